Context: an optimization exercise on an open-source flow, tuned for small area. The choices shown serve that exercise and are no tape-out recipe. In this exercise RTL edits were held to simulation tests only and were not proved equivalent to the original. The runs stand in the order in which they began. Some may have run side by side, so a run need not build on the results above it, and the first need not be the original design. Some runs may be left out. An edit can pass the tests and still lose a function that they never use. Power is estimated from default activity; no workload was simulated.

[flow/design.v]
`timescale 1ns / 1ps
module gemm(A,B,C,D,Cout,clk);
    input [31:0] A;
    input [31:0] B;
    input [31:0] C;
    input [31:0] D;  
    output [31:0] Cout;
    localparam integer alpha = 2;
    localparam integer beta = 1;
    input clk;
    reg [31:0] Cout;
    reg [7:0] A1 [0:1][0:1];
    reg [7:0] B1 [0:1][0:1];
    reg [7:0] C1 [0:1][0:1];
    reg [7:0] D1 [0:1][0:1];
    reg [7:0] Cout1 [0:1][0:1]; 
    integer i,j,k;
    integer m,n,o;
    always@ (posedge clk)
    begin
        {A1[0][0],A1[0][1],A1[1][0],A1[1][1]} = A;
        {B1[0][0],B1[0][1],B1[1][0],B1[1][1]} = B;
        {C1[0][0],C1[0][1],C1[1][0],C1[1][1]} = C;
        {D1[0][0],D1[0][1],D1[1][0],D1[1][1]} = D;
        i = 0;
        j = 0;
        k = 0;
        {Cout1[0][0],Cout1[0][1],Cout1[1][0],Cout1[1][1]} = 32'd0;  
        for(i=0;i < 2;i=i+1)
               for(j=0;j < 2;j=j+1)
                       for(k=0;k < 2;k=k+1)
                           Cout1[i][j] = Cout1[i][j] + ((A1[i][k] * B1[k][j] * alpha)+ (C1[i][k] * D1[k][j] * beta));      
        Cout = {Cout1[0][0],Cout1[0][1],Cout1[1][0],Cout1[1][1]};            
    end 
endmodule
[flow/run.sh]
#!/bin/bash
# synth_recipe.tcl (not shown) runs the flow's synth.tcl, then flattens the netlist and writes it again
# the make line also repeats each setting of config.mk as NAME=value (left out here)
make -C /OpenROAD-flow-scripts/flow DESIGN_CONFIG=/design/flow/config.mk WORK_HOME=/design/flow/orfs CLKGATE_MAP_FILE= SYNTH_SCRIPT=/design/flow/synth_recipe.tcl finish
[flow/config.mk]
export PLATFORM = sky130hd
export DESIGN_NAME = gemm
export DESIGN_NICKNAME = gemm
export VERILOG_FILES = /design/flow/design.v
export SDC_FILE = /design/flow/constraint.sdc
export NUM_CORES = 4
export LEC_CHECK = 0
export CAP_MARGIN = 20
export CORE_MARGIN = 2
export CORE_UTILIZATION = 40
export SLEW_MARGIN = 20
[flow/constraint.sdc]
create_clock -name core_clock -period 10.0 [get_ports {clk}]
set_input_delay 2.0000 -clock core_clock [delete_from_list [all_inputs] [get_ports {clk}]]
set_output_delay 2.0000 -clock core_clock [all_outputs]
set_load 0.01 [all_outputs]
==> impl_results.md, run 1 <==
- Detail Route Antenna Nets: 0
- Hold Startpoint: C[24]
- CTS tree: yes
- GP Congestion: between 0.8 and 0.9
- DR WL/cell: ~20 um
- Library cells used by synthesis: 21
- Avg Cell Area, Syn: 9.234 sq um
- Max_cap viols: 0
- Die area: 38020 sq um
- Post-place setup slack: ~0.44 ns
- Vias per std cell: 4.930
- Synthesized instance count: 1580
- Fin worst setup slack: 0.8104 ns
- CTS hold repair buffers: 0
- Slew Viols, Final: 0
- Num rows: 69
- IO Port Bufs: 152
- Clock Pin Slew Worst Setup and Hold Paths: around 0.090 ns
- Worst hold path class: in2reg
- Syn nets: 2177
- Layout cell share with drive strength beyond 1: under 10%
- NumNets Final: 2305
- Yosys warning count: 6
- Setup CP Type: in2reg
- Hold EP: Cout[16]$_DFF_P_
- Fmax: 108.8 MHz
- Post-CTS Setup Bufs: 0
- Sequential fraction of the synthesis area: ~4.4%
- DRC viols: 0
- CTS root buf: clkbuf_16
- RSZ-0062 raised after global routing: false
- Max FFs per register: 32
- Die Width: 195.0 um
- HPWL Detailed: roughly 36 mm
- Yosys reg bits: 32
- Initial Utilization: between 40% and 50%
- PD cells: 298.1 nW/um^2
- Least-Margin Pin Slew: 0.8134 ns
- IO Count: 161
- Final period util: 91.90%
- Fin cells: 2170
- Area growth from synthesis to layout: 14.98%
- Pin count of the biggest net entering global routing: 17
- Worst Path Max Fanout: 10
- GRT Resource Usage Total: 23.33%
- Post-Route WL: roughly 43 mm
- Status: finished clean
- CP Launch Type: input pin
- Vias in the first global route: 11400
- Final hold slack: roughly 2.7 ns
- Final hold violation count: 0
- Worst slew margin: around 46%
- Total CTS buffers: 5
- Fillers: 3509
- Vias: roughly 11000
- Worst Path Required: about 10 ns
- H-tree depth: 2
- P_leak: about 0.0081 uW
- First-pass GRT wire length: approximately 67 mm
- Core region area: 35740 sq um
- Die height: 195.0 um
- Setup_tns: 0 ns
- Max Buffers Root-to-Sink: 2
- Clock Sinks: 32
- Initial antenna violation count: 2
- Pre-antenna DRT Iters: 5
- Crit. End Element: register
- Congestion Overflow GR: 0
- Dpl cells: approximately 2200
- Syn Std Cell Area: approximately 15000 sq um
- Worst VDD drop: roughly 0.21 mV
- Fin crit period: just over 9 ns
- # setup viols final: 0
- Initial DRC Count: 598
- # resized after CTS: 0
- Worst EP arrival: 9.39 ns
- Hold Crit Depth: 4
## kinds of logic after synthesis
| group | after synthesis | share of synthesized area [%] |
|---|---|---|
| adders and majority gates | 468 | 51.45 |
| xor gates and xnor gates | 248 | 16.12 |
| DFF | 32 | 4.391 |
| AOI/OAI and AO/OA | 52 | 2.195 |
| buffers and inverters | 260 | 6.869 |
| and+or+nand+nor | 520 | 18.97 |
## routing by layer
layer,wire (um),GRT usage [%]
met1,21070,35.02
met4,782,4.919
met2,17740,34.99
met5,0,0
met3,2995,4.059
## report_power, final
part	total (uW)	switching, uW	internal (uW)
sequential	266	15.8	250
combinational	4550	2130	2410
clock	188	82.9	105
## how the worst max path moves through the flow
stage | startpoint | to | slack, ns | depth (start not counted)
floorplan | B[17] | Cout[23]$_DFF_P_ | 1.59 | 24
global placement | B[3] | Cout[23]$_DFF_P_ | 0.44 | 23
detailed placement | B[3] | Cout[23]$_DFF_P_ | 0.44 | 23
CTS | B[3] | Cout[23]$_DFF_P_ | 0.78 | 23
global route | B[2] | Cout[23]$_DFF_P_ | 0.49 | 23
finish | B[2] | Cout[23]$_DFF_P_ | 0.81 | 23
## Yosys cell counts, drive strengths merged
master	n	area, sq um
xor2	56	490.5
and2	321	2013
ha	248	3103
a21oi	28	140.1
dfxtp	32	640.6
nand2	191	724.4
a21o	20	150.1
xnor2	180	1592
o21bai	4	30.03
clkbuf	43	162.7
nor2	8	30.03
inv	209	784.5
xnor3	12	270.3
buf	8	55.05
fa	220	4404
## worst max-delay path, cell delays in order
cell,delay [ns]
clkdlybuf4s50_1,0.76
nand2_1,0.15
fa_1,0.53
inv_1,0.04
ha_1,0.26
inv_1,0.05
fa_1,0.51
fa_1,0.55
inv_1,0.04
ha_1,0.31
xor2_1,0.18
fa_1,0.48
inv_1,0.05
fa_1,0.47
fa_1,0.53
inv_1,0.05
fa_1,0.47
fa_1,0.54
inv_1,0.04
ha_1,0.34
a21oi_1,0.34
xnor3_1,0.49
xnor3_1,0.20
## area by class of cell
class | count | area [sq um] | area share, %
Timing Repair Buffer | 172 | 1672 | 9.964
Multi-Input combinational cell | 1288 | 12950 | 77.18
Inverter | 209 | 784.5 | 4.676
Tap cell | 461 | 576.8 | 3.438
Sequential cell | 32 | 640.6 | 3.819
Clock buffer | 7 | 152.6 | 0.9099
Antenna cell | 1 | 2.502 | 0.01492
## metrics by stage
stage          util [%]  cell area [sq um]  total power (uW)
2_1_floorplan         -              14590              3746
3_3_place_gp      46.50              16620              4768
3_5_place_dp      46.50              16620              4836
4_1_cts           46.93              16770              5060
5_1_grt           46.93              16770              5580
6_report          46.94              16780              5000
## cells in the final DEF, fill, tap and decap left out
cell type        netlist  layout
a21o_1                20      20
a21oi_1               28      28
and2_1               317     317
and2_2                 4       4
buf_4                  1      20
clkbuf_16              0       5
clkbuf_8               0       2
clkdlybuf4s50_1        0     152
dfxtp_1               32      32
diode_2                0       1
fa_1                 220     220
ha_1                 248     248
inv_1                209     209
nand2_1              188     188
nand2_2                3       3
nor2_1                 8       8
o21bai_1               4       4
xnor2_1              178     178
xnor2_2                2       2
xnor3_1               12      12
xor2_1                56      56
==> inputs of run 2 (changes only) <==
==> flow/design.v (replaced) <==
module gemm(A, B, C, D, Cout, clk);
    input [31:0] A;
    input [31:0] B;
    input [31:0] C;
    input [31:0] D;
    input clk;
    output reg [31:0] Cout;
    wire s1, s2;
    gemm_ha g2 (A[25], A[24], s1, s2);
    wire s3, s4;
    gemm_fa g4 (A[26], A[25], s2, s3, s4);
    wire s5, s6;
    gemm_fa g6 (A[27], A[26], s4, s5, s6);
    wire s7, s8;
    gemm_fa g8 (A[28], A[27], s6, s7, s8);
    wire s9, s10;
    gemm_fa g10 (A[29], A[28], s8, s9, s10);
    wire x11;
    gemm_x2 g11 (A[30], A[29], x11);
    wire x12;
    gemm_x2 g12 (x11, s10, x12);
    wire q13;
    gemm_nd g13 (B[24], B[25], q13);
    wire q14;
    gemm_and2 g14 (B[24], q13, q14);
    wire q15;
    gemm_and2 g15 (B[25], q13, q15);
    wire v16;
    gemm_inv g16 (q13, v16);
    wire p17;
    gemm_nd g17 (A[24], B[24], p17);
    wire p18;
    gemm_aoi g18 (q14, A[25], q15, A[24], v16, s1, p18);
    wire p19;
    gemm_aoi g19 (q14, A[26], q15, A[25], v16, s3, p19);
    wire p20;
    gemm_aoi g20 (q14, A[27], q15, A[26], v16, s5, p20);
    wire p21;
    gemm_aoi g21 (q14, A[28], q15, A[27], v16, s7, p21);
    wire p22;
    gemm_aoi g22 (q14, A[29], q15, A[28], v16, s9, p22);
    wire p23;
    gemm_aoi g23 (q14, A[30], q15, A[29], v16, x12, p23);
    wire q24;
    gemm_nd g24 (B[26], B[27], q24);
    wire q25;
    gemm_and2 g25 (B[26], q24, q25);
    wire q26;
    gemm_and2 g26 (B[27], q24, q26);
    wire v27;
    gemm_inv g27 (q24, v27);
    wire p28;
    gemm_nd g28 (A[24], B[26], p28);
    wire p29;
    gemm_aoi g29 (q25, A[25], q26, A[24], v27, s1, p29);
    wire p30;
    gemm_aoi g30 (q25, A[26], q26, A[25], v27, s3, p30);
    wire p31;
    gemm_aoi g31 (q25, A[27], q26, A[26], v27, s5, p31);
    wire p32;
    gemm_aoi g32 (q25, A[28], q26, A[27], v27, s7, p32);
    wire q33;
    gemm_nd g33 (B[28], B[29], q33);
    wire q34;
    gemm_and2 g34 (B[28], q33, q34);
    wire q35;
    gemm_and2 g35 (B[29], q33, q35);
    wire v36;
    gemm_inv g36 (q33, v36);
    wire p37;
    gemm_nd g37 (A[24], B[28], p37);
    wire p38;
    gemm_aoi g38 (q34, A[25], q35, A[24], v36, s1, p38);
    wire p39;
    gemm_aoi g39 (q34, A[26], q35, A[25], v36, s3, p39);
    wire p40;
    gemm_nd g40 (A[24], B[30], p40);
    wire s41, s42;
    gemm_ha g42 (C[25], C[24], s41, s42);
    wire s43, s44;
    gemm_fa g44 (C[26], C[25], s42, s43, s44);
    wire s45, s46;
    gemm_fa g46 (C[27], C[26], s44, s45, s46);
    wire s47, s48;
    gemm_fa g48 (C[28], C[27], s46, s47, s48);
    wire s49, s50;
    gemm_fa g50 (C[29], C[28], s48, s49, s50);
    wire s51, s52;
    gemm_fa g52 (C[30], C[29], s50, s51, s52);
    wire x53;
    gemm_x2 g53 (C[31], C[30], x53);
    wire x54;
    gemm_x2 g54 (x53, s52, x54);
    wire q55;
    gemm_nd g55 (D[24], D[25], q55);
    wire q56;
    gemm_and2 g56 (D[24], q55, q56);
    wire q57;
    gemm_and2 g57 (D[25], q55, q57);
    wire v58;
    gemm_inv g58 (q55, v58);
    wire p59;
    gemm_nd g59 (C[24], D[24], p59);
    wire p60;
    gemm_aoi g60 (q56, C[25], q57, C[24], v58, s41, p60);
    wire p61;
    gemm_aoi g61 (q56, C[26], q57, C[25], v58, s43, p61);
    wire p62;
    gemm_aoi g62 (q56, C[27], q57, C[26], v58, s45, p62);
    wire p63;
    gemm_aoi g63 (q56, C[28], q57, C[27], v58, s47, p63);
    wire p64;
    gemm_aoi g64 (q56, C[29], q57, C[28], v58, s49, p64);
    wire p65;
    gemm_aoi g65 (q56, C[30], q57, C[29], v58, s51, p65);
    wire p66;
    gemm_aoi g66 (q56, C[31], q57, C[30], v58, x54, p66);
    wire q67;
    gemm_nd g67 (D[26], D[27], q67);
    wire q68;
    gemm_and2 g68 (D[26], q67, q68);
    wire q69;
    gemm_and2 g69 (D[27], q67, q69);
    wire v70;
    gemm_inv g70 (q67, v70);
    wire p71;
    gemm_nd g71 (C[24], D[26], p71);
    wire p72;
    gemm_aoi g72 (q68, C[25], q69, C[24], v70, s41, p72);
    wire p73;
    gemm_aoi g73 (q68, C[26], q69, C[25], v70, s43, p73);
    wire p74;
    gemm_aoi g74 (q68, C[27], q69, C[26], v70, s45, p74);
    wire p75;
    gemm_aoi g75 (q68, C[28], q69, C[27], v70, s47, p75);
    wire p76;
    gemm_aoi g76 (q68, C[29], q69, C[28], v70, s49, p76);
    wire q77;
    gemm_nd g77 (D[28], D[29], q77);
    wire q78;
    gemm_and2 g78 (D[28], q77, q78);
    wire q79;
    gemm_and2 g79 (D[29], q77, q79);
    wire v80;
    gemm_inv g80 (q77, v80);
    wire p81;
    gemm_nd g81 (C[24], D[28], p81);
    wire p82;
    gemm_aoi g82 (q78, C[25], q79, C[24], v80, s41, p82);
    wire p83;
    gemm_aoi g83 (q78, C[26], q79, C[25], v80, s43, p83);
    wire p84;
    gemm_aoi g84 (q78, C[27], q79, C[26], v80, s45, p84);
    wire q85;
    gemm_nd g85 (D[30], D[31], q85);
    wire q86;
    gemm_and2 g86 (D[30], q85, q86);
    wire q87;
    gemm_and2 g87 (D[31], q85, q87);
    wire v88;
    gemm_inv g88 (q85, v88);
    wire p89;
    gemm_nd g89 (C[24], D[30], p89);
    wire p90;
    gemm_aoi g90 (q86, C[25], q87, C[24], v88, s41, p90);
    wire s91, s92;
    gemm_ha g92 (A[17], A[16], s91, s92);
    wire s93, s94;
    gemm_fa g94 (A[18], A[17], s92, s93, s94);
    wire s95, s96;
    gemm_fa g96 (A[19], A[18], s94, s95, s96);
    wire s97, s98;
    gemm_fa g98 (A[20], A[19], s96, s97, s98);
    wire s99, s100;
    gemm_fa g100 (A[21], A[20], s98, s99, s100);
    wire x101;
    gemm_x2 g101 (A[22], A[21], x101);
    wire x102;
    gemm_x2 g102 (x101, s100, x102);
    wire q103;
    gemm_nd g103 (B[8], B[9], q103);
    wire q104;
    gemm_and2 g104 (B[8], q103, q104);
    wire q105;
    gemm_and2 g105 (B[9], q103, q105);
    wire v106;
    gemm_inv g106 (q103, v106);
    wire p107;
    gemm_nd g107 (A[16], B[8], p107);
    wire p108;
    gemm_aoi g108 (q104, A[17], q105, A[16], v106, s91, p108);
    wire p109;
    gemm_aoi g109 (q104, A[18], q105, A[17], v106, s93, p109);
    wire p110;
    gemm_aoi g110 (q104, A[19], q105, A[18], v106, s95, p110);
    wire p111;
    gemm_aoi g111 (q104, A[20], q105, A[19], v106, s97, p111);
    wire p112;
    gemm_aoi g112 (q104, A[21], q105, A[20], v106, s99, p112);
    wire p113;
    gemm_aoi g113 (q104, A[22], q105, A[21], v106, x102, p113);
    wire q114;
    gemm_nd g114 (B[10], B[11], q114);
    wire q115;
    gemm_and2 g115 (B[10], q114, q115);
    wire q116;
    gemm_and2 g116 (B[11], q114, q116);
    wire v117;
    gemm_inv g117 (q114, v117);
    wire p118;
    gemm_nd g118 (A[16], B[10], p118);
    wire p119;
    gemm_aoi g119 (q115, A[17], q116, A[16], v117, s91, p119);
    wire p120;
    gemm_aoi g120 (q115, A[18], q116, A[17], v117, s93, p120);
    wire p121;
    gemm_aoi g121 (q115, A[19], q116, A[18], v117, s95, p121);
    wire p122;
    gemm_aoi g122 (q115, A[20], q116, A[19], v117, s97, p122);
    wire q123;
    gemm_nd g123 (B[12], B[13], q123);
    wire q124;
    gemm_and2 g124 (B[12], q123, q124);
    wire q125;
    gemm_and2 g125 (B[13], q123, q125);
    wire v126;
    gemm_inv g126 (q123, v126);
    wire p127;
    gemm_nd g127 (A[16], B[12], p127);
    wire p128;
    gemm_aoi g128 (q124, A[17], q125, A[16], v126, s91, p128);
    wire p129;
    gemm_aoi g129 (q124, A[18], q125, A[17], v126, s93, p129);
    wire p130;
    gemm_nd g130 (A[16], B[14], p130);
    wire s131, s132;
    gemm_ha g132 (C[17], C[16], s131, s132);
    wire s133, s134;
    gemm_fa g134 (C[18], C[17], s132, s133, s134);
    wire s135, s136;
    gemm_fa g136 (C[19], C[18], s134, s135, s136);
    wire s137, s138;
    gemm_fa g138 (C[20], C[19], s136, s137, s138);
    wire s139, s140;
    gemm_fa g140 (C[21], C[20], s138, s139, s140);
    wire s141, s142;
    gemm_fa g142 (C[22], C[21], s140, s141, s142);
    wire x143;
    gemm_x2 g143 (C[23], C[22], x143);
    wire x144;
    gemm_x2 g144 (x143, s142, x144);
    wire q145;
    gemm_nd g145 (D[8], D[9], q145);
    wire q146;
    gemm_and2 g146 (D[8], q145, q146);
    wire q147;
    gemm_and2 g147 (D[9], q145, q147);
    wire v148;
    gemm_inv g148 (q145, v148);
    wire p149;
    gemm_nd g149 (C[16], D[8], p149);
    wire p150;
    gemm_aoi g150 (q146, C[17], q147, C[16], v148, s131, p150);
    wire p151;
    gemm_aoi g151 (q146, C[18], q147, C[17], v148, s133, p151);
    wire p152;
    gemm_aoi g152 (q146, C[19], q147, C[18], v148, s135, p152);
    wire p153;
    gemm_aoi g153 (q146, C[20], q147, C[19], v148, s137, p153);
    wire p154;
    gemm_aoi g154 (q146, C[21], q147, C[20], v148, s139, p154);
    wire p155;
    gemm_aoi g155 (q146, C[22], q147, C[21], v148, s141, p155);
    wire p156;
    gemm_aoi g156 (q146, C[23], q147, C[22], v148, x144, p156);
    wire q157;
    gemm_nd g157 (D[10], D[11], q157);
    wire q158;
    gemm_and2 g158 (D[10], q157, q158);
    wire q159;
    gemm_and2 g159 (D[11], q157, q159);
    wire v160;
    gemm_inv g160 (q157, v160);
    wire p161;
    gemm_nd g161 (C[16], D[10], p161);
    wire p162;
    gemm_aoi g162 (q158, C[17], q159, C[16], v160, s131, p162);
    wire p163;
    gemm_aoi g163 (q158, C[18], q159, C[17], v160, s133, p163);
    wire p164;
    gemm_aoi g164 (q158, C[19], q159, C[18], v160, s135, p164);
    wire p165;
    gemm_aoi g165 (q158, C[20], q159, C[19], v160, s137, p165);
    wire p166;
    gemm_aoi g166 (q158, C[21], q159, C[20], v160, s139, p166);
    wire q167;
    gemm_nd g167 (D[12], D[13], q167);
    wire q168;
    gemm_and2 g168 (D[12], q167, q168);
    wire q169;
    gemm_and2 g169 (D[13], q167, q169);
    wire v170;
    gemm_inv g170 (q167, v170);
    wire p171;
    gemm_nd g171 (C[16], D[12], p171);
    wire p172;
    gemm_aoi g172 (q168, C[17], q169, C[16], v170, s131, p172);
    wire p173;
    gemm_aoi g173 (q168, C[18], q169, C[17], v170, s133, p173);
    wire p174;
    gemm_aoi g174 (q168, C[19], q169, C[18], v170, s135, p174);
    wire q175;
    gemm_nd g175 (D[14], D[15], q175);
    wire q176;
    gemm_and2 g176 (D[14], q175, q176);
    wire q177;
    gemm_and2 g177 (D[15], q175, q177);
    wire v178;
    gemm_inv g178 (q175, v178);
    wire p179;
    gemm_nd g179 (C[16], D[14], p179);
    wire p180;
    gemm_aoi g180 (q176, C[17], q177, C[16], v178, s131, p180);
    wire x181;
    gemm_xn2 g181 (p59, p149, x181);
    wire o182;
    gemm_or2 g182 (p59, p149, o182);
    wire s183, s184;
    gemm_fa g184 (p17, p107, o182, s183, s184);
    wire s185, s186;
    gemm_fa g186 (p60, p150, s183, s185, s186);
    wire s187, s188;
    gemm_fa g188 (p71, p161, p18, s187, s188);
    wire s189, s190;
    gemm_fa g190 (p108, s184, p61, s189, s190);
    wire s191, s192;
    gemm_fa g192 (p151, s187, s186, s191, s192);
    wire x193;
    gemm_xn2 g193 (s189, s191, x193);
    wire o194;
    gemm_or2 g194 (s189, s191, o194);
    wire s195, s196;
    gemm_fa g196 (p28, p118, p72, s195, s196);
    wire s197, s198;
    gemm_fa g198 (p162, p19, p109, s197, s198);
    wire s199, s200;
    gemm_fa g200 (s188, s195, s190, s199, s200);
    wire s201, s202;
    gemm_fa g202 (p62, p152, s197, s201, s202);
    wire s203, s204;
    gemm_fa g204 (s192, o194, s199, s203, s204);
    wire x205;
    gemm_xn2 g205 (s201, s203, x205);
    wire o206;
    gemm_or2 g206 (s201, s203, o206);
    wire s207, s208;
    gemm_fa g208 (p81, p171, p29, s207, s208);
    wire s209, s210;
    gemm_fa g210 (p119, p73, p163, s209, s210);
    wire s211, s212;
    gemm_fa g212 (s196, s207, s198, s211, s212);
    wire s213, s214;
    gemm_fa g214 (p20, p110, s209, s213, s214);
    wire s215, s216;
    gemm_fa g216 (p63, p153, s200, s215, s216);
    wire s217, s218;
    gemm_fa g218 (s202, s211, s213, s217, s218);
    wire s219, s220;
    gemm_fa g220 (s204, s215, s217, s219, s220);
    wire x221;
    gemm_xn2 g221 (o206, s219, x221);
    wire o222;
    gemm_or2 g222 (o206, s219, o222);
    wire s223, s224;
    gemm_fa g224 (p37, p127, p82, s223, s224);
    wire s225, s226;
    gemm_fa g226 (p172, p30, p120, s225, s226);
    wire s227, s228;
    gemm_fa g228 (s208, s223, s210, s227, s228);
    wire s229, s230;
    gemm_fa g230 (p74, p164, s225, s229, s230);
    wire s231, s232;
    gemm_fa g232 (p21, p111, s212, s231, s232);
    wire s233, s234;
    gemm_fa g234 (s214, s227, s229, s233, s234);
    wire s235, s236;
    gemm_fa g236 (s216, p64, p154, s235, s236);
    wire s237, s238;
    gemm_fa g238 (s231, s218, s233, s237, s238);
    wire s239, s240;
    gemm_fa g240 (s235, s220, s237, s239, s240);
    wire x241;
    gemm_xn2 g241 (o222, s239, x241);
    wire o242;
    gemm_or2 g242 (o222, s239, o242);
    wire s243, s244;
    gemm_fa g244 (p89, p179, p38, s243, s244);
    wire s245, s246;
    gemm_fa g246 (p128, p83, p173, s245, s246);
    wire s247, s248;
    gemm_fa g248 (s224, s243, s226, s247, s248);
    wire s249, s250;
    gemm_fa g250 (p31, p121, s245, s249, s250);
    wire s251, s252;
    gemm_fa g252 (p75, p165, s228, s251, s252);
    wire s253, s254;
    gemm_fa g254 (s230, s247, s249, s253, s254);
    wire s255, s256;
    gemm_fa g256 (s232, p22, p112, s255, s256);
    wire s257, s258;
    gemm_fa g258 (s251, s234, s253, s257, s258);
    wire s259, s260;
    gemm_fa g260 (p65, p155, s236, s259, s260);
    wire s261, s262;
    gemm_fa g262 (s255, s238, s257, s261, s262);
    wire s263, s264;
    gemm_fa g264 (s259, s240, s261, s263, s264);
    wire x265;
    gemm_xn2 g265 (o242, s263, x265);
    wire o266;
    gemm_or2 g266 (o242, s263, o266);
    wire x267;
    gemm_x2 g267 (p40, p130, x267);
    wire x268;
    gemm_x2 g268 (x267, p90, x268);
    wire x269;
    gemm_x2 g269 (p180, x268, x269);
    wire x270;
    gemm_x2 g270 (p39, p129, x270);
    wire x271;
    gemm_x2 g271 (s244, x269, x271);
    wire x272;
    gemm_x2 g272 (x270, x271, x272);
    wire x273;
    gemm_x2 g273 (s246, p84, x273);
    wire x274;
    gemm_x2 g274 (p174, x272, x274);
    wire x275;
    gemm_x2 g275 (x273, x274, x275);
    wire x276;
    gemm_x2 g276 (p32, p122, x276);
    wire x277;
    gemm_x2 g277 (s248, s250, x277);
    wire x278;
    gemm_x2 g278 (x275, x276, x278);
    wire x279;
    gemm_x2 g279 (x277, s252, x279);
    wire x280;
    gemm_x2 g280 (p76, p166, x280);
    wire x281;
    gemm_x2 g281 (x278, s254, x281);
    wire x282;
    gemm_x2 g282 (p23, p113, x282);
    wire x283;
    gemm_x2 g283 (x279, x280, x283);
    wire x284;
    gemm_x2 g284 (x281, x282, x284);
    wire x285;
    gemm_x2 g285 (s256, x283, x285);
    wire x286;
    gemm_x2 g286 (s258, p66, x286);
    wire x287;
    gemm_x2 g287 (p156, x284, x287);
    wire x288;
    gemm_x2 g288 (x285, x286, x288);
    wire x289;
    gemm_x2 g289 (s260, x287, x289);
    wire x290;
    gemm_x2 g290 (s262, x288, x290);
    wire x291;
    gemm_x2 g291 (x289, x290, x291);
    wire x292;
    gemm_x2 g292 (s264, x291, x292);
    wire x293;
    gemm_x2 g293 (x292, o266, x293);
    wire v294;
    gemm_inv g294 (x181, v294);
    wire v295;
    gemm_inv g295 (s185, v295);
    wire v296;
    gemm_inv g296 (x193, v296);
    wire v297;
    gemm_inv g297 (x205, v297);
    wire v298;
    gemm_inv g298 (x221, v298);
    wire v299;
    gemm_inv g299 (x241, v299);
    wire v300;
    gemm_inv g300 (x265, v300);
    wire q301;
    gemm_nd g301 (B[16], B[17], q301);
    wire q302;
    gemm_and2 g302 (B[16], q301, q302);
    wire q303;
    gemm_and2 g303 (B[17], q301, q303);
    wire v304;
    gemm_inv g304 (q301, v304);
    wire p305;
    gemm_nd g305 (A[24], B[16], p305);
    wire p306;
    gemm_aoi g306 (q302, A[25], q303, A[24], v304, s1, p306);
    wire p307;
    gemm_aoi g307 (q302, A[26], q303, A[25], v304, s3, p307);
    wire p308;
    gemm_aoi g308 (q302, A[27], q303, A[26], v304, s5, p308);
    wire p309;
    gemm_aoi g309 (q302, A[28], q303, A[27], v304, s7, p309);
    wire p310;
    gemm_aoi g310 (q302, A[29], q303, A[28], v304, s9, p310);
    wire p311;
    gemm_aoi g311 (q302, A[30], q303, A[29], v304, x12, p311);
    wire q312;
    gemm_nd g312 (B[18], B[19], q312);
    wire q313;
    gemm_and2 g313 (B[18], q312, q313);
    wire q314;
    gemm_and2 g314 (B[19], q312, q314);
    wire v315;
    gemm_inv g315 (q312, v315);
    wire p316;
    gemm_nd g316 (A[24], B[18], p316);
    wire p317;
    gemm_aoi g317 (q313, A[25], q314, A[24], v315, s1, p317);
    wire p318;
    gemm_aoi g318 (q313, A[26], q314, A[25], v315, s3, p318);
    wire p319;
    gemm_aoi g319 (q313, A[27], q314, A[26], v315, s5, p319);
    wire p320;
    gemm_aoi g320 (q313, A[28], q314, A[27], v315, s7, p320);
    wire q321;
    gemm_nd g321 (B[20], B[21], q321);
    wire q322;
    gemm_and2 g322 (B[20], q321, q322);
    wire q323;
    gemm_and2 g323 (B[21], q321, q323);
    wire v324;
    gemm_inv g324 (q321, v324);
    wire p325;
    gemm_nd g325 (A[24], B[20], p325);
    wire p326;
    gemm_aoi g326 (q322, A[25], q323, A[24], v324, s1, p326);
    wire p327;
    gemm_aoi g327 (q322, A[26], q323, A[25], v324, s3, p327);
    wire p328;
    gemm_nd g328 (A[24], B[22], p328);
    wire q329;
    gemm_nd g329 (D[16], D[17], q329);
    wire q330;
    gemm_and2 g330 (D[16], q329, q330);
    wire q331;
    gemm_and2 g331 (D[17], q329, q331);
    wire v332;
    gemm_inv g332 (q329, v332);
    wire p333;
    gemm_nd g333 (C[24], D[16], p333);
    wire p334;
    gemm_aoi g334 (q330, C[25], q331, C[24], v332, s41, p334);
    wire p335;
    gemm_aoi g335 (q330, C[26], q331, C[25], v332, s43, p335);
    wire p336;
    gemm_aoi g336 (q330, C[27], q331, C[26], v332, s45, p336);
    wire p337;
    gemm_aoi g337 (q330, C[28], q331, C[27], v332, s47, p337);
    wire p338;
    gemm_aoi g338 (q330, C[29], q331, C[28], v332, s49, p338);
    wire p339;
    gemm_aoi g339 (q330, C[30], q331, C[29], v332, s51, p339);
    wire p340;
    gemm_aoi g340 (q330, C[31], q331, C[30], v332, x54, p340);
    wire q341;
    gemm_nd g341 (D[18], D[19], q341);
    wire q342;
    gemm_and2 g342 (D[18], q341, q342);
    wire q343;
    gemm_and2 g343 (D[19], q341, q343);
    wire v344;
    gemm_inv g344 (q341, v344);
    wire p345;
    gemm_nd g345 (C[24], D[18], p345);
    wire p346;
    gemm_aoi g346 (q342, C[25], q343, C[24], v344, s41, p346);
    wire p347;
    gemm_aoi g347 (q342, C[26], q343, C[25], v344, s43, p347);
    wire p348;
    gemm_aoi g348 (q342, C[27], q343, C[26], v344, s45, p348);
    wire p349;
    gemm_aoi g349 (q342, C[28], q343, C[27], v344, s47, p349);
    wire p350;
    gemm_aoi g350 (q342, C[29], q343, C[28], v344, s49, p350);
    wire q351;
    gemm_nd g351 (D[20], D[21], q351);
    wire q352;
    gemm_and2 g352 (D[20], q351, q352);
    wire q353;
    gemm_and2 g353 (D[21], q351, q353);
    wire v354;
    gemm_inv g354 (q351, v354);
    wire p355;
    gemm_nd g355 (C[24], D[20], p355);
    wire p356;
    gemm_aoi g356 (q352, C[25], q353, C[24], v354, s41, p356);
    wire p357;
    gemm_aoi g357 (q352, C[26], q353, C[25], v354, s43, p357);
    wire p358;
    gemm_aoi g358 (q352, C[27], q353, C[26], v354, s45, p358);
    wire q359;
    gemm_nd g359 (D[22], D[23], q359);
    wire q360;
    gemm_and2 g360 (D[22], q359, q360);
    wire q361;
    gemm_and2 g361 (D[23], q359, q361);
    wire v362;
    gemm_inv g362 (q359, v362);
    wire p363;
    gemm_nd g363 (C[24], D[22], p363);
    wire p364;
    gemm_aoi g364 (q360, C[25], q361, C[24], v362, s41, p364);
    wire q365;
    gemm_nd g365 (B[0], B[1], q365);
    wire q366;
    gemm_and2 g366 (B[0], q365, q366);
    wire q367;
    gemm_and2 g367 (B[1], q365, q367);
    wire v368;
    gemm_inv g368 (q365, v368);
    wire p369;
    gemm_nd g369 (A[16], B[0], p369);
    wire p370;
    gemm_aoi g370 (q366, A[17], q367, A[16], v368, s91, p370);
    wire p371;
    gemm_aoi g371 (q366, A[18], q367, A[17], v368, s93, p371);
    wire p372;
    gemm_aoi g372 (q366, A[19], q367, A[18], v368, s95, p372);
    wire p373;
    gemm_aoi g373 (q366, A[20], q367, A[19], v368, s97, p373);
    wire p374;
    gemm_aoi g374 (q366, A[21], q367, A[20], v368, s99, p374);
    wire p375;
    gemm_aoi g375 (q366, A[22], q367, A[21], v368, x102, p375);
    wire q376;
    gemm_nd g376 (B[2], B[3], q376);
    wire q377;
    gemm_and2 g377 (B[2], q376, q377);
    wire q378;
    gemm_and2 g378 (B[3], q376, q378);
    wire v379;
    gemm_inv g379 (q376, v379);
    wire p380;
    gemm_nd g380 (A[16], B[2], p380);
    wire p381;
    gemm_aoi g381 (q377, A[17], q378, A[16], v379, s91, p381);
    wire p382;
    gemm_aoi g382 (q377, A[18], q378, A[17], v379, s93, p382);
    wire p383;
    gemm_aoi g383 (q377, A[19], q378, A[18], v379, s95, p383);
    wire p384;
    gemm_aoi g384 (q377, A[20], q378, A[19], v379, s97, p384);
    wire q385;
    gemm_nd g385 (B[4], B[5], q385);
    wire q386;
    gemm_and2 g386 (B[4], q385, q386);
    wire q387;
    gemm_and2 g387 (B[5], q385, q387);
    wire v388;
    gemm_inv g388 (q385, v388);
    wire p389;
    gemm_nd g389 (A[16], B[4], p389);
    wire p390;
    gemm_aoi g390 (q386, A[17], q387, A[16], v388, s91, p390);
    wire p391;
    gemm_aoi g391 (q386, A[18], q387, A[17], v388, s93, p391);
    wire p392;
    gemm_nd g392 (A[16], B[6], p392);
    wire q393;
    gemm_nd g393 (D[0], D[1], q393);
    wire q394;
    gemm_and2 g394 (D[0], q393, q394);
    wire q395;
    gemm_and2 g395 (D[1], q393, q395);
    wire v396;
    gemm_inv g396 (q393, v396);
    wire p397;
    gemm_nd g397 (C[16], D[0], p397);
    wire p398;
    gemm_aoi g398 (q394, C[17], q395, C[16], v396, s131, p398);
    wire p399;
    gemm_aoi g399 (q394, C[18], q395, C[17], v396, s133, p399);
    wire p400;
    gemm_aoi g400 (q394, C[19], q395, C[18], v396, s135, p400);
    wire p401;
    gemm_aoi g401 (q394, C[20], q395, C[19], v396, s137, p401);
    wire p402;
    gemm_aoi g402 (q394, C[21], q395, C[20], v396, s139, p402);
    wire p403;
    gemm_aoi g403 (q394, C[22], q395, C[21], v396, s141, p403);
    wire p404;
    gemm_aoi g404 (q394, C[23], q395, C[22], v396, x144, p404);
    wire q405;
    gemm_nd g405 (D[2], D[3], q405);
    wire q406;
    gemm_and2 g406 (D[2], q405, q406);
    wire q407;
    gemm_and2 g407 (D[3], q405, q407);
    wire v408;
    gemm_inv g408 (q405, v408);
    wire p409;
    gemm_nd g409 (C[16], D[2], p409);
    wire p410;
    gemm_aoi g410 (q406, C[17], q407, C[16], v408, s131, p410);
    wire p411;
    gemm_aoi g411 (q406, C[18], q407, C[17], v408, s133, p411);
    wire p412;
    gemm_aoi g412 (q406, C[19], q407, C[18], v408, s135, p412);
    wire p413;
    gemm_aoi g413 (q406, C[20], q407, C[19], v408, s137, p413);
    wire p414;
    gemm_aoi g414 (q406, C[21], q407, C[20], v408, s139, p414);
    wire q415;
    gemm_nd g415 (D[4], D[5], q415);
    wire q416;
    gemm_and2 g416 (D[4], q415, q416);
    wire q417;
    gemm_and2 g417 (D[5], q415, q417);
    wire v418;
    gemm_inv g418 (q415, v418);
    wire p419;
    gemm_nd g419 (C[16], D[4], p419);
    wire p420;
    gemm_aoi g420 (q416, C[17], q417, C[16], v418, s131, p420);
    wire p421;
    gemm_aoi g421 (q416, C[18], q417, C[17], v418, s133, p421);
    wire p422;
    gemm_aoi g422 (q416, C[19], q417, C[18], v418, s135, p422);
    wire q423;
    gemm_nd g423 (D[6], D[7], q423);
    wire q424;
    gemm_and2 g424 (D[6], q423, q424);
    wire q425;
    gemm_and2 g425 (D[7], q423, q425);
    wire v426;
    gemm_inv g426 (q423, v426);
    wire p427;
    gemm_nd g427 (C[16], D[6], p427);
    wire p428;
    gemm_aoi g428 (q424, C[17], q425, C[16], v426, s131, p428);
    wire x429;
    gemm_xn2 g429 (p333, p397, x429);
    wire o430;
    gemm_or2 g430 (p333, p397, o430);
    wire s431, s432;
    gemm_fa g432 (p305, p369, o430, s431, s432);
    wire s433, s434;
    gemm_fa g434 (p334, p398, s431, s433, s434);
    wire s435, s436;
    gemm_fa g436 (p345, p409, p306, s435, s436);
    wire s437, s438;
    gemm_fa g438 (p370, s432, p335, s437, s438);
    wire s439, s440;
    gemm_fa g440 (p399, s435, s434, s439, s440);
    wire x441;
    gemm_xn2 g441 (s437, s439, x441);
    wire o442;
    gemm_or2 g442 (s437, s439, o442);
    wire s443, s444;
    gemm_fa g444 (p316, p380, p346, s443, s444);
    wire s445, s446;
    gemm_fa g446 (p410, p307, p371, s445, s446);
    wire s447, s448;
    gemm_fa g448 (s436, s443, s438, s447, s448);
    wire s449, s450;
    gemm_fa g450 (p336, p400, s445, s449, s450);
    wire s451, s452;
    gemm_fa g452 (s440, o442, s447, s451, s452);
    wire x453;
    gemm_xn2 g453 (s449, s451, x453);
    wire o454;
    gemm_or2 g454 (s449, s451, o454);
    wire s455, s456;
    gemm_fa g456 (p355, p419, p317, s455, s456);
    wire s457, s458;
    gemm_fa g458 (p381, p347, p411, s457, s458);
    wire s459, s460;
    gemm_fa g460 (s444, s455, s446, s459, s460);
    wire s461, s462;
    gemm_fa g462 (p308, p372, s457, s461, s462);
    wire s463, s464;
    gemm_fa g464 (p337, p401, s448, s463, s464);
    wire s465, s466;
    gemm_fa g466 (s450, s459, s461, s465, s466);
    wire s467, s468;
    gemm_fa g468 (s452, s463, s465, s467, s468);
    wire x469;
    gemm_xn2 g469 (o454, s467, x469);
    wire o470;
    gemm_or2 g470 (o454, s467, o470);
    wire s471, s472;
    gemm_fa g472 (p325, p389, p356, s471, s472);
    wire s473, s474;
    gemm_fa g474 (p420, p318, p382, s473, s474);
    wire s475, s476;
    gemm_fa g476 (s456, s471, s458, s475, s476);
    wire s477, s478;
    gemm_fa g478 (p348, p412, s473, s477, s478);
    wire s479, s480;
    gemm_fa g480 (p309, p373, s460, s479, s480);
    wire s481, s482;
    gemm_fa g482 (s462, s475, s477, s481, s482);
    wire s483, s484;
    gemm_fa g484 (s464, p338, p402, s483, s484);
    wire s485, s486;
    gemm_fa g486 (s479, s466, s481, s485, s486);
    wire s487, s488;
    gemm_fa g488 (s483, s468, s485, s487, s488);
    wire x489;
    gemm_xn2 g489 (o470, s487, x489);
    wire o490;
    gemm_or2 g490 (o470, s487, o490);
    wire s491, s492;
    gemm_fa g492 (p363, p427, p326, s491, s492);
    wire s493, s494;
    gemm_fa g494 (p390, p357, p421, s493, s494);
    wire s495, s496;
    gemm_fa g496 (s472, s491, s474, s495, s496);
    wire s497, s498;
    gemm_fa g498 (p319, p383, s493, s497, s498);
    wire s499, s500;
    gemm_fa g500 (p349, p413, s476, s499, s500);
    wire s501, s502;
    gemm_fa g502 (s478, s495, s497, s501, s502);
    wire s503, s504;
    gemm_fa g504 (s480, p310, p374, s503, s504);
    wire s505, s506;
    gemm_fa g506 (s499, s482, s501, s505, s506);
    wire s507, s508;
    gemm_fa g508 (p339, p403, s484, s507, s508);
    wire s509, s510;
    gemm_fa g510 (s503, s486, s505, s509, s510);
    wire s511, s512;
    gemm_fa g512 (s507, s488, s509, s511, s512);
    wire x513;
    gemm_xn2 g513 (o490, s511, x513);
    wire o514;
    gemm_or2 g514 (o490, s511, o514);
    wire x515;
    gemm_x2 g515 (p328, p392, x515);
    wire x516;
    gemm_x2 g516 (x515, p364, x516);
    wire x517;
    gemm_x2 g517 (p428, x516, x517);
    wire x518;
    gemm_x2 g518 (p327, p391, x518);
    wire x519;
    gemm_x2 g519 (s492, x517, x519);
    wire x520;
    gemm_x2 g520 (x518, x519, x520);
    wire x521;
    gemm_x2 g521 (s494, p358, x521);
    wire x522;
    gemm_x2 g522 (p422, x520, x522);
    wire x523;
    gemm_x2 g523 (x521, x522, x523);
    wire x524;
    gemm_x2 g524 (p320, p384, x524);
    wire x525;
    gemm_x2 g525 (s496, s498, x525);
    wire x526;
    gemm_x2 g526 (x523, x524, x526);
    wire x527;
    gemm_x2 g527 (x525, s500, x527);
    wire x528;
    gemm_x2 g528 (p350, p414, x528);
    wire x529;
    gemm_x2 g529 (x526, s502, x529);
    wire x530;
    gemm_x2 g530 (p311, p375, x530);
    wire x531;
    gemm_x2 g531 (x527, x528, x531);
    wire x532;
    gemm_x2 g532 (x529, x530, x532);
    wire x533;
    gemm_x2 g533 (s504, x531, x533);
    wire x534;
    gemm_x2 g534 (s506, p340, x534);
    wire x535;
    gemm_x2 g535 (p404, x532, x535);
    wire x536;
    gemm_x2 g536 (x533, x534, x536);
    wire x537;
    gemm_x2 g537 (s508, x535, x537);
    wire x538;
    gemm_x2 g538 (s510, x536, x538);
    wire x539;
    gemm_x2 g539 (x537, x538, x539);
    wire x540;
    gemm_x2 g540 (s512, x539, x540);
    wire x541;
    gemm_x2 g541 (x540, o514, x541);
    wire v542;
    gemm_inv g542 (x429, v542);
    wire v543;
    gemm_inv g543 (s433, v543);
    wire v544;
    gemm_inv g544 (x441, v544);
    wire v545;
    gemm_inv g545 (x453, v545);
    wire v546;
    gemm_inv g546 (x469, v546);
    wire v547;
    gemm_inv g547 (x489, v547);
    wire v548;
    gemm_inv g548 (x513, v548);
    wire s549, s550;
    gemm_ha g550 (A[9], A[8], s549, s550);
    wire s551, s552;
    gemm_fa g552 (A[10], A[9], s550, s551, s552);
    wire s553, s554;
    gemm_fa g554 (A[11], A[10], s552, s553, s554);
    wire s555, s556;
    gemm_fa g556 (A[12], A[11], s554, s555, s556);
    wire s557, s558;
    gemm_fa g558 (A[13], A[12], s556, s557, s558);
    wire x559;
    gemm_x2 g559 (A[14], A[13], x559);
    wire x560;
    gemm_x2 g560 (x559, s558, x560);
    wire p561;
    gemm_nd g561 (A[8], B[24], p561);
    wire p562;
    gemm_aoi g562 (q14, A[9], q15, A[8], v16, s549, p562);
    wire p563;
    gemm_aoi g563 (q14, A[10], q15, A[9], v16, s551, p563);
    wire p564;
    gemm_aoi g564 (q14, A[11], q15, A[10], v16, s553, p564);
    wire p565;
    gemm_aoi g565 (q14, A[12], q15, A[11], v16, s555, p565);
    wire p566;
    gemm_aoi g566 (q14, A[13], q15, A[12], v16, s557, p566);
    wire p567;
    gemm_aoi g567 (q14, A[14], q15, A[13], v16, x560, p567);
    wire p568;
    gemm_nd g568 (A[8], B[26], p568);
    wire p569;
    gemm_aoi g569 (q25, A[9], q26, A[8], v27, s549, p569);
    wire p570;
    gemm_aoi g570 (q25, A[10], q26, A[9], v27, s551, p570);
    wire p571;
    gemm_aoi g571 (q25, A[11], q26, A[10], v27, s553, p571);
    wire p572;
    gemm_aoi g572 (q25, A[12], q26, A[11], v27, s555, p572);
    wire p573;
    gemm_nd g573 (A[8], B[28], p573);
    wire p574;
    gemm_aoi g574 (q34, A[9], q35, A[8], v36, s549, p574);
    wire p575;
    gemm_aoi g575 (q34, A[10], q35, A[9], v36, s551, p575);
    wire p576;
    gemm_nd g576 (A[8], B[30], p576);
    wire s577, s578;
    gemm_ha g578 (C[9], C[8], s577, s578);
    wire s579, s580;
    gemm_fa g580 (C[10], C[9], s578, s579, s580);
    wire s581, s582;
    gemm_fa g582 (C[11], C[10], s580, s581, s582);
    wire s583, s584;
    gemm_fa g584 (C[12], C[11], s582, s583, s584);
    wire s585, s586;
    gemm_fa g586 (C[13], C[12], s584, s585, s586);
    wire s587, s588;
    gemm_fa g588 (C[14], C[13], s586, s587, s588);
    wire x589;
    gemm_x2 g589 (C[15], C[14], x589);
    wire x590;
    gemm_x2 g590 (x589, s588, x590);
    wire p591;
    gemm_nd g591 (C[8], D[24], p591);
    wire p592;
    gemm_aoi g592 (q56, C[9], q57, C[8], v58, s577, p592);
    wire p593;
    gemm_aoi g593 (q56, C[10], q57, C[9], v58, s579, p593);
    wire p594;
    gemm_aoi g594 (q56, C[11], q57, C[10], v58, s581, p594);
    wire p595;
    gemm_aoi g595 (q56, C[12], q57, C[11], v58, s583, p595);
    wire p596;
    gemm_aoi g596 (q56, C[13], q57, C[12], v58, s585, p596);
    wire p597;
    gemm_aoi g597 (q56, C[14], q57, C[13], v58, s587, p597);
    wire p598;
    gemm_aoi g598 (q56, C[15], q57, C[14], v58, x590, p598);
    wire p599;
    gemm_nd g599 (C[8], D[26], p599);
    wire p600;
    gemm_aoi g600 (q68, C[9], q69, C[8], v70, s577, p600);
    wire p601;
    gemm_aoi g601 (q68, C[10], q69, C[9], v70, s579, p601);
    wire p602;
    gemm_aoi g602 (q68, C[11], q69, C[10], v70, s581, p602);
    wire p603;
    gemm_aoi g603 (q68, C[12], q69, C[11], v70, s583, p603);
    wire p604;
    gemm_aoi g604 (q68, C[13], q69, C[12], v70, s585, p604);
    wire p605;
    gemm_nd g605 (C[8], D[28], p605);
    wire p606;
    gemm_aoi g606 (q78, C[9], q79, C[8], v80, s577, p606);
    wire p607;
    gemm_aoi g607 (q78, C[10], q79, C[9], v80, s579, p607);
    wire p608;
    gemm_aoi g608 (q78, C[11], q79, C[10], v80, s581, p608);
    wire p609;
    gemm_nd g609 (C[8], D[30], p609);
    wire p610;
    gemm_aoi g610 (q86, C[9], q87, C[8], v88, s577, p610);
    wire s611, s612;
    gemm_ha g612 (A[1], A[0], s611, s612);
    wire s613, s614;
    gemm_fa g614 (A[2], A[1], s612, s613, s614);
    wire s615, s616;
    gemm_fa g616 (A[3], A[2], s614, s615, s616);
    wire s617, s618;
    gemm_fa g618 (A[4], A[3], s616, s617, s618);
    wire s619, s620;
    gemm_fa g620 (A[5], A[4], s618, s619, s620);
    wire x621;
    gemm_x2 g621 (A[6], A[5], x621);
    wire x622;
    gemm_x2 g622 (x621, s620, x622);
    wire p623;
    gemm_nd g623 (A[0], B[8], p623);
    wire p624;
    gemm_aoi g624 (q104, A[1], q105, A[0], v106, s611, p624);
    wire p625;
    gemm_aoi g625 (q104, A[2], q105, A[1], v106, s613, p625);
    wire p626;
    gemm_aoi g626 (q104, A[3], q105, A[2], v106, s615, p626);
    wire p627;
    gemm_aoi g627 (q104, A[4], q105, A[3], v106, s617, p627);
    wire p628;
    gemm_aoi g628 (q104, A[5], q105, A[4], v106, s619, p628);
    wire p629;
    gemm_aoi g629 (q104, A[6], q105, A[5], v106, x622, p629);
    wire p630;
    gemm_nd g630 (A[0], B[10], p630);
    wire p631;
    gemm_aoi g631 (q115, A[1], q116, A[0], v117, s611, p631);
    wire p632;
    gemm_aoi g632 (q115, A[2], q116, A[1], v117, s613, p632);
    wire p633;
    gemm_aoi g633 (q115, A[3], q116, A[2], v117, s615, p633);
    wire p634;
    gemm_aoi g634 (q115, A[4], q116, A[3], v117, s617, p634);
    wire p635;
    gemm_nd g635 (A[0], B[12], p635);
    wire p636;
    gemm_aoi g636 (q124, A[1], q125, A[0], v126, s611, p636);
    wire p637;
    gemm_aoi g637 (q124, A[2], q125, A[1], v126, s613, p637);
    wire p638;
    gemm_nd g638 (A[0], B[14], p638);
    wire s639, s640;
    gemm_ha g640 (C[1], C[0], s639, s640);
    wire s641, s642;
    gemm_fa g642 (C[2], C[1], s640, s641, s642);
    wire s643, s644;
    gemm_fa g644 (C[3], C[2], s642, s643, s644);
    wire s645, s646;
    gemm_fa g646 (C[4], C[3], s644, s645, s646);
    wire s647, s648;
    gemm_fa g648 (C[5], C[4], s646, s647, s648);
    wire s649, s650;
    gemm_fa g650 (C[6], C[5], s648, s649, s650);
    wire x651;
    gemm_x2 g651 (C[7], C[6], x651);
    wire x652;
    gemm_x2 g652 (x651, s650, x652);
    wire p653;
    gemm_nd g653 (C[0], D[8], p653);
    wire p654;
    gemm_aoi g654 (q146, C[1], q147, C[0], v148, s639, p654);
    wire p655;
    gemm_aoi g655 (q146, C[2], q147, C[1], v148, s641, p655);
    wire p656;
    gemm_aoi g656 (q146, C[3], q147, C[2], v148, s643, p656);
    wire p657;
    gemm_aoi g657 (q146, C[4], q147, C[3], v148, s645, p657);
    wire p658;
    gemm_aoi g658 (q146, C[5], q147, C[4], v148, s647, p658);
    wire p659;
    gemm_aoi g659 (q146, C[6], q147, C[5], v148, s649, p659);
    wire p660;
    gemm_aoi g660 (q146, C[7], q147, C[6], v148, x652, p660);
    wire p661;
    gemm_nd g661 (C[0], D[10], p661);
    wire p662;
    gemm_aoi g662 (q158, C[1], q159, C[0], v160, s639, p662);
    wire p663;
    gemm_aoi g663 (q158, C[2], q159, C[1], v160, s641, p663);
    wire p664;
    gemm_aoi g664 (q158, C[3], q159, C[2], v160, s643, p664);
    wire p665;
    gemm_aoi g665 (q158, C[4], q159, C[3], v160, s645, p665);
    wire p666;
    gemm_aoi g666 (q158, C[5], q159, C[4], v160, s647, p666);
    wire p667;
    gemm_nd g667 (C[0], D[12], p667);
    wire p668;
    gemm_aoi g668 (q168, C[1], q169, C[0], v170, s639, p668);
    wire p669;
    gemm_aoi g669 (q168, C[2], q169, C[1], v170, s641, p669);
    wire p670;
    gemm_aoi g670 (q168, C[3], q169, C[2], v170, s643, p670);
    wire p671;
    gemm_nd g671 (C[0], D[14], p671);
    wire p672;
    gemm_aoi g672 (q176, C[1], q177, C[0], v178, s639, p672);
    wire x673;
    gemm_xn2 g673 (p591, p653, x673);
    wire o674;
    gemm_or2 g674 (p591, p653, o674);
    wire s675, s676;
    gemm_fa g676 (p561, p623, o674, s675, s676);
    wire s677, s678;
    gemm_fa g678 (p592, p654, s675, s677, s678);
    wire s679, s680;
    gemm_fa g680 (p599, p661, p562, s679, s680);
    wire s681, s682;
    gemm_fa g682 (p624, s676, p593, s681, s682);
    wire s683, s684;
    gemm_fa g684 (p655, s679, s678, s683, s684);
    wire x685;
    gemm_xn2 g685 (s681, s683, x685);
    wire o686;
    gemm_or2 g686 (s681, s683, o686);
    wire s687, s688;
    gemm_fa g688 (p568, p630, p600, s687, s688);
    wire s689, s690;
    gemm_fa g690 (p662, p563, p625, s689, s690);
    wire s691, s692;
    gemm_fa g692 (s680, s687, s682, s691, s692);
    wire s693, s694;
    gemm_fa g694 (p594, p656, s689, s693, s694);
    wire s695, s696;
    gemm_fa g696 (s684, o686, s691, s695, s696);
    wire x697;
    gemm_xn2 g697 (s693, s695, x697);
    wire o698;
    gemm_or2 g698 (s693, s695, o698);
    wire s699, s700;
    gemm_fa g700 (p605, p667, p569, s699, s700);
    wire s701, s702;
    gemm_fa g702 (p631, p601, p663, s701, s702);
    wire s703, s704;
    gemm_fa g704 (s688, s699, s690, s703, s704);
    wire s705, s706;
    gemm_fa g706 (p564, p626, s701, s705, s706);
    wire s707, s708;
    gemm_fa g708 (p595, p657, s692, s707, s708);
    wire s709, s710;
    gemm_fa g710 (s694, s703, s705, s709, s710);
    wire s711, s712;
    gemm_fa g712 (s696, s707, s709, s711, s712);
    wire x713;
    gemm_xn2 g713 (o698, s711, x713);
    wire o714;
    gemm_or2 g714 (o698, s711, o714);
    wire s715, s716;
    gemm_fa g716 (p573, p635, p606, s715, s716);
    wire s717, s718;
    gemm_fa g718 (p668, p570, p632, s717, s718);
    wire s719, s720;
    gemm_fa g720 (s700, s715, s702, s719, s720);
    wire s721, s722;
    gemm_fa g722 (p602, p664, s717, s721, s722);
    wire s723, s724;
    gemm_fa g724 (p565, p627, s704, s723, s724);
    wire s725, s726;
    gemm_fa g726 (s706, s719, s721, s725, s726);
    wire s727, s728;
    gemm_fa g728 (s708, p596, p658, s727, s728);
    wire s729, s730;
    gemm_fa g730 (s723, s710, s725, s729, s730);
    wire s731, s732;
    gemm_fa g732 (s727, s712, s729, s731, s732);
    wire x733;
    gemm_xn2 g733 (o714, s731, x733);
    wire o734;
    gemm_or2 g734 (o714, s731, o734);
    wire s735, s736;
    gemm_fa g736 (p609, p671, p574, s735, s736);
    wire s737, s738;
    gemm_fa g738 (p636, p607, p669, s737, s738);
    wire s739, s740;
    gemm_fa g740 (s716, s735, s718, s739, s740);
    wire s741, s742;
    gemm_fa g742 (p571, p633, s737, s741, s742);
    wire s743, s744;
    gemm_fa g744 (p603, p665, s720, s743, s744);
    wire s745, s746;
    gemm_fa g746 (s722, s739, s741, s745, s746);
    wire s747, s748;
    gemm_fa g748 (s724, p566, p628, s747, s748);
    wire s749, s750;
    gemm_fa g750 (s743, s726, s745, s749, s750);
    wire s751, s752;
    gemm_fa g752 (p597, p659, s728, s751, s752);
    wire s753, s754;
    gemm_fa g754 (s747, s730, s749, s753, s754);
    wire s755, s756;
    gemm_fa g756 (s751, s732, s753, s755, s756);
    wire x757;
    gemm_xn2 g757 (o734, s755, x757);
    wire o758;
    gemm_or2 g758 (o734, s755, o758);
    wire x759;
    gemm_x2 g759 (p576, p638, x759);
    wire x760;
    gemm_x2 g760 (x759, p610, x760);
    wire x761;
    gemm_x2 g761 (p672, x760, x761);
    wire x762;
    gemm_x2 g762 (p575, p637, x762);
    wire x763;
    gemm_x2 g763 (s736, x761, x763);
    wire x764;
    gemm_x2 g764 (x762, x763, x764);
    wire x765;
    gemm_x2 g765 (s738, p608, x765);
    wire x766;
    gemm_x2 g766 (p670, x764, x766);
    wire x767;
    gemm_x2 g767 (x765, x766, x767);
    wire x768;
    gemm_x2 g768 (p572, p634, x768);
    wire x769;
    gemm_x2 g769 (s740, s742, x769);
    wire x770;
    gemm_x2 g770 (x767, x768, x770);
    wire x771;
    gemm_x2 g771 (x769, s744, x771);
    wire x772;
    gemm_x2 g772 (p604, p666, x772);
    wire x773;
    gemm_x2 g773 (x770, s746, x773);
    wire x774;
    gemm_x2 g774 (p567, p629, x774);
    wire x775;
    gemm_x2 g775 (x771, x772, x775);
    wire x776;
    gemm_x2 g776 (x773, x774, x776);
    wire x777;
    gemm_x2 g777 (s748, x775, x777);
    wire x778;
    gemm_x2 g778 (s750, p598, x778);
    wire x779;
    gemm_x2 g779 (p660, x776, x779);
    wire x780;
    gemm_x2 g780 (x777, x778, x780);
    wire x781;
    gemm_x2 g781 (s752, x779, x781);
    wire x782;
    gemm_x2 g782 (s754, x780, x782);
    wire x783;
    gemm_x2 g783 (x781, x782, x783);
    wire x784;
    gemm_x2 g784 (s756, x783, x784);
    wire x785;
    gemm_x2 g785 (x784, o758, x785);
    wire v786;
    gemm_inv g786 (x673, v786);
    wire v787;
    gemm_inv g787 (s677, v787);
    wire v788;
    gemm_inv g788 (x685, v788);
    wire v789;
    gemm_inv g789 (x697, v789);
    wire v790;
    gemm_inv g790 (x713, v790);
    wire v791;
    gemm_inv g791 (x733, v791);
    wire v792;
    gemm_inv g792 (x757, v792);
    wire p793;
    gemm_nd g793 (A[8], B[16], p793);
    wire p794;
    gemm_aoi g794 (q302, A[9], q303, A[8], v304, s549, p794);
    wire p795;
    gemm_aoi g795 (q302, A[10], q303, A[9], v304, s551, p795);
    wire p796;
    gemm_aoi g796 (q302, A[11], q303, A[10], v304, s553, p796);
    wire p797;
    gemm_aoi g797 (q302, A[12], q303, A[11], v304, s555, p797);
    wire p798;
    gemm_aoi g798 (q302, A[13], q303, A[12], v304, s557, p798);
    wire p799;
    gemm_aoi g799 (q302, A[14], q303, A[13], v304, x560, p799);
    wire p800;
    gemm_nd g800 (A[8], B[18], p800);
    wire p801;
    gemm_aoi g801 (q313, A[9], q314, A[8], v315, s549, p801);
    wire p802;
    gemm_aoi g802 (q313, A[10], q314, A[9], v315, s551, p802);
    wire p803;
    gemm_aoi g803 (q313, A[11], q314, A[10], v315, s553, p803);
    wire p804;
    gemm_aoi g804 (q313, A[12], q314, A[11], v315, s555, p804);
    wire p805;
    gemm_nd g805 (A[8], B[20], p805);
    wire p806;
    gemm_aoi g806 (q322, A[9], q323, A[8], v324, s549, p806);
    wire p807;
    gemm_aoi g807 (q322, A[10], q323, A[9], v324, s551, p807);
    wire p808;
    gemm_nd g808 (A[8], B[22], p808);
    wire p809;
    gemm_nd g809 (C[8], D[16], p809);
    wire p810;
    gemm_aoi g810 (q330, C[9], q331, C[8], v332, s577, p810);
    wire p811;
    gemm_aoi g811 (q330, C[10], q331, C[9], v332, s579, p811);
    wire p812;
    gemm_aoi g812 (q330, C[11], q331, C[10], v332, s581, p812);
    wire p813;
    gemm_aoi g813 (q330, C[12], q331, C[11], v332, s583, p813);
    wire p814;
    gemm_aoi g814 (q330, C[13], q331, C[12], v332, s585, p814);
    wire p815;
    gemm_aoi g815 (q330, C[14], q331, C[13], v332, s587, p815);
    wire p816;
    gemm_aoi g816 (q330, C[15], q331, C[14], v332, x590, p816);
    wire p817;
    gemm_nd g817 (C[8], D[18], p817);
    wire p818;
    gemm_aoi g818 (q342, C[9], q343, C[8], v344, s577, p818);
    wire p819;
    gemm_aoi g819 (q342, C[10], q343, C[9], v344, s579, p819);
    wire p820;
    gemm_aoi g820 (q342, C[11], q343, C[10], v344, s581, p820);
    wire p821;
    gemm_aoi g821 (q342, C[12], q343, C[11], v344, s583, p821);
    wire p822;
    gemm_aoi g822 (q342, C[13], q343, C[12], v344, s585, p822);
    wire p823;
    gemm_nd g823 (C[8], D[20], p823);
    wire p824;
    gemm_aoi g824 (q352, C[9], q353, C[8], v354, s577, p824);
    wire p825;
    gemm_aoi g825 (q352, C[10], q353, C[9], v354, s579, p825);
    wire p826;
    gemm_aoi g826 (q352, C[11], q353, C[10], v354, s581, p826);
    wire p827;
    gemm_nd g827 (C[8], D[22], p827);
    wire p828;
    gemm_aoi g828 (q360, C[9], q361, C[8], v362, s577, p828);
    wire p829;
    gemm_nd g829 (A[0], B[0], p829);
    wire p830;
    gemm_aoi g830 (q366, A[1], q367, A[0], v368, s611, p830);
    wire p831;
    gemm_aoi g831 (q366, A[2], q367, A[1], v368, s613, p831);
    wire p832;
    gemm_aoi g832 (q366, A[3], q367, A[2], v368, s615, p832);
    wire p833;
    gemm_aoi g833 (q366, A[4], q367, A[3], v368, s617, p833);
    wire p834;
    gemm_aoi g834 (q366, A[5], q367, A[4], v368, s619, p834);
    wire p835;
    gemm_aoi g835 (q366, A[6], q367, A[5], v368, x622, p835);
    wire p836;
    gemm_nd g836 (A[0], B[2], p836);
    wire p837;
    gemm_aoi g837 (q377, A[1], q378, A[0], v379, s611, p837);
    wire p838;
    gemm_aoi g838 (q377, A[2], q378, A[1], v379, s613, p838);
    wire p839;
    gemm_aoi g839 (q377, A[3], q378, A[2], v379, s615, p839);
    wire p840;
    gemm_aoi g840 (q377, A[4], q378, A[3], v379, s617, p840);
    wire p841;
    gemm_nd g841 (A[0], B[4], p841);
    wire p842;
    gemm_aoi g842 (q386, A[1], q387, A[0], v388, s611, p842);
    wire p843;
    gemm_aoi g843 (q386, A[2], q387, A[1], v388, s613, p843);
    wire p844;
    gemm_nd g844 (A[0], B[6], p844);
    wire p845;
    gemm_nd g845 (C[0], D[0], p845);
    wire p846;
    gemm_aoi g846 (q394, C[1], q395, C[0], v396, s639, p846);
    wire p847;
    gemm_aoi g847 (q394, C[2], q395, C[1], v396, s641, p847);
    wire p848;
    gemm_aoi g848 (q394, C[3], q395, C[2], v396, s643, p848);
    wire p849;
    gemm_aoi g849 (q394, C[4], q395, C[3], v396, s645, p849);
    wire p850;
    gemm_aoi g850 (q394, C[5], q395, C[4], v396, s647, p850);
    wire p851;
    gemm_aoi g851 (q394, C[6], q395, C[5], v396, s649, p851);
    wire p852;
    gemm_aoi g852 (q394, C[7], q395, C[6], v396, x652, p852);
    wire p853;
    gemm_nd g853 (C[0], D[2], p853);
    wire p854;
    gemm_aoi g854 (q406, C[1], q407, C[0], v408, s639, p854);
    wire p855;
    gemm_aoi g855 (q406, C[2], q407, C[1], v408, s641, p855);
    wire p856;
    gemm_aoi g856 (q406, C[3], q407, C[2], v408, s643, p856);
    wire p857;
    gemm_aoi g857 (q406, C[4], q407, C[3], v408, s645, p857);
    wire p858;
    gemm_aoi g858 (q406, C[5], q407, C[4], v408, s647, p858);
    wire p859;
    gemm_nd g859 (C[0], D[4], p859);
    wire p860;
    gemm_aoi g860 (q416, C[1], q417, C[0], v418, s639, p860);
    wire p861;
    gemm_aoi g861 (q416, C[2], q417, C[1], v418, s641, p861);
    wire p862;
    gemm_aoi g862 (q416, C[3], q417, C[2], v418, s643, p862);
    wire p863;
    gemm_nd g863 (C[0], D[6], p863);
    wire p864;
    gemm_aoi g864 (q424, C[1], q425, C[0], v426, s639, p864);
    wire x865;
    gemm_xn2 g865 (p809, p845, x865);
    wire o866;
    gemm_or2 g866 (p809, p845, o866);
    wire s867, s868;
    gemm_fa g868 (p793, p829, o866, s867, s868);
    wire s869, s870;
    gemm_fa g870 (p810, p846, s867, s869, s870);
    wire s871, s872;
    gemm_fa g872 (p817, p853, p794, s871, s872);
    wire s873, s874;
    gemm_fa g874 (p830, s868, p811, s873, s874);
    wire s875, s876;
    gemm_fa g876 (p847, s871, s870, s875, s876);
    wire x877;
    gemm_xn2 g877 (s873, s875, x877);
    wire o878;
    gemm_or2 g878 (s873, s875, o878);
    wire s879, s880;
    gemm_fa g880 (p800, p836, p818, s879, s880);
    wire s881, s882;
    gemm_fa g882 (p854, p795, p831, s881, s882);
    wire s883, s884;
    gemm_fa g884 (s872, s879, s874, s883, s884);
    wire s885, s886;
    gemm_fa g886 (p812, p848, s881, s885, s886);
    wire s887, s888;
    gemm_fa g888 (s876, o878, s883, s887, s888);
    wire x889;
    gemm_xn2 g889 (s885, s887, x889);
    wire o890;
    gemm_or2 g890 (s885, s887, o890);
    wire s891, s892;
    gemm_fa g892 (p823, p859, p801, s891, s892);
    wire s893, s894;
    gemm_fa g894 (p837, p819, p855, s893, s894);
    wire s895, s896;
    gemm_fa g896 (s880, s891, s882, s895, s896);
    wire s897, s898;
    gemm_fa g898 (p796, p832, s893, s897, s898);
    wire s899, s900;
    gemm_fa g900 (p813, p849, s884, s899, s900);
    wire s901, s902;
    gemm_fa g902 (s886, s895, s897, s901, s902);
    wire s903, s904;
    gemm_fa g904 (s888, s899, s901, s903, s904);
    wire x905;
    gemm_xn2 g905 (o890, s903, x905);
    wire o906;
    gemm_or2 g906 (o890, s903, o906);
    wire s907, s908;
    gemm_fa g908 (p805, p841, p824, s907, s908);
    wire s909, s910;
    gemm_fa g910 (p860, p802, p838, s909, s910);
    wire s911, s912;
    gemm_fa g912 (s892, s907, s894, s911, s912);
    wire s913, s914;
    gemm_fa g914 (p820, p856, s909, s913, s914);
    wire s915, s916;
    gemm_fa g916 (p797, p833, s896, s915, s916);
    wire s917, s918;
    gemm_fa g918 (s898, s911, s913, s917, s918);
    wire s919, s920;
    gemm_fa g920 (s900, p814, p850, s919, s920);
    wire s921, s922;
    gemm_fa g922 (s915, s902, s917, s921, s922);
    wire s923, s924;
    gemm_fa g924 (s919, s904, s921, s923, s924);
    wire x925;
    gemm_xn2 g925 (o906, s923, x925);
    wire o926;
    gemm_or2 g926 (o906, s923, o926);
    wire s927, s928;
    gemm_fa g928 (p827, p863, p806, s927, s928);
    wire s929, s930;
    gemm_fa g930 (p842, p825, p861, s929, s930);
    wire s931, s932;
    gemm_fa g932 (s908, s927, s910, s931, s932);
    wire s933, s934;
    gemm_fa g934 (p803, p839, s929, s933, s934);
    wire s935, s936;
    gemm_fa g936 (p821, p857, s912, s935, s936);
    wire s937, s938;
    gemm_fa g938 (s914, s931, s933, s937, s938);
    wire s939, s940;
    gemm_fa g940 (s916, p798, p834, s939, s940);
    wire s941, s942;
    gemm_fa g942 (s935, s918, s937, s941, s942);
    wire s943, s944;
    gemm_fa g944 (p815, p851, s920, s943, s944);
    wire s945, s946;
    gemm_fa g946 (s939, s922, s941, s945, s946);
    wire s947, s948;
    gemm_fa g948 (s943, s924, s945, s947, s948);
    wire x949;
    gemm_xn2 g949 (o926, s947, x949);
    wire o950;
    gemm_or2 g950 (o926, s947, o950);
    wire x951;
    gemm_x2 g951 (p808, p844, x951);
    wire x952;
    gemm_x2 g952 (x951, p828, x952);
    wire x953;
    gemm_x2 g953 (p864, x952, x953);
    wire x954;
    gemm_x2 g954 (p807, p843, x954);
    wire x955;
    gemm_x2 g955 (s928, x953, x955);
    wire x956;
    gemm_x2 g956 (x954, x955, x956);
    wire x957;
    gemm_x2 g957 (s930, p826, x957);
    wire x958;
    gemm_x2 g958 (p862, x956, x958);
    wire x959;
    gemm_x2 g959 (x957, x958, x959);
    wire x960;
    gemm_x2 g960 (p804, p840, x960);
    wire x961;
    gemm_x2 g961 (s932, s934, x961);
    wire x962;
    gemm_x2 g962 (x959, x960, x962);
    wire x963;
    gemm_x2 g963 (x961, s936, x963);
    wire x964;
    gemm_x2 g964 (p822, p858, x964);
    wire x965;
    gemm_x2 g965 (x962, s938, x965);
    wire x966;
    gemm_x2 g966 (p799, p835, x966);
    wire x967;
    gemm_x2 g967 (x963, x964, x967);
    wire x968;
    gemm_x2 g968 (x965, x966, x968);
    wire x969;
    gemm_x2 g969 (s940, x967, x969);
    wire x970;
    gemm_x2 g970 (s942, p816, x970);
    wire x971;
    gemm_x2 g971 (p852, x968, x971);
    wire x972;
    gemm_x2 g972 (x969, x970, x972);
    wire x973;
    gemm_x2 g973 (s944, x971, x973);
    wire x974;
    gemm_x2 g974 (s946, x972, x974);
    wire x975;
    gemm_x2 g975 (x973, x974, x975);
    wire x976;
    gemm_x2 g976 (s948, x975, x976);
    wire x977;
    gemm_x2 g977 (x976, o950, x977);
    wire v978;
    gemm_inv g978 (x865, v978);
    wire v979;
    gemm_inv g979 (s869, v979);
    wire v980;
    gemm_inv g980 (x877, v980);
    wire v981;
    gemm_inv g981 (x889, v981);
    wire v982;
    gemm_inv g982 (x905, v982);
    wire v983;
    gemm_inv g983 (x925, v983);
    wire v984;
    gemm_inv g984 (x949, v984);
    always @(posedge clk)
        Cout <= {x293, v300, v299, v298, v297, v296, v295, v294, x541, v548, v547, v546, v545, v544, v543, v542, x785, v792, v791, v790, v789, v788, v787, v786, x977, v984, v983, v982, v981, v980, v979, v978};
endmodule
module gemm_and2(a, b, y);
    input a, b;
    output y;
    assign y = a & b;
endmodule
module gemm_aoi(a1, a2, b1, b2, c1, c2, y);
    input a1, a2, b1, b2, c1, c2;
    output y;
    assign y = ~((a1 & a2) | (b1 & b2) | (c1 & c2));
endmodule
module gemm_fa(a, b, ci, s, co);
    input a, b, ci;
    output s, co;
    assign s = a ^ b ^ ci;
    assign co = (a & b) | (a & ci) | (b & ci);
endmodule
module gemm_ha(a, b, s, co);
    input a, b;
    output s, co;
    assign s = a ^ b;
    assign co = a & b;
endmodule
module gemm_inv(a, y);
    input a;
    output y;
    assign y = ~a;
endmodule
module gemm_nd(a, b, y);
    input a, b;
    output y;
    assign y = ~(a & b);
endmodule
module gemm_or2(a, b, y);
    input a, b;
    output y;
    assign y = a | b;
endmodule
module gemm_x2(a, b, y);
    input a, b;
    output y;
    assign y = a ^ b;
endmodule
module gemm_xn2(a, b, y);
    input a, b;
    output y;
    assign y = ~(a ^ b);
endmodule
--- a/flow/config.mk
+++ b/flow/config.mk
@@ -9,3 +9,4 @@
 export CORE_MARGIN = 2
 export CORE_UTILIZATION = 40
 export SLEW_MARGIN = 20
+export SYNTH_HIERARCHICAL = 1
==> impl_results.md, run 2 <==
- Die Width: 154.2 um (was 195.0 um)
- CTS tree: yes (unchanged)
- IO Port Bufs: 152 (unchanged)
- Crit-path leading delay family: adder cells (unchanged)
- Die area: 23760 sq um (was 38020 sq um)
- PD cells: 283.2 nW/um^2 (was 298.1 nW/um^2)
- Status: finished clean (unchanged)
- Area growth from synthesis to layout: 23.32% (was 14.98%)
- Worst Path Max Fanout: 16 (was 10)
- Worst hold path class: in2reg (unchanged)
- Syn nets: 1145 (was 2177)
- H-tree depth: 2 (unchanged)
- CP most frequent cell: fa_1 (unchanged)
- Worst slew margin: 47.57% (was 45.60%)
- Ys flop type: dfxtp_1 (unchanged)
- Post-place setup slack: 2.229 ns (was 0.4413 ns)
- Vias per std cell: 6.861 (was 4.930)
- Slowest cell on crit path: clkdlybuf4s50_1 (unchanged)
- WP buf/inv: 1 (was 7)
- Max FFs per register: 32 (unchanged)
- Initial DRC Count: 2434 (was 598)
- Worst Path Required: 10.16 ns (was 10.20 ns)
- CP Launch Type: input pin (unchanged)
- Max Buffers Root-to-Sink: 2 (unchanged)
- CTS root buf: clkbuf_16 (unchanged)
- Pre-antenna DRT Iters: 15 (was 5)
- Vias: 8734 (was 10700)
- Die height: 154.2 um (was 195.0 um)
- Setup_tns: 0 ns (unchanged)
- Initial antenna violation count: 0 (was 2)
- Syn Std Cell Area: 9019 sq um (was 14590 sq um)
- Synthesized instance count: 824 (was 1580)
- GP Congestion: 0.9615 (was 0.8681)
- Fillers: 2059 (was 3509)
- Max incr delay on CP: 0.82 ns (was 0.76 ns)
- Yosys reg bits: 32 (unchanged)
- Hold Startpoint: D[0] (was C[24])
- Post-synth top cells: a222oi_1 (224), fa_1 (184), xor2_1 (124), nand2_1 (92) (was and2_1 (317), ha_1 (248), fa_1 (220), inv_1 (209), nand2_1 (188))
- DRC viols: 0 (unchanged)
- Final period util: 75.55% (was 91.90%)
- Slew Viols, Final: 0 (unchanged)
- Post-CTS Setup Bufs: 0 (unchanged)
- Synth area leaders: fa_1 (41%), a222oi_1 (25%), xor2_1 (12%) (was fa_1 (30%), ha_1 (21%), and2_1 (14%))
- Library cells used by synthesis: 10 (was 21)
- Hold Crit Depth: 4 (unchanged)
- Post-Route WL: 35.08 mm (was 42.59 mm)
- Pin count of the biggest net entering global routing: 18 (was 17)
- Clock Pin Slew Worst Setup and Hold Paths: 0.05 ns (was 0.09 ns)
- Clock Sinks: 32 (unchanged)
- RSZ-0062 raised after global routing: false (unchanged)
- Worst-path cell chain: clkdlybuf4s50_1 > ha_1 > fa_1 > a222oi_1 > fa_1 > fa_1 > fa_1 > fa_1 > fa_1 > fa_1 > or2_1 > xor2_1 (was clkdlybuf4s50_1 > nand2_1 > fa_1 > inv_1 > ha_1 > inv_1 > fa_1 > fa_1 > inv_1 > ha_1 > xor2_1 > fa_1 > inv_1 > fa_1 > fa_1 > inv_1 > fa_1 > fa_1 > inv_1 > ha_1 > a21oi_1 > xnor3_1 > xnor3_1)
- CTS hold repair buffers: 0 (unchanged)
- Avg Cell Area, Syn: 10.94 sq um (was 9.234 sq um)
- Initial Utilization: 41.07% (was 40.82%)
- Yosys warning count: 7 (was 6)
- Worst EP arrival: 7.72 ns (was 9.39 ns)
- First-pass GRT wire length: 53.44 mm (was 67.14 mm)
- Least-Margin Pin Slew: 0.7840 ns (was 0.8134 ns)
- IO Count: 161 (unchanged)
- Largest area contributor in the netlist: fa_1 (unchanged)
- Most numerous cell in the Yosys netlist: a222oi_1 (was and2_1)
- Fin worst setup slack: 2.445 ns (was 0.8104 ns)
- Post-route cell area: 11120 sq um (was 16780 sq um)
- Crit. End Element: register (unchanged)
- Post-synth ARST share: 0% (unchanged)
- Fin crit period: 7.555 ns (was 9.190 ns)
- Num rows: 54 (was 69)
- Final hold slack: 2.438 ns (was 2.709 ns)
- HPWL Detailed: 28.35 mm (was 35.70 mm)
- Fmax: 132.4 MHz (was 108.8 MHz)
- Post-synth EDFFs: 0 (unchanged)
- Critical path depth: 12 (was 23)
- DP Area: 10960 sq um (was 16620 sq um)
- P_leak: 0.004088 uW (was 0.008134 uW)
- Sequential fraction of the synthesis area: 7.103% (was 4.391%)
- Worst VDD drop: 0.2189 mV (was 0.2099 mV)
- Critical path launch point: C[9] (was B[2])
- Most frequent cells in the layout: a222oi_1 (224), fa_1 (184), clkdlybuf4s50_1 (152) (was and2_1 (317), ha_1 (248), fa_1 (220))
- Core region area: 21960 sq um (was 35740 sq um)
- Vias in the first global route: 8725 (was 11400)
- GRT Resource Usage Total: 29.57% (was 23.33%)
- Commonest non-fill, non-tap cell in the layout: a222oi_1 (was and2_1)
- Max_cap viols: 0 (unchanged)
- # resized after CTS: 0 (unchanged)
- Post-synth top area share: 40.84% (was 30.19%)
- Congestion Overflow GR: 0 (unchanged)
- Detail Route Antenna Nets: 0 (unchanged)
- Setup CP Type: in2reg (unchanged)
- Total CTS buffers: 5 (unchanged)
- Layout cell share with drive strength beyond 1: 1.611% (was 2.108%)
- NumNets Final: 1313 (was 2305)
- ANT cells: 0 (was 1)
- DR WL/cell: 27.55 um (was 19.63 um)
- # setup viols final: 0 (unchanged)
- Final Power: 3150 uW (was 5000 uW)
- Final hold violation count: 0 (unchanged)
[run 2: cell count changes in the layout (fill, tap and decap cells not counted), moves of 20 or more]
| cell | delta |
|---|---|
| xnor2_1 | -154 |
| a222oi_1 | +224 |
| a21o_1 | -20 |
| fa_1 | -36 |
| a21oi_1 | -28 |
| or2_1 | +24 |
| ha_1 | -240 |
| and2_1 | -261 |
| inv_1 | -153 |
| xor2_1 | +68 |
| nand2_1 | -96 |
[run 2: final timing paths]
check | to | slack (ns)
max | Cout[7]$_DFF_P_ | 2.45
min | Cout[0]$_DFF_P_ | 2.44
[run 2: per-layer routing]
metal / part of all wire (%) / track usage (%) / vias to the layer above
met5: 0 / 0 / -
met4: 3.0 / 8.678 / 0
met3: 12 / 4.059 / 86
met2: 46 / 48.00 / 714
met1: 39 / 41.41 / 4262
li1: - / - / 3672
[run 2: worst min-delay path: stages]
cell and delay (ns):
clkdlybuf4s50_1 0.47, nand2_1 0.11, xnor2_1 0.07, inv_1 0.04
[run 2: power breakdown]
part           internal (uW)  switching (uW)
registers                236            12.4
logic                   1320            1410
clock network            117            53.5
[run 2: modules after synthesis, one instance, submodules excluded]
module     cells  area, sq um  times used
gemm_ha        1        12.51           8
gemm          32        640.6           1
gemm_or2       1        6.256          24
gemm_x2        1        8.758         124
gemm_inv       1        3.754          56
gemm_fa        1        20.02         184
gemm_xn2       1        8.758          24
gemm_and2      1        6.256          56
gemm_nd        1        3.754          92
gemm_aoi       1        10.01         224
[run 2: layout make-up]
cell class	instances	area, sq um	share of cell area (%)
Clock inverter	2	35.03	0.3150
Multi-Input combinational cell	736	8168	73.44
Tap cell	280	350.3	3.150
Timing Repair Buffer	161	1589	14.29
Inverter	56	210.2	1.890
Sequential cell	32	640.6	5.760
Clock buffer	6	128.9	1.159
[run 2: logic make-up (layout without fill, tap and decap cells)]
kind of cell    after synthesis  in the layout  share of synthesized area (%)
compound gates              224            224                          24.86
fa+ha+maj                   192            192                          41.95
simple gates                172            172                          9.378
xor+xnor                    148            148                          14.37
buf+inv                      56            225                          2.331
flops                        32             32                          7.103
[run 2: metrics by stage]
step | std cells | util (%)
after global placement | 1265 | 49.90
after global routing | 1273 | 50.65
after detailed placement | 1265 | 49.90
after CTS | 1273 | 50.65
after floorplan | 824 | -
final | 1273 | 50.65
==> inputs of run 3 (changes only) <==
==> flow/flow/run.sh (new file) <==
#!/bin/bash
# The standard layout, with the port buffers that global placement inserts made from the
# smallest buffer cell instead of the flow's default choice. Everything else is the standard flow's own flow.
set -euo pipefail
bash standard.sh "BUFFER_PORTS_ARGS=-buffer_cell sky130_fd_sc_hd__buf_1" finish > standard.log 2>&1
==> flow/standard.sh (new file) <==
#!/bin/bash
# synth_recipe.tcl (not shown) runs the flow's synth.tcl, then flattens the netlist and writes it again
# the make line also repeats each setting of config.mk as NAME=value (left out here)
make -C /OpenROAD-flow-scripts/flow DESIGN_CONFIG=/design/flow/config.mk WORK_HOME=/design/flow/orfs CLKGATE_MAP_FILE= SYNTH_SCRIPT=/design/flow/synth_recipe.tcl "${@:-finish}"
removed: flow/run.sh
==> impl_results.md, run 3 <==
- Crit. End Element: register (unchanged)
- Fillers: 2152 (was 2059)
- Critical path launch point: A[9] (was C[9])
- # resized after CTS: 0 (unchanged)
- Post-synth top area share: 40.84% (unchanged)
- First-pass GRT wire length: 51.35 mm (was 53.44 mm)
- Max Buffers Root-to-Sink: 2 (unchanged)
- Total CTS buffers: 5 (unchanged)
- PD cells: 296.5 nW/um^2 (was 283.2 nW/um^2)
- Flop pwr share: 8.2% (was 7.9%)
- Synth area leaders: fa_1 (41%), a222oi_1 (25%), xor2_1 (12%) (unchanged)
- Vias in the first global route: 8642 (was 8725)
- Switching Fraction: 48.72% (was 46.90%)
- CP most frequent cell: fa_1 (unchanged)
- Core region area: 21960 sq um (unchanged)
- Most frequent cells in the layout: a222oi_1 (224), fa_1 (184), buf_1 (152) (was a222oi_1 (224), fa_1 (184), clkdlybuf4s50_1 (152))
- Max incr delay on CP: 0.82 ns (about the same)
- Worst EP arrival: 7.34 ns (was 7.72 ns)
- Library cells used by synthesis: 10 (unchanged)
- Ys flop type: dfxtp_1 (unchanged)
- Worst Path Max Fanout: 14 (was 16)
- Post-synth top cells: a222oi_1 (224), fa_1 (184), xor2_1 (124), nand2_1 (92) (unchanged)
- Synthesized instance count: 824 (unchanged)
- Slowest cell on crit path: a222oi_1 (was clkdlybuf4s50_1)
- Final period util: 71.91% (was 75.55%)
- Worst Path Required: 10.15 ns (was 10.16 ns)
- Internal: 1548 uW (was 1672 uW)
- Max_cap viols: 0 (unchanged)
- Post-synth ARST share: 0% (unchanged)
- Sequential fraction of the synthesis area: 7.103% (unchanged)
- Synth Area in Compound Gates: 24.86% (unchanged)
- Largest area contributor in the netlist: fa_1 (unchanged)
- Num rows: 54 (unchanged)
- Least-Margin Pin Slew: 0.9285 ns (was 0.7840 ns)
- H-tree depth: 2 (unchanged)
- DR WL/cell: 26.13 um (was 27.55 um)
- HPWL Detailed: 27.33 mm (was 28.35 mm)
- Main combinational cell family by area after synthesis: adder cells (unchanged)
- Sw power: 1470 uW (was 1477 uW)
- Clock Sinks: 32 (unchanged)
- Pin count of the biggest net entering global routing: 18 (unchanged)
- Hold Startpoint: D[0] (unchanged)
- Initial antenna violation count: 0 (unchanged)
- Post-Synth Adder-Cell Area: 41.95% (unchanged)
- Area growth from synthesis to layout: 12.86% (was 23.32%)
- Worst slew margin: 38.10% (was 47.57%)
- Status: finished clean (unchanged)
- Detail Route Antenna Nets: 0 (unchanged)
- Congestion Overflow GR: 0 (unchanged)
- Die area: 23760 sq um (unchanged)
- ANT cells: 0 (unchanged)
- Slew Viols, Final: 0 (unchanged)
- GRT Resource Usage Total: 28.20% (was 29.57%)
- Yosys reg bits: 32 (unchanged)
- # setup viols final: 0 (unchanged)
- Initial DRC Count: 2521 (was 2434)
- Max FFs per register: 32 (unchanged)
- Vias per std cell: 6.779 (was 6.861)
- CTS hold repair buffers: 0 (unchanged)
- Die height: 154.2 um (unchanged)
- Fmax: 139.1 MHz (was 132.4 MHz)
- Fin crit period: 7.191 ns (was 7.555 ns)
- DRC viols: 0 (unchanged)
- Yosys warning count: 7 (unchanged)
- Worst-path cell chain: buf_1 > ha_1 > a222oi_1 > fa_1 > fa_1 > or2_1 > fa_1 > fa_1 > fa_1 > fa_1 > or2_1 > xor2_1 (was clkdlybuf4s50_1 > ha_1 > fa_1 > a222oi_1 > fa_1 > fa_1 > fa_1 > fa_1 > fa_1 > fa_1 > or2_1 > xor2_1)
- Setup CP Type: in2reg (unchanged)
- IO Count: 161 (unchanged)
- Post-CTS Setup Bufs: 0 (unchanged)
- Pre-antenna DRT Iters: 15 (unchanged)
- Multi-input gate area: 8168 sq um (unchanged)
- Syn nets: 1145 (unchanged)
- Clock Pin Slew Worst Setup and Hold Paths: 0.05 ns (about the same)
- Setup_tns: 0 ns (unchanged)
- CTS tree: yes (unchanged)
- Die Width: 154.2 um (unchanged)
- RSZ-0062 raised after global routing: false (unchanged)
- Most numerous cell in the Yosys netlist: a222oi_1 (unchanged)
- GP Congestion: 0.9467 (was 0.9615)
- Clock power frac: 4.6% (was 5.4%)
- Avg Cell Area, Syn: 10.94 sq um (unchanged)
- Post-synthesis xor/xnor area fraction: 14.37% (unchanged)
- Worst hold path class: in2reg (unchanged)
- Simple-gate share of the synthesized area: 9.378% (unchanged)
- Syn Std Cell Area: 9019 sq um (unchanged)
- Mux cell area share after synthesis: 0% (unchanged)
- Post-synth EDFFs: 0 (unchanged)
- CP Launch Type: input pin (unchanged)
- Final hold violation count: 0 (unchanged)
- Initial Utilization: 41.07% (unchanged)
- Core Util, Final: 46.35% (was 50.65%)
- NumNets Final: 1318 (was 1313)
- P_leak: 0.003684 uW (was 0.004088 uW)
- Logic pwr share: 87.2% (was 86.7%)
- Register area: 640.6 sq um (unchanged)
- Worst VDD drop: 0.1997 mV (was 0.2189 mV)
- CTS root buf: clkbuf_16 (unchanged)
- Vias: 8657 (was 8734)
- Layout cell share with drive strength beyond 1: 2.006% (was 1.611%)
- IO Port Bufs: 152 (unchanged)
- Final hold slack: 2.069 ns (was 2.438 ns)
- Commonest non-fill, non-tap cell in the layout: a222oi_1 (unchanged)
- Post-Route WL: 33.37 mm (was 35.08 mm)
## run 3: changes by cell type in the layout (fill, tap and decap cells not counted)
cell,before,now
buf_4,9,14
buf_1,0,152
clkdlybuf4s50_1,152,0
bufinv_16,1,0
## run 3: layout make-up
class | instances | share of cell area (%)
multi-input combinational | 736 | 80.25
sequential | 32 | 6.294
inverter | 56 | 2.065
timing repair buffer | 166 | 6.638
tap | 280 | 3.442
clock buffer | 6 | 1.266
clock inverter | 1 | 0.04917
## run 3: cells by family (layout without fill, tap and decap cells)
kind of cell | after synthesis | after routing
buf+inv | 56 | 229
compound gates | 224 | 224
fa+ha+maj | 192 | 192
simple gates | 172 | 172
xor+xnor | 148 | 148
flops | 32 | 32
## run 3: worst max-delay path, delay by kind of cell
family                     cells  cell delay [ns]
adders and majority gates      7             3.32
buffers and inverters          1             0.51
and+or+nand+nor                2             0.51
xor gates and xnor gates       1             0.16
AOI/OAI and AO/OA              1             0.82
## run 3: per-module statistics from Yosys (local to each module, per instance)
module	area [sq um]	times used	cells
gemm_fa	20.02	184	1
gemm_inv	3.754	56	1
gemm_x2	8.758	124	1
gemm_and2	6.256	56	1
gemm_or2	6.256	24	1
gemm_ha	12.51	8	1
gemm_aoi	10.01	224	1
gemm_nd	3.754	92	1
gemm	640.6	1	32
gemm_xn2	8.758	24	1
## run 3: power by group through the flow
stage | clock [uW] | combinational, uW | sequential, uW
6_report | 139 | 2630 | 247
5_1_grt | 150 | 2990 | 252
4_1_cts | 145 | 2640 | 248
3_5_place_dp | 0 | 2630 | 250
3_3_place_gp | 0 | 2590 | 250
2_1_floorplan | 0 | 1980 | 285
## run 3: worst paths after layout
| check | end | cells past startpoint |
|---|---|---|
| max | Cout[15]$_DFF_P_ | 12 |
| min | Cout[16]$_DFF_P_ | 4 |
## run 3: per-layer routing
metal / vias up / global-route usage [%] / wire [um] / part of all wire [%]
met4: 0 / 8.233 / 912 / 2.7
met1: 4205 / 37.85 / 12750 / 38
met3: 80 / 7.159 / 4622 / 14
met2: 692 / 45.21 / 15090 / 45
li1: 3680 / - / - / -
met5: - / 0 / 0 / 0
## run 3: metrics by stage
stage                     total power (uW)  setup slack [ns]  instances  cell area [sq um]
after floorplan                       2269             3.641        824               9019
after global placement                2836             2.751       1270              10040
after detailed placement              2884             2.681       1270              10040
after CTS                             3031             2.960       1277              10180
after global routing                  3387             2.649       1277              10180
final                                 3018             2.809       1277              10180
==> inputs of run 4 (changes only) <==
==> flow/flow/run.sh (replaced) <==
#!/bin/bash
# The standard layout (standard.sh) with two changes:
#  - the port buffers that global placement inserts use the smallest buffer cell;
#  - clock tree synthesis uses clkbuf_4 buffers and no dummy loads (32 flip-flops need no more).
# ORFS writes each step's full log under orfs/logs/; make's own output goes to standard.log.
set -euo pipefail
bash standard.sh \
  "BUFFER_PORTS_ARGS=-buffer_cell sky130_fd_sc_hd__buf_1" \
  "CTS_ARGS=-sink_clustering_enable -repair_clock_nets -dont_use_dummy_load -buf_list sky130_fd_sc_hd__clkbuf_4 -root_buf sky130_fd_sc_hd__clkbuf_4" \
  finish > standard.log 2>&1
==> impl_results.md, run 4 <==
- Status: finished clean (unchanged)
- Initial Utilization: 41.07% (unchanged)
- PD cells: 290.9 nW/um^2 (was 296.5 nW/um^2)
- Post-Synth Adder-Cell Area: 41.95% (unchanged)
- Post-synth top cells: a222oi_1 (224), fa_1 (184), xor2_1 (124), nand2_1 (92) (unchanged)
- Clock Pin Slew Worst Setup and Hold Paths: 0.09 ns (was 0.05 ns)
- Uppermost layer routed: met4 (unchanged)
- Slowest cell on crit path: fa_1 (was a222oi_1)
- Pre-antenna DRT Iters: 12 (was 15)
- Synth area leaders: fa_1 (41%), a222oi_1 (25%), xor2_1 (12%) (unchanged)
- Layout cell share with drive strength beyond 1: 1.910% (was 2.006%)
- Max Buffers Root-to-Sink: 2 (unchanged)
- DR WL/cell: 26.08 um (was 26.13 um)
- Max FFs per register: 32 (unchanged)
- Post-synthesis xor/xnor area fraction: 14.37% (unchanged)
- P_leak: 0.003640 uW (was 0.003684 uW)
- Met2 Wirelength: 15.17 mm (was 15.09 mm)
- Post-synth ARST share: 0% (unchanged)
- Die height: 154.2 um (unchanged)
- Worst EP arrival: 7.26 ns (was 7.34 ns)
- Synth Area in Compound Gates: 24.86% (unchanged)
- Worst VDD drop: 0.1995 mV (was 0.1997 mV)
- Initial antenna violation count: 1 (was 0)
- WP buf/inv: 1 (unchanged)
- WL met3: 4.837 mm (was 4.622 mm)
- Congestion Overflow GR: 0 (unchanged)
- Most frequent cells in the layout: a222oi_1 (224), fa_1 (184), buf_1 (152) (unchanged)
- Worst Path Max Fanout: 14 (unchanged)
- Core region area: 21960 sq um (unchanged)
- CP Launch Type: input pin (unchanged)
- Critical path launch point: A[9] (unchanged)
- Vias per std cell: 6.829 (was 6.779)
- Num rows: 54 (unchanged)
- Syn Std Cell Area: 9019 sq um (unchanged)
- Max_cap viols: 0 (unchanged)
- Detail Route Antenna Nets: 0 (unchanged)
- CP most frequent cell: fa_1 (unchanged)
- Slew Viols, Final: 0 (unchanged)
- Total CTS buffers: 5 (unchanged)
- CTS tree: yes (unchanged)
- Worst-path cell chain: buf_1 > ha_1 > fa_1 > a222oi_1 > fa_1 > fa_1 > fa_1 > fa_1 > fa_1 > fa_1 > or2_1 > xor2_1 (was buf_1 > ha_1 > a222oi_1 > fa_1 > fa_1 > or2_1 > fa_1 > fa_1 > fa_1 > fa_1 > or2_1 > xor2_1)
- Post-CTS Setup Bufs: 0 (unchanged)
- # setup viols final: 0 (unchanged)
- Yosys warning count: 7 (unchanged)
- Crit-path leading delay family: adder cells (unchanged)
- H-tree depth: 2 (unchanged)
- Simple-gate share of the synthesized area: 9.378% (unchanged)
- Post-synth EDFFs: 0 (unchanged)
- Mux cell area share after synthesis: 0% (unchanged)
- RSZ-0062 raised after global routing: false (unchanged)
- M1 WL: 12.51 mm (was 12.75 mm)
- Crit. End Element: register (unchanged)
- CTS hold repair buffers: 0 (unchanged)
- Post-synth top area share: 40.84% (unchanged)
- Area growth from synthesis to layout: 11.82% (was 12.86%)
- Final hold violation count: 0 (unchanged)
- Commonest non-fill, non-tap cell in the layout: a222oi_1 (unchanged)
- Worst Path Required: 10.22 ns (was 10.15 ns)
- Worst hold path class: in2reg (unchanged)
- Syn nets: 1145 (unchanged)
- Yosys reg bits: 32 (unchanged)
- Clock Sinks: 32 (unchanged)
- IO Port Bufs: 152 (unchanged)
- NumNets Final: 1318 (unchanged)
- Avg Cell Area, Syn: 10.94 sq um (unchanged)
- Sequential fraction of the synthesis area: 7.103% (unchanged)
- Worst slew margin: 43.52% (was 38.10%)
- Post-route cell area: 10080 sq um (was 10180 sq um)
- HPWL Detailed: 27.33 mm (unchanged)
- CTS root buf: clkbuf_4 (was clkbuf_16)
- Die Width: 154.2 um (unchanged)
- Die area: 23760 sq um (unchanged)
- Fillers: 2160 (was 2152)
- GRT Resource Usage Total: 28.22% (was 28.20%)
- Final period util: 70.44% (was 71.91%)
- Vias in the first global route: 8637 (was 8642)
- Most numerous cell in the Yosys netlist: a222oi_1 (unchanged)
- Hold Startpoint: D[0] (unchanged)
- # resized after CTS: 0 (unchanged)
- Largest area contributor in the netlist: fa_1 (unchanged)
- DRC viols: 0 (unchanged)
- Pin count of the biggest net entering global routing: 18 (unchanged)
- Fin crit period: 7.044 ns (was 7.191 ns)
- Main combinational cell family by area after synthesis: adder cells (unchanged)
- Initial DRC Count: 2525 (was 2521)
- GP Congestion: 0.9467 (unchanged)
- DP Area: 10040 sq um (unchanged)
- Ys flop type: dfxtp_1 (unchanged)
- Setup CP Type: in2reg (unchanged)
- Least-Margin Pin Slew: 0.8472 ns (was 0.9285 ns)
- First-pass GRT wire length: 51.43 mm (was 51.35 mm)
- Synthesized instance count: 824 (unchanged)
- Vias: 8714 (was 8657)
- Library cells used by synthesis: 10 (unchanged)
- Fmax: 142.0 MHz (was 139.1 MHz)
- IO Count: 161 (unchanged)
- Post-Route WL: 33.27 mm (was 33.37 mm)
- Max incr delay on CP: 0.59 ns (was 0.82 ns)
- Setup_tns: 0 ns (unchanged)
==> run 4: path summary, 6_finish.rpt <==
path	cells past startpoint	endpoint
setup / recovery	12	Cout[15]$_DFF_P_
hold / removal	4	Cout[16]$_DFF_P_
==> run 4: routing by layer <==
layer / up-vias / global-route usage [%]
met3: 72 / 6.144
met4: 0 / 7.566
met1: 4237 / 38.60
met2: 727 / 45.48
li1: 3678 / -
met5: - / 0
==> run 4: area by class of cell <==
type                            count  area, sq um  share of cell area [%]
Multi-Input combinational cell    736         8168                   80.99
Timing Repair Buffer              166        675.6                   6.700
Sequential cell                    32        640.6                   6.352
Tap cell                          280        350.3                   3.474
Inverter                           56        210.2                   2.084
Clock buffer                        5        37.54                  0.3722
Antenna cell                        1        2.502                 0.02481
==> run 4: cells by family after synthesis <==
group / count (synthesis)
buf+inv: 56
flops: 32
xor+xnor: 148
fa+ha+maj: 192
simple gates: 172
compound gates: 224
==> run 4: stage by stage <==
stage               cells  util, %  hold WS, ns  setup slack, ns  power [uW]
global route         1276    45.93        2.011            2.777        3307
floorplan             824        -        2.185            3.641        2269
detailed placement   1270    45.74        2.337            2.681        2884
CTS                  1275    45.91        1.991            3.040        2951
global placement     1270    45.74        2.341            2.751        2836
finish               1276    45.93        2.015            2.956        2934
==> run 4: Yosys stat by module (local to each module, per instance) <==
module | copies in the design | flops+latches | area [sq um] | cells
gemm | 1 | 32 | 640.6 | 32
gemm_fa | 184 | 0 | 20.02 | 1
gemm_ha | 8 | 0 | 12.51 | 1
gemm_aoi | 224 | 0 | 10.01 | 1
gemm_x2 | 124 | 0 | 8.758 | 1
gemm_xn2 | 24 | 0 | 8.758 | 1
gemm_and2 | 56 | 0 | 6.256 | 1
gemm_or2 | 24 | 0 | 6.256 | 1
gemm_inv | 56 | 0 | 3.754 | 1
gemm_nd | 92 | 0 | 3.754 | 1
==> run 4: report_power, final <==
part / switching (uW) / internal [uW] / leakage [uW] / total [uW]
registers: 11.4 / 235 / 0.000270 / 246
logic: 1400 / 1220 / 0.00335 / 2630
clock network: 38.8 / 23.4 / 0.0000230 / 62.2
total: 1450 / 1480 / 0.00364 / 2930
==> inputs of run 5 (changes only) <==
==> flow/design.v (replaced) <==
module gemm(A, B, C, D, Cout, clk);
    input [31:0] A;
    input [31:0] B;
    input [31:0] C;
    input [31:0] D;
    input clk;
    output reg [31:0] Cout;
    wire s1, s2;
    gemm_ha g2 (A[25], A[24], s1, s2);
    wire s3, s4;
    gemm_fa g4 (A[26], A[25], s2, s3, s4);
    wire s5, s6;
    gemm_fa g6 (A[27], A[26], s4, s5, s6);
    wire s7, s8;
    gemm_fa g8 (A[28], A[27], s6, s7, s8);
    wire s9, s10;
    gemm_fa g10 (A[29], A[28], s8, s9, s10);
    wire x11;
    gemm_x2 g11 (A[30], A[29], x11);
    wire x12;
    gemm_x2 g12 (x11, s10, x12);
    wire v13;
    gemm_inv g13 (B[24], v13);
    wire v14;
    gemm_inv g14 (B[25], v14);
    wire q15;
    gemm_nr g15 (v13, B[25], q15);
    wire q16;
    gemm_nr g16 (B[24], v14, q16);
    wire q17;
    gemm_nr g17 (v13, v14, q17);
    wire p18;
    gemm_nd g18 (A[24], B[24], p18);
    wire p19;
    gemm_aoi g19 (q15, A[25], q16, A[24], q17, s1, p19);
    wire p20;
    gemm_aoi g20 (q15, A[26], q16, A[25], q17, s3, p20);
    wire p21;
    gemm_aoi g21 (q15, A[27], q16, A[26], q17, s5, p21);
    wire p22;
    gemm_aoi g22 (q15, A[28], q16, A[27], q17, s7, p22);
    wire p23;
    gemm_aoi g23 (q15, A[29], q16, A[28], q17, s9, p23);
    wire p24;
    gemm_aoi g24 (q15, A[30], q16, A[29], q17, x12, p24);
    wire v25;
    gemm_inv g25 (B[26], v25);
    wire v26;
    gemm_inv g26 (B[27], v26);
    wire q27;
    gemm_nr g27 (v25, B[27], q27);
    wire q28;
    gemm_nr g28 (B[26], v26, q28);
    wire q29;
    gemm_nr g29 (v25, v26, q29);
    wire p30;
    gemm_nd g30 (A[24], B[26], p30);
    wire p31;
    gemm_aoi g31 (q27, A[25], q28, A[24], q29, s1, p31);
    wire p32;
    gemm_aoi g32 (q27, A[26], q28, A[25], q29, s3, p32);
    wire p33;
    gemm_aoi g33 (q27, A[27], q28, A[26], q29, s5, p33);
    wire p34;
    gemm_aoi g34 (q27, A[28], q28, A[27], q29, s7, p34);
    wire v35;
    gemm_inv g35 (B[28], v35);
    wire v36;
    gemm_inv g36 (B[29], v36);
    wire q37;
    gemm_nr g37 (v35, B[29], q37);
    wire q38;
    gemm_nr g38 (B[28], v36, q38);
    wire q39;
    gemm_nr g39 (v35, v36, q39);
    wire p40;
    gemm_nd g40 (A[24], B[28], p40);
    wire p41;
    gemm_aoi g41 (q37, A[25], q38, A[24], q39, s1, p41);
    wire p42;
    gemm_aoi g42 (q37, A[26], q38, A[25], q39, s3, p42);
    wire p43;
    gemm_nd g43 (A[24], B[30], p43);
    wire s44, s45;
    gemm_ha g45 (C[25], C[24], s44, s45);
    wire s46, s47;
    gemm_fa g47 (C[26], C[25], s45, s46, s47);
    wire s48, s49;
    gemm_fa g49 (C[27], C[26], s47, s48, s49);
    wire s50, s51;
    gemm_fa g51 (C[28], C[27], s49, s50, s51);
    wire s52, s53;
    gemm_fa g53 (C[29], C[28], s51, s52, s53);
    wire s54, s55;
    gemm_fa g55 (C[30], C[29], s53, s54, s55);
    wire x56;
    gemm_x2 g56 (C[31], C[30], x56);
    wire x57;
    gemm_x2 g57 (x56, s55, x57);
    wire v58;
    gemm_inv g58 (D[24], v58);
    wire v59;
    gemm_inv g59 (D[25], v59);
    wire q60;
    gemm_nr g60 (v58, D[25], q60);
    wire q61;
    gemm_nr g61 (D[24], v59, q61);
    wire q62;
    gemm_nr g62 (v58, v59, q62);
    wire p63;
    gemm_nd g63 (C[24], D[24], p63);
    wire p64;
    gemm_aoi g64 (q60, C[25], q61, C[24], q62, s44, p64);
    wire p65;
    gemm_aoi g65 (q60, C[26], q61, C[25], q62, s46, p65);
    wire p66;
    gemm_aoi g66 (q60, C[27], q61, C[26], q62, s48, p66);
    wire p67;
    gemm_aoi g67 (q60, C[28], q61, C[27], q62, s50, p67);
    wire p68;
    gemm_aoi g68 (q60, C[29], q61, C[28], q62, s52, p68);
    wire p69;
    gemm_aoi g69 (q60, C[30], q61, C[29], q62, s54, p69);
    wire p70;
    gemm_aoi g70 (q60, C[31], q61, C[30], q62, x57, p70);
    wire v71;
    gemm_inv g71 (D[26], v71);
    wire v72;
    gemm_inv g72 (D[27], v72);
    wire q73;
    gemm_nr g73 (v71, D[27], q73);
    wire q74;
    gemm_nr g74 (D[26], v72, q74);
    wire q75;
    gemm_nr g75 (v71, v72, q75);
    wire p76;
    gemm_nd g76 (C[24], D[26], p76);
    wire p77;
    gemm_aoi g77 (q73, C[25], q74, C[24], q75, s44, p77);
    wire p78;
    gemm_aoi g78 (q73, C[26], q74, C[25], q75, s46, p78);
    wire p79;
    gemm_aoi g79 (q73, C[27], q74, C[26], q75, s48, p79);
    wire p80;
    gemm_aoi g80 (q73, C[28], q74, C[27], q75, s50, p80);
    wire p81;
    gemm_aoi g81 (q73, C[29], q74, C[28], q75, s52, p81);
    wire v82;
    gemm_inv g82 (D[28], v82);
    wire v83;
    gemm_inv g83 (D[29], v83);
    wire q84;
    gemm_nr g84 (v82, D[29], q84);
    wire q85;
    gemm_nr g85 (D[28], v83, q85);
    wire q86;
    gemm_nr g86 (v82, v83, q86);
    wire p87;
    gemm_nd g87 (C[24], D[28], p87);
    wire p88;
    gemm_aoi g88 (q84, C[25], q85, C[24], q86, s44, p88);
    wire p89;
    gemm_aoi g89 (q84, C[26], q85, C[25], q86, s46, p89);
    wire p90;
    gemm_aoi g90 (q84, C[27], q85, C[26], q86, s48, p90);
    wire p91;
    gemm_nd g91 (C[24], D[30], p91);
    wire p92;
    gemm_nd g92 (C[25], D[30], p92);
    wire p93;
    gemm_nd g93 (C[24], D[31], p93);
    wire s94, s95;
    gemm_ha g95 (A[17], A[16], s94, s95);
    wire s96, s97;
    gemm_fa g97 (A[18], A[17], s95, s96, s97);
    wire s98, s99;
    gemm_fa g99 (A[19], A[18], s97, s98, s99);
    wire s100, s101;
    gemm_fa g101 (A[20], A[19], s99, s100, s101);
    wire s102, s103;
    gemm_fa g103 (A[21], A[20], s101, s102, s103);
    wire x104;
    gemm_x2 g104 (A[22], A[21], x104);
    wire x105;
    gemm_x2 g105 (x104, s103, x105);
    wire v106;
    gemm_inv g106 (B[8], v106);
    wire v107;
    gemm_inv g107 (B[9], v107);
    wire q108;
    gemm_nr g108 (v106, B[9], q108);
    wire q109;
    gemm_nr g109 (B[8], v107, q109);
    wire q110;
    gemm_nr g110 (v106, v107, q110);
    wire p111;
    gemm_nd g111 (A[16], B[8], p111);
    wire p112;
    gemm_aoi g112 (q108, A[17], q109, A[16], q110, s94, p112);
    wire p113;
    gemm_aoi g113 (q108, A[18], q109, A[17], q110, s96, p113);
    wire p114;
    gemm_aoi g114 (q108, A[19], q109, A[18], q110, s98, p114);
    wire p115;
    gemm_aoi g115 (q108, A[20], q109, A[19], q110, s100, p115);
    wire p116;
    gemm_aoi g116 (q108, A[21], q109, A[20], q110, s102, p116);
    wire p117;
    gemm_aoi g117 (q108, A[22], q109, A[21], q110, x105, p117);
    wire v118;
    gemm_inv g118 (B[10], v118);
    wire v119;
    gemm_inv g119 (B[11], v119);
    wire q120;
    gemm_nr g120 (v118, B[11], q120);
    wire q121;
    gemm_nr g121 (B[10], v119, q121);
    wire q122;
    gemm_nr g122 (v118, v119, q122);
    wire p123;
    gemm_nd g123 (A[16], B[10], p123);
    wire p124;
    gemm_aoi g124 (q120, A[17], q121, A[16], q122, s94, p124);
    wire p125;
    gemm_aoi g125 (q120, A[18], q121, A[17], q122, s96, p125);
    wire p126;
    gemm_aoi g126 (q120, A[19], q121, A[18], q122, s98, p126);
    wire p127;
    gemm_aoi g127 (q120, A[20], q121, A[19], q122, s100, p127);
    wire v128;
    gemm_inv g128 (B[12], v128);
    wire v129;
    gemm_inv g129 (B[13], v129);
    wire q130;
    gemm_nr g130 (v128, B[13], q130);
    wire q131;
    gemm_nr g131 (B[12], v129, q131);
    wire q132;
    gemm_nr g132 (v128, v129, q132);
    wire p133;
    gemm_nd g133 (A[16], B[12], p133);
    wire p134;
    gemm_aoi g134 (q130, A[17], q131, A[16], q132, s94, p134);
    wire p135;
    gemm_aoi g135 (q130, A[18], q131, A[17], q132, s96, p135);
    wire p136;
    gemm_nd g136 (A[16], B[14], p136);
    wire s137, s138;
    gemm_ha g138 (C[17], C[16], s137, s138);
    wire s139, s140;
    gemm_fa g140 (C[18], C[17], s138, s139, s140);
    wire s141, s142;
    gemm_fa g142 (C[19], C[18], s140, s141, s142);
    wire s143, s144;
    gemm_fa g144 (C[20], C[19], s142, s143, s144);
    wire s145, s146;
    gemm_fa g146 (C[21], C[20], s144, s145, s146);
    wire s147, s148;
    gemm_fa g148 (C[22], C[21], s146, s147, s148);
    wire x149;
    gemm_x2 g149 (C[23], C[22], x149);
    wire x150;
    gemm_x2 g150 (x149, s148, x150);
    wire v151;
    gemm_inv g151 (D[8], v151);
    wire v152;
    gemm_inv g152 (D[9], v152);
    wire q153;
    gemm_nr g153 (v151, D[9], q153);
    wire q154;
    gemm_nr g154 (D[8], v152, q154);
    wire q155;
    gemm_nr g155 (v151, v152, q155);
    wire p156;
    gemm_nd g156 (C[16], D[8], p156);
    wire p157;
    gemm_aoi g157 (q153, C[17], q154, C[16], q155, s137, p157);
    wire p158;
    gemm_aoi g158 (q153, C[18], q154, C[17], q155, s139, p158);
    wire p159;
    gemm_aoi g159 (q153, C[19], q154, C[18], q155, s141, p159);
    wire p160;
    gemm_aoi g160 (q153, C[20], q154, C[19], q155, s143, p160);
    wire p161;
    gemm_aoi g161 (q153, C[21], q154, C[20], q155, s145, p161);
    wire p162;
    gemm_aoi g162 (q153, C[22], q154, C[21], q155, s147, p162);
    wire p163;
    gemm_aoi g163 (q153, C[23], q154, C[22], q155, x150, p163);
    wire v164;
    gemm_inv g164 (D[10], v164);
    wire v165;
    gemm_inv g165 (D[11], v165);
    wire q166;
    gemm_nr g166 (v164, D[11], q166);
    wire q167;
    gemm_nr g167 (D[10], v165, q167);
    wire q168;
    gemm_nr g168 (v164, v165, q168);
    wire p169;
    gemm_nd g169 (C[16], D[10], p169);
    wire p170;
    gemm_aoi g170 (q166, C[17], q167, C[16], q168, s137, p170);
    wire p171;
    gemm_aoi g171 (q166, C[18], q167, C[17], q168, s139, p171);
    wire p172;
    gemm_aoi g172 (q166, C[19], q167, C[18], q168, s141, p172);
    wire p173;
    gemm_aoi g173 (q166, C[20], q167, C[19], q168, s143, p173);
    wire p174;
    gemm_aoi g174 (q166, C[21], q167, C[20], q168, s145, p174);
    wire v175;
    gemm_inv g175 (D[12], v175);
    wire v176;
    gemm_inv g176 (D[13], v176);
    wire q177;
    gemm_nr g177 (v175, D[13], q177);
    wire q178;
    gemm_nr g178 (D[12], v176, q178);
    wire q179;
    gemm_nr g179 (v175, v176, q179);
    wire p180;
    gemm_nd g180 (C[16], D[12], p180);
    wire p181;
    gemm_aoi g181 (q177, C[17], q178, C[16], q179, s137, p181);
    wire p182;
    gemm_aoi g182 (q177, C[18], q178, C[17], q179, s139, p182);
    wire p183;
    gemm_aoi g183 (q177, C[19], q178, C[18], q179, s141, p183);
    wire p184;
    gemm_nd g184 (C[16], D[14], p184);
    wire p185;
    gemm_nd g185 (C[17], D[14], p185);
    wire p186;
    gemm_nd g186 (C[16], D[15], p186);
    wire o187;
    gemm_or2 g187 (p63, p156, o187);
    wire x188;
    gemm_x2 g188 (p63, p156, x188);
    wire s189, s190;
    gemm_fa g190 (p18, p111, o187, s189, s190);
    wire s191, s192;
    gemm_fa g192 (p64, p157, s189, s191, s192);
    wire s193, s194;
    gemm_fa g194 (p76, p169, p19, s193, s194);
    wire s195, s196;
    gemm_fa g196 (p112, s190, p65, s195, s196);
    wire s197, s198;
    gemm_fa g198 (p158, s193, s192, s197, s198);
    wire o199;
    gemm_or2 g199 (s195, s197, o199);
    wire x200;
    gemm_x2 g200 (s195, s197, x200);
    wire s201, s202;
    gemm_fa g202 (p30, p123, p77, s201, s202);
    wire s203, s204;
    gemm_fa g204 (p170, p20, p113, s203, s204);
    wire s205, s206;
    gemm_fa g206 (s194, s201, s196, s205, s206);
    wire s207, s208;
    gemm_fa g208 (p66, p159, s203, s207, s208);
    wire s209, s210;
    gemm_fa g210 (s198, o199, s205, s209, s210);
    wire o211;
    gemm_or2 g211 (s207, s209, o211);
    wire x212;
    gemm_x2 g212 (s207, s209, x212);
    wire s213, s214;
    gemm_fa g214 (p87, p180, p31, s213, s214);
    wire s215, s216;
    gemm_fa g216 (p124, p78, p171, s215, s216);
    wire s217, s218;
    gemm_fa g218 (s202, s213, s204, s217, s218);
    wire s219, s220;
    gemm_fa g220 (p21, p114, s215, s219, s220);
    wire s221, s222;
    gemm_fa g222 (p67, p160, s206, s221, s222);
    wire s223, s224;
    gemm_fa g224 (s208, s217, s219, s223, s224);
    wire s225, s226;
    gemm_fa g226 (s210, s221, s223, s225, s226);
    wire o227;
    gemm_or2 g227 (o211, s225, o227);
    wire x228;
    gemm_x2 g228 (o211, s225, x228);
    wire s229, s230;
    gemm_fa g230 (p40, p133, p88, s229, s230);
    wire s231, s232;
    gemm_fa g232 (p181, p32, p125, s231, s232);
    wire s233, s234;
    gemm_fa g234 (s214, s229, s216, s233, s234);
    wire s235, s236;
    gemm_fa g236 (p79, p172, s231, s235, s236);
    wire s237, s238;
    gemm_fa g238 (p22, p115, s218, s237, s238);
    wire s239, s240;
    gemm_fa g240 (s220, s233, s235, s239, s240);
    wire s241, s242;
    gemm_fa g242 (s222, p68, p161, s241, s242);
    wire s243, s244;
    gemm_fa g244 (s237, s224, s239, s243, s244);
    wire s245, s246;
    gemm_fa g246 (s241, s226, s243, s245, s246);
    wire o247;
    gemm_or2 g247 (o227, s245, o247);
    wire x248;
    gemm_x2 g248 (o227, s245, x248);
    wire s249, s250;
    gemm_fa g250 (p91, p184, p41, s249, s250);
    wire s251, s252;
    gemm_fa g252 (p134, p89, p182, s251, s252);
    wire s253, s254;
    gemm_fa g254 (s230, s249, s232, s253, s254);
    wire s255, s256;
    gemm_fa g256 (p33, p126, s251, s255, s256);
    wire s257, s258;
    gemm_fa g258 (p80, p173, s234, s257, s258);
    wire s259, s260;
    gemm_fa g260 (s236, s253, s255, s259, s260);
    wire s261, s262;
    gemm_fa g262 (s238, p23, p116, s261, s262);
    wire s263, s264;
    gemm_fa g264 (s257, s240, s259, s263, s264);
    wire s265, s266;
    gemm_fa g266 (p69, p162, s242, s265, s266);
    wire s267, s268;
    gemm_fa g268 (s261, s244, s263, s267, s268);
    wire s269, s270;
    gemm_fa g270 (s265, s246, s267, s269, s270);
    wire o271;
    gemm_or2 g271 (o247, s269, o271);
    wire x272;
    gemm_x2 g272 (o247, s269, x272);
    wire x273;
    gemm_x2 g273 (p43, p92, x273);
    wire x274;
    gemm_x2 g274 (p93, p136, x274);
    wire x275;
    gemm_x2 g275 (p185, p186, x275);
    wire x276;
    gemm_x2 g276 (x273, x274, x276);
    wire x277;
    gemm_x2 g277 (x275, x276, x277);
    wire x278;
    gemm_x2 g278 (x277, p42, x278);
    wire x279;
    gemm_x2 g279 (p135, s250, x279);
    wire x280;
    gemm_x2 g280 (x278, x279, x280);
    wire x281;
    gemm_x2 g281 (s252, p90, x281);
    wire x282;
    gemm_x2 g282 (p183, x280, x282);
    wire x283;
    gemm_x2 g283 (x281, x282, x283);
    wire x284;
    gemm_x2 g284 (p34, p127, x284);
    wire x285;
    gemm_x2 g285 (s254, s256, x285);
    wire x286;
    gemm_x2 g286 (x283, x284, x286);
    wire x287;
    gemm_x2 g287 (x285, s258, x287);
    wire x288;
    gemm_x2 g288 (p81, p174, x288);
    wire x289;
    gemm_x2 g289 (x286, s260, x289);
    wire x290;
    gemm_x2 g290 (p24, p117, x290);
    wire x291;
    gemm_x2 g291 (x287, x288, x291);
    wire x292;
    gemm_x2 g292 (x289, x290, x292);
    wire x293;
    gemm_x2 g293 (s262, x291, x293);
    wire x294;
    gemm_x2 g294 (s264, p70, x294);
    wire x295;
    gemm_x2 g295 (p163, x292, x295);
    wire x296;
    gemm_x2 g296 (x293, x294, x296);
    wire x297;
    gemm_x2 g297 (s266, x295, x297);
    wire x298;
    gemm_x2 g298 (s268, x296, x298);
    wire x299;
    gemm_x2 g299 (x297, x298, x299);
    wire x300;
    gemm_x2 g300 (s270, x299, x300);
    wire x301;
    gemm_x2 g301 (x300, o271, x301);
    wire v302;
    gemm_inv g302 (s191, v302);
    wire v303;
    gemm_inv g303 (B[16], v303);
    wire v304;
    gemm_inv g304 (B[17], v304);
    wire q305;
    gemm_nr g305 (v303, B[17], q305);
    wire q306;
    gemm_nr g306 (B[16], v304, q306);
    wire q307;
    gemm_nr g307 (v303, v304, q307);
    wire p308;
    gemm_nd g308 (A[24], B[16], p308);
    wire p309;
    gemm_aoi g309 (q305, A[25], q306, A[24], q307, s1, p309);
    wire p310;
    gemm_aoi g310 (q305, A[26], q306, A[25], q307, s3, p310);
    wire p311;
    gemm_aoi g311 (q305, A[27], q306, A[26], q307, s5, p311);
    wire p312;
    gemm_aoi g312 (q305, A[28], q306, A[27], q307, s7, p312);
    wire p313;
    gemm_aoi g313 (q305, A[29], q306, A[28], q307, s9, p313);
    wire p314;
    gemm_aoi g314 (q305, A[30], q306, A[29], q307, x12, p314);
    wire v315;
    gemm_inv g315 (B[18], v315);
    wire v316;
    gemm_inv g316 (B[19], v316);
    wire q317;
    gemm_nr g317 (v315, B[19], q317);
    wire q318;
    gemm_nr g318 (B[18], v316, q318);
    wire q319;
    gemm_nr g319 (v315, v316, q319);
    wire p320;
    gemm_nd g320 (A[24], B[18], p320);
    wire p321;
    gemm_aoi g321 (q317, A[25], q318, A[24], q319, s1, p321);
    wire p322;
    gemm_aoi g322 (q317, A[26], q318, A[25], q319, s3, p322);
    wire p323;
    gemm_aoi g323 (q317, A[27], q318, A[26], q319, s5, p323);
    wire p324;
    gemm_aoi g324 (q317, A[28], q318, A[27], q319, s7, p324);
    wire v325;
    gemm_inv g325 (B[20], v325);
    wire v326;
    gemm_inv g326 (B[21], v326);
    wire q327;
    gemm_nr g327 (v325, B[21], q327);
    wire q328;
    gemm_nr g328 (B[20], v326, q328);
    wire q329;
    gemm_nr g329 (v325, v326, q329);
    wire p330;
    gemm_nd g330 (A[24], B[20], p330);
    wire p331;
    gemm_aoi g331 (q327, A[25], q328, A[24], q329, s1, p331);
    wire p332;
    gemm_aoi g332 (q327, A[26], q328, A[25], q329, s3, p332);
    wire p333;
    gemm_nd g333 (A[24], B[22], p333);
    wire v334;
    gemm_inv g334 (D[16], v334);
    wire v335;
    gemm_inv g335 (D[17], v335);
    wire q336;
    gemm_nr g336 (v334, D[17], q336);
    wire q337;
    gemm_nr g337 (D[16], v335, q337);
    wire q338;
    gemm_nr g338 (v334, v335, q338);
    wire p339;
    gemm_nd g339 (C[24], D[16], p339);
    wire p340;
    gemm_aoi g340 (q336, C[25], q337, C[24], q338, s44, p340);
    wire p341;
    gemm_aoi g341 (q336, C[26], q337, C[25], q338, s46, p341);
    wire p342;
    gemm_aoi g342 (q336, C[27], q337, C[26], q338, s48, p342);
    wire p343;
    gemm_aoi g343 (q336, C[28], q337, C[27], q338, s50, p343);
    wire p344;
    gemm_aoi g344 (q336, C[29], q337, C[28], q338, s52, p344);
    wire p345;
    gemm_aoi g345 (q336, C[30], q337, C[29], q338, s54, p345);
    wire p346;
    gemm_aoi g346 (q336, C[31], q337, C[30], q338, x57, p346);
    wire v347;
    gemm_inv g347 (D[18], v347);
    wire v348;
    gemm_inv g348 (D[19], v348);
    wire q349;
    gemm_nr g349 (v347, D[19], q349);
    wire q350;
    gemm_nr g350 (D[18], v348, q350);
    wire q351;
    gemm_nr g351 (v347, v348, q351);
    wire p352;
    gemm_nd g352 (C[24], D[18], p352);
    wire p353;
    gemm_aoi g353 (q349, C[25], q350, C[24], q351, s44, p353);
    wire p354;
    gemm_aoi g354 (q349, C[26], q350, C[25], q351, s46, p354);
    wire p355;
    gemm_aoi g355 (q349, C[27], q350, C[26], q351, s48, p355);
    wire p356;
    gemm_aoi g356 (q349, C[28], q350, C[27], q351, s50, p356);
    wire p357;
    gemm_aoi g357 (q349, C[29], q350, C[28], q351, s52, p357);
    wire v358;
    gemm_inv g358 (D[20], v358);
    wire v359;
    gemm_inv g359 (D[21], v359);
    wire q360;
    gemm_nr g360 (v358, D[21], q360);
    wire q361;
    gemm_nr g361 (D[20], v359, q361);
    wire q362;
    gemm_nr g362 (v358, v359, q362);
    wire p363;
    gemm_nd g363 (C[24], D[20], p363);
    wire p364;
    gemm_aoi g364 (q360, C[25], q361, C[24], q362, s44, p364);
    wire p365;
    gemm_aoi g365 (q360, C[26], q361, C[25], q362, s46, p365);
    wire p366;
    gemm_aoi g366 (q360, C[27], q361, C[26], q362, s48, p366);
    wire p367;
    gemm_nd g367 (C[24], D[22], p367);
    wire p368;
    gemm_nd g368 (C[25], D[22], p368);
    wire p369;
    gemm_nd g369 (C[24], D[23], p369);
    wire v370;
    gemm_inv g370 (B[0], v370);
    wire v371;
    gemm_inv g371 (B[1], v371);
    wire q372;
    gemm_nr g372 (v370, B[1], q372);
    wire q373;
    gemm_nr g373 (B[0], v371, q373);
    wire q374;
    gemm_nr g374 (v370, v371, q374);
    wire p375;
    gemm_nd g375 (A[16], B[0], p375);
    wire p376;
    gemm_aoi g376 (q372, A[17], q373, A[16], q374, s94, p376);
    wire p377;
    gemm_aoi g377 (q372, A[18], q373, A[17], q374, s96, p377);
    wire p378;
    gemm_aoi g378 (q372, A[19], q373, A[18], q374, s98, p378);
    wire p379;
    gemm_aoi g379 (q372, A[20], q373, A[19], q374, s100, p379);
    wire p380;
    gemm_aoi g380 (q372, A[21], q373, A[20], q374, s102, p380);
    wire p381;
    gemm_aoi g381 (q372, A[22], q373, A[21], q374, x105, p381);
    wire v382;
    gemm_inv g382 (B[2], v382);
    wire v383;
    gemm_inv g383 (B[3], v383);
    wire q384;
    gemm_nr g384 (v382, B[3], q384);
    wire q385;
    gemm_nr g385 (B[2], v383, q385);
    wire q386;
    gemm_nr g386 (v382, v383, q386);
    wire p387;
    gemm_nd g387 (A[16], B[2], p387);
    wire p388;
    gemm_aoi g388 (q384, A[17], q385, A[16], q386, s94, p388);
    wire p389;
    gemm_aoi g389 (q384, A[18], q385, A[17], q386, s96, p389);
    wire p390;
    gemm_aoi g390 (q384, A[19], q385, A[18], q386, s98, p390);
    wire p391;
    gemm_aoi g391 (q384, A[20], q385, A[19], q386, s100, p391);
    wire v392;
    gemm_inv g392 (B[4], v392);
    wire v393;
    gemm_inv g393 (B[5], v393);
    wire q394;
    gemm_nr g394 (v392, B[5], q394);
    wire q395;
    gemm_nr g395 (B[4], v393, q395);
    wire q396;
    gemm_nr g396 (v392, v393, q396);
    wire p397;
    gemm_nd g397 (A[16], B[4], p397);
    wire p398;
    gemm_aoi g398 (q394, A[17], q395, A[16], q396, s94, p398);
    wire p399;
    gemm_aoi g399 (q394, A[18], q395, A[17], q396, s96, p399);
    wire p400;
    gemm_nd g400 (A[16], B[6], p400);
    wire v401;
    gemm_inv g401 (D[0], v401);
    wire v402;
    gemm_inv g402 (D[1], v402);
    wire q403;
    gemm_nr g403 (v401, D[1], q403);
    wire q404;
    gemm_nr g404 (D[0], v402, q404);
    wire q405;
    gemm_nr g405 (v401, v402, q405);
    wire p406;
    gemm_nd g406 (C[16], D[0], p406);
    wire p407;
    gemm_aoi g407 (q403, C[17], q404, C[16], q405, s137, p407);
    wire p408;
    gemm_aoi g408 (q403, C[18], q404, C[17], q405, s139, p408);
    wire p409;
    gemm_aoi g409 (q403, C[19], q404, C[18], q405, s141, p409);
    wire p410;
    gemm_aoi g410 (q403, C[20], q404, C[19], q405, s143, p410);
    wire p411;
    gemm_aoi g411 (q403, C[21], q404, C[20], q405, s145, p411);
    wire p412;
    gemm_aoi g412 (q403, C[22], q404, C[21], q405, s147, p412);
    wire p413;
    gemm_aoi g413 (q403, C[23], q404, C[22], q405, x150, p413);
    wire v414;
    gemm_inv g414 (D[2], v414);
    wire v415;
    gemm_inv g415 (D[3], v415);
    wire q416;
    gemm_nr g416 (v414, D[3], q416);
    wire q417;
    gemm_nr g417 (D[2], v415, q417);
    wire q418;
    gemm_nr g418 (v414, v415, q418);
    wire p419;
    gemm_nd g419 (C[16], D[2], p419);
    wire p420;
    gemm_aoi g420 (q416, C[17], q417, C[16], q418, s137, p420);
    wire p421;
    gemm_aoi g421 (q416, C[18], q417, C[17], q418, s139, p421);
    wire p422;
    gemm_aoi g422 (q416, C[19], q417, C[18], q418, s141, p422);
    wire p423;
    gemm_aoi g423 (q416, C[20], q417, C[19], q418, s143, p423);
    wire p424;
    gemm_aoi g424 (q416, C[21], q417, C[20], q418, s145, p424);
    wire v425;
    gemm_inv g425 (D[4], v425);
    wire v426;
    gemm_inv g426 (D[5], v426);
    wire q427;
    gemm_nr g427 (v425, D[5], q427);
    wire q428;
    gemm_nr g428 (D[4], v426, q428);
    wire q429;
    gemm_nr g429 (v425, v426, q429);
    wire p430;
    gemm_nd g430 (C[16], D[4], p430);
    wire p431;
    gemm_aoi g431 (q427, C[17], q428, C[16], q429, s137, p431);
    wire p432;
    gemm_aoi g432 (q427, C[18], q428, C[17], q429, s139, p432);
    wire p433;
    gemm_aoi g433 (q427, C[19], q428, C[18], q429, s141, p433);
    wire p434;
    gemm_nd g434 (C[16], D[6], p434);
    wire p435;
    gemm_nd g435 (C[17], D[6], p435);
    wire p436;
    gemm_nd g436 (C[16], D[7], p436);
    wire o437;
    gemm_or2 g437 (p339, p406, o437);
    wire x438;
    gemm_x2 g438 (p339, p406, x438);
    wire s439, s440;
    gemm_fa g440 (p308, p375, o437, s439, s440);
    wire s441, s442;
    gemm_fa g442 (p340, p407, s439, s441, s442);
    wire s443, s444;
    gemm_fa g444 (p352, p419, p309, s443, s444);
    wire s445, s446;
    gemm_fa g446 (p376, s440, p341, s445, s446);
    wire s447, s448;
    gemm_fa g448 (p408, s443, s442, s447, s448);
    wire o449;
    gemm_or2 g449 (s445, s447, o449);
    wire x450;
    gemm_x2 g450 (s445, s447, x450);
    wire s451, s452;
    gemm_fa g452 (p320, p387, p353, s451, s452);
    wire s453, s454;
    gemm_fa g454 (p420, p310, p377, s453, s454);
    wire s455, s456;
    gemm_fa g456 (s444, s451, s446, s455, s456);
    wire s457, s458;
    gemm_fa g458 (p342, p409, s453, s457, s458);
    wire s459, s460;
    gemm_fa g460 (s448, o449, s455, s459, s460);
    wire o461;
    gemm_or2 g461 (s457, s459, o461);
    wire x462;
    gemm_x2 g462 (s457, s459, x462);
    wire s463, s464;
    gemm_fa g464 (p363, p430, p321, s463, s464);
    wire s465, s466;
    gemm_fa g466 (p388, p354, p421, s465, s466);
    wire s467, s468;
    gemm_fa g468 (s452, s463, s454, s467, s468);
    wire s469, s470;
    gemm_fa g470 (p311, p378, s465, s469, s470);
    wire s471, s472;
    gemm_fa g472 (p343, p410, s456, s471, s472);
    wire s473, s474;
    gemm_fa g474 (s458, s467, s469, s473, s474);
    wire s475, s476;
    gemm_fa g476 (s460, s471, s473, s475, s476);
    wire o477;
    gemm_or2 g477 (o461, s475, o477);
    wire x478;
    gemm_x2 g478 (o461, s475, x478);
    wire s479, s480;
    gemm_fa g480 (p330, p397, p364, s479, s480);
    wire s481, s482;
    gemm_fa g482 (p431, p322, p389, s481, s482);
    wire s483, s484;
    gemm_fa g484 (s464, s479, s466, s483, s484);
    wire s485, s486;
    gemm_fa g486 (p355, p422, s481, s485, s486);
    wire s487, s488;
    gemm_fa g488 (p312, p379, s468, s487, s488);
    wire s489, s490;
    gemm_fa g490 (s470, s483, s485, s489, s490);
    wire s491, s492;
    gemm_fa g492 (s472, p344, p411, s491, s492);
    wire s493, s494;
    gemm_fa g494 (s487, s474, s489, s493, s494);
    wire s495, s496;
    gemm_fa g496 (s491, s476, s493, s495, s496);
    wire o497;
    gemm_or2 g497 (o477, s495, o497);
    wire x498;
    gemm_x2 g498 (o477, s495, x498);
    wire s499, s500;
    gemm_fa g500 (p367, p434, p331, s499, s500);
    wire s501, s502;
    gemm_fa g502 (p398, p365, p432, s501, s502);
    wire s503, s504;
    gemm_fa g504 (s480, s499, s482, s503, s504);
    wire s505, s506;
    gemm_fa g506 (p323, p390, s501, s505, s506);
    wire s507, s508;
    gemm_fa g508 (p356, p423, s484, s507, s508);
    wire s509, s510;
    gemm_fa g510 (s486, s503, s505, s509, s510);
    wire s511, s512;
    gemm_fa g512 (s488, p313, p380, s511, s512);
    wire s513, s514;
    gemm_fa g514 (s507, s490, s509, s513, s514);
    wire s515, s516;
    gemm_fa g516 (p345, p412, s492, s515, s516);
    wire s517, s518;
    gemm_fa g518 (s511, s494, s513, s517, s518);
    wire s519, s520;
    gemm_fa g520 (s515, s496, s517, s519, s520);
    wire o521;
    gemm_or2 g521 (o497, s519, o521);
    wire x522;
    gemm_x2 g522 (o497, s519, x522);
    wire x523;
    gemm_x2 g523 (p333, p368, x523);
    wire x524;
    gemm_x2 g524 (p369, p400, x524);
    wire x525;
    gemm_x2 g525 (p435, p436, x525);
    wire x526;
    gemm_x2 g526 (x523, x524, x526);
    wire x527;
    gemm_x2 g527 (x525, x526, x527);
    wire x528;
    gemm_x2 g528 (x527, p332, x528);
    wire x529;
    gemm_x2 g529 (p399, s500, x529);
    wire x530;
    gemm_x2 g530 (x528, x529, x530);
    wire x531;
    gemm_x2 g531 (s502, p366, x531);
    wire x532;
    gemm_x2 g532 (p433, x530, x532);
    wire x533;
    gemm_x2 g533 (x531, x532, x533);
    wire x534;
    gemm_x2 g534 (p324, p391, x534);
    wire x535;
    gemm_x2 g535 (s504, s506, x535);
    wire x536;
    gemm_x2 g536 (x533, x534, x536);
    wire x537;
    gemm_x2 g537 (x535, s508, x537);
    wire x538;
    gemm_x2 g538 (p357, p424, x538);
    wire x539;
    gemm_x2 g539 (x536, s510, x539);
    wire x540;
    gemm_x2 g540 (p314, p381, x540);
    wire x541;
    gemm_x2 g541 (x537, x538, x541);
    wire x542;
    gemm_x2 g542 (x539, x540, x542);
    wire x543;
    gemm_x2 g543 (s512, x541, x543);
    wire x544;
    gemm_x2 g544 (s514, p346, x544);
    wire x545;
    gemm_x2 g545 (p413, x542, x545);
    wire x546;
    gemm_x2 g546 (x543, x544, x546);
    wire x547;
    gemm_x2 g547 (s516, x545, x547);
    wire x548;
    gemm_x2 g548 (s518, x546, x548);
    wire x549;
    gemm_x2 g549 (x547, x548, x549);
    wire x550;
    gemm_x2 g550 (s520, x549, x550);
    wire x551;
    gemm_x2 g551 (x550, o521, x551);
    wire v552;
    gemm_inv g552 (s441, v552);
    wire s553, s554;
    gemm_ha g554 (A[9], A[8], s553, s554);
    wire s555, s556;
    gemm_fa g556 (A[10], A[9], s554, s555, s556);
    wire s557, s558;
    gemm_fa g558 (A[11], A[10], s556, s557, s558);
    wire s559, s560;
    gemm_fa g560 (A[12], A[11], s558, s559, s560);
    wire s561, s562;
    gemm_fa g562 (A[13], A[12], s560, s561, s562);
    wire x563;
    gemm_x2 g563 (A[14], A[13], x563);
    wire x564;
    gemm_x2 g564 (x563, s562, x564);
    wire p565;
    gemm_nd g565 (A[8], B[24], p565);
    wire p566;
    gemm_aoi g566 (q15, A[9], q16, A[8], q17, s553, p566);
    wire p567;
    gemm_aoi g567 (q15, A[10], q16, A[9], q17, s555, p567);
    wire p568;
    gemm_aoi g568 (q15, A[11], q16, A[10], q17, s557, p568);
    wire p569;
    gemm_aoi g569 (q15, A[12], q16, A[11], q17, s559, p569);
    wire p570;
    gemm_aoi g570 (q15, A[13], q16, A[12], q17, s561, p570);
    wire p571;
    gemm_aoi g571 (q15, A[14], q16, A[13], q17, x564, p571);
    wire p572;
    gemm_nd g572 (A[8], B[26], p572);
    wire p573;
    gemm_aoi g573 (q27, A[9], q28, A[8], q29, s553, p573);
    wire p574;
    gemm_aoi g574 (q27, A[10], q28, A[9], q29, s555, p574);
    wire p575;
    gemm_aoi g575 (q27, A[11], q28, A[10], q29, s557, p575);
    wire p576;
    gemm_aoi g576 (q27, A[12], q28, A[11], q29, s559, p576);
    wire p577;
    gemm_nd g577 (A[8], B[28], p577);
    wire p578;
    gemm_aoi g578 (q37, A[9], q38, A[8], q39, s553, p578);
    wire p579;
    gemm_aoi g579 (q37, A[10], q38, A[9], q39, s555, p579);
    wire p580;
    gemm_nd g580 (A[8], B[30], p580);
    wire s581, s582;
    gemm_ha g582 (C[9], C[8], s581, s582);
    wire s583, s584;
    gemm_fa g584 (C[10], C[9], s582, s583, s584);
    wire s585, s586;
    gemm_fa g586 (C[11], C[10], s584, s585, s586);
    wire s587, s588;
    gemm_fa g588 (C[12], C[11], s586, s587, s588);
    wire s589, s590;
    gemm_fa g590 (C[13], C[12], s588, s589, s590);
    wire s591, s592;
    gemm_fa g592 (C[14], C[13], s590, s591, s592);
    wire x593;
    gemm_x2 g593 (C[15], C[14], x593);
    wire x594;
    gemm_x2 g594 (x593, s592, x594);
    wire p595;
    gemm_nd g595 (C[8], D[24], p595);
    wire p596;
    gemm_aoi g596 (q60, C[9], q61, C[8], q62, s581, p596);
    wire p597;
    gemm_aoi g597 (q60, C[10], q61, C[9], q62, s583, p597);
    wire p598;
    gemm_aoi g598 (q60, C[11], q61, C[10], q62, s585, p598);
    wire p599;
    gemm_aoi g599 (q60, C[12], q61, C[11], q62, s587, p599);
    wire p600;
    gemm_aoi g600 (q60, C[13], q61, C[12], q62, s589, p600);
    wire p601;
    gemm_aoi g601 (q60, C[14], q61, C[13], q62, s591, p601);
    wire p602;
    gemm_aoi g602 (q60, C[15], q61, C[14], q62, x594, p602);
    wire p603;
    gemm_nd g603 (C[8], D[26], p603);
    wire p604;
    gemm_aoi g604 (q73, C[9], q74, C[8], q75, s581, p604);
    wire p605;
    gemm_aoi g605 (q73, C[10], q74, C[9], q75, s583, p605);
    wire p606;
    gemm_aoi g606 (q73, C[11], q74, C[10], q75, s585, p606);
    wire p607;
    gemm_aoi g607 (q73, C[12], q74, C[11], q75, s587, p607);
    wire p608;
    gemm_aoi g608 (q73, C[13], q74, C[12], q75, s589, p608);
    wire p609;
    gemm_nd g609 (C[8], D[28], p609);
    wire p610;
    gemm_aoi g610 (q84, C[9], q85, C[8], q86, s581, p610);
    wire p611;
    gemm_aoi g611 (q84, C[10], q85, C[9], q86, s583, p611);
    wire p612;
    gemm_aoi g612 (q84, C[11], q85, C[10], q86, s585, p612);
    wire p613;
    gemm_nd g613 (C[8], D[30], p613);
    wire p614;
    gemm_nd g614 (C[9], D[30], p614);
    wire p615;
    gemm_nd g615 (C[8], D[31], p615);
    wire s616, s617;
    gemm_ha g617 (A[1], A[0], s616, s617);
    wire s618, s619;
    gemm_fa g619 (A[2], A[1], s617, s618, s619);
    wire s620, s621;
    gemm_fa g621 (A[3], A[2], s619, s620, s621);
    wire s622, s623;
    gemm_fa g623 (A[4], A[3], s621, s622, s623);
    wire s624, s625;
    gemm_fa g625 (A[5], A[4], s623, s624, s625);
    wire x626;
    gemm_x2 g626 (A[6], A[5], x626);
    wire x627;
    gemm_x2 g627 (x626, s625, x627);
    wire p628;
    gemm_nd g628 (A[0], B[8], p628);
    wire p629;
    gemm_aoi g629 (q108, A[1], q109, A[0], q110, s616, p629);
    wire p630;
    gemm_aoi g630 (q108, A[2], q109, A[1], q110, s618, p630);
    wire p631;
    gemm_aoi g631 (q108, A[3], q109, A[2], q110, s620, p631);
    wire p632;
    gemm_aoi g632 (q108, A[4], q109, A[3], q110, s622, p632);
    wire p633;
    gemm_aoi g633 (q108, A[5], q109, A[4], q110, s624, p633);
    wire p634;
    gemm_aoi g634 (q108, A[6], q109, A[5], q110, x627, p634);
    wire p635;
    gemm_nd g635 (A[0], B[10], p635);
    wire p636;
    gemm_aoi g636 (q120, A[1], q121, A[0], q122, s616, p636);
    wire p637;
    gemm_aoi g637 (q120, A[2], q121, A[1], q122, s618, p637);
    wire p638;
    gemm_aoi g638 (q120, A[3], q121, A[2], q122, s620, p638);
    wire p639;
    gemm_aoi g639 (q120, A[4], q121, A[3], q122, s622, p639);
    wire p640;
    gemm_nd g640 (A[0], B[12], p640);
    wire p641;
    gemm_aoi g641 (q130, A[1], q131, A[0], q132, s616, p641);
    wire p642;
    gemm_aoi g642 (q130, A[2], q131, A[1], q132, s618, p642);
    wire p643;
    gemm_nd g643 (A[0], B[14], p643);
    wire s644, s645;
    gemm_ha g645 (C[1], C[0], s644, s645);
    wire s646, s647;
    gemm_fa g647 (C[2], C[1], s645, s646, s647);
    wire s648, s649;
    gemm_fa g649 (C[3], C[2], s647, s648, s649);
    wire s650, s651;
    gemm_fa g651 (C[4], C[3], s649, s650, s651);
    wire s652, s653;
    gemm_fa g653 (C[5], C[4], s651, s652, s653);
    wire s654, s655;
    gemm_fa g655 (C[6], C[5], s653, s654, s655);
    wire x656;
    gemm_x2 g656 (C[7], C[6], x656);
    wire x657;
    gemm_x2 g657 (x656, s655, x657);
    wire p658;
    gemm_nd g658 (C[0], D[8], p658);
    wire p659;
    gemm_aoi g659 (q153, C[1], q154, C[0], q155, s644, p659);
    wire p660;
    gemm_aoi g660 (q153, C[2], q154, C[1], q155, s646, p660);
    wire p661;
    gemm_aoi g661 (q153, C[3], q154, C[2], q155, s648, p661);
    wire p662;
    gemm_aoi g662 (q153, C[4], q154, C[3], q155, s650, p662);
    wire p663;
    gemm_aoi g663 (q153, C[5], q154, C[4], q155, s652, p663);
    wire p664;
    gemm_aoi g664 (q153, C[6], q154, C[5], q155, s654, p664);
    wire p665;
    gemm_aoi g665 (q153, C[7], q154, C[6], q155, x657, p665);
    wire p666;
    gemm_nd g666 (C[0], D[10], p666);
    wire p667;
    gemm_aoi g667 (q166, C[1], q167, C[0], q168, s644, p667);
    wire p668;
    gemm_aoi g668 (q166, C[2], q167, C[1], q168, s646, p668);
    wire p669;
    gemm_aoi g669 (q166, C[3], q167, C[2], q168, s648, p669);
    wire p670;
    gemm_aoi g670 (q166, C[4], q167, C[3], q168, s650, p670);
    wire p671;
    gemm_aoi g671 (q166, C[5], q167, C[4], q168, s652, p671);
    wire p672;
    gemm_nd g672 (C[0], D[12], p672);
    wire p673;
    gemm_aoi g673 (q177, C[1], q178, C[0], q179, s644, p673);
    wire p674;
    gemm_aoi g674 (q177, C[2], q178, C[1], q179, s646, p674);
    wire p675;
    gemm_aoi g675 (q177, C[3], q178, C[2], q179, s648, p675);
    wire p676;
    gemm_nd g676 (C[0], D[14], p676);
    wire p677;
    gemm_nd g677 (C[1], D[14], p677);
    wire p678;
    gemm_nd g678 (C[0], D[15], p678);
    wire o679;
    gemm_or2 g679 (p595, p658, o679);
    wire x680;
    gemm_x2 g680 (p595, p658, x680);
    wire s681, s682;
    gemm_fa g682 (p565, p628, o679, s681, s682);
    wire s683, s684;
    gemm_fa g684 (p596, p659, s681, s683, s684);
    wire s685, s686;
    gemm_fa g686 (p603, p666, p566, s685, s686);
    wire s687, s688;
    gemm_fa g688 (p629, s682, p597, s687, s688);
    wire s689, s690;
    gemm_fa g690 (p660, s685, s684, s689, s690);
    wire o691;
    gemm_or2 g691 (s687, s689, o691);
    wire x692;
    gemm_x2 g692 (s687, s689, x692);
    wire s693, s694;
    gemm_fa g694 (p572, p635, p604, s693, s694);
    wire s695, s696;
    gemm_fa g696 (p667, p567, p630, s695, s696);
    wire s697, s698;
    gemm_fa g698 (s686, s693, s688, s697, s698);
    wire s699, s700;
    gemm_fa g700 (p598, p661, s695, s699, s700);
    wire s701, s702;
    gemm_fa g702 (s690, o691, s697, s701, s702);
    wire o703;
    gemm_or2 g703 (s699, s701, o703);
    wire x704;
    gemm_x2 g704 (s699, s701, x704);
    wire s705, s706;
    gemm_fa g706 (p609, p672, p573, s705, s706);
    wire s707, s708;
    gemm_fa g708 (p636, p605, p668, s707, s708);
    wire s709, s710;
    gemm_fa g710 (s694, s705, s696, s709, s710);
    wire s711, s712;
    gemm_fa g712 (p568, p631, s707, s711, s712);
    wire s713, s714;
    gemm_fa g714 (p599, p662, s698, s713, s714);
    wire s715, s716;
    gemm_fa g716 (s700, s709, s711, s715, s716);
    wire s717, s718;
    gemm_fa g718 (s702, s713, s715, s717, s718);
    wire o719;
    gemm_or2 g719 (o703, s717, o719);
    wire x720;
    gemm_x2 g720 (o703, s717, x720);
    wire s721, s722;
    gemm_fa g722 (p577, p640, p610, s721, s722);
    wire s723, s724;
    gemm_fa g724 (p673, p574, p637, s723, s724);
    wire s725, s726;
    gemm_fa g726 (s706, s721, s708, s725, s726);
    wire s727, s728;
    gemm_fa g728 (p606, p669, s723, s727, s728);
    wire s729, s730;
    gemm_fa g730 (p569, p632, s710, s729, s730);
    wire s731, s732;
    gemm_fa g732 (s712, s725, s727, s731, s732);
    wire s733, s734;
    gemm_fa g734 (s714, p600, p663, s733, s734);
    wire s735, s736;
    gemm_fa g736 (s729, s716, s731, s735, s736);
    wire s737, s738;
    gemm_fa g738 (s733, s718, s735, s737, s738);
    wire o739;
    gemm_or2 g739 (o719, s737, o739);
    wire x740;
    gemm_x2 g740 (o719, s737, x740);
    wire s741, s742;
    gemm_fa g742 (p613, p676, p578, s741, s742);
    wire s743, s744;
    gemm_fa g744 (p641, p611, p674, s743, s744);
    wire s745, s746;
    gemm_fa g746 (s722, s741, s724, s745, s746);
    wire s747, s748;
    gemm_fa g748 (p575, p638, s743, s747, s748);
    wire s749, s750;
    gemm_fa g750 (p607, p670, s726, s749, s750);
    wire s751, s752;
    gemm_fa g752 (s728, s745, s747, s751, s752);
    wire s753, s754;
    gemm_fa g754 (s730, p570, p633, s753, s754);
    wire s755, s756;
    gemm_fa g756 (s749, s732, s751, s755, s756);
    wire s757, s758;
    gemm_fa g758 (p601, p664, s734, s757, s758);
    wire s759, s760;
    gemm_fa g760 (s753, s736, s755, s759, s760);
    wire s761, s762;
    gemm_fa g762 (s757, s738, s759, s761, s762);
    wire o763;
    gemm_or2 g763 (o739, s761, o763);
    wire x764;
    gemm_x2 g764 (o739, s761, x764);
    wire x765;
    gemm_x2 g765 (p580, p614, x765);
    wire x766;
    gemm_x2 g766 (p615, p643, x766);
    wire x767;
    gemm_x2 g767 (p677, p678, x767);
    wire x768;
    gemm_x2 g768 (x765, x766, x768);
    wire x769;
    gemm_x2 g769 (x767, x768, x769);
    wire x770;
    gemm_x2 g770 (x769, p579, x770);
    wire x771;
    gemm_x2 g771 (p642, s742, x771);
    wire x772;
    gemm_x2 g772 (x770, x771, x772);
    wire x773;
    gemm_x2 g773 (s744, p612, x773);
    wire x774;
    gemm_x2 g774 (p675, x772, x774);
    wire x775;
    gemm_x2 g775 (x773, x774, x775);
    wire x776;
    gemm_x2 g776 (p576, p639, x776);
    wire x777;
    gemm_x2 g777 (s746, s748, x777);
    wire x778;
    gemm_x2 g778 (x775, x776, x778);
    wire x779;
    gemm_x2 g779 (x777, s750, x779);
    wire x780;
    gemm_x2 g780 (p608, p671, x780);
    wire x781;
    gemm_x2 g781 (x778, s752, x781);
    wire x782;
    gemm_x2 g782 (p571, p634, x782);
    wire x783;
    gemm_x2 g783 (x779, x780, x783);
    wire x784;
    gemm_x2 g784 (x781, x782, x784);
    wire x785;
    gemm_x2 g785 (s754, x783, x785);
    wire x786;
    gemm_x2 g786 (s756, p602, x786);
    wire x787;
    gemm_x2 g787 (p665, x784, x787);
    wire x788;
    gemm_x2 g788 (x785, x786, x788);
    wire x789;
    gemm_x2 g789 (s758, x787, x789);
    wire x790;
    gemm_x2 g790 (s760, x788, x790);
    wire x791;
    gemm_x2 g791 (x789, x790, x791);
    wire x792;
    gemm_x2 g792 (s762, x791, x792);
    wire x793;
    gemm_x2 g793 (x792, o763, x793);
    wire v794;
    gemm_inv g794 (s683, v794);
    wire p795;
    gemm_nd g795 (A[8], B[16], p795);
    wire p796;
    gemm_aoi g796 (q305, A[9], q306, A[8], q307, s553, p796);
    wire p797;
    gemm_aoi g797 (q305, A[10], q306, A[9], q307, s555, p797);
    wire p798;
    gemm_aoi g798 (q305, A[11], q306, A[10], q307, s557, p798);
    wire p799;
    gemm_aoi g799 (q305, A[12], q306, A[11], q307, s559, p799);
    wire p800;
    gemm_aoi g800 (q305, A[13], q306, A[12], q307, s561, p800);
    wire p801;
    gemm_aoi g801 (q305, A[14], q306, A[13], q307, x564, p801);
    wire p802;
    gemm_nd g802 (A[8], B[18], p802);
    wire p803;
    gemm_aoi g803 (q317, A[9], q318, A[8], q319, s553, p803);
    wire p804;
    gemm_aoi g804 (q317, A[10], q318, A[9], q319, s555, p804);
    wire p805;
    gemm_aoi g805 (q317, A[11], q318, A[10], q319, s557, p805);
    wire p806;
    gemm_aoi g806 (q317, A[12], q318, A[11], q319, s559, p806);
    wire p807;
    gemm_nd g807 (A[8], B[20], p807);
    wire p808;
    gemm_aoi g808 (q327, A[9], q328, A[8], q329, s553, p808);
    wire p809;
    gemm_aoi g809 (q327, A[10], q328, A[9], q329, s555, p809);
    wire p810;
    gemm_nd g810 (A[8], B[22], p810);
    wire p811;
    gemm_nd g811 (C[8], D[16], p811);
    wire p812;
    gemm_aoi g812 (q336, C[9], q337, C[8], q338, s581, p812);
    wire p813;
    gemm_aoi g813 (q336, C[10], q337, C[9], q338, s583, p813);
    wire p814;
    gemm_aoi g814 (q336, C[11], q337, C[10], q338, s585, p814);
    wire p815;
    gemm_aoi g815 (q336, C[12], q337, C[11], q338, s587, p815);
    wire p816;
    gemm_aoi g816 (q336, C[13], q337, C[12], q338, s589, p816);
    wire p817;
    gemm_aoi g817 (q336, C[14], q337, C[13], q338, s591, p817);
    wire p818;
    gemm_aoi g818 (q336, C[15], q337, C[14], q338, x594, p818);
    wire p819;
    gemm_nd g819 (C[8], D[18], p819);
    wire p820;
    gemm_aoi g820 (q349, C[9], q350, C[8], q351, s581, p820);
    wire p821;
    gemm_aoi g821 (q349, C[10], q350, C[9], q351, s583, p821);
    wire p822;
    gemm_aoi g822 (q349, C[11], q350, C[10], q351, s585, p822);
    wire p823;
    gemm_aoi g823 (q349, C[12], q350, C[11], q351, s587, p823);
    wire p824;
    gemm_aoi g824 (q349, C[13], q350, C[12], q351, s589, p824);
    wire p825;
    gemm_nd g825 (C[8], D[20], p825);
    wire p826;
    gemm_aoi g826 (q360, C[9], q361, C[8], q362, s581, p826);
    wire p827;
    gemm_aoi g827 (q360, C[10], q361, C[9], q362, s583, p827);
    wire p828;
    gemm_aoi g828 (q360, C[11], q361, C[10], q362, s585, p828);
    wire p829;
    gemm_nd g829 (C[8], D[22], p829);
    wire p830;
    gemm_nd g830 (C[9], D[22], p830);
    wire p831;
    gemm_nd g831 (C[8], D[23], p831);
    wire p832;
    gemm_nd g832 (A[0], B[0], p832);
    wire p833;
    gemm_aoi g833 (q372, A[1], q373, A[0], q374, s616, p833);
    wire p834;
    gemm_aoi g834 (q372, A[2], q373, A[1], q374, s618, p834);
    wire p835;
    gemm_aoi g835 (q372, A[3], q373, A[2], q374, s620, p835);
    wire p836;
    gemm_aoi g836 (q372, A[4], q373, A[3], q374, s622, p836);
    wire p837;
    gemm_aoi g837 (q372, A[5], q373, A[4], q374, s624, p837);
    wire p838;
    gemm_aoi g838 (q372, A[6], q373, A[5], q374, x627, p838);
    wire p839;
    gemm_nd g839 (A[0], B[2], p839);
    wire p840;
    gemm_aoi g840 (q384, A[1], q385, A[0], q386, s616, p840);
    wire p841;
    gemm_aoi g841 (q384, A[2], q385, A[1], q386, s618, p841);
    wire p842;
    gemm_aoi g842 (q384, A[3], q385, A[2], q386, s620, p842);
    wire p843;
    gemm_aoi g843 (q384, A[4], q385, A[3], q386, s622, p843);
    wire p844;
    gemm_nd g844 (A[0], B[4], p844);
    wire p845;
    gemm_aoi g845 (q394, A[1], q395, A[0], q396, s616, p845);
    wire p846;
    gemm_aoi g846 (q394, A[2], q395, A[1], q396, s618, p846);
    wire p847;
    gemm_nd g847 (A[0], B[6], p847);
    wire p848;
    gemm_nd g848 (C[0], D[0], p848);
    wire p849;
    gemm_aoi g849 (q403, C[1], q404, C[0], q405, s644, p849);
    wire p850;
    gemm_aoi g850 (q403, C[2], q404, C[1], q405, s646, p850);
    wire p851;
    gemm_aoi g851 (q403, C[3], q404, C[2], q405, s648, p851);
    wire p852;
    gemm_aoi g852 (q403, C[4], q404, C[3], q405, s650, p852);
    wire p853;
    gemm_aoi g853 (q403, C[5], q404, C[4], q405, s652, p853);
    wire p854;
    gemm_aoi g854 (q403, C[6], q404, C[5], q405, s654, p854);
    wire p855;
    gemm_aoi g855 (q403, C[7], q404, C[6], q405, x657, p855);
    wire p856;
    gemm_nd g856 (C[0], D[2], p856);
    wire p857;
    gemm_aoi g857 (q416, C[1], q417, C[0], q418, s644, p857);
    wire p858;
    gemm_aoi g858 (q416, C[2], q417, C[1], q418, s646, p858);
    wire p859;
    gemm_aoi g859 (q416, C[3], q417, C[2], q418, s648, p859);
    wire p860;
    gemm_aoi g860 (q416, C[4], q417, C[3], q418, s650, p860);
    wire p861;
    gemm_aoi g861 (q416, C[5], q417, C[4], q418, s652, p861);
    wire p862;
    gemm_nd g862 (C[0], D[4], p862);
    wire p863;
    gemm_aoi g863 (q427, C[1], q428, C[0], q429, s644, p863);
    wire p864;
    gemm_aoi g864 (q427, C[2], q428, C[1], q429, s646, p864);
    wire p865;
    gemm_aoi g865 (q427, C[3], q428, C[2], q429, s648, p865);
    wire p866;
    gemm_nd g866 (C[0], D[6], p866);
    wire p867;
    gemm_nd g867 (C[1], D[6], p867);
    wire p868;
    gemm_nd g868 (C[0], D[7], p868);
    wire o869;
    gemm_or2 g869 (p811, p848, o869);
    wire x870;
    gemm_x2 g870 (p811, p848, x870);
    wire s871, s872;
    gemm_fa g872 (p795, p832, o869, s871, s872);
    wire s873, s874;
    gemm_fa g874 (p812, p849, s871, s873, s874);
    wire s875, s876;
    gemm_fa g876 (p819, p856, p796, s875, s876);
    wire s877, s878;
    gemm_fa g878 (p833, s872, p813, s877, s878);
    wire s879, s880;
    gemm_fa g880 (p850, s875, s874, s879, s880);
    wire o881;
    gemm_or2 g881 (s877, s879, o881);
    wire x882;
    gemm_x2 g882 (s877, s879, x882);
    wire s883, s884;
    gemm_fa g884 (p802, p839, p820, s883, s884);
    wire s885, s886;
    gemm_fa g886 (p857, p797, p834, s885, s886);
    wire s887, s888;
    gemm_fa g888 (s876, s883, s878, s887, s888);
    wire s889, s890;
    gemm_fa g890 (p814, p851, s885, s889, s890);
    wire s891, s892;
    gemm_fa g892 (s880, o881, s887, s891, s892);
    wire o893;
    gemm_or2 g893 (s889, s891, o893);
    wire x894;
    gemm_x2 g894 (s889, s891, x894);
    wire s895, s896;
    gemm_fa g896 (p825, p862, p803, s895, s896);
    wire s897, s898;
    gemm_fa g898 (p840, p821, p858, s897, s898);
    wire s899, s900;
    gemm_fa g900 (s884, s895, s886, s899, s900);
    wire s901, s902;
    gemm_fa g902 (p798, p835, s897, s901, s902);
    wire s903, s904;
    gemm_fa g904 (p815, p852, s888, s903, s904);
    wire s905, s906;
    gemm_fa g906 (s890, s899, s901, s905, s906);
    wire s907, s908;
    gemm_fa g908 (s892, s903, s905, s907, s908);
    wire o909;
    gemm_or2 g909 (o893, s907, o909);
    wire x910;
    gemm_x2 g910 (o893, s907, x910);
    wire s911, s912;
    gemm_fa g912 (p807, p844, p826, s911, s912);
    wire s913, s914;
    gemm_fa g914 (p863, p804, p841, s913, s914);
    wire s915, s916;
    gemm_fa g916 (s896, s911, s898, s915, s916);
    wire s917, s918;
    gemm_fa g918 (p822, p859, s913, s917, s918);
    wire s919, s920;
    gemm_fa g920 (p799, p836, s900, s919, s920);
    wire s921, s922;
    gemm_fa g922 (s902, s915, s917, s921, s922);
    wire s923, s924;
    gemm_fa g924 (s904, p816, p853, s923, s924);
    wire s925, s926;
    gemm_fa g926 (s919, s906, s921, s925, s926);
    wire s927, s928;
    gemm_fa g928 (s923, s908, s925, s927, s928);
    wire o929;
    gemm_or2 g929 (o909, s927, o929);
    wire x930;
    gemm_x2 g930 (o909, s927, x930);
    wire s931, s932;
    gemm_fa g932 (p829, p866, p808, s931, s932);
    wire s933, s934;
    gemm_fa g934 (p845, p827, p864, s933, s934);
    wire s935, s936;
    gemm_fa g936 (s912, s931, s914, s935, s936);
    wire s937, s938;
    gemm_fa g938 (p805, p842, s933, s937, s938);
    wire s939, s940;
    gemm_fa g940 (p823, p860, s916, s939, s940);
    wire s941, s942;
    gemm_fa g942 (s918, s935, s937, s941, s942);
    wire s943, s944;
    gemm_fa g944 (s920, p800, p837, s943, s944);
    wire s945, s946;
    gemm_fa g946 (s939, s922, s941, s945, s946);
    wire s947, s948;
    gemm_fa g948 (p817, p854, s924, s947, s948);
    wire s949, s950;
    gemm_fa g950 (s943, s926, s945, s949, s950);
    wire s951, s952;
    gemm_fa g952 (s947, s928, s949, s951, s952);
    wire o953;
    gemm_or2 g953 (o929, s951, o953);
    wire x954;
    gemm_x2 g954 (o929, s951, x954);
    wire x955;
    gemm_x2 g955 (p810, p830, x955);
    wire x956;
    gemm_x2 g956 (p831, p847, x956);
    wire x957;
    gemm_x2 g957 (p867, p868, x957);
    wire x958;
    gemm_x2 g958 (x955, x956, x958);
    wire x959;
    gemm_x2 g959 (x957, x958, x959);
    wire x960;
    gemm_x2 g960 (x959, p809, x960);
    wire x961;
    gemm_x2 g961 (p846, s932, x961);
    wire x962;
    gemm_x2 g962 (x960, x961, x962);
    wire x963;
    gemm_x2 g963 (s934, p828, x963);
    wire x964;
    gemm_x2 g964 (p865, x962, x964);
    wire x965;
    gemm_x2 g965 (x963, x964, x965);
    wire x966;
    gemm_x2 g966 (p806, p843, x966);
    wire x967;
    gemm_x2 g967 (s936, s938, x967);
    wire x968;
    gemm_x2 g968 (x965, x966, x968);
    wire x969;
    gemm_x2 g969 (x967, s940, x969);
    wire x970;
    gemm_x2 g970 (p824, p861, x970);
    wire x971;
    gemm_x2 g971 (x968, s942, x971);
    wire x972;
    gemm_x2 g972 (p801, p838, x972);
    wire x973;
    gemm_x2 g973 (x969, x970, x973);
    wire x974;
    gemm_x2 g974 (x971, x972, x974);
    wire x975;
    gemm_x2 g975 (s944, x973, x975);
    wire x976;
    gemm_x2 g976 (s946, p818, x976);
    wire x977;
    gemm_x2 g977 (p855, x974, x977);
    wire x978;
    gemm_x2 g978 (x975, x976, x978);
    wire x979;
    gemm_x2 g979 (s948, x977, x979);
    wire x980;
    gemm_x2 g980 (s950, x978, x980);
    wire x981;
    gemm_x2 g981 (x979, x980, x981);
    wire x982;
    gemm_x2 g982 (s952, x981, x982);
    wire x983;
    gemm_x2 g983 (x982, o953, x983);
    wire v984;
    gemm_inv g984 (s873, v984);
    always @(posedge clk)
        Cout <= {x301, x272, x248, x228, x212, x200, v302, x188, x551, x522, x498, x478, x462, x450, v552, x438, x793, x764, x740, x720, x704, x692, v794, x680, x983, x954, x930, x910, x894, x882, v984, x870};
endmodule
module gemm_aoi(a1, a2, b1, b2, c1, c2, y);
    input a1, a2, b1, b2, c1, c2;
    output y;
    assign y = ~((a1 & a2) | (b1 & b2) | (c1 & c2));
endmodule
module gemm_fa(a, b, ci, s, co);
    input a, b, ci;
    output s, co;
    assign s = a ^ b ^ ci;
    assign co = (a & b) | (a & ci) | (b & ci);
endmodule
module gemm_ha(a, b, s, co);
    input a, b;
    output s, co;
    assign s = a ^ b;
    assign co = a & b;
endmodule
module gemm_inv(a, y);
    input a;
    output y;
    assign y = ~a;
endmodule
module gemm_nd(a, b, y);
    input a, b;
    output y;
    assign y = ~(a & b);
endmodule
module gemm_nr(a, b, y);
    input a, b;
    output y;
    assign y = ~(a | b);
endmodule
module gemm_or2(a, b, y);
    input a, b;
    output y;
    assign y = a | b;
endmodule
module gemm_x2(a, b, y);
    input a, b;
    output y;
    assign y = a ^ b;
endmodule
--- a/flow/config.mk
+++ b/flow/config.mk
@@ -8,5 +8,7 @@
 export CAP_MARGIN = 20
 export CORE_MARGIN = 2
 export CORE_UTILIZATION = 40
+export GPL_TIMING_DRIVEN = 0
+export PLACE_DENSITY = 0.5
 export SLEW_MARGIN = 20
 export SYNTH_HIERARCHICAL = 1
==> impl_results.md, run 5 <==
- Status: finished clean (unchanged)
- Clock Sinks: 32 (unchanged)
- CTS tree: yes (unchanged)
- Die area: 23380 sq um (was 23760 sq um)
- Initial antenna violation count: 2 (was 1)
- Worst-path cell chain: buf_1 > ha_1 > fa_1 > a222oi_1 > fa_1 > fa_1 > fa_1 > fa_1 > fa_1 > fa_1 > or2_1 > xor2_1 (unchanged)
- Pre-antenna DRT Iters: 12 (unchanged)
- # setup viols final: 0 (unchanged)
- Largest area contributor in the netlist: fa_1 (unchanged)
- Synth area leaders: fa_1 (42%), a222oi_1 (24%), xor2_1 (15%) (was fa_1 (41%), a222oi_1 (25%), xor2_1 (12%))
- Vias in the first global route: 8146 (was 8637)
- Detail Route Antenna Nets: 0 (unchanged)
- Fillers: 2178 (was 2160)
- Die Width: 152.9 um (was 154.2 um)
- Area growth from synthesis to layout: 10.92% (was 11.82%)
- Post-synthesis xor/xnor area fraction: 15.41% (was 14.37%)
- RSZ-0062 raised after global routing: false (unchanged)
- Worst hold path class: in2reg (unchanged)
- Max FFs per register: 32 (unchanged)
- Ys flop type: dfxtp_1 (unchanged)
- IO Count: 161 (unchanged)
- GRT Resource Usage Total: 28.57% (was 28.22%)
- Post-synth top area share: 41.53% (was 40.84%)
- Worst Path Required: 10.22 ns (about the same)
- IO Port Bufs: 152 (unchanged)
- Initial Utilization: 40.64% (was 41.07%)
- DP Area: 9789 sq um (was 10040 sq um)
- Worst Path Max Fanout: 17 (was 14)
- CP Launch Type: input pin (unchanged)
- Post-CTS Setup Bufs: 0 (unchanged)
- Yosys warning count: 7 (unchanged)
- Num rows: 54 (unchanged)
- Most numerous cell in the Yosys netlist: a222oi_1 (unchanged)
- Commonest non-fill, non-tap cell in the layout: a222oi_1 (unchanged)
- Yosys reg bits: 32 (unchanged)
- Die height: 152.9 um (was 154.2 um)
- Post-synth ARST share: 0% (unchanged)
- Max Buffers Root-to-Sink: 2 (unchanged)
- Max incr delay on CP: 0.70 ns (was 0.59 ns)
- Post-Synth Adder-Cell Area: 42.66% (was 41.95%)
- Least-Margin Pin Slew: 1.157 ns (was 0.8472 ns)
- P_leak: 0.003340 uW (was 0.003640 uW)
- Slowest cell on crit path: buf_1 (was fa_1)
- HPWL Detailed: 28.55 mm (was 27.33 mm)
- Crit. End Element: register (unchanged)
- Vias: 8426 (was 8714)
- Multi-input gate area: 8033 sq um (was 8168 sq um)
- Met2 Wirelength: 15.52 mm (was 15.17 mm)
- Total CTS buffers: 5 (unchanged)
- Post-synth top cells: a222oi_1 (216), fa_1 (184), xor2_1 (156), nand2_1 (80), nor2_1 (72) (was a222oi_1 (224), fa_1 (184), xor2_1 (124), nand2_1 (92))
- Post-synth EDFFs: 0 (unchanged)
- Setup CP Type: in2reg (unchanged)
- H-tree depth: 2 (unchanged)
- WL met3: 3.573 mm (was 4.837 mm)
- Worst slew margin: 22.57% (was 43.52%)
- Pin count of the biggest net entering global routing: 18 (unchanged)
- Mux cell area share after synthesis: 0% (unchanged)
- Post-Route WL: 34.07 mm (was 33.27 mm)
- Sequential fraction of the synthesis area: 7.223% (was 7.103%)
- Clock Pin Slew Worst Setup and Hold Paths: 0.10 ns (was 0.09 ns)
- Core Util, Final: 45.08% (was 45.93%)
- Uppermost layer routed: met5 (was met4)
- GP Congestion: 0.9299 (was 0.9467)
- Main combinational cell family by area after synthesis: adder cells (unchanged)
- CP most frequent cell: fa_1 (unchanged)
- CTS root buf: clkbuf_4 (unchanged)
- M1 WL: 14.36 mm (was 12.51 mm)
- Max_cap viols: 0 (unchanged)
- Congestion Overflow GR: 0 (unchanged)
- PD cells: 260.7 nW/um^2 (was 290.9 nW/um^2)
- Slew Viols, Final: 0 (unchanged)
- DRC viols: 0 (unchanged)
- First-pass GRT wire length: 50.87 mm (was 51.43 mm)
- Initial DRC Count: 1692 (was 2525)
- Vias per std cell: 6.671 (was 6.829)
- Avg Cell Area, Syn: 10.76 sq um (was 10.94 sq um)
- Worst EP arrival: 7.48 ns (was 7.26 ns)
- Fmax: 137.8 MHz (was 142.0 MHz)
- Most frequent cells in the layout: a222oi_1 (216), fa_1 (184), xor2_1 (156) (was a222oi_1 (224), fa_1 (184), buf_1 (152))
- Setup_tns: 0 ns (unchanged)
- Simple-gate share of the synthesized area: 8.126% (was 9.378%)
- NumNets Final: 1305 (was 1318)
- Final period util: 72.58% (was 70.44%)
- Register area: 640.6 sq um (unchanged)
- CTS hold repair buffers: 0 (unchanged)
- Library cells used by synthesis: 9 (was 10)
- Synthesized instance count: 824 (unchanged)
- Fin crit period: 7.258 ns (was 7.044 ns)
- Worst VDD drop: 0.1769 mV (was 0.1995 mV)
- Layout cell share with drive strength beyond 1: 0.6110% (was 1.910%)
- Core region area: 21820 sq um (was 21960 sq um)
- DR WL/cell: 26.98 um (was 26.08 um)
- Synth Area in Compound Gates: 24.38% (was 24.86%)
- Syn nets: 1145 (unchanged)
- Final hold violation count: 0 (unchanged)
- Syn Std Cell Area: 8869 sq um (was 9019 sq um)
- Post-route cell area: 9837 sq um (was 10080 sq um)
- # resized after CTS: 0 (unchanged)
-- run 5: cell types whose count changed after synthesis --
cell / change
a222oi_1: -8
xnor2_1: -24
and2_1: -56
xor2_1: +32
nor2_1: +72
inv_1: -4
nand2_1: -12
-- run 5: worst paths after layout --
path / slack (ns) / cells past startpoint / to / startpoint
worst max-delay path: 2.74 / 12 / Cout[23]$_DFF_P_ / C[24]
worst min-delay path: 2.00 / 3 / Cout[8]$_DFF_P_ / D[8]
-- run 5: report_power, final --
| group | switching [uW] | total (uW) | internal (uW) |
|---|---|---|---|
| Sequential | 12.1 | 240 | 228 |
| Clock | 38.6 | 62.0 | 23.4 |
| Combinational | 1260 | 2260 | 1000 |
-- run 5: worst max-delay path, delay by kind of cell --
family	cells	cell delay, ns
simple gates	1	0.25
fa+ha+maj	8	3.84
buf+inv	1	0.70
xor+xnor	1	0.16
compound gates	1	0.51
-- run 5: cell families after synthesis --
kind of cell	count (synthesis)
AO/OA/AOI/OAI	216
XOR/XNOR	156
adder cells (fa/ha/maj)	192
buffers and inverters	52
flip-flops	32
AND/OR/NAND/NOR	176
-- run 5: stage by stage --
step / cells / total power (uW) / setup WS (ns) / hold WS, ns
after detailed placement: 1256 / 2509 / 2.468 / 2.331
after global placement: 1256 / 2476 / 2.506 / 2.330
after global routing: 1263 / 2869 / 2.556 / 1.996
after CTS: 1261 / 2575 / 2.824 / 1.964
after floorplan: 824 / 1922 / 3.642 / 2.170
final: 1263 / 2565 / 2.742 / 1.998
-- run 5: routing by layer --
layer,up-vias,GRT usage (%)
li1,3626,-
met1,4200,40.67
met2,556,46.15
met3,42,5.047
met4,2,5.600
met5,-,0
-- run 5: per-module statistics from Yosys (local to each module, per instance) --
module | cells | flops+latches | cell area (sq um)
gemm_aoi | 1 | 0 | 10.01
gemm_nr | 1 | 0 | 3.754
gemm_nd | 1 | 0 | 3.754
gemm_or2 | 1 | 0 | 6.256
gemm | 32 | 32 | 640.6
gemm_x2 | 1 | 0 | 8.758
gemm_fa | 1 | 0 | 20.02
gemm_ha | 1 | 0 | 12.51
gemm_inv | 1 | 0 | 3.754
-- run 5: layout make-up --
type | instances | share of cell area, %
Tap cell | 280 | 3.561
Timing Repair Buffer | 153 | 5.876
Sequential cell | 32 | 6.512
Clock buffer | 5 | 0.3816
Multi-Input combinational cell | 740 | 81.66
Inverter | 52 | 1.984
Antenna cell | 1 | 0.02544
==> inputs of run 6 (changes only) <==
==> flow/design.v (replaced) <==
module gemm(A, B, C, D, Cout, clk);
    input [31:0] A;
    input [31:0] B;
    input [31:0] C;
    input [31:0] D;
    input clk;
    output reg [31:0] Cout;
    wire s1, s2;
    gemm_ha g2 (A[24], A[16], s1, s2);
    wire s3, s4;
    gemm_fa g4 (A[25], A[17], s2, s3, s4);
    wire s5, s6;
    gemm_fa g6 (A[26], A[18], s4, s5, s6);
    wire s7, s8;
    gemm_fa g8 (A[27], A[19], s6, s7, s8);
    wire s9, s10;
    gemm_fa g10 (A[28], A[20], s8, s9, s10);
    wire s11, s12;
    gemm_fa g12 (A[29], A[21], s10, s11, s12);
    wire x13;
    gemm_x2 g13 (A[30], A[22], x13);
    wire x14;
    gemm_x2 g14 (x13, s12, x14);
    wire v15;
    gemm_inv g15 (B[24], v15);
    wire v16;
    gemm_inv g16 (B[8], v16);
    wire q17;
    gemm_nr g17 (v15, B[8], q17);
    wire q18;
    gemm_nr g18 (B[24], v16, q18);
    wire q19;
    gemm_nr g19 (v15, v16, q19);
    wire p20;
    gemm_aoi g20 (q17, A[24], q18, A[16], q19, s1, p20);
    wire p21;
    gemm_aoi g21 (q17, A[25], q18, A[17], q19, s3, p21);
    wire p22;
    gemm_aoi g22 (q17, A[26], q18, A[18], q19, s5, p22);
    wire p23;
    gemm_aoi g23 (q17, A[27], q18, A[19], q19, s7, p23);
    wire p24;
    gemm_aoi g24 (q17, A[28], q18, A[20], q19, s9, p24);
    wire p25;
    gemm_aoi g25 (q17, A[29], q18, A[21], q19, s11, p25);
    wire p26;
    gemm_aoi g26 (q17, A[30], q18, A[22], q19, x14, p26);
    wire v27;
    gemm_inv g27 (B[25], v27);
    wire v28;
    gemm_inv g28 (B[9], v28);
    wire q29;
    gemm_nr g29 (v27, B[9], q29);
    wire q30;
    gemm_nr g30 (B[25], v28, q30);
    wire q31;
    gemm_nr g31 (v27, v28, q31);
    wire p32;
    gemm_aoi g32 (q29, A[24], q30, A[16], q31, s1, p32);
    wire p33;
    gemm_aoi g33 (q29, A[25], q30, A[17], q31, s3, p33);
    wire p34;
    gemm_aoi g34 (q29, A[26], q30, A[18], q31, s5, p34);
    wire p35;
    gemm_aoi g35 (q29, A[27], q30, A[19], q31, s7, p35);
    wire p36;
    gemm_aoi g36 (q29, A[28], q30, A[20], q31, s9, p36);
    wire p37;
    gemm_aoi g37 (q29, A[29], q30, A[21], q31, s11, p37);
    wire v38;
    gemm_inv g38 (B[26], v38);
    wire v39;
    gemm_inv g39 (B[10], v39);
    wire q40;
    gemm_nr g40 (v38, B[10], q40);
    wire q41;
    gemm_nr g41 (B[26], v39, q41);
    wire q42;
    gemm_nr g42 (v38, v39, q42);
    wire p43;
    gemm_aoi g43 (q40, A[24], q41, A[16], q42, s1, p43);
    wire p44;
    gemm_aoi g44 (q40, A[25], q41, A[17], q42, s3, p44);
    wire p45;
    gemm_aoi g45 (q40, A[26], q41, A[18], q42, s5, p45);
    wire p46;
    gemm_aoi g46 (q40, A[27], q41, A[19], q42, s7, p46);
    wire p47;
    gemm_aoi g47 (q40, A[28], q41, A[20], q42, s9, p47);
    wire v48;
    gemm_inv g48 (B[27], v48);
    wire v49;
    gemm_inv g49 (B[11], v49);
    wire q50;
    gemm_nr g50 (v48, B[11], q50);
    wire q51;
    gemm_nr g51 (B[27], v49, q51);
    wire q52;
    gemm_nr g52 (v48, v49, q52);
    wire p53;
    gemm_aoi g53 (q50, A[24], q51, A[16], q52, s1, p53);
    wire p54;
    gemm_aoi g54 (q50, A[25], q51, A[17], q52, s3, p54);
    wire p55;
    gemm_aoi g55 (q50, A[26], q51, A[18], q52, s5, p55);
    wire p56;
    gemm_aoi g56 (q50, A[27], q51, A[19], q52, s7, p56);
    wire v57;
    gemm_inv g57 (B[28], v57);
    wire v58;
    gemm_inv g58 (B[12], v58);
    wire q59;
    gemm_nr g59 (v57, B[12], q59);
    wire q60;
    gemm_nr g60 (B[28], v58, q60);
    wire q61;
    gemm_nr g61 (v57, v58, q61);
    wire p62;
    gemm_aoi g62 (q59, A[24], q60, A[16], q61, s1, p62);
    wire p63;
    gemm_aoi g63 (q59, A[25], q60, A[17], q61, s3, p63);
    wire p64;
    gemm_aoi g64 (q59, A[26], q60, A[18], q61, s5, p64);
    wire v65;
    gemm_inv g65 (B[29], v65);
    wire v66;
    gemm_inv g66 (B[13], v66);
    wire q67;
    gemm_nr g67 (v65, B[13], q67);
    wire q68;
    gemm_nr g68 (B[29], v66, q68);
    wire q69;
    gemm_nr g69 (v65, v66, q69);
    wire p70;
    gemm_aoi g70 (q67, A[24], q68, A[16], q69, s1, p70);
    wire p71;
    gemm_aoi g71 (q67, A[25], q68, A[17], q69, s3, p71);
    wire p72;
    gemm_nd g72 (A[24], B[30], p72);
    wire p73;
    gemm_nd g73 (A[16], B[14], p73);
    wire s74, s75;
    gemm_ha g75 (C[24], C[16], s74, s75);
    wire s76, s77;
    gemm_fa g77 (C[25], C[17], s75, s76, s77);
    wire s78, s79;
    gemm_fa g79 (C[26], C[18], s77, s78, s79);
    wire s80, s81;
    gemm_fa g81 (C[27], C[19], s79, s80, s81);
    wire s82, s83;
    gemm_fa g83 (C[28], C[20], s81, s82, s83);
    wire s84, s85;
    gemm_fa g85 (C[29], C[21], s83, s84, s85);
    wire s86, s87;
    gemm_fa g87 (C[30], C[22], s85, s86, s87);
    wire x88;
    gemm_x2 g88 (C[31], C[23], x88);
    wire x89;
    gemm_x2 g89 (x88, s87, x89);
    wire v90;
    gemm_inv g90 (D[24], v90);
    wire v91;
    gemm_inv g91 (D[8], v91);
    wire q92;
    gemm_nr g92 (v90, D[8], q92);
    wire q93;
    gemm_nr g93 (D[24], v91, q93);
    wire q94;
    gemm_nr g94 (v90, v91, q94);
    wire p95;
    gemm_aoi g95 (q92, C[24], q93, C[16], q94, s74, p95);
    wire p96;
    gemm_aoi g96 (q92, C[25], q93, C[17], q94, s76, p96);
    wire p97;
    gemm_aoi g97 (q92, C[26], q93, C[18], q94, s78, p97);
    wire p98;
    gemm_aoi g98 (q92, C[27], q93, C[19], q94, s80, p98);
    wire p99;
    gemm_aoi g99 (q92, C[28], q93, C[20], q94, s82, p99);
    wire p100;
    gemm_aoi g100 (q92, C[29], q93, C[21], q94, s84, p100);
    wire p101;
    gemm_aoi g101 (q92, C[30], q93, C[22], q94, s86, p101);
    wire p102;
    gemm_aoi g102 (q92, C[31], q93, C[23], q94, x89, p102);
    wire v103;
    gemm_inv g103 (D[25], v103);
    wire v104;
    gemm_inv g104 (D[9], v104);
    wire q105;
    gemm_nr g105 (v103, D[9], q105);
    wire q106;
    gemm_nr g106 (D[25], v104, q106);
    wire q107;
    gemm_nr g107 (v103, v104, q107);
    wire p108;
    gemm_aoi g108 (q105, C[24], q106, C[16], q107, s74, p108);
    wire p109;
    gemm_aoi g109 (q105, C[25], q106, C[17], q107, s76, p109);
    wire p110;
    gemm_aoi g110 (q105, C[26], q106, C[18], q107, s78, p110);
    wire p111;
    gemm_aoi g111 (q105, C[27], q106, C[19], q107, s80, p111);
    wire p112;
    gemm_aoi g112 (q105, C[28], q106, C[20], q107, s82, p112);
    wire p113;
    gemm_aoi g113 (q105, C[29], q106, C[21], q107, s84, p113);
    wire p114;
    gemm_aoi g114 (q105, C[30], q106, C[22], q107, s86, p114);
    wire v115;
    gemm_inv g115 (D[26], v115);
    wire v116;
    gemm_inv g116 (D[10], v116);
    wire q117;
    gemm_nr g117 (v115, D[10], q117);
    wire q118;
    gemm_nr g118 (D[26], v116, q118);
    wire q119;
    gemm_nr g119 (v115, v116, q119);
    wire p120;
    gemm_aoi g120 (q117, C[24], q118, C[16], q119, s74, p120);
    wire p121;
    gemm_aoi g121 (q117, C[25], q118, C[17], q119, s76, p121);
    wire p122;
    gemm_aoi g122 (q117, C[26], q118, C[18], q119, s78, p122);
    wire p123;
    gemm_aoi g123 (q117, C[27], q118, C[19], q119, s80, p123);
    wire p124;
    gemm_aoi g124 (q117, C[28], q118, C[20], q119, s82, p124);
    wire p125;
    gemm_aoi g125 (q117, C[29], q118, C[21], q119, s84, p125);
    wire v126;
    gemm_inv g126 (D[27], v126);
    wire v127;
    gemm_inv g127 (D[11], v127);
    wire q128;
    gemm_nr g128 (v126, D[11], q128);
    wire q129;
    gemm_nr g129 (D[27], v127, q129);
    wire q130;
    gemm_nr g130 (v126, v127, q130);
    wire p131;
    gemm_aoi g131 (q128, C[24], q129, C[16], q130, s74, p131);
    wire p132;
    gemm_aoi g132 (q128, C[25], q129, C[17], q130, s76, p132);
    wire p133;
    gemm_aoi g133 (q128, C[26], q129, C[18], q130, s78, p133);
    wire p134;
    gemm_aoi g134 (q128, C[27], q129, C[19], q130, s80, p134);
    wire p135;
    gemm_aoi g135 (q128, C[28], q129, C[20], q130, s82, p135);
    wire v136;
    gemm_inv g136 (D[28], v136);
    wire v137;
    gemm_inv g137 (D[12], v137);
    wire q138;
    gemm_nr g138 (v136, D[12], q138);
    wire q139;
    gemm_nr g139 (D[28], v137, q139);
    wire q140;
    gemm_nr g140 (v136, v137, q140);
    wire p141;
    gemm_aoi g141 (q138, C[24], q139, C[16], q140, s74, p141);
    wire p142;
    gemm_aoi g142 (q138, C[25], q139, C[17], q140, s76, p142);
    wire p143;
    gemm_aoi g143 (q138, C[26], q139, C[18], q140, s78, p143);
    wire p144;
    gemm_aoi g144 (q138, C[27], q139, C[19], q140, s80, p144);
    wire v145;
    gemm_inv g145 (D[29], v145);
    wire v146;
    gemm_inv g146 (D[13], v146);
    wire q147;
    gemm_nr g147 (v145, D[13], q147);
    wire q148;
    gemm_nr g148 (D[29], v146, q148);
    wire q149;
    gemm_nr g149 (v145, v146, q149);
    wire p150;
    gemm_aoi g150 (q147, C[24], q148, C[16], q149, s74, p150);
    wire p151;
    gemm_aoi g151 (q147, C[25], q148, C[17], q149, s76, p151);
    wire p152;
    gemm_aoi g152 (q147, C[26], q148, C[18], q149, s78, p152);
    wire v153;
    gemm_inv g153 (D[30], v153);
    wire v154;
    gemm_inv g154 (D[14], v154);
    wire q155;
    gemm_nr g155 (v153, D[14], q155);
    wire q156;
    gemm_nr g156 (D[30], v154, q156);
    wire q157;
    gemm_nr g157 (v153, v154, q157);
    wire p158;
    gemm_aoi g158 (q155, C[24], q156, C[16], q157, s74, p158);
    wire p159;
    gemm_aoi g159 (q155, C[25], q156, C[17], q157, s76, p159);
    wire p160;
    gemm_nd g160 (C[24], D[31], p160);
    wire p161;
    gemm_nd g161 (C[16], D[15], p161);
    wire s162, s163;
    gemm_fa g163 (p20, p108, p96, s162, s163);
    wire s164, s165;
    gemm_fa g165 (p32, p120, p21, s164, s165);
    wire s166, s167;
    gemm_fa g167 (p109, s163, p97, s166, s167);
    wire o168;
    gemm_or2 g168 (s164, s166, o168);
    wire x169;
    gemm_x2 g169 (s164, s166, x169);
    wire s170, s171;
    gemm_fa g171 (p43, p131, p33, s170, s171);
    wire s172, s173;
    gemm_fa g173 (p121, s165, p22, s172, s173);
    wire s174, s175;
    gemm_fa g175 (p110, s170, p98, s174, s175);
    wire s176, s177;
    gemm_fa g177 (s167, s172, o168, s176, s177);
    wire o178;
    gemm_or2 g178 (s174, s176, o178);
    wire x179;
    gemm_x2 g179 (s174, s176, x179);
    wire s180, s181;
    gemm_fa g181 (p53, p141, p44, s180, s181);
    wire s182, s183;
    gemm_fa g183 (p132, s171, p34, s182, s183);
    wire s184, s185;
    gemm_fa g185 (p122, s180, p23, s184, s185);
    wire s186, s187;
    gemm_fa g187 (p111, s173, s182, s186, s187);
    wire s188, s189;
    gemm_fa g189 (s175, p99, s184, s188, s189);
    wire s190, s191;
    gemm_fa g191 (s186, s177, s188, s190, s191);
    wire o192;
    gemm_or2 g192 (o178, s190, o192);
    wire x193;
    gemm_x2 g193 (o178, s190, x193);
    wire s194, s195;
    gemm_fa g195 (p62, p150, p54, s194, s195);
    wire s196, s197;
    gemm_fa g197 (p142, s181, p45, s196, s197);
    wire s198, s199;
    gemm_fa g199 (p133, s194, p35, s198, s199);
    wire s200, s201;
    gemm_fa g201 (p123, s183, s196, s200, s201);
    wire s202, s203;
    gemm_fa g203 (s185, p24, p112, s202, s203);
    wire s204, s205;
    gemm_fa g205 (s187, s198, s200, s204, s205);
    wire s206, s207;
    gemm_fa g207 (p100, s189, s202, s206, s207);
    wire s208, s209;
    gemm_fa g209 (s204, s191, s206, s208, s209);
    wire o210;
    gemm_or2 g210 (o192, s208, o210);
    wire x211;
    gemm_x2 g211 (o192, s208, x211);
    wire s212, s213;
    gemm_fa g213 (p70, p158, p63, s212, s213);
    wire s214, s215;
    gemm_fa g215 (p151, s195, p55, s214, s215);
    wire s216, s217;
    gemm_fa g217 (p143, s212, p46, s216, s217);
    wire s218, s219;
    gemm_fa g219 (p134, s197, s214, s218, s219);
    wire s220, s221;
    gemm_fa g221 (s199, p36, p124, s220, s221);
    wire s222, s223;
    gemm_fa g223 (s201, s216, s218, s222, s223);
    wire s224, s225;
    gemm_fa g225 (p25, p113, s203, s224, s225);
    wire s226, s227;
    gemm_fa g227 (s220, s205, s222, s226, s227);
    wire s228, s229;
    gemm_fa g229 (p101, s207, s224, s228, s229);
    wire s230, s231;
    gemm_fa g231 (s226, s209, s228, s230, s231);
    wire o232;
    gemm_or2 g232 (o210, s230, o232);
    wire x233;
    gemm_x2 g233 (o210, s230, x233);
    wire x234;
    gemm_x2 g234 (p72, p73, x234);
    wire x235;
    gemm_x2 g235 (p160, p161, x235);
    wire x236;
    gemm_x2 g236 (x234, x235, x236);
    wire x237;
    gemm_x2 g237 (x236, p71, x237);
    wire x238;
    gemm_x2 g238 (p159, x237, x238);
    wire x239;
    gemm_x2 g239 (s213, p64, x239);
    wire x240;
    gemm_x2 g240 (p152, x238, x240);
    wire x241;
    gemm_x2 g241 (x239, x240, x241);
    wire x242;
    gemm_x2 g242 (p56, p144, x242);
    wire x243;
    gemm_x2 g243 (s215, x241, x243);
    wire x244;
    gemm_x2 g244 (x242, x243, x244);
    wire x245;
    gemm_x2 g245 (s217, p47, x245);
    wire x246;
    gemm_x2 g246 (p135, s219, x246);
    wire x247;
    gemm_x2 g247 (x244, x245, x247);
    wire x248;
    gemm_x2 g248 (x246, p37, x248);
    wire x249;
    gemm_x2 g249 (p125, s221, x249);
    wire x250;
    gemm_x2 g250 (x247, s223, x250);
    wire x251;
    gemm_x2 g251 (p26, x248, x251);
    wire x252;
    gemm_x2 g252 (x249, x250, x252);
    wire x253;
    gemm_x2 g253 (p114, s225, x253);
    wire x254;
    gemm_x2 g254 (x251, x252, x254);
    wire x255;
    gemm_x2 g255 (s227, p102, x255);
    wire x256;
    gemm_x2 g256 (x253, x254, x256);
    wire x257;
    gemm_x2 g257 (x255, s229, x257);
    wire x258;
    gemm_x2 g258 (x256, x257, x258);
    wire x259;
    gemm_x2 g259 (x258, s231, x259);
    wire x260;
    gemm_x2 g260 (x259, o232, x260);
    wire v261;
    gemm_inv g261 (p95, v261);
    wire v262;
    gemm_inv g262 (s162, v262);
    wire v263;
    gemm_inv g263 (B[16], v263);
    wire v264;
    gemm_inv g264 (B[0], v264);
    wire q265;
    gemm_nr g265 (v263, B[0], q265);
    wire q266;
    gemm_nr g266 (B[16], v264, q266);
    wire q267;
    gemm_nr g267 (v263, v264, q267);
    wire p268;
    gemm_aoi g268 (q265, A[24], q266, A[16], q267, s1, p268);
    wire p269;
    gemm_aoi g269 (q265, A[25], q266, A[17], q267, s3, p269);
    wire p270;
    gemm_aoi g270 (q265, A[26], q266, A[18], q267, s5, p270);
    wire p271;
    gemm_aoi g271 (q265, A[27], q266, A[19], q267, s7, p271);
    wire p272;
    gemm_aoi g272 (q265, A[28], q266, A[20], q267, s9, p272);
    wire p273;
    gemm_aoi g273 (q265, A[29], q266, A[21], q267, s11, p273);
    wire p274;
    gemm_aoi g274 (q265, A[30], q266, A[22], q267, x14, p274);
    wire v275;
    gemm_inv g275 (B[17], v275);
    wire v276;
    gemm_inv g276 (B[1], v276);
    wire q277;
    gemm_nr g277 (v275, B[1], q277);
    wire q278;
    gemm_nr g278 (B[17], v276, q278);
    wire q279;
    gemm_nr g279 (v275, v276, q279);
    wire p280;
    gemm_aoi g280 (q277, A[24], q278, A[16], q279, s1, p280);
    wire p281;
    gemm_aoi g281 (q277, A[25], q278, A[17], q279, s3, p281);
    wire p282;
    gemm_aoi g282 (q277, A[26], q278, A[18], q279, s5, p282);
    wire p283;
    gemm_aoi g283 (q277, A[27], q278, A[19], q279, s7, p283);
    wire p284;
    gemm_aoi g284 (q277, A[28], q278, A[20], q279, s9, p284);
    wire p285;
    gemm_aoi g285 (q277, A[29], q278, A[21], q279, s11, p285);
    wire v286;
    gemm_inv g286 (B[18], v286);
    wire v287;
    gemm_inv g287 (B[2], v287);
    wire q288;
    gemm_nr g288 (v286, B[2], q288);
    wire q289;
    gemm_nr g289 (B[18], v287, q289);
    wire q290;
    gemm_nr g290 (v286, v287, q290);
    wire p291;
    gemm_aoi g291 (q288, A[24], q289, A[16], q290, s1, p291);
    wire p292;
    gemm_aoi g292 (q288, A[25], q289, A[17], q290, s3, p292);
    wire p293;
    gemm_aoi g293 (q288, A[26], q289, A[18], q290, s5, p293);
    wire p294;
    gemm_aoi g294 (q288, A[27], q289, A[19], q290, s7, p294);
    wire p295;
    gemm_aoi g295 (q288, A[28], q289, A[20], q290, s9, p295);
    wire v296;
    gemm_inv g296 (B[19], v296);
    wire v297;
    gemm_inv g297 (B[3], v297);
    wire q298;
    gemm_nr g298 (v296, B[3], q298);
    wire q299;
    gemm_nr g299 (B[19], v297, q299);
    wire q300;
    gemm_nr g300 (v296, v297, q300);
    wire p301;
    gemm_aoi g301 (q298, A[24], q299, A[16], q300, s1, p301);
    wire p302;
    gemm_aoi g302 (q298, A[25], q299, A[17], q300, s3, p302);
    wire p303;
    gemm_aoi g303 (q298, A[26], q299, A[18], q300, s5, p303);
    wire p304;
    gemm_aoi g304 (q298, A[27], q299, A[19], q300, s7, p304);
    wire v305;
    gemm_inv g305 (B[20], v305);
    wire v306;
    gemm_inv g306 (B[4], v306);
    wire q307;
    gemm_nr g307 (v305, B[4], q307);
    wire q308;
    gemm_nr g308 (B[20], v306, q308);
    wire q309;
    gemm_nr g309 (v305, v306, q309);
    wire p310;
    gemm_aoi g310 (q307, A[24], q308, A[16], q309, s1, p310);
    wire p311;
    gemm_aoi g311 (q307, A[25], q308, A[17], q309, s3, p311);
    wire p312;
    gemm_aoi g312 (q307, A[26], q308, A[18], q309, s5, p312);
    wire v313;
    gemm_inv g313 (B[21], v313);
    wire v314;
    gemm_inv g314 (B[5], v314);
    wire q315;
    gemm_nr g315 (v313, B[5], q315);
    wire q316;
    gemm_nr g316 (B[21], v314, q316);
    wire q317;
    gemm_nr g317 (v313, v314, q317);
    wire p318;
    gemm_aoi g318 (q315, A[24], q316, A[16], q317, s1, p318);
    wire p319;
    gemm_aoi g319 (q315, A[25], q316, A[17], q317, s3, p319);
    wire p320;
    gemm_nd g320 (A[24], B[22], p320);
    wire p321;
    gemm_nd g321 (A[16], B[6], p321);
    wire v322;
    gemm_inv g322 (D[16], v322);
    wire v323;
    gemm_inv g323 (D[0], v323);
    wire q324;
    gemm_nr g324 (v322, D[0], q324);
    wire q325;
    gemm_nr g325 (D[16], v323, q325);
    wire q326;
    gemm_nr g326 (v322, v323, q326);
    wire p327;
    gemm_aoi g327 (q324, C[24], q325, C[16], q326, s74, p327);
    wire p328;
    gemm_aoi g328 (q324, C[25], q325, C[17], q326, s76, p328);
    wire p329;
    gemm_aoi g329 (q324, C[26], q325, C[18], q326, s78, p329);
    wire p330;
    gemm_aoi g330 (q324, C[27], q325, C[19], q326, s80, p330);
    wire p331;
    gemm_aoi g331 (q324, C[28], q325, C[20], q326, s82, p331);
    wire p332;
    gemm_aoi g332 (q324, C[29], q325, C[21], q326, s84, p332);
    wire p333;
    gemm_aoi g333 (q324, C[30], q325, C[22], q326, s86, p333);
    wire p334;
    gemm_aoi g334 (q324, C[31], q325, C[23], q326, x89, p334);
    wire v335;
    gemm_inv g335 (D[17], v335);
    wire v336;
    gemm_inv g336 (D[1], v336);
    wire q337;
    gemm_nr g337 (v335, D[1], q337);
    wire q338;
    gemm_nr g338 (D[17], v336, q338);
    wire q339;
    gemm_nr g339 (v335, v336, q339);
    wire p340;
    gemm_aoi g340 (q337, C[24], q338, C[16], q339, s74, p340);
    wire p341;
    gemm_aoi g341 (q337, C[25], q338, C[17], q339, s76, p341);
    wire p342;
    gemm_aoi g342 (q337, C[26], q338, C[18], q339, s78, p342);
    wire p343;
    gemm_aoi g343 (q337, C[27], q338, C[19], q339, s80, p343);
    wire p344;
    gemm_aoi g344 (q337, C[28], q338, C[20], q339, s82, p344);
    wire p345;
    gemm_aoi g345 (q337, C[29], q338, C[21], q339, s84, p345);
    wire p346;
    gemm_aoi g346 (q337, C[30], q338, C[22], q339, s86, p346);
    wire v347;
    gemm_inv g347 (D[18], v347);
    wire v348;
    gemm_inv g348 (D[2], v348);
    wire q349;
    gemm_nr g349 (v347, D[2], q349);
    wire q350;
    gemm_nr g350 (D[18], v348, q350);
    wire q351;
    gemm_nr g351 (v347, v348, q351);
    wire p352;
    gemm_aoi g352 (q349, C[24], q350, C[16], q351, s74, p352);
    wire p353;
    gemm_aoi g353 (q349, C[25], q350, C[17], q351, s76, p353);
    wire p354;
    gemm_aoi g354 (q349, C[26], q350, C[18], q351, s78, p354);
    wire p355;
    gemm_aoi g355 (q349, C[27], q350, C[19], q351, s80, p355);
    wire p356;
    gemm_aoi g356 (q349, C[28], q350, C[20], q351, s82, p356);
    wire p357;
    gemm_aoi g357 (q349, C[29], q350, C[21], q351, s84, p357);
    wire v358;
    gemm_inv g358 (D[19], v358);
    wire v359;
    gemm_inv g359 (D[3], v359);
    wire q360;
    gemm_nr g360 (v358, D[3], q360);
    wire q361;
    gemm_nr g361 (D[19], v359, q361);
    wire q362;
    gemm_nr g362 (v358, v359, q362);
    wire p363;
    gemm_aoi g363 (q360, C[24], q361, C[16], q362, s74, p363);
    wire p364;
    gemm_aoi g364 (q360, C[25], q361, C[17], q362, s76, p364);
    wire p365;
    gemm_aoi g365 (q360, C[26], q361, C[18], q362, s78, p365);
    wire p366;
    gemm_aoi g366 (q360, C[27], q361, C[19], q362, s80, p366);
    wire p367;
    gemm_aoi g367 (q360, C[28], q361, C[20], q362, s82, p367);
    wire v368;
    gemm_inv g368 (D[20], v368);
    wire v369;
    gemm_inv g369 (D[4], v369);
    wire q370;
    gemm_nr g370 (v368, D[4], q370);
    wire q371;
    gemm_nr g371 (D[20], v369, q371);
    wire q372;
    gemm_nr g372 (v368, v369, q372);
    wire p373;
    gemm_aoi g373 (q370, C[24], q371, C[16], q372, s74, p373);
    wire p374;
    gemm_aoi g374 (q370, C[25], q371, C[17], q372, s76, p374);
    wire p375;
    gemm_aoi g375 (q370, C[26], q371, C[18], q372, s78, p375);
    wire p376;
    gemm_aoi g376 (q370, C[27], q371, C[19], q372, s80, p376);
    wire v377;
    gemm_inv g377 (D[21], v377);
    wire v378;
    gemm_inv g378 (D[5], v378);
    wire q379;
    gemm_nr g379 (v377, D[5], q379);
    wire q380;
    gemm_nr g380 (D[21], v378, q380);
    wire q381;
    gemm_nr g381 (v377, v378, q381);
    wire p382;
    gemm_aoi g382 (q379, C[24], q380, C[16], q381, s74, p382);
    wire p383;
    gemm_aoi g383 (q379, C[25], q380, C[17], q381, s76, p383);
    wire p384;
    gemm_aoi g384 (q379, C[26], q380, C[18], q381, s78, p384);
    wire v385;
    gemm_inv g385 (D[22], v385);
    wire v386;
    gemm_inv g386 (D[6], v386);
    wire q387;
    gemm_nr g387 (v385, D[6], q387);
    wire q388;
    gemm_nr g388 (D[22], v386, q388);
    wire q389;
    gemm_nr g389 (v385, v386, q389);
    wire p390;
    gemm_aoi g390 (q387, C[24], q388, C[16], q389, s74, p390);
    wire p391;
    gemm_aoi g391 (q387, C[25], q388, C[17], q389, s76, p391);
    wire p392;
    gemm_nd g392 (C[24], D[23], p392);
    wire p393;
    gemm_nd g393 (C[16], D[7], p393);
    wire s394, s395;
    gemm_fa g395 (p268, p340, p328, s394, s395);
    wire s396, s397;
    gemm_fa g397 (p280, p352, p269, s396, s397);
    wire s398, s399;
    gemm_fa g399 (p341, s395, p329, s398, s399);
    wire o400;
    gemm_or2 g400 (s396, s398, o400);
    wire x401;
    gemm_x2 g401 (s396, s398, x401);
    wire s402, s403;
    gemm_fa g403 (p291, p363, p281, s402, s403);
    wire s404, s405;
    gemm_fa g405 (p353, s397, p270, s404, s405);
    wire s406, s407;
    gemm_fa g407 (p342, s402, p330, s406, s407);
    wire s408, s409;
    gemm_fa g409 (s399, s404, o400, s408, s409);
    wire o410;
    gemm_or2 g410 (s406, s408, o410);
    wire x411;
    gemm_x2 g411 (s406, s408, x411);
    wire s412, s413;
    gemm_fa g413 (p301, p373, p292, s412, s413);
    wire s414, s415;
    gemm_fa g415 (p364, s403, p282, s414, s415);
    wire s416, s417;
    gemm_fa g417 (p354, s412, p271, s416, s417);
    wire s418, s419;
    gemm_fa g419 (p343, s405, s414, s418, s419);
    wire s420, s421;
    gemm_fa g421 (s407, p331, s416, s420, s421);
    wire s422, s423;
    gemm_fa g423 (s418, s409, s420, s422, s423);
    wire o424;
    gemm_or2 g424 (o410, s422, o424);
    wire x425;
    gemm_x2 g425 (o410, s422, x425);
    wire s426, s427;
    gemm_fa g427 (p310, p382, p302, s426, s427);
    wire s428, s429;
    gemm_fa g429 (p374, s413, p293, s428, s429);
    wire s430, s431;
    gemm_fa g431 (p365, s426, p283, s430, s431);
    wire s432, s433;
    gemm_fa g433 (p355, s415, s428, s432, s433);
    wire s434, s435;
    gemm_fa g435 (s417, p272, p344, s434, s435);
    wire s436, s437;
    gemm_fa g437 (s419, s430, s432, s436, s437);
    wire s438, s439;
    gemm_fa g439 (p332, s421, s434, s438, s439);
    wire s440, s441;
    gemm_fa g441 (s436, s423, s438, s440, s441);
    wire o442;
    gemm_or2 g442 (o424, s440, o442);
    wire x443;
    gemm_x2 g443 (o424, s440, x443);
    wire s444, s445;
    gemm_fa g445 (p318, p390, p311, s444, s445);
    wire s446, s447;
    gemm_fa g447 (p383, s427, p303, s446, s447);
    wire s448, s449;
    gemm_fa g449 (p375, s444, p294, s448, s449);
    wire s450, s451;
    gemm_fa g451 (p366, s429, s446, s450, s451);
    wire s452, s453;
    gemm_fa g453 (s431, p284, p356, s452, s453);
    wire s454, s455;
    gemm_fa g455 (s433, s448, s450, s454, s455);
    wire s456, s457;
    gemm_fa g457 (p273, p345, s435, s456, s457);
    wire s458, s459;
    gemm_fa g459 (s452, s437, s454, s458, s459);
    wire s460, s461;
    gemm_fa g461 (p333, s439, s456, s460, s461);
    wire s462, s463;
    gemm_fa g463 (s458, s441, s460, s462, s463);
    wire o464;
    gemm_or2 g464 (o442, s462, o464);
    wire x465;
    gemm_x2 g465 (o442, s462, x465);
    wire x466;
    gemm_x2 g466 (p320, p321, x466);
    wire x467;
    gemm_x2 g467 (p392, p393, x467);
    wire x468;
    gemm_x2 g468 (x466, x467, x468);
    wire x469;
    gemm_x2 g469 (x468, p319, x469);
    wire x470;
    gemm_x2 g470 (p391, x469, x470);
    wire x471;
    gemm_x2 g471 (s445, p312, x471);
    wire x472;
    gemm_x2 g472 (p384, x470, x472);
    wire x473;
    gemm_x2 g473 (x471, x472, x473);
    wire x474;
    gemm_x2 g474 (p304, p376, x474);
    wire x475;
    gemm_x2 g475 (s447, x473, x475);
    wire x476;
    gemm_x2 g476 (x474, x475, x476);
    wire x477;
    gemm_x2 g477 (s449, p295, x477);
    wire x478;
    gemm_x2 g478 (p367, s451, x478);
    wire x479;
    gemm_x2 g479 (x476, x477, x479);
    wire x480;
    gemm_x2 g480 (x478, p285, x480);
    wire x481;
    gemm_x2 g481 (p357, s453, x481);
    wire x482;
    gemm_x2 g482 (x479, s455, x482);
    wire x483;
    gemm_x2 g483 (p274, x480, x483);
    wire x484;
    gemm_x2 g484 (x481, x482, x484);
    wire x485;
    gemm_x2 g485 (p346, s457, x485);
    wire x486;
    gemm_x2 g486 (x483, x484, x486);
    wire x487;
    gemm_x2 g487 (s459, p334, x487);
    wire x488;
    gemm_x2 g488 (x485, x486, x488);
    wire x489;
    gemm_x2 g489 (x487, s461, x489);
    wire x490;
    gemm_x2 g490 (x488, x489, x490);
    wire x491;
    gemm_x2 g491 (x490, s463, x491);
    wire x492;
    gemm_x2 g492 (x491, o464, x492);
    wire v493;
    gemm_inv g493 (p327, v493);
    wire v494;
    gemm_inv g494 (s394, v494);
    wire s495, s496;
    gemm_ha g496 (A[8], A[0], s495, s496);
    wire s497, s498;
    gemm_fa g498 (A[9], A[1], s496, s497, s498);
    wire s499, s500;
    gemm_fa g500 (A[10], A[2], s498, s499, s500);
    wire s501, s502;
    gemm_fa g502 (A[11], A[3], s500, s501, s502);
    wire s503, s504;
    gemm_fa g504 (A[12], A[4], s502, s503, s504);
    wire s505, s506;
    gemm_fa g506 (A[13], A[5], s504, s505, s506);
    wire x507;
    gemm_x2 g507 (A[14], A[6], x507);
    wire x508;
    gemm_x2 g508 (x507, s506, x508);
    wire p509;
    gemm_aoi g509 (q17, A[8], q18, A[0], q19, s495, p509);
    wire p510;
    gemm_aoi g510 (q17, A[9], q18, A[1], q19, s497, p510);
    wire p511;
    gemm_aoi g511 (q17, A[10], q18, A[2], q19, s499, p511);
    wire p512;
    gemm_aoi g512 (q17, A[11], q18, A[3], q19, s501, p512);
    wire p513;
    gemm_aoi g513 (q17, A[12], q18, A[4], q19, s503, p513);
    wire p514;
    gemm_aoi g514 (q17, A[13], q18, A[5], q19, s505, p514);
    wire p515;
    gemm_aoi g515 (q17, A[14], q18, A[6], q19, x508, p515);
    wire p516;
    gemm_aoi g516 (q29, A[8], q30, A[0], q31, s495, p516);
    wire p517;
    gemm_aoi g517 (q29, A[9], q30, A[1], q31, s497, p517);
    wire p518;
    gemm_aoi g518 (q29, A[10], q30, A[2], q31, s499, p518);
    wire p519;
    gemm_aoi g519 (q29, A[11], q30, A[3], q31, s501, p519);
    wire p520;
    gemm_aoi g520 (q29, A[12], q30, A[4], q31, s503, p520);
    wire p521;
    gemm_aoi g521 (q29, A[13], q30, A[5], q31, s505, p521);
    wire p522;
    gemm_aoi g522 (q40, A[8], q41, A[0], q42, s495, p522);
    wire p523;
    gemm_aoi g523 (q40, A[9], q41, A[1], q42, s497, p523);
    wire p524;
    gemm_aoi g524 (q40, A[10], q41, A[2], q42, s499, p524);
    wire p525;
    gemm_aoi g525 (q40, A[11], q41, A[3], q42, s501, p525);
    wire p526;
    gemm_aoi g526 (q40, A[12], q41, A[4], q42, s503, p526);
    wire p527;
    gemm_aoi g527 (q50, A[8], q51, A[0], q52, s495, p527);
    wire p528;
    gemm_aoi g528 (q50, A[9], q51, A[1], q52, s497, p528);
    wire p529;
    gemm_aoi g529 (q50, A[10], q51, A[2], q52, s499, p529);
    wire p530;
    gemm_aoi g530 (q50, A[11], q51, A[3], q52, s501, p530);
    wire p531;
    gemm_aoi g531 (q59, A[8], q60, A[0], q61, s495, p531);
    wire p532;
    gemm_aoi g532 (q59, A[9], q60, A[1], q61, s497, p532);
    wire p533;
    gemm_aoi g533 (q59, A[10], q60, A[2], q61, s499, p533);
    wire p534;
    gemm_aoi g534 (q67, A[8], q68, A[0], q69, s495, p534);
    wire p535;
    gemm_aoi g535 (q67, A[9], q68, A[1], q69, s497, p535);
    wire p536;
    gemm_nd g536 (A[8], B[30], p536);
    wire p537;
    gemm_nd g537 (A[0], B[14], p537);
    wire s538, s539;
    gemm_ha g539 (C[8], C[0], s538, s539);
    wire s540, s541;
    gemm_fa g541 (C[9], C[1], s539, s540, s541);
    wire s542, s543;
    gemm_fa g543 (C[10], C[2], s541, s542, s543);
    wire s544, s545;
    gemm_fa g545 (C[11], C[3], s543, s544, s545);
    wire s546, s547;
    gemm_fa g547 (C[12], C[4], s545, s546, s547);
    wire s548, s549;
    gemm_fa g549 (C[13], C[5], s547, s548, s549);
    wire s550, s551;
    gemm_fa g551 (C[14], C[6], s549, s550, s551);
    wire x552;
    gemm_x2 g552 (C[15], C[7], x552);
    wire x553;
    gemm_x2 g553 (x552, s551, x553);
    wire p554;
    gemm_aoi g554 (q92, C[8], q93, C[0], q94, s538, p554);
    wire p555;
    gemm_aoi g555 (q92, C[9], q93, C[1], q94, s540, p555);
    wire p556;
    gemm_aoi g556 (q92, C[10], q93, C[2], q94, s542, p556);
    wire p557;
    gemm_aoi g557 (q92, C[11], q93, C[3], q94, s544, p557);
    wire p558;
    gemm_aoi g558 (q92, C[12], q93, C[4], q94, s546, p558);
    wire p559;
    gemm_aoi g559 (q92, C[13], q93, C[5], q94, s548, p559);
    wire p560;
    gemm_aoi g560 (q92, C[14], q93, C[6], q94, s550, p560);
    wire p561;
    gemm_aoi g561 (q92, C[15], q93, C[7], q94, x553, p561);
    wire p562;
    gemm_aoi g562 (q105, C[8], q106, C[0], q107, s538, p562);
    wire p563;
    gemm_aoi g563 (q105, C[9], q106, C[1], q107, s540, p563);
    wire p564;
    gemm_aoi g564 (q105, C[10], q106, C[2], q107, s542, p564);
    wire p565;
    gemm_aoi g565 (q105, C[11], q106, C[3], q107, s544, p565);
    wire p566;
    gemm_aoi g566 (q105, C[12], q106, C[4], q107, s546, p566);
    wire p567;
    gemm_aoi g567 (q105, C[13], q106, C[5], q107, s548, p567);
    wire p568;
    gemm_aoi g568 (q105, C[14], q106, C[6], q107, s550, p568);
    wire p569;
    gemm_aoi g569 (q117, C[8], q118, C[0], q119, s538, p569);
    wire p570;
    gemm_aoi g570 (q117, C[9], q118, C[1], q119, s540, p570);
    wire p571;
    gemm_aoi g571 (q117, C[10], q118, C[2], q119, s542, p571);
    wire p572;
    gemm_aoi g572 (q117, C[11], q118, C[3], q119, s544, p572);
    wire p573;
    gemm_aoi g573 (q117, C[12], q118, C[4], q119, s546, p573);
    wire p574;
    gemm_aoi g574 (q117, C[13], q118, C[5], q119, s548, p574);
    wire p575;
    gemm_aoi g575 (q128, C[8], q129, C[0], q130, s538, p575);
    wire p576;
    gemm_aoi g576 (q128, C[9], q129, C[1], q130, s540, p576);
    wire p577;
    gemm_aoi g577 (q128, C[10], q129, C[2], q130, s542, p577);
    wire p578;
    gemm_aoi g578 (q128, C[11], q129, C[3], q130, s544, p578);
    wire p579;
    gemm_aoi g579 (q128, C[12], q129, C[4], q130, s546, p579);
    wire p580;
    gemm_aoi g580 (q138, C[8], q139, C[0], q140, s538, p580);
    wire p581;
    gemm_aoi g581 (q138, C[9], q139, C[1], q140, s540, p581);
    wire p582;
    gemm_aoi g582 (q138, C[10], q139, C[2], q140, s542, p582);
    wire p583;
    gemm_aoi g583 (q138, C[11], q139, C[3], q140, s544, p583);
    wire p584;
    gemm_aoi g584 (q147, C[8], q148, C[0], q149, s538, p584);
    wire p585;
    gemm_aoi g585 (q147, C[9], q148, C[1], q149, s540, p585);
    wire p586;
    gemm_aoi g586 (q147, C[10], q148, C[2], q149, s542, p586);
    wire p587;
    gemm_aoi g587 (q155, C[8], q156, C[0], q157, s538, p587);
    wire p588;
    gemm_aoi g588 (q155, C[9], q156, C[1], q157, s540, p588);
    wire p589;
    gemm_nd g589 (C[8], D[31], p589);
    wire p590;
    gemm_nd g590 (C[0], D[15], p590);
    wire s591, s592;
    gemm_fa g592 (p509, p562, p555, s591, s592);
    wire s593, s594;
    gemm_fa g594 (p516, p569, p510, s593, s594);
    wire s595, s596;
    gemm_fa g596 (p563, s592, p556, s595, s596);
    wire o597;
    gemm_or2 g597 (s593, s595, o597);
    wire x598;
    gemm_x2 g598 (s593, s595, x598);
    wire s599, s600;
    gemm_fa g600 (p522, p575, p517, s599, s600);
    wire s601, s602;
    gemm_fa g602 (p570, s594, p511, s601, s602);
    wire s603, s604;
    gemm_fa g604 (p564, s599, p557, s603, s604);
    wire s605, s606;
    gemm_fa g606 (s596, s601, o597, s605, s606);
    wire o607;
    gemm_or2 g607 (s603, s605, o607);
    wire x608;
    gemm_x2 g608 (s603, s605, x608);
    wire s609, s610;
    gemm_fa g610 (p527, p580, p523, s609, s610);
    wire s611, s612;
    gemm_fa g612 (p576, s600, p518, s611, s612);
    wire s613, s614;
    gemm_fa g614 (p571, s609, p512, s613, s614);
    wire s615, s616;
    gemm_fa g616 (p565, s602, s611, s615, s616);
    wire s617, s618;
    gemm_fa g618 (s604, p558, s613, s617, s618);
    wire s619, s620;
    gemm_fa g620 (s615, s606, s617, s619, s620);
    wire o621;
    gemm_or2 g621 (o607, s619, o621);
    wire x622;
    gemm_x2 g622 (o607, s619, x622);
    wire s623, s624;
    gemm_fa g624 (p531, p584, p528, s623, s624);
    wire s625, s626;
    gemm_fa g626 (p581, s610, p524, s625, s626);
    wire s627, s628;
    gemm_fa g628 (p577, s623, p519, s627, s628);
    wire s629, s630;
    gemm_fa g630 (p572, s612, s625, s629, s630);
    wire s631, s632;
    gemm_fa g632 (s614, p513, p566, s631, s632);
    wire s633, s634;
    gemm_fa g634 (s616, s627, s629, s633, s634);
    wire s635, s636;
    gemm_fa g636 (p559, s618, s631, s635, s636);
    wire s637, s638;
    gemm_fa g638 (s633, s620, s635, s637, s638);
    wire o639;
    gemm_or2 g639 (o621, s637, o639);
    wire x640;
    gemm_x2 g640 (o621, s637, x640);
    wire s641, s642;
    gemm_fa g642 (p534, p587, p532, s641, s642);
    wire s643, s644;
    gemm_fa g644 (p585, s624, p529, s643, s644);
    wire s645, s646;
    gemm_fa g646 (p582, s641, p525, s645, s646);
    wire s647, s648;
    gemm_fa g648 (p578, s626, s643, s647, s648);
    wire s649, s650;
    gemm_fa g650 (s628, p520, p573, s649, s650);
    wire s651, s652;
    gemm_fa g652 (s630, s645, s647, s651, s652);
    wire s653, s654;
    gemm_fa g654 (p514, p567, s632, s653, s654);
    wire s655, s656;
    gemm_fa g656 (s649, s634, s651, s655, s656);
    wire s657, s658;
    gemm_fa g658 (p560, s636, s653, s657, s658);
    wire s659, s660;
    gemm_fa g660 (s655, s638, s657, s659, s660);
    wire o661;
    gemm_or2 g661 (o639, s659, o661);
    wire x662;
    gemm_x2 g662 (o639, s659, x662);
    wire x663;
    gemm_x2 g663 (p536, p537, x663);
    wire x664;
    gemm_x2 g664 (p589, p590, x664);
    wire x665;
    gemm_x2 g665 (x663, x664, x665);
    wire x666;
    gemm_x2 g666 (x665, p535, x666);
    wire x667;
    gemm_x2 g667 (p588, x666, x667);
    wire x668;
    gemm_x2 g668 (s642, p533, x668);
    wire x669;
    gemm_x2 g669 (p586, x667, x669);
    wire x670;
    gemm_x2 g670 (x668, x669, x670);
    wire x671;
    gemm_x2 g671 (p530, p583, x671);
    wire x672;
    gemm_x2 g672 (s644, x670, x672);
    wire x673;
    gemm_x2 g673 (x671, x672, x673);
    wire x674;
    gemm_x2 g674 (s646, p526, x674);
    wire x675;
    gemm_x2 g675 (p579, s648, x675);
    wire x676;
    gemm_x2 g676 (x673, x674, x676);
    wire x677;
    gemm_x2 g677 (x675, p521, x677);
    wire x678;
    gemm_x2 g678 (p574, s650, x678);
    wire x679;
    gemm_x2 g679 (x676, s652, x679);
    wire x680;
    gemm_x2 g680 (p515, x677, x680);
    wire x681;
    gemm_x2 g681 (x678, x679, x681);
    wire x682;
    gemm_x2 g682 (p568, s654, x682);
    wire x683;
    gemm_x2 g683 (x680, x681, x683);
    wire x684;
    gemm_x2 g684 (s656, p561, x684);
    wire x685;
    gemm_x2 g685 (x682, x683, x685);
    wire x686;
    gemm_x2 g686 (x684, s658, x686);
    wire x687;
    gemm_x2 g687 (x685, x686, x687);
    wire x688;
    gemm_x2 g688 (x687, s660, x688);
    wire x689;
    gemm_x2 g689 (x688, o661, x689);
    wire v690;
    gemm_inv g690 (p554, v690);
    wire v691;
    gemm_inv g691 (s591, v691);
    wire p692;
    gemm_aoi g692 (q265, A[8], q266, A[0], q267, s495, p692);
    wire p693;
    gemm_aoi g693 (q265, A[9], q266, A[1], q267, s497, p693);
    wire p694;
    gemm_aoi g694 (q265, A[10], q266, A[2], q267, s499, p694);
    wire p695;
    gemm_aoi g695 (q265, A[11], q266, A[3], q267, s501, p695);
    wire p696;
    gemm_aoi g696 (q265, A[12], q266, A[4], q267, s503, p696);
    wire p697;
    gemm_aoi g697 (q265, A[13], q266, A[5], q267, s505, p697);
    wire p698;
    gemm_aoi g698 (q265, A[14], q266, A[6], q267, x508, p698);
    wire p699;
    gemm_aoi g699 (q277, A[8], q278, A[0], q279, s495, p699);
    wire p700;
    gemm_aoi g700 (q277, A[9], q278, A[1], q279, s497, p700);
    wire p701;
    gemm_aoi g701 (q277, A[10], q278, A[2], q279, s499, p701);
    wire p702;
    gemm_aoi g702 (q277, A[11], q278, A[3], q279, s501, p702);
    wire p703;
    gemm_aoi g703 (q277, A[12], q278, A[4], q279, s503, p703);
    wire p704;
    gemm_aoi g704 (q277, A[13], q278, A[5], q279, s505, p704);
    wire p705;
    gemm_aoi g705 (q288, A[8], q289, A[0], q290, s495, p705);
    wire p706;
    gemm_aoi g706 (q288, A[9], q289, A[1], q290, s497, p706);
    wire p707;
    gemm_aoi g707 (q288, A[10], q289, A[2], q290, s499, p707);
    wire p708;
    gemm_aoi g708 (q288, A[11], q289, A[3], q290, s501, p708);
    wire p709;
    gemm_aoi g709 (q288, A[12], q289, A[4], q290, s503, p709);
    wire p710;
    gemm_aoi g710 (q298, A[8], q299, A[0], q300, s495, p710);
    wire p711;
    gemm_aoi g711 (q298, A[9], q299, A[1], q300, s497, p711);
    wire p712;
    gemm_aoi g712 (q298, A[10], q299, A[2], q300, s499, p712);
    wire p713;
    gemm_aoi g713 (q298, A[11], q299, A[3], q300, s501, p713);
    wire p714;
    gemm_aoi g714 (q307, A[8], q308, A[0], q309, s495, p714);
    wire p715;
    gemm_aoi g715 (q307, A[9], q308, A[1], q309, s497, p715);
    wire p716;
    gemm_aoi g716 (q307, A[10], q308, A[2], q309, s499, p716);
    wire p717;
    gemm_aoi g717 (q315, A[8], q316, A[0], q317, s495, p717);
    wire p718;
    gemm_aoi g718 (q315, A[9], q316, A[1], q317, s497, p718);
    wire p719;
    gemm_nd g719 (A[8], B[22], p719);
    wire p720;
    gemm_nd g720 (A[0], B[6], p720);
    wire p721;
    gemm_aoi g721 (q324, C[8], q325, C[0], q326, s538, p721);
    wire p722;
    gemm_aoi g722 (q324, C[9], q325, C[1], q326, s540, p722);
    wire p723;
    gemm_aoi g723 (q324, C[10], q325, C[2], q326, s542, p723);
    wire p724;
    gemm_aoi g724 (q324, C[11], q325, C[3], q326, s544, p724);
    wire p725;
    gemm_aoi g725 (q324, C[12], q325, C[4], q326, s546, p725);
    wire p726;
    gemm_aoi g726 (q324, C[13], q325, C[5], q326, s548, p726);
    wire p727;
    gemm_aoi g727 (q324, C[14], q325, C[6], q326, s550, p727);
    wire p728;
    gemm_aoi g728 (q324, C[15], q325, C[7], q326, x553, p728);
    wire p729;
    gemm_aoi g729 (q337, C[8], q338, C[0], q339, s538, p729);
    wire p730;
    gemm_aoi g730 (q337, C[9], q338, C[1], q339, s540, p730);
    wire p731;
    gemm_aoi g731 (q337, C[10], q338, C[2], q339, s542, p731);
    wire p732;
    gemm_aoi g732 (q337, C[11], q338, C[3], q339, s544, p732);
    wire p733;
    gemm_aoi g733 (q337, C[12], q338, C[4], q339, s546, p733);
    wire p734;
    gemm_aoi g734 (q337, C[13], q338, C[5], q339, s548, p734);
    wire p735;
    gemm_aoi g735 (q337, C[14], q338, C[6], q339, s550, p735);
    wire p736;
    gemm_aoi g736 (q349, C[8], q350, C[0], q351, s538, p736);
    wire p737;
    gemm_aoi g737 (q349, C[9], q350, C[1], q351, s540, p737);
    wire p738;
    gemm_aoi g738 (q349, C[10], q350, C[2], q351, s542, p738);
    wire p739;
    gemm_aoi g739 (q349, C[11], q350, C[3], q351, s544, p739);
    wire p740;
    gemm_aoi g740 (q349, C[12], q350, C[4], q351, s546, p740);
    wire p741;
    gemm_aoi g741 (q349, C[13], q350, C[5], q351, s548, p741);
    wire p742;
    gemm_aoi g742 (q360, C[8], q361, C[0], q362, s538, p742);
    wire p743;
    gemm_aoi g743 (q360, C[9], q361, C[1], q362, s540, p743);
    wire p744;
    gemm_aoi g744 (q360, C[10], q361, C[2], q362, s542, p744);
    wire p745;
    gemm_aoi g745 (q360, C[11], q361, C[3], q362, s544, p745);
    wire p746;
    gemm_aoi g746 (q360, C[12], q361, C[4], q362, s546, p746);
    wire p747;
    gemm_aoi g747 (q370, C[8], q371, C[0], q372, s538, p747);
    wire p748;
    gemm_aoi g748 (q370, C[9], q371, C[1], q372, s540, p748);
    wire p749;
    gemm_aoi g749 (q370, C[10], q371, C[2], q372, s542, p749);
    wire p750;
    gemm_aoi g750 (q370, C[11], q371, C[3], q372, s544, p750);
    wire p751;
    gemm_aoi g751 (q379, C[8], q380, C[0], q381, s538, p751);
    wire p752;
    gemm_aoi g752 (q379, C[9], q380, C[1], q381, s540, p752);
    wire p753;
    gemm_aoi g753 (q379, C[10], q380, C[2], q381, s542, p753);
    wire p754;
    gemm_aoi g754 (q387, C[8], q388, C[0], q389, s538, p754);
    wire p755;
    gemm_aoi g755 (q387, C[9], q388, C[1], q389, s540, p755);
    wire p756;
    gemm_nd g756 (C[8], D[23], p756);
    wire p757;
    gemm_nd g757 (C[0], D[7], p757);
    wire s758, s759;
    gemm_fa g759 (p692, p729, p722, s758, s759);
    wire s760, s761;
    gemm_fa g761 (p699, p736, p693, s760, s761);
    wire s762, s763;
    gemm_fa g763 (p730, s759, p723, s762, s763);
    wire o764;
    gemm_or2 g764 (s760, s762, o764);
    wire x765;
    gemm_x2 g765 (s760, s762, x765);
    wire s766, s767;
    gemm_fa g767 (p705, p742, p700, s766, s767);
    wire s768, s769;
    gemm_fa g769 (p737, s761, p694, s768, s769);
    wire s770, s771;
    gemm_fa g771 (p731, s766, p724, s770, s771);
    wire s772, s773;
    gemm_fa g773 (s763, s768, o764, s772, s773);
    wire o774;
    gemm_or2 g774 (s770, s772, o774);
    wire x775;
    gemm_x2 g775 (s770, s772, x775);
    wire s776, s777;
    gemm_fa g777 (p710, p747, p706, s776, s777);
    wire s778, s779;
    gemm_fa g779 (p743, s767, p701, s778, s779);
    wire s780, s781;
    gemm_fa g781 (p738, s776, p695, s780, s781);
    wire s782, s783;
    gemm_fa g783 (p732, s769, s778, s782, s783);
    wire s784, s785;
    gemm_fa g785 (s771, p725, s780, s784, s785);
    wire s786, s787;
    gemm_fa g787 (s782, s773, s784, s786, s787);
    wire o788;
    gemm_or2 g788 (o774, s786, o788);
    wire x789;
    gemm_x2 g789 (o774, s786, x789);
    wire s790, s791;
    gemm_fa g791 (p714, p751, p711, s790, s791);
    wire s792, s793;
    gemm_fa g793 (p748, s777, p707, s792, s793);
    wire s794, s795;
    gemm_fa g795 (p744, s790, p702, s794, s795);
    wire s796, s797;
    gemm_fa g797 (p739, s779, s792, s796, s797);
    wire s798, s799;
    gemm_fa g799 (s781, p696, p733, s798, s799);
    wire s800, s801;
    gemm_fa g801 (s783, s794, s796, s800, s801);
    wire s802, s803;
    gemm_fa g803 (p726, s785, s798, s802, s803);
    wire s804, s805;
    gemm_fa g805 (s800, s787, s802, s804, s805);
    wire o806;
    gemm_or2 g806 (o788, s804, o806);
    wire x807;
    gemm_x2 g807 (o788, s804, x807);
    wire s808, s809;
    gemm_fa g809 (p717, p754, p715, s808, s809);
    wire s810, s811;
    gemm_fa g811 (p752, s791, p712, s810, s811);
    wire s812, s813;
    gemm_fa g813 (p749, s808, p708, s812, s813);
    wire s814, s815;
    gemm_fa g815 (p745, s793, s810, s814, s815);
    wire s816, s817;
    gemm_fa g817 (s795, p703, p740, s816, s817);
    wire s818, s819;
    gemm_fa g819 (s797, s812, s814, s818, s819);
    wire s820, s821;
    gemm_fa g821 (p697, p734, s799, s820, s821);
    wire s822, s823;
    gemm_fa g823 (s816, s801, s818, s822, s823);
    wire s824, s825;
    gemm_fa g825 (p727, s803, s820, s824, s825);
    wire s826, s827;
    gemm_fa g827 (s822, s805, s824, s826, s827);
    wire o828;
    gemm_or2 g828 (o806, s826, o828);
    wire x829;
    gemm_x2 g829 (o806, s826, x829);
    wire x830;
    gemm_x2 g830 (p719, p720, x830);
    wire x831;
    gemm_x2 g831 (p756, p757, x831);
    wire x832;
    gemm_x2 g832 (x830, x831, x832);
    wire x833;
    gemm_x2 g833 (x832, p718, x833);
    wire x834;
    gemm_x2 g834 (p755, x833, x834);
    wire x835;
    gemm_x2 g835 (s809, p716, x835);
    wire x836;
    gemm_x2 g836 (p753, x834, x836);
    wire x837;
    gemm_x2 g837 (x835, x836, x837);
    wire x838;
    gemm_x2 g838 (p713, p750, x838);
    wire x839;
    gemm_x2 g839 (s811, x837, x839);
    wire x840;
    gemm_x2 g840 (x838, x839, x840);
    wire x841;
    gemm_x2 g841 (s813, p709, x841);
    wire x842;
    gemm_x2 g842 (p746, s815, x842);
    wire x843;
    gemm_x2 g843 (x840, x841, x843);
    wire x844;
    gemm_x2 g844 (x842, p704, x844);
    wire x845;
    gemm_x2 g845 (p741, s817, x845);
    wire x846;
    gemm_x2 g846 (x843, s819, x846);
    wire x847;
    gemm_x2 g847 (p698, x844, x847);
    wire x848;
    gemm_x2 g848 (x845, x846, x848);
    wire x849;
    gemm_x2 g849 (p735, s821, x849);
    wire x850;
    gemm_x2 g850 (x847, x848, x850);
    wire x851;
    gemm_x2 g851 (s823, p728, x851);
    wire x852;
    gemm_x2 g852 (x849, x850, x852);
    wire x853;
    gemm_x2 g853 (x851, s825, x853);
    wire x854;
    gemm_x2 g854 (x852, x853, x854);
    wire x855;
    gemm_x2 g855 (x854, s827, x855);
    wire x856;
    gemm_x2 g856 (x855, o828, x856);
    wire v857;
    gemm_inv g857 (p721, v857);
    wire v858;
    gemm_inv g858 (s758, v858);
    always @(posedge clk)
        Cout <= {x260, x233, x211, x193, x179, x169, v262, v261, x492, x465, x443, x425, x411, x401, v494, v493, x689, x662, x640, x622, x608, x598, v691, v690, x856, x829, x807, x789, x775, x765, v858, v857};
endmodule
module gemm_aoi(a1, a2, b1, b2, c1, c2, y);
    input a1, a2, b1, b2, c1, c2;
    output y;
    assign y = ~((a1 & a2) | (b1 & b2) | (c1 & c2));
endmodule
module gemm_fa(a, b, ci, s, co);
    input a, b, ci;
    output s, co;
    assign s = a ^ b ^ ci;
    assign co = (a & b) | (a & ci) | (b & ci);
endmodule
module gemm_ha(a, b, s, co);
    input a, b;
    output s, co;
    assign s = a ^ b;
    assign co = a & b;
endmodule
module gemm_inv(a, y);
    input a;
    output y;
    assign y = ~a;
endmodule
module gemm_nd(a, b, y);
    input a, b;
    output y;
    assign y = ~(a & b);
endmodule
module gemm_nr(a, b, y);
    input a, b;
    output y;
    assign y = ~(a | b);
endmodule
module gemm_or2(a, b, y);
    input a, b;
    output y;
    assign y = a | b;
endmodule
module gemm_x2(a, b, y);
    input a, b;
    output y;
    assign y = a ^ b;
endmodule
==> impl_results.md, run 6 <==
- Status: finished clean (unchanged)
- Crit-path leading delay family: adder cells (unchanged)
- Final hold violation count: 0 (unchanged)
- Post-Route WL: 34.58 mm (was 34.07 mm)
- First-pass GRT wire length: 51.27 mm (was 50.87 mm)
- Initial DRC Count: 2229 (was 1692)
- Logic pwr share: 87.7% (was 88.2%)
- Sw power: 1216 uW (was 1310 uW)
- Worst-path cell chain: buf_1 > ha_1 > fa_1 > a222oi_1 > fa_1 > fa_1 > or2_1 > fa_1 > fa_1 > fa_1 > fa_1 > or2_1 > xor2_1 (was buf_1 > ha_1 > fa_1 > a222oi_1 > fa_1 > fa_1 > fa_1 > fa_1 > fa_1 > fa_1 > or2_1 > xor2_1)
- Syn Std Cell Area: 7990 sq um (was 8869 sq um)
- HPWL Detailed: 25.37 mm (was 28.55 mm)
- Synth area leaders: fa_1 (37%), a222oi_1 (31%), xor2_1 (15%) (was fa_1 (42%), a222oi_1 (24%), xor2_1 (15%))
- Worst EP arrival: 7.63 ns (was 7.48 ns)
- Final Power: 2382 uW (was 2565 uW)
- Worst hold path class: in2reg (unchanged)
- Setup CP Type: in2reg (unchanged)
- P_leak: 0.002996 uW (was 0.003340 uW)
- Sequential fraction of the synthesis area: 8.018% (was 7.223%)
- # resized after CTS: 0 (unchanged)
- IO Count: 161 (unchanged)
- Max Buffers Root-to-Sink: 2 (unchanged)
- CP Launch Type: input pin (unchanged)
- Clock power frac: 2.5% (was 2.4%)
- Fin worst setup slack: 2.568 ns (was 2.742 ns)
- Pre-antenna DRT Iters: 17 (was 12)
- Num rows: 51 (was 54)
- Detail Route Antenna Nets: 0 (unchanged)
- Vias: 8454 (was 8426)
- RSZ-0062 raised after global routing: false (unchanged)
- Fmax: 134.6 MHz (was 137.8 MHz)
- Slew Viols, Final: 0 (unchanged)
- Layout cell share with drive strength beyond 1: 1.557% (was 0.6110%)
- Post-synth EDFFs: 0 (unchanged)
- Worst Path Required: 10.20 ns (was 10.22 ns)
- Least-Margin Pin Slew: 1.162 ns (was 1.157 ns)
- Fin crit period: 7.432 ns (was 7.258 ns)
- Worst Path Max Fanout: 17 (unchanged)
- Pin count of the biggest net entering global routing: 18 (unchanged)
- Die area: 21120 sq um (was 23380 sq um)
- Clock Sinks: 32 (unchanged)
- Most frequent cells in the layout: a222oi_1 (248), buf_1 (152), fa_1 (146) (was a222oi_1 (216), fa_1 (184), xor2_1 (156))
- Die Width: 145.3 um (was 152.9 um)
- Slowest cell on crit path: fa_1 (was buf_1)
- PD cells: 265.6 nW/um^2 (was 260.7 nW/um^2)
- CTS root buf: clkbuf_4 (unchanged)
- Max_cap viols: 0 (unchanged)
- Initial Utilization: 40.92% (was 40.64%)
- Post-synth top cells: a222oi_1 (248), fa_1 (146), xor2_1 (136), nor2_1 (78), inv_1 (60) (was a222oi_1 (216), fa_1 (184), xor2_1 (156), nand2_1 (80), nor2_1 (72))
- Yosys reg bits: 32 (unchanged)
- NumNets Final: 1180 (was 1305)
- WP buf/inv: 1 (unchanged)
- Syn nets: 1019 (was 1145)
- IO Port Bufs: 152 (unchanged)
- Post-synth ARST share: 0% (unchanged)
- DR WL/cell: 29.68 um (was 26.98 um)
- Most numerous cell in the Yosys netlist: a222oi_1 (unchanged)
- Fillers: 1972 (was 2178)
- DRC viols: 0 (unchanged)
- DP Area: 8924 sq um (was 9789 sq um)
- GRT Resource Usage Total: 31.41% (was 28.57%)
- Post-place setup slack: 2.433 ns (was 2.468 ns)
- Avg Cell Area, Syn: 10.80 sq um (was 10.76 sq um)
- Post-route cell area: 8969 sq um (was 9837 sq um)
- Clock Pin Slew Worst Setup and Hold Paths: 0.08 ns (was 0.10 ns)
- Hold Startpoint: D[24] (was D[8])
- Switching Fraction: 51.03% (was 51.07%)
- Commonest non-fill, non-tap cell in the layout: a222oi_1 (unchanged)
- Final period util: 74.32% (was 72.58%)
- GP Congestion: 0.9723 (was 0.9299)
- Area growth from synthesis to layout: 12.25% (was 10.92%)
- Yosys warning count: 7 (unchanged)
- Internal: 1167 uW (was 1255 uW)
- CTS hold repair buffers: 0 (unchanged)
- Synthesized instance count: 740 (was 824)
- Max FFs per register: 32 (unchanged)
- Flop pwr share: 9.9% (was 9.4%)
- Worst slew margin: 22.54% (was 22.57%)
- Hold Crit Depth: 4 (was 3)
- Die height: 145.3 um (was 152.9 um)
- Post-synth top area share: 36.58% (was 41.53%)
- Ys flop type: dfxtp_1 (unchanged)
- Crit. End Element: register (unchanged)
- Library cells used by synthesis: 9 (unchanged)
- Worst VDD drop: 0.1386 mV (was 0.1769 mV)
- Congestion Overflow GR: 0 (unchanged)
- Vias per std cell: 7.257 (was 6.671)
- Initial antenna violation count: 1 (was 2)
- Largest area contributor in the netlist: fa_1 (unchanged)
- Core region area: 19530 sq um (was 21820 sq um)
- Vias in the first global route: 8518 (was 8146)
- Hold EP: Cout[24]$_DFF_P_ (was Cout[8]$_DFF_P_)
- CTS tree: yes (unchanged)
- Post-CTS Setup Bufs: 0 (unchanged)
- Total CTS buffers: 5 (unchanged)
- H-tree depth: 2 (unchanged)
- # setup viols final: 0 (unchanged)
- CP most frequent cell: fa_1 (unchanged)
- Setup_tns: 0 ns (unchanged)
- Max incr delay on CP: 1.08 ns (was 0.70 ns)
## run 6: changes by cell type in the layout (fill, tap and decap cells not counted), sizes merged
cell / before / now
a222oi: 216 / 248
buf: 153 / 154
fa: 184 / 146
ha: 8 / 4
inv: 52 / 60
nand2: 80 / 16
nor2: 72 / 78
or2: 24 / 20
xor2: 156 / 136
## run 6: worst min-delay path, cell delays in order
cell and delay (ns):
buf_1 0.11, nor2_2 0.16, a222oi_1 0.28, inv_1 0.06
## run 6: kinds of logic after synthesis
| kind of cell | Yosys count | synth area share [%] |
|---|---|---|
| AND/OR/NAND/NOR | 114 | 5.982 |
| XOR/XNOR | 136 | 14.91 |
| AO/OA/AOI/OAI | 248 | 31.07 |
| adder cells (fa/ha/maj) | 150 | 37.21 |
| buffers and inverters | 60 | 2.819 |
| flip-flops | 32 | 8.017 |
## run 6: through the flow
stage                     util [%]  hold slack, ns  cells
after floorplan                  -           2.115    740
after global placement       45.54           2.387   1157
after detailed placement     45.70           2.385   1159
after CTS                    45.89           2.343   1164
after global routing         45.93           2.423   1165
final                        45.93           2.358   1165
## run 6: layout make-up
| cell class | instances | area, sq um | area share, % |
|---|---|---|---|
| inverters | 60 | 225.2 | 2.511 |
| flip-flops and latches | 32 | 640.6 | 7.143 |
| diodes | 1 | 2.502 | 0.02790 |
| clock buffers | 5 | 37.54 | 0.4185 |
| repair buffers | 154 | 589.3 | 6.571 |
| well taps | 265 | 331.6 | 3.697 |
| multi-input cells | 648 | 7142 | 79.63 |
## run 6: power groups by stage
stage	Combinational [uW]	Clock [uW]	Sequential, uW
2_1_floorplan	1520	0	272
3_3_place_gp	2030	0	238
3_5_place_dp	2080	0	240
4_1_cts	2080	61.7	236
5_1_grt	2320	64.7	242
6_report	2090	58.5	236
## run 6: per-module statistics from Yosys (local to each module, per instance), a selection
| module | copies in the design | flip-flops and latches | cells | cell area, sq um |
|---|---|---|---|---|
| gemm_nd | 16 | 0 | 1 | 3.754 |
| gemm_x2 | 136 | 0 | 1 | 8.758 |
| gemm_inv | 60 | 0 | 1 | 3.754 |
| gemm_fa | 146 | 0 | 1 | 20.02 |
| gemm_nr | 78 | 0 | 1 | 3.754 |
| gemm_or2 | 20 | 0 | 1 | 6.256 |
| gemm_aoi | 248 | 0 | 1 | 10.01 |
| gemm_ha | 4 | 0 | 1 | 12.51 |
## run 6: worst max-delay path by stage
stage | end | start | depth (start not counted)
2_1_floorplan | Cout[15]$_DFF_P_ | A[8] | 12
3_3_place_gp | Cout[23]$_DFF_P_ | C[24] | 13
3_5_place_dp | Cout[23]$_DFF_P_ | C[24] | 13
4_1_cts | Cout[23]$_DFF_P_ | C[24] | 13
5_1_grt | Cout[23]$_DFF_P_ | C[24] | 13
6_report | Cout[23]$_DFF_P_ | C[24] | 13
## run 6: layer usage
metal	GRT usage, %	routed length [um]	vias up
li1	-	-	3490
met1	43.78	13390	4125
met2	49.15	15660	775
met3	6.270	4617	64
met4	10.59	908	0
met5	0	0	-
==> inputs of run 7 (changes only) <==
--- a/flow/config.mk
+++ b/flow/config.mk
@@ -5,10 +5,10 @@
 export SDC_FILE = /design/flow/constraint.sdc
 export NUM_CORES = 4
 export LEC_CHECK = 0
-export CAP_MARGIN = 20
+export CAP_MARGIN = 10
 export CORE_MARGIN = 2
 export CORE_UTILIZATION = 40
 export GPL_TIMING_DRIVEN = 0
 export PLACE_DENSITY = 0.5
-export SLEW_MARGIN = 20
+export SLEW_MARGIN = 10
 export SYNTH_HIERARCHICAL = 1
==> impl_results.md, run 7 <==
- Congestion Overflow GR: 0 (unchanged)
- CP most frequent cell: fa_1 (unchanged)
- Worst-path cell chain: buf_1 > ha_1 > fa_1 > a222oi_1 > fa_1 > fa_1 > or2_1 > fa_1 > fa_1 > fa_1 > fa_1 > or2_1 > xor2_1 (unchanged)
- Die height: 145.3 um (unchanged)
- Worst Path Required: 10.21 ns (was 10.20 ns)
- IO Count: 161 (unchanged)
- GRT Resource Usage Total: 31.45% (was 31.41%)
- Fmax: 134.8 MHz (was 134.6 MHz)
- Commonest non-fill, non-tap cell in the layout: a222oi_1 (unchanged)
- Status: finished clean (unchanged)
- Max incr delay on CP: 1.07 ns (was 1.08 ns)
- Library cells used by synthesis: 9 (unchanged)
- Worst Path Max Fanout: 17 (unchanged)
- Die area: 21120 sq um (unchanged)
- Post-synth top area share: 36.58% (unchanged)
- Final hold violation count: 0 (unchanged)
- Area growth from synthesis to layout: 11.98% (was 12.25%)
- Switching Fraction: 50.95% (was 51.03%)
- Fillers: 1986 (was 1972)
- NumNets Final: 1179 (was 1180)
- Crit. End Element: register (unchanged)
- # resized after CTS: 0 (unchanged)
- First-pass GRT wire length: 51.20 mm (was 51.27 mm)
- Most frequent cells in the layout: a222oi_1 (248), buf_1 (152), fa_1 (146) (unchanged)
- Core region area: 19530 sq um (unchanged)
- CTS root buf: clkbuf_4 (unchanged)
- Clock Pin Slew Worst Setup and Hold Paths: 0.09 ns (was 0.08 ns)
- Final period util: 74.17% (was 74.32%)
- Syn Std Cell Area: 7990 sq um (unchanged)
- Post-CTS Setup Bufs: 0 (unchanged)
- Final Power: 2372 uW (was 2382 uW)
- Pin count of the biggest net entering global routing: 18 (unchanged)
- Post-synth EDFFs: 0 (unchanged)
- Least-Margin Pin Slew: 1.265 ns (was 1.162 ns)
- Worst EP arrival: 7.63 ns (about the same)
- Vias in the first global route: 8539 (was 8518)
- Yosys reg bits: 32 (unchanged)
- Num rows: 51 (unchanged)
- Largest area contributor in the netlist: fa_1 (unchanged)
- HPWL Detailed: 25.33 mm (was 25.37 mm)
- Sequential fraction of the synthesis area: 8.018% (unchanged)
- Internal: 1163 uW (was 1167 uW)
- Worst VDD drop: 0.1396 mV (was 0.1386 mV)
- Hold Crit Depth: 4 (unchanged)
- Vias per std cell: 7.266 (was 7.257)
- Most numerous cell in the Yosys netlist: a222oi_1 (unchanged)
- Flop pwr share: 9.9% (about the same)
- P_leak: 0.002990 uW (was 0.002996 uW)
- Initial DRC Count: 2321 (was 2229)
- Max Buffers Root-to-Sink: 2 (unchanged)
- Clock power frac: 2.5% (about the same)
- IO Port Bufs: 152 (unchanged)
- Max FFs per register: 32 (unchanged)
- Logic pwr share: 87.6% (was 87.7%)
- PD cells: 265.1 nW/um^2 (was 265.6 nW/um^2)
- Final hold slack: 2.362 ns (was 2.358 ns)
- Sw power: 1208 uW (was 1216 uW)
- Setup CP Type: in2reg (unchanged)
- CTS hold repair buffers: 0 (unchanged)
- Vias: 8458 (was 8454)
- Post-route cell area: 8947 sq um (was 8969 sq um)
- Yosys warning count: 7 (unchanged)
- DP Area: 8892 sq um (was 8924 sq um)
- Setup_tns: 0 ns (unchanged)
- Worst slew margin: 15.35% (was 22.54%)
- Slowest cell on crit path: fa_1 (unchanged)
- Clock Sinks: 32 (unchanged)
- Ys flop type: dfxtp_1 (unchanged)
- Syn nets: 1019 (unchanged)
- Post-synth ARST share: 0% (unchanged)
- Fin crit period: 7.417 ns (was 7.432 ns)
- Slew Viols, Final: 0 (unchanged)
- Post-synth top cells: a222oi_1 (248), fa_1 (146), xor2_1 (136), nor2_1 (78), inv_1 (60) (unchanged)
- Synthesized instance count: 740 (unchanged)
- RSZ-0062 raised after global routing: false (unchanged)
- Post-Route WL: 34.37 mm (was 34.58 mm)
- DR WL/cell: 29.53 um (was 29.68 um)
- Avg Cell Area, Syn: 10.80 sq um (unchanged)
- Initial antenna violation count: 1 (unchanged)
- GP Congestion: 0.9723 (unchanged)
- # setup viols final: 0 (unchanged)
- Synth area leaders: fa_1 (37%), a222oi_1 (31%), xor2_1 (15%) (unchanged)
- Total CTS buffers: 5 (unchanged)
- Initial Utilization: 40.92% (unchanged)
- Detail Route Antenna Nets: 0 (unchanged)
- DRC viols: 0 (unchanged)
- Layout cell share with drive strength beyond 1: 1.002% (was 1.557%)
- Core Util, Final: 45.82% (was 45.93%)
- H-tree depth: 2 (unchanged)
- Pre-antenna DRT Iters: 15 (was 17)
- CP Launch Type: input pin (unchanged)
- Die Width: 145.3 um (unchanged)
- Worst hold path class: in2reg (unchanged)
- CTS tree: yes (unchanged)
- Max_cap viols: 0 (unchanged)
run 7: cell types whose count changed in the layout (fill, tap and decap cells not counted):
cell,previous run,this run
nor2_1,71,75
nor2_2,7,3
buf_6,1,0
run 7: Yosys stat by module, one instance, submodules excluded:
| module | flip-flops and latches | cells |
|---|---|---|
| gemm_nd | 0 | 1 |
| gemm_nr | 0 | 1 |
| gemm_aoi | 0 | 1 |
| gemm_ha | 0 | 1 |
| gemm_x2 | 0 | 1 |
| gemm_or2 | 0 | 1 |
| gemm | 32 | 32 |
| gemm_inv | 0 | 1 |
| gemm_fa | 0 | 1 |
run 7: logic make-up (layout without fill, tap and decap cells):
logic type / Yosys count / count (layout) / share of synthesized area, %
flops: 32 / 32 / 8.017
compound gates: 248 / 248 / 31.07
simple gates: 114 / 114 / 5.982
fa+ha+maj: 150 / 150 / 37.21
other cells: 0 / 1 / 0
buf+inv: 60 / 218 / 2.819
xor+xnor: 136 / 136 / 14.91
run 7: power groups by stage:
stage | sequential [uW] | combinational (uW) | clock, uW
floorplan | 272 | 1520 | 0
global placement | 238 | 2030 | 0
detailed placement | 240 | 2080 | 0
CTS | 237 | 2080 | 61.7
global route | 243 | 2310 | 64.7
finish | 236 | 2080 | 59.0
run 7: final timing paths:
check                 startpoint          endpoint  slack (ns)
worst min-delay path       D[16]  Cout[16]$_DFF_P_        2.36
worst max-delay path       C[24]  Cout[23]$_DFF_P_        2.58
run 7: per-layer routing:
metal  vias to the layer above  wire [um]  GRT usage (%)
met2                       763      15410          49.53
met4                         0       1165          10.93
met5                         -          0              0
met3                        81       4658          5.831
li1                       3489          -              -
met1                      4125      13140          43.74
run 7: area by class of cell:
class | count | area [sq um] | area share (%)
multi-input combinational | 648 | 7132 | 79.71
sequential | 32 | 640.6 | 7.160
timing repair buffer | 153 | 578.1 | 6.461
tap | 265 | 331.6 | 3.706
inverter | 60 | 225.2 | 2.517
clock buffer | 5 | 37.54 | 0.4195
antenna | 1 | 2.502 | 0.02797
run 7: critical path: cells and delay by family:
kind | cells | cell delay [ns]
buf+inv | 1 | 0.47
xor+xnor | 1 | 0.16
fa+ha+maj | 8 | 4.24
compound gates | 1 | 0.23
simple gates | 2 | 0.51
run 7: stage by stage:
step	std cells	setup slack, ns
after detailed placement	1157	2.421
after global placement	1157	2.478
after floorplan	740	3.433
after global routing	1164	2.497
final	1164	2.583
after CTS	1162	2.773
==> inputs of run 8 (changes only) <==
--- a/flow/design.v
+++ b/flow/design.v
@@ -380,7 +380,7 @@
     wire s230, s231;
     gemm_fa g231 (s226, s209, s228, s230, s231);
     wire o232;
-    gemm_or2 g232 (o210, s230, o232);
+    gemm_nr g232 (o210, s230, o232);
     wire x233;
     gemm_x2 g233 (o210, s230, x233);
     wire x234;
@@ -436,7 +436,7 @@
     wire x259;
     gemm_x2 g259 (x258, s231, x259);
     wire x260;
-    gemm_x2 g260 (x259, o232, x260);
+    gemm_xn2 g260 (o232, x259, x260);
     wire v261;
     gemm_inv g261 (p95, v261);
     wire v262;
@@ -782,7 +782,7 @@
     wire s462, s463;
     gemm_fa g463 (s458, s441, s460, s462, s463);
     wire o464;
-    gemm_or2 g464 (o442, s462, o464);
+    gemm_nr g464 (o442, s462, o464);
     wire x465;
     gemm_x2 g465 (o442, s462, x465);
     wire x466;
@@ -838,7 +838,7 @@
     wire x491;
     gemm_x2 g491 (x490, s463, x491);
     wire x492;
-    gemm_x2 g492 (x491, o464, x492);
+    gemm_xn2 g492 (o464, x491, x492);
     wire v493;
     gemm_inv g493 (p327, v493);
     wire v494;
@@ -1088,7 +1088,7 @@
     wire s659, s660;
     gemm_fa g660 (s655, s638, s657, s659, s660);
     wire o661;
-    gemm_or2 g661 (o639, s659, o661);
+    gemm_nr g661 (o639, s659, o661);
     wire x662;
     gemm_x2 g662 (o639, s659, x662);
     wire x663;
@@ -1144,7 +1144,7 @@
     wire x688;
     gemm_x2 g688 (x687, s660, x688);
     wire x689;
-    gemm_x2 g689 (x688, o661, x689);
+    gemm_xn2 g689 (o661, x688, x689);
     wire v690;
     gemm_inv g690 (p554, v690);
     wire v691;
@@ -1360,7 +1360,7 @@
     wire s826, s827;
     gemm_fa g827 (s822, s805, s824, s826, s827);
     wire o828;
-    gemm_or2 g828 (o806, s826, o828);
+    gemm_nr g828 (o806, s826, o828);
     wire x829;
     gemm_x2 g829 (o806, s826, x829);
     wire x830;
@@ -1416,7 +1416,7 @@
     wire x855;
     gemm_x2 g855 (x854, s827, x855);
     wire x856;
-    gemm_x2 g856 (x855, o828, x856);
+    gemm_xn2 g856 (o828, x855, x856);
     wire v857;
     gemm_inv g857 (p721, v857);
     wire v858;
@@ -1466,3 +1466,8 @@
     output y;
     assign y = a ^ b;
 endmodule
+module gemm_xn2(a, b, y);
+    input a, b;
+    output y;
+    assign y = ~(a ^ b);
+endmodule
--- a/flow/config.mk
+++ b/flow/config.mk
@@ -5,10 +5,10 @@
 export SDC_FILE = /design/flow/constraint.sdc
 export NUM_CORES = 4
 export LEC_CHECK = 0
-export CAP_MARGIN = 10
+export CAP_MARGIN = 20
 export CORE_MARGIN = 2
 export CORE_UTILIZATION = 40
 export GPL_TIMING_DRIVEN = 0
 export PLACE_DENSITY = 0.5
-export SLEW_MARGIN = 10
+export SLEW_MARGIN = 20
 export SYNTH_HIERARCHICAL = 1
==> impl_results.md, run 8 <==
- Status: finished clean (unchanged)
- # resized after CTS: 0 (unchanged)
- Multi-input gate area: 7127 sq um (was 7132 sq um)
- Uppermost layer routed: met4 (unchanged)
- GRT Resource Usage Total: 31.53% (was 31.45%)
- Ys flop type: dfxtp_1 (unchanged)
- Vias per std cell: 7.357 (was 7.266)
- Switching Fraction: 50.53% (was 50.95%)
- Hold Crit Depth: 4 (unchanged)
- Max incr delay on CP: 1.08 ns (was 1.07 ns)
- CP most frequent cell: fa_1 (unchanged)
- Final hold violation count: 0 (unchanged)
- Yosys reg bits: 32 (unchanged)
- WP buf/inv: 1 (unchanged)
- RSZ-0062 raised after global routing: false (unchanged)
- Post-synth top cells: a222oi_1 (248), fa_1 (146), xor2_1 (132), nor2_1 (82), inv_1 (60) (was a222oi_1 (248), fa_1 (146), xor2_1 (136), nor2_1 (78), inv_1 (60))
- Post-CTS Setup Bufs: 0 (unchanged)
- Library cells used by synthesis: 10 (was 9)
- Fillers: 1933 (was 1986)
- Yosys warning count: 7 (unchanged)
- Critical path depth: 13 (unchanged)
- Pre-antenna DRT Iters: 13 (was 15)
- Initial Utilization: 40.87% (was 40.92%)
- Fmax: 138.6 MHz (was 134.8 MHz)
- Internal: 1201 uW (was 1163 uW)
- Die area: 21100 sq um (was 21120 sq um)
- DP Area: 8902 sq um (was 8892 sq um)
- WL met3: 4.894 mm (was 4.658 mm)
- H-tree depth: 2 (unchanged)
- Worst Path Required: 10.25 ns (was 10.21 ns)
- CTS tree: yes (unchanged)
- DRC viols: 0 (unchanged)
- DR WL/cell: 29.92 um (was 29.53 um)
- Setup_tns: 0 ns (unchanged)
- Most numerous cell in the Yosys netlist: a222oi_1 (unchanged)
- Fin crit period: 7.213 ns (was 7.417 ns)
- Synthesized instance count: 740 (unchanged)
- CP Launch Type: input pin (unchanged)
- HPWL Detailed: 25.16 mm (was 25.33 mm)
- Syn Std Cell Area: 7980 sq um (was 7990 sq um)
- Pin count of the biggest net entering global routing: 18 (unchanged)
- Clock Sinks: 32 (unchanged)
- Slowest cell on crit path: fa_1 (unchanged)
- Worst hold path class: in2reg (unchanged)
- CTS root buf: clkbuf_4 (unchanged)
- Post-route cell area: 8972 sq um (was 8947 sq um)
- P_leak: 0.003010 uW (was 0.002990 uW)
- Synth area leaders: fa_1 (37%), a222oi_1 (31%), xor2_1 (14%) (was fa_1 (37%), a222oi_1 (31%), xor2_1 (15%))
- Critical path launch point: C[24] (unchanged)
- Final hold slack: 2.313 ns (was 2.362 ns)
- Syn nets: 1019 (unchanged)
- Dpl cells: 1159 (was 1157)
- Post-synth EDFFs: 0 (unchanged)
- Max Buffers Root-to-Sink: 2 (unchanged)
- Worst-path cell chain: buf_1 > ha_1 > fa_1 > a222oi_1 > fa_1 > fa_1 > or2_1 > fa_1 > fa_1 > fa_1 > fa_1 > nor2_1 > xnor2_1 (was buf_1 > ha_1 > fa_1 > a222oi_1 > fa_1 > fa_1 > or2_1 > fa_1 > fa_1 > fa_1 > fa_1 > or2_1 > xor2_1)
- Most frequent cells in the layout: a222oi_1 (248), buf_1 (152), fa_1 (146) (unchanged)
- Least-Margin Pin Slew: 1.175 ns (was 1.265 ns)
- Clock power frac: 2.7% (was 2.5%)
- Congestion Overflow GR: 0 (unchanged)
- Largest area contributor in the netlist: fa_1 (unchanged)
- Commonest non-fill, non-tap cell in the layout: a222oi_1 (unchanged)
- Core Util, Final: 45.95% (was 45.82%)
- Initial antenna violation count: 1 (unchanged)
- Total CTS buffers: 5 (unchanged)
- Worst EP arrival: 7.46 ns (was 7.63 ns)
- # setup viols final: 0 (unchanged)
- Sequential fraction of the synthesis area: 8.028% (was 8.018%)
- Initial DRC Count: 2298 (was 2321)
- NumNets Final: 1182 (was 1179)
- Post-Route WL: 34.91 mm (was 34.37 mm)
- Avg Cell Area, Syn: 10.78 sq um (was 10.80 sq um)
- Vias: 8586 (was 8458)
- Setup CP Type: in2reg (unchanged)
- First-pass GRT wire length: 51.36 mm (was 51.20 mm)
- Vias in the first global route: 8573 (was 8539)
- Layout cell share with drive strength beyond 1: 1.554% (was 1.002%)
- Logic pwr share: 87.6% (about the same)
- Post-synth top area share: 36.63% (was 36.58%)
- IO Port Bufs: 152 (unchanged)
- Slew Viols, Final: 0 (unchanged)
- Worst slew margin: 21.39% (was 15.35%)
- Die Width: 145.2 um (was 145.3 um)
- Die height: 145.2 um (was 145.3 um)
- Worst Path Max Fanout: 17 (unchanged)
- Crit. End Element: register (unchanged)
- Max_cap viols: 0 (unchanged)
- Fin cells: 1167 (was 1164)
- M1 WL: 13.13 mm (was 13.14 mm)
- CTS hold repair buffers: 0 (unchanged)
- Detail Route Antenna Nets: 0 (unchanged)
- Post-synth ARST share: 0% (unchanged)
- Num rows: 51 (unchanged)
- PD cells: 270.7 nW/um^2 (was 265.1 nW/um^2)
- Core region area: 19530 sq um (unchanged)
- Final period util: 72.13% (was 74.17%)
- Flop pwr share: 9.7% (was 9.9%)
- Register area: 640.6 sq um (unchanged)
- Crit-path leading delay family: adder cells (unchanged)
- Clock Pin Slew Worst Setup and Hold Paths: 0.08 ns (was 0.09 ns)
- GP Congestion: 0.9782 (was 0.9723)
- IO Count: 161 (unchanged)
- Worst VDD drop: 0.1654 mV (was 0.1396 mV)
- Area growth from synthesis to layout: 12.43% (was 11.98%)
- Hold Startpoint: D[16] (unchanged)
- Met2 Wirelength: 15.71 mm (was 15.41 mm)
- Max FFs per register: 32 (unchanged)
- Sw power: 1227 uW (was 1208 uW)
-- run 8: per-layer routing --
layer	global-route usage, %	vias up
li1	-	3499
met1	41.99	4188
met2	50.24	811
met3	8.019	88
met4	10.44	0
met5	0	-
-- run 8: stage by stage --
stage / total power [uW] / setup slack, ns
finish: 2428 / 2.787
global route: 2661 / 2.622
CTS: 2418 / 2.963
detailed placement: 2356 / 2.618
global placement: 2313 / 2.666
floorplan: 1836 / 3.625
-- run 8: worst paths after layout --
kind | end | slack, ns
hold / removal | Cout[16]$_DFF_P_ | 2.31
setup / recovery | Cout[23]$_DFF_P_ | 2.79
-- run 8: cells by family after synthesis --
| logic type | after synthesis | synth area share, % |
|---|---|---|
| xor gates and xnor gates | 136 | 14.93 |
| buffers and inverters | 60 | 2.822 |
| and+or+nand+nor | 114 | 5.864 |
| DFF | 32 | 8.028 |
| AOI/OAI and AO/OA | 248 | 31.11 |
| adders and majority gates | 150 | 37.25 |
-- run 8: power groups by stage --
stage	Sequential (uW)	Clock, uW	Combinational, uW
6_report	236	64.4	2130
5_1_grt	243	71.0	2350
4_1_cts	237	66.9	2110
3_5_place_dp	240	0	2120
3_3_place_gp	239	0	2070
2_1_floorplan	272	0	1560
-- run 8: modules after synthesis, one instance, submodules excluded --
module    area (sq um)  flops+latches
gemm             640.6             32
gemm_aoi         10.01              0
gemm_fa          20.02              0
gemm_ha          12.51              0
gemm_inv         3.754              0
gemm_nd          3.754              0
gemm_nr          3.754              0
gemm_or2         6.256              0
gemm_x2          8.758              0
gemm_xn2         8.758              0
-- run 8: layout make-up --
type,count,area share [%]
Multi-Input combinational cell,648,79.43
Tap cell,265,3.695
Clock buffer,5,0.4184
Antenna cell,1,0.02789
Inverter,60,2.510
Timing Repair Buffer,156,6.777
Sequential cell,32,7.140
-- run 8: worst min-delay path: cells and delay by family --
family	cells	cell delay, ns
compound gates	1	0.27
buf+inv	2	0.17
simple gates	1	0.15
==> inputs of run 9 (changes only) <==
--- a/flow/config.mk
+++ b/flow/config.mk
@@ -5,10 +5,10 @@
 export SDC_FILE = /design/flow/constraint.sdc
 export NUM_CORES = 4
 export LEC_CHECK = 0
-export CAP_MARGIN = 20
+export CAP_MARGIN = 10
 export CORE_MARGIN = 2
 export CORE_UTILIZATION = 40
 export GPL_TIMING_DRIVEN = 0
 export PLACE_DENSITY = 0.5
-export SLEW_MARGIN = 20
+export SLEW_MARGIN = 10
 export SYNTH_HIERARCHICAL = 1
==> impl_results.md, run 9 <==
- Max incr delay on CP: 1.07 ns (was 1.08 ns)
- Post-synth top cells: a222oi_1 (248), fa_1 (146), xor2_1 (132), nor2_1 (82), inv_1 (60) (unchanged)
- PD cells: 271.4 nW/um^2 (was 270.7 nW/um^2)
- Dpl cells: 1157 (was 1159)
- Slew Viols, Final: 0 (unchanged)
- Worst Path Required: 10.22 ns (was 10.25 ns)
- Area growth from synthesis to layout: 11.96% (was 12.43%)
- Status: finished clean (unchanged)
- Fin cells: 1163 (was 1167)
- RSZ-0062 raised after global routing: false (unchanged)
- Largest area contributor in the netlist: fa_1 (unchanged)
- Least-Margin Pin Slew: 1.273 ns (was 1.175 ns)
- Final period util: 71.88% (was 72.13%)
- Fin crit period: 7.188 ns (was 7.213 ns)
- GP Congestion: 0.9782 (unchanged)
- Clock Sinks: 32 (unchanged)
- Total CTS buffers: 5 (unchanged)
- Final hold violation count: 0 (unchanged)
- Core Util, Final: 45.76% (was 45.95%)
- WP buf/inv: 1 (unchanged)
- P_leak: 0.002987 uW (was 0.003010 uW)
- Flop pwr share: 9.8% (was 9.7%)
- Logic pwr share: 87.6% (about the same)
- Max FFs per register: 32 (unchanged)
- Detail Route Antenna Nets: 0 (unchanged)
- CTS tree: yes (unchanged)
- Crit-path leading delay family: adder cells (unchanged)
- CP Launch Type: input pin (unchanged)
- Final Power: 2425 uW (was 2428 uW)
- Num rows: 51 (unchanged)
- Crit. End Element: register (unchanged)
- Vias in the first global route: 8488 (was 8573)
- Congestion Overflow GR: 0 (unchanged)
- Library cells used by synthesis: 10 (unchanged)
- Avg Cell Area, Syn: 10.78 sq um (unchanged)
- HPWL Detailed: 24.99 mm (was 25.16 mm)
- Synthesized instance count: 740 (unchanged)
- Die height: 145.2 um (unchanged)
- Slowest cell on crit path: fa_1 (unchanged)
- Clock Pin Slew Worst Setup and Hold Paths: 0.09 ns (was 0.08 ns)
- IO Count: 161 (unchanged)
- Initial Utilization: 40.87% (unchanged)
- NumNets Final: 1178 (was 1182)
- Vias per std cell: 7.185 (was 7.357)
- Switching Fraction: 50.42% (was 50.53%)
- Yosys reg bits: 32 (unchanged)
- CTS hold repair buffers: 0 (unchanged)
- Layout cell share with drive strength beyond 1: 1.115% (was 1.554%)
- Yosys warning count: 7 (unchanged)
- IO Port Bufs: 152 (unchanged)
- Worst Path Max Fanout: 17 (unchanged)
- Internal: 1202 uW (was 1201 uW)
- Pre-antenna DRT Iters: 12 (was 13)
- Worst hold path class: in2reg (unchanged)
- Worst VDD drop: 0.1662 mV (was 0.1654 mV)
- H-tree depth: 2 (unchanged)
- Sw power: 1223 uW (was 1227 uW)
- DRC viols: 0 (unchanged)
- Max_cap viols: 0 (unchanged)
- Syn nets: 1019 (unchanged)
- Final hold slack: 2.312 ns (was 2.313 ns)
- Die Width: 145.2 um (unchanged)
- Most frequent cells in the layout: a222oi_1 (248), buf_1 (152), fa_1 (146) (unchanged)
- Post-synth EDFFs: 0 (unchanged)
- Synth area leaders: fa_1 (37%), a222oi_1 (31%), xor2_1 (14%) (unchanged)
- Core region area: 19530 sq um (unchanged)
- Clock power frac: 2.6% (was 2.7%)
- Post-Route WL: 34.63 mm (was 34.91 mm)
- Initial DRC Count: 2315 (was 2298)
- Setup CP Type: in2reg (unchanged)
- CTS root buf: clkbuf_4 (unchanged)
- GRT Resource Usage Total: 31.44% (was 31.53%)
- Setup_tns: 0 ns (unchanged)
- Post-synth ARST share: 0% (unchanged)
- Sequential fraction of the synthesis area: 8.028% (unchanged)
- Initial antenna violation count: 1 (unchanged)
- Pin count of the biggest net entering global routing: 18 (unchanged)
- Post-synth top area share: 36.63% (unchanged)
- # setup viols final: 0 (unchanged)
- DR WL/cell: 29.78 um (was 29.92 um)
- # resized after CTS: 0 (unchanged)
- Die area: 21100 sq um (unchanged)
- Ys flop type: dfxtp_1 (unchanged)
- Most numerous cell in the Yosys netlist: a222oi_1 (unchanged)
- Post-CTS Setup Bufs: 0 (unchanged)
- Commonest non-fill, non-tap cell in the layout: a222oi_1 (unchanged)
- Max Buffers Root-to-Sink: 2 (unchanged)
- Vias: 8356 (was 8586)
- Worst EP arrival: 7.41 ns (was 7.46 ns)
- Worst-path cell chain: buf_1 > ha_1 > fa_1 > a222oi_1 > fa_1 > fa_1 > or2_1 > fa_1 > fa_1 > fa_1 > fa_1 > nor2_1 > xnor2_1 (unchanged)
- Worst slew margin: 14.82% (was 21.39%)
- Fmax: 139.1 MHz (was 138.6 MHz)
- First-pass GRT wire length: 51.08 mm (was 51.36 mm)
- Fillers: 1926 (was 1933)
- CP most frequent cell: fa_1 (unchanged)
- Syn Std Cell Area: 7980 sq um (unchanged)
==> run 9: cell counts after synthesis <==
No cell type changed its count.
==> run 9: kinds of logic (layout without fill, tap and decap cells) <==
kind of cell	after synthesis	after routing	share of synthesized area, %
AOI/OAI and AO/OA	248	248	31.11
xor gates and xnor gates	136	136	14.93
adders and majority gates	150	150	37.25
buffers and inverters	60	217	2.822
DFF	32	32	8.028
other	0	1	0
and+or+nand+nor	114	114	5.864
==> run 9: routing by layer <==
| layer | wire, um | track usage (%) | vias to the layer above | share of wire, % |
|---|---|---|---|---|
| met3 | 4301 | 6.698 | 66 | 12 |
| met5 | 0 | 0 | - | 0 |
| met2 | 15740 | 50.24 | 701 | 45 |
| met1 | 13690 | 42.91 | 4099 | 40 |
| met4 | 901 | 9.559 | 0 | 2.6 |
| li1 | - | - | 3490 | - |
==> run 9: metrics by stage <==
| step | setup slack, ns | cell area (sq um) |
|---|---|---|
| after floorplan | 3.625 | 7980 |
| after global placement | 2.666 | 8882 |
| after detailed placement | 2.612 | 8882 |
| after CTS | 2.971 | 8920 |
| after global routing | 2.693 | 8935 |
| final | 2.812 | 8935 |
==> run 9: worst paths after layout <==
kind,from,end,slack [ns],depth (start not counted)
min,D[16],Cout[0]$_DFF_P_,2.31,4
max,C[24],Cout[23]$_DFF_P_,2.81,13
==> run 9: power by group through the flow <==
stage          clock [uW]  sequential, uW  combinational (uW)
6_report             63.3             238                2120
5_1_grt              71.1             244                2350
4_1_cts              65.5             239                2100
3_5_place_dp            0             242                2100
3_3_place_gp            0             239                2070
2_1_floorplan           0             272                1560
==> run 9: per-module statistics from Yosys, one instance, submodules excluded <==
module    flops+latches  cells inside
gemm_nd               0             1
gemm_x2               0             1
gemm_or2              0             1
gemm_inv              0             1
gemm_xn2              0             1
gemm_nr               0             1
gemm_aoi              0             1
gemm_fa               0             1
gemm_ha               0             1
gemm                 32            32
==> run 9: cell type report <==
cell class	instances	area, sq um	area share (%)
Multi-Input combinational cell	648	7127	79.76
Clock buffer	5	37.54	0.4201
Sequential cell	32	640.6	7.170
Inverter	60	225.2	2.521
Antenna cell	1	2.502	0.02801
Timing Repair Buffer	152	570.5	6.386
Tap cell	265	331.6	3.711
==> run 9: worst min-delay path, cell delays in order <==
cell      delay, ns
buf_1          0.11
nor2_2         0.15
a222oi_1       0.27
inv_1          0.06
==> inputs of run 10 (changes only) <==
==> flow/run.sh (new file) <==
#!/bin/bash
# synth_recipe.tcl (not shown) runs the flow's synth.tcl, then flattens the netlist and writes it again
# the make line also repeats each setting of config.mk as NAME=value (left out here)
make -C /OpenROAD-flow-scripts/flow DESIGN_CONFIG=/design/flow/config.mk WORK_HOME=/design/flow/orfs CLKGATE_MAP_FILE= SYNTH_SCRIPT=/design/flow/synth_recipe.tcl finish
--- a/flow/config.mk
+++ b/flow/config.mk
@@ -8,6 +8,7 @@
 export CAP_MARGIN = 10
 export CORE_MARGIN = 2
 export CORE_UTILIZATION = 40
+export CTS_BUF_LIST = sky130_fd_sc_hd__clkbuf_4
 export GPL_TIMING_DRIVEN = 0
 export PLACE_DENSITY = 0.5
 export SLEW_MARGIN = 10
removed: flow/flow/run.sh
removed: flow/standard.sh
==> impl_results.md, run 10 <==
- Die Width: 145.2 um (unchanged)
- Hold Crit Depth: 5 (was 4)
- P_leak: 0.003418 uW (was 0.002987 uW)
- CP Launch Type: input pin (unchanged)
- Switching Fraction: 48.28% (was 50.42%)
- CTS root buf: clkbuf_4 (unchanged)
- Vias in the first global route: 8883 (was 8488)
- Fin crit period: 7.766 ns (was 7.188 ns)
- Fmax: 128.8 MHz (was 139.1 MHz)
- Die area: 21100 sq um (unchanged)
- Flop pwr share: 9.3% (was 9.8%)
- Syn Std Cell Area: 7980 sq um (unchanged)
- Clock Pin Slew Worst Setup and Hold Paths: 0.08 ns (was 0.09 ns)
- Initial DRC Count: 2207 (was 2315)
- Clock power frac: 2.8% (was 2.6%)
- Pin count of the biggest net entering global routing: 18 (unchanged)
- HPWL Detailed: 25.36 mm (was 24.99 mm)
- Sequential fraction of the synthesis area: 8.028% (unchanged)
- Detail Route Antenna Nets: 0 (unchanged)
- Vias per std cell: 7.325 (was 7.185)
- Post-Route WL: 34.88 mm (was 34.63 mm)
- Most numerous cell in the Yosys netlist: a222oi_1 (unchanged)
- Die height: 145.2 um (unchanged)
- Core region area: 19530 sq um (unchanged)
- Fin worst setup slack: 2.234 ns (was 2.812 ns)
- GP Congestion: 1.020 (was 0.9782)
- Crit-path leading delay family: adder cells (unchanged)
- GRT Resource Usage Total: 31.86% (was 31.44%)
- # resized after CTS: 0 (unchanged)
- Yosys reg bits: 32 (unchanged)
- Slowest cell on crit path: fa_1 (unchanged)
- Vias: 8548 (was 8356)
- IO Port Bufs: 152 (unchanged)
- Setup_tns: 0 ns (unchanged)
- Post-synth EDFFs: 0 (unchanged)
- Least-Margin Pin Slew: 1.310 ns (was 1.273 ns)
- Fillers: 1838 (was 1926)
- Post-synth ARST share: 0% (unchanged)
- Largest area contributor in the netlist: fa_1 (unchanged)
- Layout cell share with drive strength beyond 1: 0.9989% (was 1.115%)
- Worst EP arrival: 7.97 ns (was 7.41 ns)
- # setup viols final: 0 (unchanged)
- Post-synth top cells: a222oi_1 (248), fa_1 (146), xor2_1 (132), nor2_1 (82), inv_1 (60) (unchanged)
- Worst VDD drop: 0.1333 mV (was 0.1662 mV)
- Synthesized instance count: 740 (unchanged)
- Yosys warning count: 7 (unchanged)
- Hold Startpoint: D[0] (was D[16])
- Slew Viols, Final: 0 (unchanged)
- Ys flop type: dfxtp_1 (unchanged)
- Status: finished clean (unchanged)
- Sw power: 1227 uW (was 1223 uW)
- Max FFs per register: 32 (unchanged)
- CP most frequent cell: fa_1 (unchanged)
- DR WL/cell: 29.88 um (was 29.78 um)
- Post-place setup slack: 2.101 ns (was 2.612 ns)
- DRC viols: 0 (unchanged)
- Congestion Overflow GR: 0 (unchanged)
- Total CTS buffers: 5 (unchanged)
- Synth area leaders: fa_1 (37%), a222oi_1 (31%), xor2_1 (14%) (unchanged)
- Setup CP Type: in2reg (unchanged)
- Avg Cell Area, Syn: 10.78 sq um (unchanged)
- Worst-path cell chain: clkdlybuf4s50_1 > ha_1 > fa_1 > a222oi_1 > fa_1 > fa_1 > or2_1 > fa_1 > fa_1 > fa_1 > fa_1 > nor2_1 > xnor2_1 (was buf_1 > ha_1 > fa_1 > a222oi_1 > fa_1 > fa_1 > or2_1 > fa_1 > fa_1 > fa_1 > fa_1 > nor2_1 > xnor2_1)
- Internal: 1314 uW (was 1202 uW)
- Worst slew margin: 12.33% (was 14.82%)
- Clock Sinks: 32 (unchanged)
- NumNets Final: 1179 (was 1178)
- Post-synth top area share: 36.63% (unchanged)
- H-tree depth: 2 (unchanged)
- Worst hold path class: in2reg (unchanged)
- Logic pwr share: 87.9% (was 87.6%)
- IO Count: 161 (unchanged)
- First-pass GRT wire length: 52.50 mm (was 51.08 mm)
- Max_cap viols: 0 (unchanged)
- PD cells: 256.5 nW/um^2 (was 271.4 nW/um^2)
- Crit. End Element: register (unchanged)
- WP buf/inv: 1 (unchanged)
- RSZ-0062 raised after global routing: false (unchanged)
- Final period util: 77.66% (was 71.88%)
- Library cells used by synthesis: 10 (unchanged)
- Syn nets: 1019 (unchanged)
- Initial Utilization: 40.87% (unchanged)
- Area growth from synthesis to layout: 24.13% (was 11.96%)
- Final hold violation count: 0 (unchanged)
- Num rows: 51 (unchanged)
- Worst Path Max Fanout: 17 (unchanged)
- Most frequent cells in the layout: a222oi_1 (248), clkdlybuf4s50_1 (152), fa_1 (146) (was a222oi_1 (248), buf_1 (152), fa_1 (146))
- Worst Path Required: 10.21 ns (was 10.22 ns)
- CTS tree: yes (unchanged)
- Commonest non-fill, non-tap cell in the layout: a222oi_1 (unchanged)
- Critical path launch point: C[8] (was C[24])
- Max Buffers Root-to-Sink: 2 (unchanged)
- Pre-antenna DRT Iters: 15 (was 12)
- Initial antenna violation count: 1 (unchanged)
- CTS hold repair buffers: 0 (unchanged)
- Critical path depth: 13 (unchanged)
- Post-CTS Setup Bufs: 0 (unchanged)
- Max incr delay on CP: 1.04 ns (was 1.07 ns)
run 10: cell types whose count changed in the layout (fill, tap and decap cells not counted):
cell | previous run | this run
clkbuf_4 | 5 | 7
buf_6 | 0 | 1
buf_1 | 152 | 0
clkdlybuf4s50_1 | 0 | 152
clkinv_1 | 0 | 1
nor2_1 | 77 | 81
nor2_2 | 5 | 1
run 10: layer usage:
layer | vias up | track usage, % | wire length, um
li1 | 3487 | - | -
met1 | 4172 | 42.60 | 12890
met2 | 807 | 51.07 | 16020
met3 | 82 | 5.849 | 4836
met4 | 0 | 13.09 | 1121
met5 | - | 0 | 0
run 10: logic make-up (layout without fill, tap and decap cells):
logic type,count (synthesis),count (layout),share of synthesized area [%]
buffers and inverters,60,221,2.822
XOR/XNOR,136,136,14.93
other,0,1,0
AND/OR/NAND/NOR,114,114,5.864
AO/OA/AOI/OAI,248,248,31.11
flip-flops,32,32,8.028
adder cells (fa/ha/maj),150,150,37.25
run 10: stage by stage:
step	cells	utilization [%]	cell area [sq um]	hold WS (ns)	total power (uW)
floorplan	740	-	7980	2.115	1836
global placement	1157	50.36	9833	2.738	2421
detailed placement	1157	50.36	9833	2.737	2457
CTS	1165	50.65	9889	2.831	2530
global route	1167	50.73	9906	2.900	2767
finish	1167	50.73	9906	2.831	2541
run 10: power by group through the flow:
| stage | registers, uW | logic [uW] | clock network [uW] |
|---|---|---|---|
| 2_1_floorplan | 272 | 1560 | 0 |
| 3_3_place_gp | 240 | 2180 | 0 |
| 3_5_place_dp | 241 | 2220 | 0 |
| 4_1_cts | 238 | 2220 | 73.3 |
| 5_1_grt | 243 | 2450 | 76.5 |
| 6_report | 237 | 2230 | 70.1 |
run 10: path summary, 6_finish.rpt:
| check | slack, ns | endpoint |
|---|---|---|
| worst max-delay path | 2.23 | Cout[15]$_DFF_P_ |
| worst min-delay path | 2.83 | Cout[0]$_DFF_P_ |
run 10: final cells by class:
cell class / count / area [sq um] / share of cell area [%]
clock buffers: 7 / 52.55 / 0.5305
flip-flops and latches: 32 / 640.6 / 6.467
repair buffers: 153 / 1533 / 15.47
well taps: 265 / 331.6 / 3.347
clock inverters: 1 / 3.754 / 0.03789
inverters: 60 / 225.2 / 2.274
diodes: 1 / 2.502 / 0.02526
multi-input cells: 648 / 7117 / 71.85
run 10: Yosys stat by module (local to each module, per instance):
module,flip-flops and latches,copies in the design,cells inside
gemm_nd,0,16,1
gemm_ha,0,4,1
gemm,32,1,32
gemm_fa,0,146,1
gemm_nr,0,82,1
gemm_or2,0,16,1
gemm_x2,0,132,1
gemm_aoi,0,248,1
gemm_inv,0,60,1
gemm_xn2,0,4,1

## port drivers added, routing unchanged
The flow's constraints put no driver on any port. The routed layouts listed below were extracted and timed again, unchanged, in two steps. Step 1: set_driving_cell puts a clkbuf_16 on clk and a buf_2 on each other input, an assumption about the parent block. Step 2 moves the port delays by t, midway between the first and last clock arrival at a register: inputs arrive t later, outputs are due t later. That takes back most of the time a late clock gives input paths. Three values: ideal ports, drivers, drivers and shift; two values: the first two.
run | shift t [ns] | slack for setup (ns) | worst hold slack (ns)
run 1 | 0.357 | 0.810 / 0.814 / 0.457 | 2.709 / 2.684 / 2.737
run 2 | 0.313 | 2.445 / 2.460 / 2.147 | 2.438 / 2.431 / 2.744
run 3 | 0.305 | 2.809 / 2.817 / 2.512 | 2.069 / 2.067 / 2.372
run 4 | 0.356 | 2.956 / 2.959 / 2.603 | 2.015 / 2.019 / 2.375
run 5 | 0.348 | 2.742 / 2.746 / 2.398 | 1.998 / 1.994 / 2.342
run 6 | 0.344 | 2.568 / 2.578 / 2.234 | 2.358 / 2.358 / 2.401
run 7 | 0.346 | 2.583 / 2.593 / 2.247 | 2.362 / 2.362 / 2.404
run 8 | 0.364 | 2.787 / 2.796 / 2.432 | 2.313 / 2.309 / 2.409
run 9 | 0.360 | 2.812 / 2.821 / 2.461 | 2.312 / 2.308 / 2.409
run 10 | 0.350 | 2.234 / 2.243 / 1.892 | 2.831 / 2.821 / 2.759
After both steps every run listed still meets setup and hold. For run 8, which loses most, drivers alone change the setup slack by +0.009 ns; drivers and shift together by -0.355 ns.
